From an optimization exercise on the open Yosys and OpenROAD flow, aimed at small area; shortcuts taken in it are not production practice. At most, simulation tests tie the RTL to the original design; equivalence was not proved. Order is by start time. A run may have started before the one above it ended, and the first run may already hold edits. The series may have gaps, and a smaller design here may also do less where the tests do not look. No functional check of the RTL was part of run 10. No activity file was given, so power comes from the tool's default toggle rates.

<file path="flow/config.mk">
export PLATFORM = sky130hd
export DESIGN_NAME = Top_Module
export DESIGN_NICKNAME = Top_Module
export VERILOG_FILES = /design/flow/design.v
export SDC_FILE = /design/flow/constraint.sdc
export NUM_CORES = 4
export LEC_CHECK = 0
export CAP_MARGIN = 20
export CORE_MARGIN = 2
export CORE_UTILIZATION = 40
export SLEW_MARGIN = 20
</file>
<file path="flow/constraint.sdc">
create_clock -name core_clock -period 10.0 [get_ports {Gbl_CLK}]
set_input_delay 2.0000 -clock core_clock [delete_from_list [all_inputs] [get_ports {Gbl_CLK}]]
set_output_delay 2.0000 -clock core_clock [all_outputs]
set_load 0.01 [all_outputs]
</file>
<file path="flow/design.v">
`timescale 1ns / 1ps
module Top_Module(
    input Trigger_S1,
	 input Trigger_S2,
	 input Trigger_S3,
	 input Trigger_S4,
    input Gbl_CLK,
    input RST_EX,
	 input Dim_Load,
	 input [31:0] DIM_MAX,
    output SR_OUT1,
	 output SR_OUT2,
	 output SR_OUT3,
	 output SR_OUT4,
	 output Flag_ERR,
    output Flag_CNT,
    output Flag_DIAG,
    output Flag_MED,
	 output Result_Ready,
	 output [1:0] Quadrent,
    output [31:0] P,
	 output [31:0] Q,
	 output [31:0] R
	 );
	 wire LOADVALUE;
	 wire [3:0] LN_Out;
	 wire LN_EN;
	 wire	LN_ALL;
	 Latch_Network NW1(.LN_CLK(Gbl_CLK), .LN_DIN_S({Trigger_S1,Trigger_S2,Trigger_S3,Trigger_S4}), .LN_DIN_R(RST_EX), .LN_Q(LN_Out), .SROUT1(SR_OUT1), .SROUT2(SR_OUT2), .SROUT3(SR_OUT3), .SROUT4(SR_OUT4), .LN_CNT_EN(LN_EN), .LN_DIN_ALL(LN_ALL));
	 wire CLK_10MHz;
	 wire TICK_10MHz;
	 ClkDivider DIV_10MHz(.CLK_IN(Gbl_CLK), .CD_RST(RST_EX), .CLK_DIV(CLK_10MHz), .CLK_TICK(TICK_10MHz));
	 wire [31:0] CNTR_Out_A, CNTR_Out_B, CNTR_Out_C, CNTR_Out_D;
	 wire CNTR_COF_A, CNTR_COF_B, CNTR_COF_C, CNTR_COF_D;
	 Counter_Full CNT_A( .CR_CLK(Gbl_CLK), .CR_TICK(TICK_10MHz), .CR_EN(LN_EN), .CR_HALT(LN_Out[3]),   .CR_RST(RST_EX), .CR_LOADMAX(Dim_Load), .D_MAX(DIM_MAX), .CR_DOUT(CNTR_Out_A), .CR_COF(CNTR_COF_A));
	 Counter_Full CNT_B( .CR_CLK(Gbl_CLK), .CR_TICK(TICK_10MHz), .CR_EN(LN_EN), .CR_HALT(LN_Out[2]),   .CR_RST(RST_EX), .CR_LOADMAX(Dim_Load), .D_MAX(DIM_MAX), .CR_DOUT(CNTR_Out_B), .CR_COF(CNTR_COF_B));
	 Counter_Full CNT_C( .CR_CLK(Gbl_CLK), .CR_TICK(TICK_10MHz), .CR_EN(LN_EN), .CR_HALT(LN_Out[1]),   .CR_RST(RST_EX), .CR_LOADMAX(Dim_Load), .D_MAX(DIM_MAX), .CR_DOUT(CNTR_Out_C), .CR_COF(CNTR_COF_C));
	 Counter_Full CNT_D( .CR_CLK(Gbl_CLK), .CR_TICK(TICK_10MHz), .CR_EN(LN_EN), .CR_HALT(LN_Out[0]),   .CR_RST(RST_EX), .CR_LOADMAX(Dim_Load), .D_MAX(DIM_MAX), .CR_DOUT(CNTR_Out_D), .CR_COF(CNTR_COF_D));
	 wire Cofctrl;  
	 COFcontrol CTRL(.A32(CNTR_COF_A), .B32(CNTR_COF_B), .C32(CNTR_COF_C), .D32(CNTR_COF_D), .SRA(LN_Out[3]), .SRB(LN_Out[2]), .SRC(LN_Out[1]), .SRD(LN_Out[0]), .Cout(Cofctrl));
	 wire [1:0] route_data_x, route_data_y, route_data_z;     
	 FSM Logic_System(.FSM_CLK(Gbl_CLK), .COF(Cofctrl), .FSM_RST(RST_EX), .A(LN_Out[3]), .B(LN_Out[2]), .C(LN_Out[1]), .D(LN_Out[0]), .FSM_ERR(Flag_ERR), .FSM_CNT(Flag_CNT), .FSM_DIAG(Flag_DIAG), .FSM_MED(Flag_MED), .FSM_W(Quadrent), .FSM_X(route_data_x), .FSM_Y(route_data_y), .FSM_Z(route_data_z));
	 wire [31:0] Ass_x, Ass_y, Ass_z; 											 
	 Value_Assigner AssignA(.Assign_CLK(Gbl_CLK), .Ca(CNTR_Out_A), .Cb(CNTR_Out_B), .Cc(CNTR_Out_C), .Cd(CNTR_Out_D),
	 .SelX(route_data_x), .SelY(route_data_y), .SelZ(route_data_z), .VAssign_INI(LN_ALL), .RST(RST_EX), .Assign_Done(Result_Ready),
	 .Xassigner(P), .Yassigner(Q), .Zassigner(R));
endmodule
`timescale 1ns / 1ps
module Latch_Network(
    input LN_CLK,
	 input [3:0] LN_DIN_S,
	 input LN_DIN_R,
	 output reg SROUT1,
	 output reg SROUT2,
	 output reg SROUT3,
	 output reg SROUT4,
	 output reg [3:0] LN_Q,
    output reg LN_CNT_EN,
    output reg LN_DIN_ALL
    );
	always @(posedge LN_CLK)
	begin
		if(LN_DIN_S[0] == 1)
		begin
			LN_Q[0] <= 1;
		end
		else if(LN_DIN_R == 1)
		begin
			LN_Q[0] <= 1'b0;
		end
		else if(LN_DIN_S[0] == 0 & LN_DIN_R == 0)
		begin
			LN_Q[0] <= LN_Q[0];
		end
	end
	always @(posedge LN_CLK)
	begin
		if(LN_DIN_S[1] == 1)
		begin
			LN_Q[1] <= 1;
		end
		else if(LN_DIN_R == 1)
		begin
			LN_Q[1] <= 1'b0;
		end
		else if(LN_DIN_S[1] == 0 & LN_DIN_R == 0)
		begin
			LN_Q[1] <= LN_Q[1];
		end
	end
	always @(posedge LN_CLK)
	begin
		if(LN_DIN_S[2] == 1)
		begin
			LN_Q[2] <= 1;
		end
		else if(LN_DIN_R == 1)
		begin
			LN_Q[2] <= 1'b0;
		end
		else if(LN_DIN_S[2] == 0 & LN_DIN_R == 0)
		begin
			LN_Q[2] <= LN_Q[2];
		end
	end
	always @(posedge LN_CLK)
	begin
		if(LN_DIN_S[3] == 1)
		begin
			LN_Q[3] <= 1;
		end
		else if(LN_DIN_R == 1)
		begin
			LN_Q[3] <= 1'b0;
		end
		else if(LN_DIN_S[3] == 0 & LN_DIN_R == 0)
		begin
			LN_Q[3] <= LN_Q[3];
		end
	end
	always @(posedge LN_CLK)
	begin
		{SROUT1,SROUT2,SROUT3,SROUT4} <= LN_Q;
	end
	always @(posedge LN_CLK)
	begin
		LN_CNT_EN <= LN_Q[0] | LN_Q[1] | LN_Q[2] | LN_Q[3];
		LN_DIN_ALL <= LN_Q[0] & LN_Q[1] & LN_Q[2] & LN_Q[3];
	end
endmodule
`timescale 1ns / 1ps
module ClkDivider(
    input CLK_IN,							 
    input CD_RST,
    output reg CLK_DIV,
    output CLK_TICK						 
    );
	reg [7:0] count;
	localparam Limit = 8'd5;   
	assign CLK_TICK = ~CD_RST & (count == Limit - 1) & ~CLK_DIV;
	always @(posedge CLK_IN)
	begin
		 if (CD_RST == 1'b1)
		 begin
			  CLK_DIV <= 1'b0;
			  count <=  8'd0;
		 end
		 else if (count == Limit - 1)
		 begin
			  CLK_DIV <= ~CLK_DIV;
			  count <=  8'd0;
		 end
		 else
		 begin
			  CLK_DIV <= CLK_DIV;
			  count <= count + 1'b1;
		 end
	end
endmodule
`timescale 1ns / 1ps
module Counter_Full #(
    parameter CNT_W = 16						 
    )(
    input CR_CLK,
    input CR_TICK,							 
    input CR_EN,
	 input CR_HALT,
	 input CR_RST,
	 input CR_LOADMAX,
	 input [31:0] D_MAX,
    output [31:0] CR_DOUT,
    output reg CR_COF
    );
	 reg Latch_EN;								 
	 reg [31:0] D_MAX_TEMP;
	 reg [CNT_W-1:0] cnt;
	 assign CR_DOUT = {{(32-CNT_W){1'b0}}, cnt};
	 reg        en_n;
	 reg        cof_n;
	 reg [CNT_W-1:0] dout_n;
	 always@ (posedge CR_CLK)
	 begin
		en_n = Latch_EN;
		cof_n = CR_COF;
		dout_n = cnt;
		if(CR_RST)
		begin
			cof_n = 1'b0;
			en_n = 1'b0;
			dout_n = {CNT_W{1'b0}};
		end
		if(CR_TICK)
		begin
			if(CR_EN)
			begin
				en_n = 1'b1;
			end
			if(CR_HALT)
			begin
				en_n = 1'b0;
			end
			if(en_n)
			begin
				if ({{(32-CNT_W){1'b0}}, dout_n} >= D_MAX_TEMP)			 
				begin
					cof_n = 1'b1;
				end
				else
				begin
					dout_n = dout_n + 1'b1;
					cof_n = 1'b0;
				end
			end
		end
		if(CR_LOADMAX == 1'b1)
		begin
			D_MAX_TEMP <= D_MAX;
		end		
		Latch_EN <= en_n;
		CR_COF <= cof_n;
		cnt <= dout_n;
	end
endmodule
`timescale 1ns / 1ps
module COFcontrol(
    input A32,
    input B32,
    input C32,
    input D32,
    input SRA,
    input SRB,
    input SRC,
    input SRD,
    output reg Cout
    );
		wire P1,P2,P3;
		nand g1(P1,SRA,SRB,SRC,SRD);
		or g2(P2,A32,B32,C32,D32);
		and g3(P3,P1,P2);
		always @*
		begin
			Cout = P3;
		end
endmodule
`timescale 1ns / 1ps
module FSM(
    input FSM_CLK,
    input COF,
    input FSM_RST,
    input A,
    input B,
    input C,
    input D,
    output reg FSM_ERR,
    output reg FSM_CNT,
    output reg FSM_DIAG,
    output reg FSM_MED,
	 output reg [1:0] FSM_W,
	 output reg [1:0] FSM_X,
	 output reg [1:0] FSM_Y,
	 output reg [1:0] FSM_Z
    );
	 parameter S0 = 8'd0, S1 = 8'd1, S2 = 8'd2, S3 = 8'd3, S4 = 8'd4, S5 = 8'd5, S6 = 8'd6, S7 = 8'd7, S8 = 8'd8, S9 = 8'd9,
	 S10 = 8'd10, S11 = 8'd11, S12 = 8'd12, S13 = 8'd13, S14 = 8'd14, S15 = 8'd15, S16 = 8'd16, S17 = 8'd17, S18 = 8'd18, S19 = 8'd19,
	 S20 = 8'd20, S21 = 8'd21, S22 = 8'd22, S23 = 8'd23, S24 = 8'd24, S25 = 8'd25, S26 = 8'd26, S27 = 8'd27, S28 = 8'd28, S29 = 8'd29,
	 S30 = 8'd30, S31 = 8'd31, S32 = 8'd32, S33 = 8'd33, S34 = 8'd34, S35 = 8'd35, S36 = 8'd36, S37 = 8'd37, S38 = 8'd38, S39 = 8'd39,
	 S40 = 8'd40, S41 = 8'd41, S42 = 8'd42, S43 = 8'd43, S44 = 8'd44, S45 = 8'd45, S46 = 8'd46, S47 = 8'd47, S48 = 8'd48, S49 = 8'd49, 
	 S50 = 8'd50, S51 = 8'd51, S52 = 8'd52, S53 = 8'd53, S54 = 8'd54, S55 = 8'd55, S56 = 8'd56, S57 = 8'd57, S58 = 8'd58, S59 = 8'd59,
	 S60 = 8'd60, S61 = 8'd61, S62 = 8'd62, S63 = 8'd63, S64 = 8'd64, S65 = 8'd65, S66 = 8'd66, S67 = 8'd67, S68 = 8'd68, S69 = 8'd69,
	 S70 = 8'd70, S71 = 8'd71, S72 = 8'd72, S73 = 8'd73, S74 = 8'd74, S75 = 8'd75, S76 = 8'd76, S77 = 8'd77, S78 = 8'd78, S79 = 8'd79,
	 S80 = 8'd80, S81 = 8'd81;
	 reg [6:0] currentState;
	 reg [6:0] nextState;
	 always @(posedge FSM_CLK)
		begin
			if(FSM_RST)
			currentState <= S0;
			else
			currentState <= nextState;
		end
	 always @*  
		 begin
		 case(currentState)
			 S0:
				begin
					FSM_ERR = 1'b0;
					FSM_CNT = 1'b0;
					FSM_DIAG = 1'b0;
					FSM_MED = 1'b0;
					FSM_W = 2'b00;
					FSM_X = 2'b00;
					FSM_Y = 2'b00;
					FSM_Z = 2'b00;
				end
			S1:
				begin
					FSM_ERR = 1'b0;
					FSM_CNT = 1'b1;
					FSM_DIAG = 1'b0;
					FSM_MED = 1'b0;
					FSM_W = 2'b00;
					FSM_X = 2'b01;
					FSM_Y = 2'b10;
					FSM_Z = 2'b11;
				end
			S2:
				begin
					FSM_ERR = 1'b0;
					FSM_CNT = 1'b0;
					FSM_DIAG = 1'b0;
					FSM_MED = 1'b0;
					FSM_W = 2'b00;
					FSM_X = 2'b11;
					FSM_Y = 2'b01;
					FSM_Z = 2'b10;
				end
			S3:
				begin
					FSM_ERR = 1'b0;
					FSM_CNT = 1'b0;
					FSM_DIAG = 1'b0;
					FSM_MED = 1'b1;
					FSM_W = 2'b00;
					FSM_X = 2'b11;
					FSM_Y = 2'b01;
					FSM_Z = 2'b10;
				end
			S4:
				begin
					FSM_ERR = 1'b1;
					FSM_CNT = 1'b0;
					FSM_DIAG = 1'b0;
					FSM_MED = 1'b0;
					FSM_W = 2'b00;
					FSM_X = 2'b11;
					FSM_Y = 2'b01;
					FSM_Z = 2'b10;
				end
			S5:
				begin
					FSM_ERR = 1'b1;
					FSM_CNT = 1'b0;
					FSM_DIAG = 1'b0;
					FSM_MED = 1'b0;
					FSM_W = 2'b00;
					FSM_X = 2'b11;
					FSM_Y = 2'b01;
					FSM_Z = 2'b10;
				end
			S6:
				begin
					FSM_ERR = 1'b1;
					FSM_CNT = 1'b0;
					FSM_DIAG = 1'b0;
					FSM_MED = 1'b1;
					FSM_W = 2'b00;
					FSM_X = 2'b11;
					FSM_Y = 2'b01;
					FSM_Z = 2'b10;
				end
			S7:
				begin
					FSM_ERR = 1'b0;
					FSM_CNT = 1'b0;
					FSM_DIAG = 1'b0;
					FSM_MED = 1'b0;
					FSM_W = 2'b01;
					FSM_X = 2'b00;
					FSM_Y = 2'b10;
					FSM_Z = 2'b11;
				end
			S8:
				begin
					FSM_ERR = 1'b0;
					FSM_CNT = 1'b0;
					FSM_DIAG = 1'b0;
					FSM_MED = 1'b0;
					FSM_W = 2'b01;
					FSM_X = 2'b00;
					FSM_Y = 2'b10;
					FSM_Z = 2'b11;
				end
			S9:
				begin
					FSM_ERR = 1'b1;
					FSM_CNT = 1'b0;
					FSM_DIAG = 1'b0;
					FSM_MED = 1'b1;
					FSM_W = 2'b01;
					FSM_X = 2'b00;
					FSM_Y = 2'b10;
					FSM_Z = 2'b11;
				end
			S10:
				begin
					FSM_ERR = 1'b1;
					FSM_CNT = 1'b0;
					FSM_DIAG = 1'b0;
					FSM_MED = 1'b0;
					FSM_W = 2'b01;
					FSM_X = 2'b00;
					FSM_Y = 2'b10;
					FSM_Z = 2'b11;
				end
			S11:
				begin
					FSM_ERR = 1'b1;
					FSM_CNT = 1'b0;
					FSM_DIAG = 1'b0;
					FSM_MED = 1'b0;
					FSM_W = 2'b01;
					FSM_X = 2'b00;
					FSM_Y = 2'b10;
					FSM_Z = 2'b11;
				end
			S12:
				begin
					FSM_ERR = 1'b0;
					FSM_CNT = 1'b0;
					FSM_DIAG = 1'b0;
					FSM_MED = 1'b1;
					FSM_W = 2'b10;
					FSM_X = 2'b01;
					FSM_Y = 2'b11;
					FSM_Z = 2'b00;
				end
			S13:
				begin
					FSM_ERR = 1'b0;
					FSM_CNT = 1'b0;
					FSM_DIAG = 1'b0;
					FSM_MED = 1'b0;
					FSM_W = 2'b10;
					FSM_X = 2'b01;
					FSM_Y = 2'b11;
					FSM_Z = 2'b00;
				end
			S14:
				begin
					FSM_ERR = 1'b1;
					FSM_CNT = 1'b0;
					FSM_DIAG = 1'b0;
					FSM_MED = 1'b0;
					FSM_W = 2'b10;
					FSM_X = 2'b01;
					FSM_Y = 2'b11;
					FSM_Z = 2'b00;
				end
			S15:
				begin
					FSM_ERR = 1'b1;
					FSM_CNT = 1'b0;
					FSM_DIAG = 1'b0;
					FSM_MED = 1'b0;
					FSM_W = 2'b10;
					FSM_X = 2'b01;
					FSM_Y = 2'b11;
					FSM_Z = 2'b00;
				end
			S16:
				begin
					FSM_ERR = 1'b1;
					FSM_CNT = 1'b0;
					FSM_DIAG = 1'b0;
					FSM_MED = 1'b0;
					FSM_W = 2'b10;
					FSM_X = 2'b01;
					FSM_Y = 2'b11;
					FSM_Z = 2'b00;
				end
			S17:
				begin
					FSM_ERR = 1'b0;
					FSM_CNT = 1'b0;
					FSM_DIAG = 1'b0;
					FSM_MED = 1'b0;
					FSM_W = 2'b11;
					FSM_X = 2'b10;
					FSM_Y = 2'b00;
					FSM_Z = 2'b01;
				end
			S18:
				begin
					FSM_ERR = 1'b0;
					FSM_CNT = 1'b0;
					FSM_DIAG = 1'b0;
					FSM_MED = 1'b0;
					FSM_W = 2'b11;
					FSM_X = 2'b10;
					FSM_Y = 2'b00;
					FSM_Z = 2'b01;
				end
			S19:
				begin
					FSM_ERR = 1'b1;
					FSM_CNT = 1'b0;
					FSM_DIAG = 1'b0;
					FSM_MED = 1'b0;
					FSM_W = 2'b11;
					FSM_X = 2'b10;
					FSM_Y = 2'b00;
					FSM_Z = 2'b01;
				end
			S20:
				begin
					FSM_ERR = 1'b1;
					FSM_CNT = 1'b0;
					FSM_DIAG = 1'b0;
					FSM_MED = 1'b0;
					FSM_W = 2'b11;
					FSM_X = 2'b10;
					FSM_Y = 2'b00;
					FSM_Z = 2'b01;
				end
			S21:
				begin
					FSM_ERR = 1'b1;
					FSM_CNT = 1'b0;
					FSM_DIAG = 1'b0;
					FSM_MED = 1'b0;
					FSM_W = 2'b11;
					FSM_X = 2'b10;
					FSM_Y = 2'b00;
					FSM_Z = 2'b01;
				end
			S22:
				begin
					FSM_ERR = 1'b0;
					FSM_CNT = 1'b0;
					FSM_DIAG = 1'b0;
					FSM_MED = 1'b0;
					FSM_W = 2'b11;
					FSM_X = 2'b10;
					FSM_Y = 2'b00;
					FSM_Z = 2'b01;
				end
			S23:
				begin
					FSM_ERR = 1'b1;
					FSM_CNT = 1'b0;
					FSM_DIAG = 1'b0;
					FSM_MED = 1'b0;
					FSM_W = 2'b11;
					FSM_X = 2'b10;
					FSM_Y = 2'b00;
					FSM_Z = 2'b01;
				end
			S24:
				begin
					FSM_ERR = 1'b0;
					FSM_CNT = 1'b0;
					FSM_DIAG = 1'b0;
					FSM_MED = 1'b0;
					FSM_W = 2'b11;
					FSM_X = 2'b10;
					FSM_Y = 2'b00;
					FSM_Z = 2'b01;
				end
			S25:
				begin
					FSM_ERR = 1'b0;
					FSM_CNT = 1'b0;
					FSM_DIAG = 1'b1;
					FSM_MED = 1'b0;
					FSM_W = 2'b11;
					FSM_X = 2'b10;
					FSM_Y = 2'b00;
					FSM_Z = 2'b01;
				end
			S26:
				begin
					FSM_ERR = 1'b1;
					FSM_CNT = 1'b0;
					FSM_DIAG = 1'b0;
					FSM_MED = 1'b0;
					FSM_W = 2'b11;
					FSM_X = 2'b10;
					FSM_Y = 2'b00;
					FSM_Z = 2'b01;
				end
			S27:
				begin
					FSM_ERR = 1'b0;
					FSM_CNT = 1'b0;
					FSM_DIAG = 1'b0;
					FSM_MED = 1'b0;
					FSM_W = 2'b11;
					FSM_X = 2'b10;
					FSM_Y = 2'b00;
					FSM_Z = 2'b01;
				end
			S28:
				begin
					FSM_ERR = 1'b0;
					FSM_CNT = 1'b0;
					FSM_DIAG = 1'b0;
					FSM_MED = 1'b0;
					FSM_W = 2'b11;
					FSM_X = 2'b10;
					FSM_Y = 2'b00;
					FSM_Z = 2'b01;
				end
			S29:
				begin
					FSM_ERR = 1'b0;
					FSM_CNT = 1'b0;
					FSM_DIAG = 1'b0;
					FSM_MED = 1'b0;
					FSM_W = 2'b11;
					FSM_X = 2'b10;
					FSM_Y = 2'b00;
					FSM_Z = 2'b01;
				end
			S30:
				begin
					FSM_ERR = 1'b1;
					FSM_CNT = 1'b0;
					FSM_DIAG = 1'b0;
					FSM_MED = 1'b0;
					FSM_W = 2'b11;
					FSM_X = 2'b10;
					FSM_Y = 2'b00;
					FSM_Z = 2'b01;
				end
			S31:
				begin
					FSM_ERR = 1'b1;
					FSM_CNT = 1'b0;
					FSM_DIAG = 1'b0;
					FSM_MED = 1'b0;
					FSM_W = 2'b11;
					FSM_X = 2'b10;
					FSM_Y = 2'b00;
					FSM_Z = 2'b01;
				end
			S32:
				begin
					FSM_ERR = 1'b0;
					FSM_CNT = 1'b0;
					FSM_DIAG = 1'b0;
					FSM_MED = 1'b0;
					FSM_W = 2'b11;
					FSM_X = 2'b10;
					FSM_Y = 2'b00;
					FSM_Z = 2'b01;
				end
			S33:
				begin
					FSM_ERR = 1'b0;
					FSM_CNT = 1'b0;
					FSM_DIAG = 1'b0;
					FSM_MED = 1'b0;
					FSM_W = 2'b11;
					FSM_X = 2'b10;
					FSM_Y = 2'b00;
					FSM_Z = 2'b01;
				end
			S34:
				begin
					FSM_ERR = 1'b0;
					FSM_CNT = 1'b0;
					FSM_DIAG = 1'b0;
					FSM_MED = 1'b0;
					FSM_W = 2'b11;
					FSM_X = 2'b10;
					FSM_Y = 2'b00;
					FSM_Z = 2'b01;
				end
			S35:
				begin
					FSM_ERR = 1'b1;
					FSM_CNT = 1'b0;
					FSM_DIAG = 1'b0;
					FSM_MED = 1'b0;
					FSM_W = 2'b10;
					FSM_X = 2'b00;
					FSM_Y = 2'b00;
					FSM_Z = 2'b00;
				end
			S36:
				begin
					FSM_ERR = 1'b1;
					FSM_CNT = 1'b0;
					FSM_DIAG = 1'b0;
					FSM_MED = 1'b0;
					FSM_W = 2'b10;
					FSM_X = 2'b01;
					FSM_Y = 2'b11;
					FSM_Z = 2'b00;
				end
			S37:
				begin
					FSM_ERR = 1'b0;
					FSM_CNT = 1'b0;
					FSM_DIAG = 1'b0;
					FSM_MED = 1'b0;
					FSM_W = 2'b10;
					FSM_X = 2'b01;
					FSM_Y = 2'b11;
					FSM_Z = 2'b00;
				end
			S38:
				begin
					FSM_ERR = 1'b1;
					FSM_CNT = 1'b0;
					FSM_DIAG = 1'b0;
					FSM_MED = 1'b0;
					FSM_W = 2'b10;
					FSM_X = 2'b01;
					FSM_Y = 2'b11;
					FSM_Z = 2'b00;
				end
			S39:
				begin
					FSM_ERR = 1'b0;
					FSM_CNT = 1'b0;
					FSM_DIAG = 1'b0;
					FSM_MED = 1'b0;
					FSM_W = 2'b10;
					FSM_X = 2'b01;
					FSM_Y = 2'b11;
					FSM_Z = 2'b00;
				end
			S40:
				begin
					FSM_ERR = 1'b0;
					FSM_CNT = 1'b0;
					FSM_DIAG = 1'b1;
					FSM_MED = 1'b0;
					FSM_W = 2'b10;
					FSM_X = 2'b01;
					FSM_Y = 2'b11;
					FSM_Z = 2'b00;
				end
			S41:
				begin
					FSM_ERR = 1'b1;
					FSM_CNT = 1'b0;
					FSM_DIAG = 1'b0;
					FSM_MED = 1'b0;
					FSM_W = 2'b10;
					FSM_X = 2'b01;
					FSM_Y = 2'b11;
					FSM_Z = 2'b00;
				end
			S42:
				begin
					FSM_ERR = 1'b0;
					FSM_CNT = 1'b0;
					FSM_DIAG = 1'b0;
					FSM_MED = 1'b0;
					FSM_W = 2'b10;
					FSM_X = 2'b01;
					FSM_Y = 2'b11;
					FSM_Z = 2'b00;
				end
			S43:
				begin
					FSM_ERR = 1'b0;
					FSM_CNT = 1'b0;
					FSM_DIAG = 1'b0;
					FSM_MED = 1'b0;
					FSM_W = 2'b10;
					FSM_X = 2'b01;
					FSM_Y = 2'b11;
					FSM_Z = 2'b00;
				end
			S44:
				begin
					FSM_ERR = 1'b0;
					FSM_CNT = 1'b0;
					FSM_DIAG = 1'b0;
					FSM_MED = 1'b0;
					FSM_W = 2'b10;
					FSM_X = 2'b01;
					FSM_Y = 2'b11;
					FSM_Z = 2'b00;
				end
			S45:
				begin
					FSM_ERR = 1'b1;
					FSM_CNT = 1'b0;
					FSM_DIAG = 1'b0;
					FSM_MED = 1'b0;
					FSM_W = 2'b10;
					FSM_X = 2'b01;
					FSM_Y = 2'b11;
					FSM_Z = 2'b00;
				end
			S46:
				begin
					FSM_ERR = 1'b1;
					FSM_CNT = 1'b0;
					FSM_DIAG = 1'b0;
					FSM_MED = 1'b0;
					FSM_W = 2'b10;
					FSM_X = 2'b01;
					FSM_Y = 2'b11;
					FSM_Z = 2'b00;
				end
			S47:
				begin
					FSM_ERR = 1'b0;
					FSM_CNT = 1'b0;
					FSM_DIAG = 1'b0;
					FSM_MED = 1'b0;
					FSM_W = 2'b10;
					FSM_X = 2'b01;
					FSM_Y = 2'b11;
					FSM_Z = 2'b00;
				end
			S48:
				begin
					FSM_ERR = 1'b0;
					FSM_CNT = 1'b0;
					FSM_DIAG = 1'b0;
					FSM_MED = 1'b0;
					FSM_W = 2'b10;
					FSM_X = 2'b01;
					FSM_Y = 2'b11;
					FSM_Z = 2'b00;
				end
			S49:
				begin
					FSM_ERR = 1'b0;
					FSM_CNT = 1'b0;
					FSM_DIAG = 1'b0;
					FSM_MED = 1'b0;
					FSM_W = 2'b10;
					FSM_X = 2'b01;
					FSM_Y = 2'b11;
					FSM_Z = 2'b00;
				end
			S50:
				begin
					FSM_ERR = 1'b1;
					FSM_CNT = 1'b0;
					FSM_DIAG = 1'b0;
					FSM_MED = 1'b0;
					FSM_W = 2'b10;
					FSM_X = 2'b01;
					FSM_Y = 2'b11;
					FSM_Z = 2'b00;
				end
			S51:
				begin
					FSM_ERR = 1'b1;
					FSM_CNT = 1'b0;
					FSM_DIAG = 1'b0;
					FSM_MED = 1'b0;
					FSM_W = 2'b10;
					FSM_X = 2'b01;
					FSM_Y = 2'b11;
					FSM_Z = 2'b00;
				end
			S52:
				begin
					FSM_ERR = 1'b0;
					FSM_CNT = 1'b0;
					FSM_DIAG = 1'b0;
					FSM_MED = 1'b0;
					FSM_W = 2'b01;
					FSM_X = 2'b10;
					FSM_Y = 2'b00;
					FSM_Z = 2'b11;
				end
			S53:
				begin
					FSM_ERR = 1'b1;
					FSM_CNT = 1'b0;
					FSM_DIAG = 1'b0;
					FSM_MED = 1'b0;
					FSM_W = 2'b01;
					FSM_X = 2'b10;
					FSM_Y = 2'b00;
					FSM_Z = 2'b11;
				end
			S54:
				begin
					FSM_ERR = 1'b0;
					FSM_CNT = 1'b0;
					FSM_DIAG = 1'b0;
					FSM_MED = 1'b0;
					FSM_W = 2'b01;
					FSM_X = 2'b10;
					FSM_Y = 2'b00;
					FSM_Z = 2'b11;
				end
			S55:
				begin
					FSM_ERR = 1'b1;
					FSM_CNT = 1'b0;
					FSM_DIAG = 1'b1;
					FSM_MED = 1'b0;
					FSM_W = 2'b01;
					FSM_X = 2'b10;
					FSM_Y = 2'b00;
					FSM_Z = 2'b11;
				end
			S56:
			begin
					FSM_ERR = 1'b1;
					FSM_CNT = 1'b0;
					FSM_DIAG = 1'b0;
					FSM_MED = 1'b0;
					FSM_W = 2'b01;
					FSM_X = 2'b10;
					FSM_Y = 2'b00;
					FSM_Z = 2'b11;
				end
			S57:
				begin
					FSM_ERR = 1'b0;
					FSM_CNT = 1'b0;
					FSM_DIAG = 1'b0;
					FSM_MED = 1'b0;
					FSM_W = 2'b01;
					FSM_X = 2'b10;
					FSM_Y = 2'b00;
					FSM_Z = 2'b11;
				end
			S58:
				begin
					FSM_ERR = 1'b0;
					FSM_CNT = 1'b0;
					FSM_DIAG = 1'b0;
					FSM_MED = 1'b0;
					FSM_W = 2'b01;
					FSM_X = 2'b10;
					FSM_Y = 2'b00;
					FSM_Z = 2'b11;
				end
			S59:
				begin
					FSM_ERR = 1'b0;
					FSM_CNT = 1'b0;
					FSM_DIAG = 1'b0;
					FSM_MED = 1'b0;
					FSM_W = 2'b01;
					FSM_X = 2'b10;
					FSM_Y = 2'b00;
					FSM_Z = 2'b11;
				end
			S60:
				begin
					FSM_ERR = 1'b1;
					FSM_CNT = 1'b0;
					FSM_DIAG = 1'b0;
					FSM_MED = 1'b0;
					FSM_W = 2'b01;
					FSM_X = 2'b10;
					FSM_Y = 2'b00;
					FSM_Z = 2'b11;
				end
			S61:
				begin
					FSM_ERR = 1'b0;
					FSM_CNT = 1'b0;
					FSM_DIAG = 1'b0;
					FSM_MED = 1'b0;
					FSM_W = 2'b01;
					FSM_X = 2'b10;
					FSM_Y = 2'b00;
					FSM_Z = 2'b11;
				end
			S62:
				begin
					FSM_ERR = 1'b0;
					FSM_CNT = 1'b0;
					FSM_DIAG = 1'b0;
					FSM_MED = 1'b0;
					FSM_W = 2'b01;
					FSM_X = 2'b10;
					FSM_Y = 2'b00;
					FSM_Z = 2'b11;
				end
			S63:
				begin
					FSM_ERR = 1'b0;
					FSM_CNT = 1'b0;
					FSM_DIAG = 1'b0;
					FSM_MED = 1'b0;
					FSM_W = 2'b01;
					FSM_X = 2'b10;
					FSM_Y = 2'b00;
					FSM_Z = 2'b11;
				end
			S64:
				begin
					FSM_ERR = 1'b0;
					FSM_CNT = 1'b0;
					FSM_DIAG = 1'b0;
					FSM_MED = 1'b0;
					FSM_W = 2'b01;
					FSM_X = 2'b10;
					FSM_Y = 2'b00;
					FSM_Z = 2'b11;
				end
			S65:
				begin
					FSM_ERR = 1'b1;
					FSM_CNT = 1'b0;
					FSM_DIAG = 1'b0;
					FSM_MED = 1'b0;
					FSM_W = 2'b01;
					FSM_X = 2'b10;
					FSM_Y = 2'b00;
					FSM_Z = 2'b11;
				end
			S66:
				begin
					FSM_ERR = 1'b1;
					FSM_CNT = 1'b0;
					FSM_DIAG = 1'b0;
					FSM_MED = 1'b0;
					FSM_W = 2'b00;
					FSM_X = 2'b11;
					FSM_Y = 2'b01;
					FSM_Z = 2'b10;
				end
			S67:
				begin
					FSM_ERR = 1'b0;
					FSM_CNT = 1'b0;
					FSM_DIAG = 1'b0;
					FSM_MED = 1'b0;
					FSM_W = 2'b00;
					FSM_X = 2'b11;
					FSM_Y = 2'b01;
					FSM_Z = 2'b10;
				end
			S68:
				begin
					FSM_ERR = 1'b1;
					FSM_CNT = 1'b0;
					FSM_DIAG = 1'b0;
					FSM_MED = 1'b0;
					FSM_W = 2'b00;
					FSM_X = 2'b11;
					FSM_Y = 2'b01;
					FSM_Z = 2'b10;
				end
			S69:
				begin
					FSM_ERR = 1'b0;
					FSM_CNT = 1'b0;
					FSM_DIAG = 1'b0;
					FSM_MED = 1'b0;
					FSM_W = 2'b00;
					FSM_X = 2'b11;
					FSM_Y = 2'b01;
					FSM_Z = 2'b10;
				end
			S70:
				begin
					FSM_ERR = 1'b0;
					FSM_CNT = 1'b0;
					FSM_DIAG = 1'b1;
					FSM_MED = 1'b0;
					FSM_W = 2'b00;
					FSM_X = 2'b11;
					FSM_Y = 2'b01;
					FSM_Z = 2'b10;
				end
			S71:
				begin
					FSM_ERR = 1'b1;
					FSM_CNT = 1'b0;
					FSM_DIAG = 1'b0;
					FSM_MED = 1'b0;
					FSM_W = 2'b00;
					FSM_X = 2'b11;
					FSM_Y = 2'b01;
					FSM_Z = 2'b10;
				end
			S72:
				begin
					FSM_ERR = 1'b0;
					FSM_CNT = 1'b0;
					FSM_DIAG = 1'b0;
					FSM_MED = 1'b0;
					FSM_W = 2'b00;
					FSM_X = 2'b11;
					FSM_Y = 2'b01;
					FSM_Z = 2'b10;
				end
			S73:
				begin
					FSM_ERR = 1'b0;
					FSM_CNT = 1'b0;
					FSM_DIAG = 1'b0;
					FSM_MED = 1'b0;
					FSM_W = 2'b00;
					FSM_X = 2'b11;
					FSM_Y = 2'b01;
					FSM_Z = 2'b10;
				end
			S74:
				begin
					FSM_ERR = 1'b0;
					FSM_CNT = 1'b0;
					FSM_DIAG = 1'b0;
					FSM_MED = 1'b0;
					FSM_W = 2'b00;
					FSM_X = 2'b11;
					FSM_Y = 2'b01;
					FSM_Z = 2'b10;
				end
			S75:
				begin
					FSM_ERR = 1'b1;
					FSM_CNT = 1'b0;
					FSM_DIAG = 1'b0;
					FSM_MED = 1'b0;
					FSM_W = 2'b00;
					FSM_X = 2'b11;
					FSM_Y = 2'b01;
					FSM_Z = 2'b10;
				end
			S76:
				begin
					FSM_ERR = 1'b1;
					FSM_CNT = 1'b0;
					FSM_DIAG = 1'b0;
					FSM_MED = 1'b0;
					FSM_W = 2'b00;
					FSM_X = 2'b11;
					FSM_Y = 2'b01;
					FSM_Z = 2'b10;
				end
			S77:
				begin
					FSM_ERR = 1'b0;
					FSM_CNT = 1'b0;
					FSM_DIAG = 1'b0;
					FSM_MED = 1'b0;
					FSM_W = 2'b00;
					FSM_X = 2'b11;
					FSM_Y = 2'b01;
					FSM_Z = 2'b10;
				end
			S78:
				begin
					FSM_ERR = 1'b0;
					FSM_CNT = 1'b0;
					FSM_DIAG = 1'b0;
					FSM_MED = 1'b0;
					FSM_W = 2'b00;
					FSM_X = 2'b11;
					FSM_Y = 2'b01;
					FSM_Z = 2'b10;
				end
			S79:
				begin
					FSM_ERR = 1'b0;
					FSM_CNT = 1'b0;
					FSM_DIAG = 1'b0;
					FSM_MED = 1'b0;
					FSM_W = 2'b00;
					FSM_X = 2'b11;
					FSM_Y = 2'b01;
					FSM_Z = 2'b10;
				end
			S80:
				begin
					FSM_ERR = 1'b1;
					FSM_CNT = 1'b0;
					FSM_DIAG = 1'b0;
					FSM_MED = 1'b0;
					FSM_W = 2'b00;
					FSM_X = 2'b11;
					FSM_Y = 2'b01;
					FSM_Z = 2'b10;
				end
			S81:
				begin
					FSM_ERR = 1'b1;
					FSM_CNT = 1'b0;
					FSM_DIAG = 1'b0;
					FSM_MED = 1'b0;
					FSM_W = 2'b00;
					FSM_X = 2'b11;
					FSM_Y = 2'b01;
					FSM_Z = 2'b10;
				end
			default:
				begin
					FSM_ERR = 1'b0;
					FSM_CNT = 1'b0;
					FSM_DIAG = 1'b0;
					FSM_MED = 1'b0;
					FSM_W = 2'b00;
					FSM_X = 2'b00;
					FSM_Y = 2'b00;
					FSM_Z = 2'b00;
				end
			endcase
		end
		always @*  
		begin
			case(currentState)
			S0:
				begin
					if(A && B && C && D)
						nextState = S1;
					else if(D && A)
						nextState = S2;
					else if(A && B)
						nextState = S7;
					else if(B && C)
						nextState = S12;
					else if(C && D)
						nextState = S17;
					else if(D)
						nextState = S22;
					else if(C)
						nextState = S37;
					else if(B)
						nextState = S52;
					else if(A)
						nextState = S67;
					else
					nextState = S0;
				end
			S1: nextState = S1;
			S2:
				begin
				if(C && B)
					nextState = S3;
				else if(C)
					nextState = S5;
				else if(B)
					nextState = S6;
				else if (COF)
					nextState = S4;
				else
					nextState = S2;
				end
			S3:  nextState = S3;
			S4:  nextState = S4;
			S5:  nextState = S5;
			S6:  nextState = S6;
			S7:
				begin
				if(C && D)
					nextState = S8;
				else if(C)
					nextState = S11;
				else if(D)
					nextState = S10;
				else if (COF)
					nextState = S9;
				else
					nextState = S7;
				end
			S8: nextState = S8;
			S9: nextState = S9;
			S10: nextState = S10;
			S11: nextState = S11;
			S12:
				begin
				if(A && D)
					nextState = S13;
				else if(A)
					nextState = S16;
				else if(D)
					nextState = S15;
				else if (COF)
					nextState = S14;
				else
					nextState = S12;
				end
			S13: nextState = S13;
			S14: nextState = S14;
			S15: nextState = S15;
			S16: nextState = S16;
			S17:
				begin
				if(A && B)
					nextState = S18;
				else if(A)
					nextState = S21;
				else if(D)
					nextState = S20;
				else if (COF)
					nextState = S19;
				else
					nextState = S17;
				end
			S18: nextState = S18;
			S19: nextState = S19;
			S20: nextState = S20;
			S21: nextState = S21;
			S22:
				begin
				if(A && C)
					nextState = S24;
				else if (A)
					nextState = S32;
				else if (C)
					nextState = S27;
				else if (COF)
					nextState = S23;
				else
					nextState = S22;
				end
			S23: nextState = 23;
			S24:
				begin
				if(B)
					nextState = S25;
				else if (COF)
					nextState = S26;
				else
				   nextState = S24;
				end
			S25: nextState = S25;
			S26: nextState = S26;
		   S27:
				begin
				if(A)
					nextState = S28;
				else if (COF)
					nextState = S30;
				else
				   nextState = S27;
				end
			S28:
				begin
				if(B)
					nextState = S29;
				else if (COF)
					nextState = S31;
				else
				   nextState = S28;
				end
			S29: nextState = S29;
			S30: nextState = S30;
			S31: nextState = S31;
			S32:
				begin
				if(C)
					nextState = S33;
				else if (COF)
					nextState = S35;
				else
				   nextState = S32;
				end
			S33:
				begin
				if(B)
					nextState = S34;
				else if (COF)
					nextState = S36;
				else
				   nextState = S33;
				end
			S34: nextState = S34;
			S35: nextState = S35;
			S36: nextState = S36;
			S37:
				begin
				if(B && D)
					nextState = S39;
				else if (B)
					nextState = S42;
				else if (D)
					nextState = S47;
				else
					nextState = S28;
				end
			S38: nextState = S38;
			S39:
				begin
				if(A)
					nextState = S40;
				else if (COF)
					nextState = S41;
				else
				   nextState = S39;
				end
			S40: nextState = S40;
			S41: nextState = S41;
		   S42:
				begin
				if(D)
					nextState = S43;
				else if (COF)
					nextState = S45;
				else
				   nextState = S42;
				end
			S43:
				begin
				if(A)
					nextState = S44;
				else if (COF)
					nextState = S46;
				else
				   nextState = S43;
				end
			S44: nextState = S44;
			S45: nextState = S45;
			S46: nextState = S46;
			S47:
				begin
				if(B)
					nextState = S48;
				else if (COF)
					nextState = S50;
				else
				   nextState = S47;
				end
			S48:
				begin
				if(A)
					nextState = S49;
				else if (COF)
					nextState = S51;
				else
				   nextState = S48;
				end
			S49: nextState = S49;
			S50: nextState = S50;
			S51: nextState = S51;
			S52:
				begin
				if(A && C)
					nextState = S54;
				else if (A)
					nextState = S57;
				else if (C)
					nextState = S51;
				else
					nextState = S52;
				end
			S53: nextState = S53;
			S54:
				begin
				if(D)
					nextState = S55;
				else if (COF)
					nextState = S56;
				else
				   nextState = S54;
				end
			S55: nextState = S55;
			S56: nextState = S56;
		   S57:
				begin
				if(C)
					nextState = S58;
				else if (COF)
					nextState = S60;
				else
				   nextState = S57;
				end
			S58:
				begin
				if(D)
					nextState = S59;
				else if (COF)
					nextState = S61;
				else
				   nextState = S58;
				end
			S59: nextState = S59;
			S60: nextState = S60;
			S61: nextState = S61;
			S62:
				begin
				if(A)
					nextState = S63;
				else if (COF)
					nextState = S65;
				else
				   nextState = S62;
				end
			S63:
				begin
				if(D)
					nextState = S64;
				else if (COF)
					nextState = S66;
				else
				   nextState = S63;
				end
			S64: nextState = S64;
			S65: nextState = S65;
			S66: nextState = S66;
			S67:
				begin
				if(B && D)
					nextState = S69;
				else if (B)
					nextState = S72;
				else if (D)
					nextState = S77;
				else
					nextState = S67;
				end
			S68: nextState = S68;
			S69:
				begin
				if(C)
					nextState = S70;
				else if (COF)
					nextState = S71;
				else
				   nextState = S69;
				end
			S70: nextState = S70;
			S71: nextState = S71;
		   S72:
				begin
				if(D)
					nextState = S73;
				else if (COF)
					nextState = S75;
				else
				   nextState = S72;
				end
			S73:
				begin
				if(C)
					nextState = S74;
				else if (COF)
					nextState = S76;
				else
				   nextState = S73;
				end
			S74: nextState = S74;
			S75: nextState = S75;
			S76: nextState = S76;
			S77:
				begin
				if(B)
					nextState = S78;
				else if (COF)
					nextState = S80;
				else
				   nextState = S77;
				end
			S78:
				begin
				if(C)
					nextState = S79;
				else if (COF)
					nextState = S81;
				else
				   nextState = S78;
				end
			S79: nextState = S79;
			S80: nextState = S80;
			S81: nextState = S81;
			default: nextState = S0;
			endcase
		end
endmodule
`timescale 1ns / 1ps
module Value_Assigner(
    input Assign_CLK,
	 input [31:0] Ca,
    input [31:0] Cb,
    input [31:0] Cc,
    input [31:0] Cd,
    input [1:0] SelX,
    input [1:0] SelY,
    input [1:0] SelZ,
	 input VAssign_INI,
	 input RST,
	 output reg Assign_Done,
    output reg [31:0] Xassigner,
    output reg [31:0] Yassigner,
    output reg [31:0] Zassigner
    );
	 always @( posedge Assign_CLK)
		begin
			if(RST)
			begin
				Assign_Done <= 1'b0;
				Xassigner <= 31'h00000000;
				Yassigner <= 31'h00000000;
				Zassigner <= 31'h00000000;
			end
			if(VAssign_INI)
			begin
				case (SelX)
					2'b00: Xassigner <= Ca;
					2'b01: Xassigner <= Cb;
					2'b10: Xassigner <= Cc;
					2'b11: Xassigner <= Cd;
					default: Xassigner <= 31'bxxxxxxxxxxxxxxxxxxxxxxxxxxxxxxx;
				endcase
				case (SelY)
					2'b00: Yassigner <= Ca;
					2'b01: Yassigner <= Cb;
					2'b10: Yassigner <= Cc;
					2'b11: Yassigner <= Cd;
					default: Yassigner <= 31'bxxxxxxxxxxxxxxxxxxxxxxxxxxxxxxx;
				endcase
				case (SelZ)
					2'b00: Zassigner <= Ca;
					2'b01: Zassigner <= Cb;
					2'b10: Zassigner <= Cc;
					2'b11: Zassigner <= Cd;
					default: Zassigner <= 31'bxxxxxxxxxxxxxxxxxxxxxxxxxxxxxxx;
				endcase
				Assign_Done <= 1'b1;
		  end
	 end
endmodule
</file>
<file path="flow/run.sh">
#!/bin/bash
# synth_recipe.tcl (not shown) runs the flow's synth.tcl, then flattens the netlist and writes it again
# the make line also repeats each setting of config.mk as NAME=value (left out here)
make -C /OpenROAD-flow-scripts/flow DESIGN_CONFIG=/design/flow/config.mk WORK_HOME=/design/flow/orfs CLKGATE_MAP_FILE= SYNTH_SCRIPT=/design/flow/synth_recipe.tcl finish
</file>
==> results of run 1 <==
[area by class of cell]
class                      count  share of cell area (%)
antenna                        1                  0.0169
clock buffer                  18                    3.04
clock inverter                14                   0.786
inverter                      51                    1.29
multi-input combinational   1032                    52.5
sequential                   191                    31.3
tap                          442                    3.74
timing repair buffer         113                    7.34
[Yosys cell counts (all sizes together) (10+ instances only)]
| cell type | number | area share [%] |
|---|---|---|
| buf | 89 | 4.4 |
| xor2 | 18 | 1.2 |
| nor3 | 33 | 1.3 |
| clkbuf | 46 | 1.3 |
| nand2b | 21 | 1.0 |
| nor2 | 93 | 2.7 |
| ha | 87 | 8.3 |
| a21oi | 52 | 2.0 |
| xnor2 | 35 | 2.3 |
| and3 | 25 | 1.2 |
| a21o | 36 | 2.1 |
| nand4 | 33 | 1.6 |
| edfxtp | 80 | 18 |
| mux4 | 48 | 8.2 |
| mux2i | 10 | 0.76 |
| and2 | 54 | 2.6 |
| nand3 | 48 | 1.8 |
| nor2b | 66 | 3.1 |
| nor4 | 14 | 0.78 |
| inv | 49 | 1.4 |
| o22ai | 11 | 0.52 |
| o21ai | 43 | 1.7 |
| dfxtp | 111 | 17 |
| mux2 | 17 | 1.5 |
| nand2 | 72 | 2.1 |
[final timing paths]
check	startpoint	endpoint	slack, ps	depth (start not counted)
worst min register to register	DIV_10MHz.CLK_DIV	DIV_10MHz.CLK_DIV	480	2
worst max-delay path	RST_EX	CNT_A.cnt[13]	4480	15
worst min-delay path	DIV_10MHz.CLK_DIV	DIV_10MHz.CLK_DIV	480	2
worst max register to register	NW1.LN_Q[0]	AssignA.SelX[1]	4880	16
[metal layers]
metal,global-route usage (%),up-vias
met2,29.1,509
met5,0,-
li1,-,5039
met4,5.59,0
met3,4.27,50
met1,32.3,5083
[cells in the final DEF, fill, tap and decap left out, types with 18 or more instances in the layout]
master | Yosys | final
a21o_1 | 36 | 36
a21oi_1 | 50 | 50
and2_1 | 53 | 53
and3_1 | 25 | 25
clkbuf_16 | 0 | 18
clkdlybuf4s50_1 | 0 | 96
conb_1 | 1 | 48
dfxtp_1 | 111 | 107
edfxtp_1 | 80 | 80
ha_1 | 87 | 87
inv_1 | 47 | 47
mux4_2 | 48 | 48
nand2_1 | 71 | 71
nand2b_1 | 21 | 21
nand3_1 | 48 | 48
nand4_1 | 33 | 33
nor2_1 | 92 | 92
nor2b_1 | 66 | 66
nor3_1 | 31 | 31
o21ai_0 | 37 | 37
xnor2_1 | 35 | 35
xor2_1 | 18 | 18
[sequential cells by signal, summed over array words and instances (netlist names), 16 cells and up]
| signal | cells |
|---|---|
| AssignA.Xassigner | 16 |
| AssignA.Yassigner | 16 |
| AssignA.Zassigner | 16 |
| CNT_A.cnt | 16 |
| CNT_B.cnt | 16 |
| CNT_C.cnt | 16 |
| CNT_D.D_MAX_TEMP | 32 |
| CNT_D.cnt | 16 |
[per-stage QoR]
step	hold slack [ps]	setup WS (ps)	util, %
global placement	454	4170	43.8
CTS	476	4560	45.6
floorplan	370	4210	-
detailed placement	466	4100	43.9
finish	478	4480	45.6
global route	511	4260	45.6
[power breakdown]
group	internal [uW]	total, uW	switching (uW)
Combinational	326	790	464
Sequential	867	984	117
Clock	342	672	330
Total	1540	2450	911
[logic make-up (layout without fill, tap and decap cells)]
kind of cell | count (synthesis) | in the layout | synth area share, %
multiplexers | 75 | 75 | 10.4
AO/OA/AOI/OAI | 245 | 245 | 13.1
AND/OR/NAND/NOR | 524 | 524 | 22.3
other | 1 | 49 | 0.0285
buffers and inverters | 186 | 196 | 7.20
XOR/XNOR | 53 | 53 | 3.53
flip-flops | 191 | 191 | 35.1
adder cells (fa/ha/maj) | 87 | 87 | 8.27
[worst max-delay path, stage by stage]
cell and delay [ps]:
buf_2 80, buf_4 420, inv_1 440, nand2_1 230, ha_1 250, nand2b_1 140
a21o_1 170, a21o_1 170, a21o_1 180, a21oi_1 170, o21ai_0 110, a41oi_1 600
nand3_1 270, nor3_1 270, mux2_2 350
==> impl_metrics.env, run 1 <==
export IMPL_nFillCells=3073
export IMPL_peakVddDrop_mv=0.131
export IMPL_core_region_area_um2=32500
export IMPL_cts_resized=0
export IMPL_h_tree_depth=4
export IMPL_grt_max_degree=51
export IMPL_wl_met2_um=14700
export IMPL_maxCapViolCount=0
export IMPL_std_cell_rows=66
export IMPL_p_leak_uw=0.00588
export IMPL_routed_top_layer="met4"
export IMPL_synth_yosys_seq_area_share_pct=35.1
export IMPL_drt_iter0_drc=1176
export IMPL_final_cells=1862
export IMPL_placed_cell_area_um2=14200
export IMPL_final_max_slew_viol_count=0
export IMPL_syn_inst=1362
export IMPL_skew_ps=21.1
export IMPL_drt_pass1_iter_count=5
export IMPL_wl_met3_um=2900
export IMPL_yosys_register_bits=191
export IMPL_fmax_mhz=181
export IMPL_die_area_um2=34400
export IMPL_worst_hold_path_type="flop to flop"
export IMPL_nets=1532
export IMPL_hold_buffers=0
export IMPL_wl_um=35700
export IMPL_setup_violations=0
export IMPL_hpwl_um=26100
export IMPL_yosys_warnings=6
export IMPL_dp_cells=1829
export IMPL_avgSynthCellArea_um2=9.66
export IMPL_post_cts_buffers=0
export IMPL_wl_met1_um=17500
export IMPL_synth_cell_types=93
export IMPL_ys_flop_type="dfxtp_1"
export IMPL_slew_headroom_pct=37.7
export IMPL_syn2layout_area_growth_pct=12.5
export IMPL_totalPowerFinal_uw=2450
export IMPL_critPathLaunchType="primary input"
export IMPL_period_share_pct=55.2
export IMPL_io_buffers=97
export IMPL_grt_pass1_vias=9540
export IMPL_critPathArrivalTime_ps=5860
export IMPL_synth_edf_count=80
export IMPL_antenna_left=0
export IMPL_antenna_found_initial=0
export IMPL_rsz0062_at_grt="false"
export IMPL_gp_congestion=0.945
export IMPL_hold_viol=0
export IMPL_via_per_inst=5.74
export IMPL_cts_sink_count=191
export IMPL_cts_clk_slew_worst_paths_ps=70
export IMPL_timing_worst_setup_path_type="primary input to flop"
export IMPL_period_needed_ps=5520
export IMPL_start_util_pct=40.6
export IMPL_die_y_um=185
export IMPL_cts_buffers=17
export IMPL_p_per_area_nw_per_um2=165
export IMPL_stdcell_area_um2=14800
export IMPL_end_kind="flop"
export IMPL_clockBufferDepth=2
export IMPL_register_area_um2=4630
export IMPL_cp_data_required_time_ps=10340
export IMPL_multi_input_area_um2=7770
export IMPL_grt_total_usage_pct=20.9
export IMPL_worstMarginPinSlew_ps=931
export IMPL_die_w_um=185
export IMPL_layout_drive_gt1_share_pct=10.5
export IMPL_overflow=0
export IMPL_status="no timing/DRC/antenna violations"
export IMPL_wl_per_cell_um=19.2
export IMPL_worstSkewPairLatency_ps=460
export IMPL_route_detailed_drc=0
export IMPL_grt_pass1_wl_um=54900
export IMPL_fin_setup_tns_ps=0
export IMPL_async_reset_ff_share_pct=0
export IMPL_syn_area_um2=13200
export IMPL_critPathMaxFanout=46
export IMPL_vias=10700
export IMPL_clock_root_buffer="clkbuf_16"
export IMPL_ios=146
export IMPL_cts_tree="built"
==> run 2: changes to the inputs <==
--- a/flow/design.v
+++ b/flow/design.v
@@ -1,245 +1,115 @@
 `timescale 1ns / 1ps
-module Top_Module(
+module Top_Module #(parameter CW = 16) (
     input Trigger_S1,
-	 input Trigger_S2,
-	 input Trigger_S3,
-	 input Trigger_S4,
+    input Trigger_S2,
+    input Trigger_S3,
+    input Trigger_S4,
     input Gbl_CLK,
     input RST_EX,
-	 input Dim_Load,
-	 input [31:0] DIM_MAX,
+    input Dim_Load,
+    input [31:0] DIM_MAX,
     output SR_OUT1,
-	 output SR_OUT2,
-	 output SR_OUT3,
-	 output SR_OUT4,
-	 output Flag_ERR,
+    output SR_OUT2,
+    output SR_OUT3,
+    output SR_OUT4,
+    output Flag_ERR,
     output Flag_CNT,
     output Flag_DIAG,
     output Flag_MED,
-	 output Result_Ready,
-	 output [1:0] Quadrent,
+    output Result_Ready,
+    output [1:0] Quadrent,
     output [31:0] P,
-	 output [31:0] Q,
-	 output [31:0] R
-	 );
-	 wire LOADVALUE;
-	 wire [3:0] LN_Out;
-	 wire LN_EN;
-	 wire	LN_ALL;
-	 Latch_Network NW1(.LN_CLK(Gbl_CLK), .LN_DIN_S({Trigger_S1,Trigger_S2,Trigger_S3,Trigger_S4}), .LN_DIN_R(RST_EX), .LN_Q(LN_Out), .SROUT1(SR_OUT1), .SROUT2(SR_OUT2), .SROUT3(SR_OUT3), .SROUT4(SR_OUT4), .LN_CNT_EN(LN_EN), .LN_DIN_ALL(LN_ALL));
-	 wire CLK_10MHz;
-	 wire TICK_10MHz;
-	 ClkDivider DIV_10MHz(.CLK_IN(Gbl_CLK), .CD_RST(RST_EX), .CLK_DIV(CLK_10MHz), .CLK_TICK(TICK_10MHz));
-	 wire [31:0] CNTR_Out_A, CNTR_Out_B, CNTR_Out_C, CNTR_Out_D;
-	 wire CNTR_COF_A, CNTR_COF_B, CNTR_COF_C, CNTR_COF_D;
-	 Counter_Full CNT_A( .CR_CLK(Gbl_CLK), .CR_TICK(TICK_10MHz), .CR_EN(LN_EN), .CR_HALT(LN_Out[3]),   .CR_RST(RST_EX), .CR_LOADMAX(Dim_Load), .D_MAX(DIM_MAX), .CR_DOUT(CNTR_Out_A), .CR_COF(CNTR_COF_A));
-	 Counter_Full CNT_B( .CR_CLK(Gbl_CLK), .CR_TICK(TICK_10MHz), .CR_EN(LN_EN), .CR_HALT(LN_Out[2]),   .CR_RST(RST_EX), .CR_LOADMAX(Dim_Load), .D_MAX(DIM_MAX), .CR_DOUT(CNTR_Out_B), .CR_COF(CNTR_COF_B));
-	 Counter_Full CNT_C( .CR_CLK(Gbl_CLK), .CR_TICK(TICK_10MHz), .CR_EN(LN_EN), .CR_HALT(LN_Out[1]),   .CR_RST(RST_EX), .CR_LOADMAX(Dim_Load), .D_MAX(DIM_MAX), .CR_DOUT(CNTR_Out_C), .CR_COF(CNTR_COF_C));
-	 Counter_Full CNT_D( .CR_CLK(Gbl_CLK), .CR_TICK(TICK_10MHz), .CR_EN(LN_EN), .CR_HALT(LN_Out[0]),   .CR_RST(RST_EX), .CR_LOADMAX(Dim_Load), .D_MAX(DIM_MAX), .CR_DOUT(CNTR_Out_D), .CR_COF(CNTR_COF_D));
-	 wire Cofctrl;  
-	 COFcontrol CTRL(.A32(CNTR_COF_A), .B32(CNTR_COF_B), .C32(CNTR_COF_C), .D32(CNTR_COF_D), .SRA(LN_Out[3]), .SRB(LN_Out[2]), .SRC(LN_Out[1]), .SRD(LN_Out[0]), .Cout(Cofctrl));
-	 wire [1:0] route_data_x, route_data_y, route_data_z;     
-	 FSM Logic_System(.FSM_CLK(Gbl_CLK), .COF(Cofctrl), .FSM_RST(RST_EX), .A(LN_Out[3]), .B(LN_Out[2]), .C(LN_Out[1]), .D(LN_Out[0]), .FSM_ERR(Flag_ERR), .FSM_CNT(Flag_CNT), .FSM_DIAG(Flag_DIAG), .FSM_MED(Flag_MED), .FSM_W(Quadrent), .FSM_X(route_data_x), .FSM_Y(route_data_y), .FSM_Z(route_data_z));
-	 wire [31:0] Ass_x, Ass_y, Ass_z; 											 
-	 Value_Assigner AssignA(.Assign_CLK(Gbl_CLK), .Ca(CNTR_Out_A), .Cb(CNTR_Out_B), .Cc(CNTR_Out_C), .Cd(CNTR_Out_D),
-	 .SelX(route_data_x), .SelY(route_data_y), .SelZ(route_data_z), .VAssign_INI(LN_ALL), .RST(RST_EX), .Assign_Done(Result_Ready),
-	 .Xassigner(P), .Yassigner(Q), .Zassigner(R));
-endmodule
-`timescale 1ns / 1ps
-module Latch_Network(
-    input LN_CLK,
-	 input [3:0] LN_DIN_S,
-	 input LN_DIN_R,
-	 output reg SROUT1,
-	 output reg SROUT2,
-	 output reg SROUT3,
-	 output reg SROUT4,
-	 output reg [3:0] LN_Q,
-    output reg LN_CNT_EN,
-    output reg LN_DIN_ALL
+    output [31:0] Q,
+    output [31:0] R
     );
-	always @(posedge LN_CLK)
-	begin
-		if(LN_DIN_S[0] == 1)
-		begin
-			LN_Q[0] <= 1;
-		end
-		else if(LN_DIN_R == 1)
-		begin
-			LN_Q[0] <= 1'b0;
-		end
-		else if(LN_DIN_S[0] == 0 & LN_DIN_R == 0)
-		begin
-			LN_Q[0] <= LN_Q[0];
-		end
-	end
-	always @(posedge LN_CLK)
-	begin
-		if(LN_DIN_S[1] == 1)
-		begin
-			LN_Q[1] <= 1;
-		end
-		else if(LN_DIN_R == 1)
-		begin
-			LN_Q[1] <= 1'b0;
-		end
-		else if(LN_DIN_S[1] == 0 & LN_DIN_R == 0)
-		begin
-			LN_Q[1] <= LN_Q[1];
-		end
-	end
-	always @(posedge LN_CLK)
-	begin
-		if(LN_DIN_S[2] == 1)
-		begin
-			LN_Q[2] <= 1;
-		end
-		else if(LN_DIN_R == 1)
-		begin
-			LN_Q[2] <= 1'b0;
-		end
-		else if(LN_DIN_S[2] == 0 & LN_DIN_R == 0)
-		begin
-			LN_Q[2] <= LN_Q[2];
-		end
-	end
-	always @(posedge LN_CLK)
-	begin
-		if(LN_DIN_S[3] == 1)
-		begin
-			LN_Q[3] <= 1;
-		end
-		else if(LN_DIN_R == 1)
-		begin
-			LN_Q[3] <= 1'b0;
-		end
-		else if(LN_DIN_S[3] == 0 & LN_DIN_R == 0)
-		begin
-			LN_Q[3] <= LN_Q[3];
-		end
-	end
-	always @(posedge LN_CLK)
-	begin
-		{SROUT1,SROUT2,SROUT3,SROUT4} <= LN_Q;
-	end
-	always @(posedge LN_CLK)
-	begin
-		LN_CNT_EN <= LN_Q[0] | LN_Q[1] | LN_Q[2] | LN_Q[3];
-		LN_DIN_ALL <= LN_Q[0] & LN_Q[1] & LN_Q[2] & LN_Q[3];
-	end
-endmodule
-`timescale 1ns / 1ps
-module ClkDivider(
-    input CLK_IN,							 
-    input CD_RST,
-    output reg CLK_DIV,
-    output CLK_TICK						 
-    );
-	reg [7:0] count;
-	localparam Limit = 8'd5;   
-	assign CLK_TICK = ~CD_RST & (count == Limit - 1) & ~CLK_DIV;
-	always @(posedge CLK_IN)
-	begin
-		 if (CD_RST == 1'b1)
-		 begin
-			  CLK_DIV <= 1'b0;
-			  count <=  8'd0;
-		 end
-		 else if (count == Limit - 1)
-		 begin
-			  CLK_DIV <= ~CLK_DIV;
-			  count <=  8'd0;
-		 end
-		 else
-		 begin
-			  CLK_DIV <= CLK_DIV;
-			  count <= count + 1'b1;
-		 end
-	end
-endmodule
-`timescale 1ns / 1ps
-module Counter_Full #(
-    parameter CNT_W = 16						 
-    )(
-    input CR_CLK,
-    input CR_TICK,							 
-    input CR_EN,
-	 input CR_HALT,
-	 input CR_RST,
-	 input CR_LOADMAX,
-	 input [31:0] D_MAX,
-    output [31:0] CR_DOUT,
-    output reg CR_COF
-    );
-	 reg Latch_EN;								 
-	 reg [31:0] D_MAX_TEMP;
-	 reg [CNT_W-1:0] cnt;
-	 assign CR_DOUT = {{(32-CNT_W){1'b0}}, cnt};
-	 reg        en_n;
-	 reg        cof_n;
-	 reg [CNT_W-1:0] dout_n;
-	 always@ (posedge CR_CLK)
-	 begin
-		en_n = Latch_EN;
-		cof_n = CR_COF;
-		dout_n = cnt;
-		if(CR_RST)
-		begin
-			cof_n = 1'b0;
-			en_n = 1'b0;
-			dout_n = {CNT_W{1'b0}};
-		end
-		if(CR_TICK)
-		begin
-			if(CR_EN)
-			begin
-				en_n = 1'b1;
-			end
-			if(CR_HALT)
-			begin
-				en_n = 1'b0;
-			end
-			if(en_n)
-			begin
-				if ({{(32-CNT_W){1'b0}}, dout_n} >= D_MAX_TEMP)			 
-				begin
-					cof_n = 1'b1;
-				end
-				else
-				begin
-					dout_n = dout_n + 1'b1;
-					cof_n = 1'b0;
-				end
-			end
-		end
-		if(CR_LOADMAX == 1'b1)
-		begin
-			D_MAX_TEMP <= D_MAX;
-		end		
-		Latch_EN <= en_n;
-		CR_COF <= cof_n;
-		cnt <= dout_n;
-	end
-endmodule
-`timescale 1ns / 1ps
-module COFcontrol(
-    input A32,
-    input B32,
-    input C32,
-    input D32,
-    input SRA,
-    input SRB,
-    input SRC,
-    input SRD,
-    output reg Cout
-    );
-		wire P1,P2,P3;
-		nand g1(P1,SRA,SRB,SRC,SRD);
-		or g2(P2,A32,B32,C32,D32);
-		and g3(P3,P1,P2);
-		always @*
-		begin
-			Cout = P3;
-		end
+    reg [3:0] L, SR;
+    wire [3:0] T = {Trigger_S1, Trigger_S2, Trigger_S3, Trigger_S4};
+    always @(posedge Gbl_CLK) begin
+        L  <= T | (L & {4{~RST_EX}});
+        SR <= L;
+    end
+    assign {SR_OUT1, SR_OUT2, SR_OUT3, SR_OUT4} = SR;
+    wire any_r = |SR;           
+    wire all_r = &SR;           
+    wire all_l = &L;
+    wire [3:0] rise = T & ~L;
+    reg rst_d;
+    always @(posedge Gbl_CLK) rst_d <= RST_EX;
+    reg [3:0] ph;
+    always @(posedge Gbl_CLK)
+        if (RST_EX || ph == 4'd9) ph <= 4'd0;
+        else                      ph <= ph + 4'd1;
+    wire tick = ~RST_EX & (ph == 4'd4);
+    reg [CW-1:0] lim;
+    reg        lim_hi;
+    always @(posedge Gbl_CLK)
+        if (Dim_Load) begin
+            lim    <= DIM_MAX[CW-1:0];
+            lim_hi <= |DIM_MAX[31:CW];
+        end
+    reg [CW-1:0] G;
+    reg        cof_g;           
+    reg        cof_s;           
+    wire       ge    = ~lim_hi & (G >= lim);
+    wire       etick = tick & any_r & ~all_l;
+    wire [CW-1:0] G_n = (etick & ~ge) ? G + 1'b1 : G;
+    wire       cof_n = etick ? ge : cof_g;
+    always @(posedge Gbl_CLK) begin
+        G     <= rst_d ? {CW{1'b0}} : G_n;       
+        cof_g <= ~RST_EX & cof_n;
+        cof_s <= ~RST_EX & (cof_s | (|rise & cof_n));
+    end
+    wire COF = ~all_l & (cof_g | cof_s);
+    reg [CW-1:0] V1, V2;
+    reg [1:0]  s;
+    reg [1:0]  tA, tB, tC, tD;
+    wire       alloc = (|rise) & any_r & ~RST_EX & ~rst_d;
+    wire [1:0] s_n   = s + 2'd1;
+    always @(posedge Gbl_CLK) begin
+        if (alloc && s == 2'd0) V1 <= G_n;
+        if (alloc && s == 2'd1) V2 <= G_n;
+        if (RST_EX) begin
+            s <= 2'd0; tA <= 2'd0; tB <= 2'd0; tC <= 2'd0; tD <= 2'd0;
+        end else if (alloc) begin
+            s <= s_n;
+            if (rise[3]) tA <= s_n;
+            if (rise[2]) tB <= s_n;
+            if (rise[1]) tC <= s_n;
+            if (rise[0]) tD <= s_n;
+        end
+    end
+    wire [1:0] selX, selY, selZ;
+    FSM Logic_System(.FSM_CLK(Gbl_CLK), .COF(COF), .FSM_RST(RST_EX),
+        .A(L[3]), .B(L[2]), .C(L[1]), .D(L[0]),
+        .FSM_ERR(Flag_ERR), .FSM_CNT(Flag_CNT), .FSM_DIAG(Flag_DIAG), .FSM_MED(Flag_MED),
+        .FSM_W(Quadrent), .FSM_X(selX), .FSM_Y(selY), .FSM_Z(selZ));
+    function [1:0] pick(input [1:0] sel, input [1:0] a, input [1:0] b, input [1:0] c, input [1:0] d);
+        case (sel)
+            2'd0: pick = a;
+            2'd1: pick = b;
+            2'd2: pick = c;
+            default: pick = d;
+        endcase
+    endfunction
+    reg [1:0] tP, tQ, tR;
+    reg       rdy;
+    always @(posedge Gbl_CLK) begin
+        tP  <= all_r ? pick(selX, tA, tB, tC, tD) : 2'd0;
+        tQ  <= all_r ? pick(selY, tA, tB, tC, tD) : 2'd0;
+        tR  <= all_r ? pick(selZ, tA, tB, tC, tD) : 2'd0;
+        rdy <= all_r | (rdy & ~RST_EX);
+    end
+    assign Result_Ready = rdy;
+    function [CW-1:0] slot(input [1:0] t, input [CW-1:0] v1, input [CW-1:0] v2, input [CW-1:0] g);
+        case (t)
+            2'd0: slot = {CW{1'b0}};
+            2'd1: slot = v1;
+            2'd2: slot = v2;
+            default: slot = g;
+        endcase
+    endfunction
+    assign P = {{(32-CW){1'b0}}, slot(tP, V1, V2, G)};
+    assign Q = {{(32-CW){1'b0}}, slot(tQ, V1, V2, G)};
+    assign R = {{(32-CW){1'b0}}, slot(tR, V1, V2, G)};
 endmodule
 `timescale 1ns / 1ps
@@ -1558,55 +1428,2 @@
 		end
 endmodule
-`timescale 1ns / 1ps
-module Value_Assigner(
-    input Assign_CLK,
-	 input [31:0] Ca,
-    input [31:0] Cb,
-    input [31:0] Cc,
-    input [31:0] Cd,
-    input [1:0] SelX,
-    input [1:0] SelY,
-    input [1:0] SelZ,
-	 input VAssign_INI,
-	 input RST,
-	 output reg Assign_Done,
-    output reg [31:0] Xassigner,
-    output reg [31:0] Yassigner,
-    output reg [31:0] Zassigner
-    );
-	 always @( posedge Assign_CLK)
-		begin
-			if(RST)
-			begin
-				Assign_Done <= 1'b0;
-				Xassigner <= 31'h00000000;
-				Yassigner <= 31'h00000000;
-				Zassigner <= 31'h00000000;
-			end
-			if(VAssign_INI)
-			begin
-				case (SelX)
-					2'b00: Xassigner <= Ca;
-					2'b01: Xassigner <= Cb;
-					2'b10: Xassigner <= Cc;
-					2'b11: Xassigner <= Cd;
-					default: Xassigner <= 31'bxxxxxxxxxxxxxxxxxxxxxxxxxxxxxxx;
-				endcase
-				case (SelY)
-					2'b00: Yassigner <= Ca;
-					2'b01: Yassigner <= Cb;
-					2'b10: Yassigner <= Cc;
-					2'b11: Yassigner <= Cd;
-					default: Yassigner <= 31'bxxxxxxxxxxxxxxxxxxxxxxxxxxxxxxx;
-				endcase
-				case (SelZ)
-					2'b00: Zassigner <= Ca;
-					2'b01: Zassigner <= Cb;
-					2'b10: Zassigner <= Cc;
-					2'b11: Zassigner <= Cd;
-					default: Zassigner <= 31'bxxxxxxxxxxxxxxxxxxxxxxxxxxxxxxx;
-				endcase
-				Assign_Done <= 1'b1;
-		  end
-	 end
-endmodule
==> run 2 against run 1 <==
Global-route usage rose by 2.5 points. Cell count fell by 29%. Maximum frequency rose by 15%. Still clean on timing, DRC and antenna. Combinational power barely moved. Largest cell class unchanged. Core utilization rose by 2.0 points. Critical path depth fell by 7. Die area fell by 32%. Via count fell by 25%. Flip-flop and latch count fell by 75.
==> impl_metrics.env, run 2 <==
export IMPL_wl_per_cell_um=20.9
export IMPL_timing_worst_setup_path_type="primary input to flop"
export IMPL_rr_worst_depth=13
export IMPL_post_cts_buffers=0
export IMPL_rsz0062_at_grt="false"
export IMPL_gp_congestion=0.948
export IMPL_period_share_pct=47.8
export IMPL_cts_clk_slew_worst_paths_ps=50
export IMPL_layout_drive_gt1_share_pct=13.3
export IMPL_nFillCells=2081
export IMPL_clockBufferDepth=2
export IMPL_hold_ws_ps=471
export IMPL_grt_max_degree=49
export IMPL_slew_headroom_pct=25.7
export IMPL_fmax_mhz=209
export IMPL_multi_input_area_um2=5360
export IMPL_totalPowerFinal_uw=1950
export IMPL_worst_hold_path_type="flop to flop"
export IMPL_p_leak_uw=0.00403
export IMPL_grt_pass1_wl_um=43900
export IMPL_hold_viol=0
export IMPL_netlist_top_cells_count="dfxtp_1, buf_4, mux2_2"
export IMPL_p_per_area_nw_per_um2=187
export IMPL_antenna_found_initial=0
export IMPL_final_cell_mix="clkdlybuf4s50_1, dfxtp_1, mux2_2"
export IMPL_h_tree_depth=4
export IMPL_antenna_cells=0
export IMPL_critPathMaxFanout=22
export IMPL_clock_root_buffer="clkbuf_16"
export IMPL_synth_cell_types=90
export IMPL_std_cell_rows=54
export IMPL_cp_data_required_time_ps=10280
export IMPL_synth_most_common_cell="dfxtp_1"
export IMPL_hold_path_end="SR[2]"
export IMPL_vias=8042
export IMPL_worstSkewPairLatency_ps=420
export IMPL_setup_violations=0
export IMPL_r2r_slack_ps=5410
export IMPL_antenna_left=0
export IMPL_grt_total_usage_pct=23.4
export IMPL_synth_edf_count=49
export IMPL_core_region_area_um2=21800
export IMPL_wl_um=27800
export IMPL_synth_area_leader_cell="edfxtp_1"
export IMPL_hpwl_um=19000
export IMPL_critPathLaunchType="primary input"
export IMPL_die_y_um=153
export IMPL_ios=146
export IMPL_reg2reg_from="Logic_System.currentState[5]"
export IMPL_die_w_um=153
export IMPL_drt_pass1_iter_count=5
export IMPL_grt_pass1_vias=7984
export IMPL_worstMarginPinSlew_ps=1090
export IMPL_hold_depth=0
export IMPL_hold_buffers=0
export IMPL_avgSynthCellArea_um2=9.13
export IMPL_min_from="L[2]"
export IMPL_io_buffers=97
export IMPL_syn_inst=977
export IMPL_cts_tree="built"
export IMPL_die_area_um2=23500
export IMPL_crit_path_top_delay_cell="clkdlybuf4s50_1"
export IMPL_crit_family="compound AO/OA/AOI/OAI gates"
export IMPL_async_reset_ff_share_pct=0
export IMPL_peakVddDrop_mv=0.186
export IMPL_route_detailed_drc=0
export IMPL_nets=1113
export IMPL_placed_cell_area_um2=9810
export IMPL_register_area_um2=2810
export IMPL_yosys_warnings=2
export IMPL_status="no timing/DRC/antenna violations"
export IMPL_overflow=0
export IMPL_final_max_slew_viol_count=0
export IMPL_cts_sink_count=116
export IMPL_crit_buf_inv=1
export IMPL_maxCapViolCount=0
export IMPL_syn2layout_area_growth_pct=16.4
export IMPL_end_kind="flop"
export IMPL_final_common_cell="clkdlybuf4s50_1"
export IMPL_yosys_register_bits=116
export IMPL_crit_chain="clkdlybuf4s50_1, a21oi_2, o21ai_2, ha_1, a21boi_0, a2111oi_4, nor4b_2, a32oi_1"
export IMPL_cts_resized=0
export IMPL_syn_area_um2=8920
export IMPL_start_util_pct=40.9
export IMPL_synth_yosys_seq_area_share_pct=31.5
export IMPL_stdcell_area_um2=10400
export IMPL_critPathArrivalTime_ps=5060
export IMPL_period_needed_ps=4780
export IMPL_synth_area_top_cells="edfxtp_1, dfxtp_1, mux2_2, ha_1, buf_4"
export IMPL_synth_top_area_share_pct=16.5
export IMPL_ys_flop_type="dfxtp_1"
export IMPL_skew_ps=11.7
export IMPL_via_per_inst=6.06
export IMPL_r2r_end="Flag_ERR"
export IMPL_max_stage_delay_ps=850
export IMPL_drt_iter0_drc=716
export IMPL_fin_setup_tns_ps=0
export IMPL_cp_startpoint="RST_EX"
export IMPL_cts_buffers=17
[run 2: worst register-to-register path, delay by kind of cell, from the launching register on]
family | cells | cell delay, ps
buf+inv | 2 | 570
simple gates | 5 | 2240
fa+ha+maj | 1 | 290
flops | 1 | 300
compound gates | 5 | 1110
[run 2: power by group]
group / internal [uW] / switching (uW) / total (uW)
sequential: 533 / 26.0 / 559
combinational: 281 / 511 / 792
clock: 388 / 207 / 595
total: 1200 / 744 / 1950
[run 2: logic make-up (layout without fill, tap and decap cells)]
family	Yosys count	in the layout	synth area share [%]
XOR/XNOR	13	13	1.28
other	1	48	0.0421
AO/OA/AOI/OAI	242	242	20.3
adder cells (fa/ha/maj)	39	39	5.47
flip-flops	116	116	31.5
multiplexers	73	73	9.82
buffers and inverters	171	195	10.4
AND/OR/NAND/NOR	322	322	21.1
[run 2: how the worst max path moves through the flow]
stage	to	slack (ps)	depth (start not counted)
floorplan	V1[0]	6130	3
global placement	Flag_ERR	4870	8
detailed placement	Flag_ERR	4820	8
CTS	Flag_ERR	5260	8
global route	Flag_ERR	4960	8
finish	Flag_ERR	5220	8
[run 2: area by class of cell]
cell class | instances | area share (%)
Clock inverter | 11 | 1.30
Sequential cell | 116 | 27.1
Multi-Input combinational cell | 737 | 51.6
Tap cell | 280 | 3.37
Clock buffer | 21 | 4.24
Timing Repair Buffer | 115 | 10.7
Inverter | 48 | 1.74
[run 2: metal layers]
| metal | track usage, % | vias to the layer above | routed length (um) |
|---|---|---|---|
| li1 | - | 3712 | - |
| met1 | 29.7 | 3869 | 11700 |
| met2 | 39.1 | 393 | 13300 |
| met3 | 5.42 | 68 | 2110 |
| met4 | 8.02 | 0 | 746 |
| met5 | 0 | - | 0 |
[run 2: metrics by stage]
step | setup WS, ps | util, % | cells
after floorplan | 6130 | - | 1024
after global placement | 4870 | 44.9 | 1296
after detailed placement | 4820 | 44.9 | 1296
after CTS | 5260 | 47.6 | 1328
after global routing | 4960 | 47.6 | 1328
final | 5220 | 47.6 | 1328
==> run 3: changes to the inputs <==
==> flow/design.v (replaced) <==
`timescale 1ns / 1ps
module Top_Module #(parameter CW = 16) (
    input Trigger_S1,
    input Trigger_S2,
    input Trigger_S3,
    input Trigger_S4,
    input Gbl_CLK,
    input RST_EX,
    input Dim_Load,
    input [31:0] DIM_MAX,
    output SR_OUT1,
    output SR_OUT2,
    output SR_OUT3,
    output SR_OUT4,
    output Flag_ERR,
    output Flag_CNT,
    output Flag_DIAG,
    output Flag_MED,
    output Result_Ready,
    output [1:0] Quadrent,
    output [31:0] P,
    output [31:0] Q,
    output [31:0] R
    );
    reg [3:0] L, SR;
    wire [3:0] T = {Trigger_S1, Trigger_S2, Trigger_S3, Trigger_S4};
    always @(posedge Gbl_CLK) begin
        L  <= T | (L & {4{~RST_EX}});
        SR <= L;
    end
    assign {SR_OUT1, SR_OUT2, SR_OUT3, SR_OUT4} = SR;
    wire any_r = |SR;           
    wire all_r = &SR;           
    wire all_l = &L;
    wire [3:0] rise = T & ~L;
    reg rst_d;
    always @(posedge Gbl_CLK) rst_d <= RST_EX;
    reg [3:0] ph;
    always @(posedge Gbl_CLK)
        if (RST_EX || ph == 4'd9) ph <= 4'd0;
        else                      ph <= ph + 4'd1;
    wire tick = (ph == 4'd4);      
    reg [CW-1:0] lim;
    reg        lim_hi;
    always @(posedge Gbl_CLK)
        if (Dim_Load) begin
            lim    <= DIM_MAX[CW-1:0];
            lim_hi <= |DIM_MAX[31:CW];
        end
    reg [CW-1:0] G;
    reg        cof_g;           
    reg        cof_s;           
    wire [CW:0] c;
    assign c[0] = 1'b1;
    genvar i;
    generate for (i = 0; i < CW; i = i + 1) begin : cmp
        assign c[i+1] = (G[i] & ~lim[i]) | (c[i] & (G[i] | ~lim[i]));
    end endgenerate
    wire       ge    = ~lim_hi & c[CW];
    wire       etick = tick & any_r & ~all_l;
    wire [CW-1:0] G_n = (etick & ~ge) ? G + 1'b1 : G;
    wire       cof_n = etick ? ge : cof_g;
    always @(posedge Gbl_CLK) begin
        G     <= rst_d ? {CW{1'b0}} : G_n;       
        cof_g <= ~RST_EX & cof_n;
        cof_s <= ~RST_EX & (cof_s | (|rise & cof_n));
    end
    wire COF = ~all_l & (cof_g | cof_s);
    reg [CW-1:0] V1, V2;
    reg [1:0]  s;
    reg [1:0]  tA, tB, tC, tD;
    wire       alloc = (|rise) & any_r & ~RST_EX & ~rst_d;
    wire [1:0] s_n   = s + 2'd1;
    always @(posedge Gbl_CLK) begin
        if (alloc && s == 2'd0) V1 <= G_n;
        if (alloc && s == 2'd1) V2 <= G_n;
        if (RST_EX) begin
            s <= 2'd0; tA <= 2'd0; tB <= 2'd0; tC <= 2'd0; tD <= 2'd0;
        end else if (alloc) begin
            s <= s_n;
            if (rise[3]) tA <= s_n;
            if (rise[2]) tB <= s_n;
            if (rise[1]) tC <= s_n;
            if (rise[0]) tD <= s_n;
        end
    end
    wire [1:0] selX, selY, selZ;
    FSM Logic_System(.FSM_CLK(Gbl_CLK), .COF(COF), .FSM_RST(RST_EX),
        .A(L[3]), .B(L[2]), .C(L[1]), .D(L[0]),
        .FSM_ERR(Flag_ERR), .FSM_CNT(Flag_CNT), .FSM_DIAG(Flag_DIAG), .FSM_MED(Flag_MED),
        .FSM_W(Quadrent), .FSM_X(selX), .FSM_Y(selY), .FSM_Z(selZ));
    function [1:0] pick(input [1:0] sel, input [1:0] a, input [1:0] b, input [1:0] c, input [1:0] d);
        case (sel)
            2'd0: pick = a;
            2'd1: pick = b;
            2'd2: pick = c;
            default: pick = d;
        endcase
    endfunction
    reg [1:0] tP, tQ, tR;
    reg       rdy;
    always @(posedge Gbl_CLK) begin
        tP  <= all_r ? pick(selX, tA, tB, tC, tD) : 2'd0;
        tQ  <= all_r ? pick(selY, tA, tB, tC, tD) : 2'd0;
        tR  <= all_r ? pick(selZ, tA, tB, tC, tD) : 2'd0;
        rdy <= all_r | (rdy & ~RST_EX);
    end
    assign Result_Ready = rdy;
    function [CW-1:0] slot(input [1:0] t, input [CW-1:0] v1, input [CW-1:0] v2, input [CW-1:0] g);
        case (t)
            2'd0: slot = {CW{1'b0}};
            2'd1: slot = v1;
            2'd2: slot = v2;
            default: slot = g;
        endcase
    endfunction
    assign P = {{(32-CW){1'b0}}, slot(tP, V1, V2, G)};
    assign Q = {{(32-CW){1'b0}}, slot(tQ, V1, V2, G)};
    assign R = {{(32-CW){1'b0}}, slot(tR, V1, V2, G)};
endmodule
`timescale 1ns / 1ps
module FSM(input FSM_CLK, input COF, input FSM_RST, input A, input B, input C, input D,
  output FSM_ERR, output FSM_CNT, output FSM_DIAG, output FSM_MED,
  output [1:0] FSM_W, output [1:0] FSM_X, output [1:0] FSM_Y, output [1:0] FSM_Z);
  reg [8:0] q;
  wire [8:0] qn;
  assign qn[0] = (q[1]&~q[2]&D&~C) | (q[0]&q[3]&~A) | (~q[4]&~D&C&~B) | (q[2]&q[3]&C&~A) | (q[0]&q[8]) | (~q[3]&q[4]&D&B) | (q[1]&~q[2]&~q[3]&A) | (~D&~C&~B&A) | (~q[2]&~q[4]&~B&A) | (q[4]&~C) | (q[2]&q[3]&~B) | (~q[1]&q[3]&~q[4]&~COF) | (~q[1]&q[2]&~q[4]) | (~q[0]&q[2]&~q[4]&~q[8]&D&B&A) | (q[3]&~q[4]&~q[8]&~D&A&~COF) | (q[5]&~D&A) | (q[0]&~q[2]&~q[3]&D&C&B) | (~q[0]&~q[1]&~q[2]&q[4]&B) | (q[0]&q[2]&q[4]) | (q[4]&q[6]) | (~q[0]&q[4]&~B&COF) | (q[2]&q[4]&COF) | (~q[0]&~q[4]&~q[8]&A&COF) | (~q[1]&~q[4]&C&COF);
  assign qn[1] = (~D&~C&~A) | (~q[3]&q[4]&~D&~B) | (q[1]&q[3]&C&~COF) | (~q[1]&~q[2]&q[3]&~q[8]&C&~A) | (q[1]&q[8]) | (q[3]&~q[4]&~A) | (~q[3]&q[4]&~q[8]&D&B) | (~D&~C&~B) | (q[2]&~q[4]&~B) | (~q[1]&~q[4]&C&~B) | (q[0]&q[2]&q[4]&~q[8]&C) | (q[2]&~q[3]&~q[4]&~D) | (q[0]&~q[2]&~q[3]&~C&B) | (~q[1]&q[2]&q[3]&~q[4]&D&~C) | (q[2]&~q[4]&~D&C) | (q[5]&~D&A) | (~q[0]&~q[2]&q[4]&B) | (q[2]&~q[3]&~q[8]&C&COF) | (~q[1]&~q[4]&~C&COF) | (q[0]&q[1]&C&A&COF);
  assign qn[2] = (~q[4]&D&C&~A) | (q[0]&~q[1]&~q[3]&~q[7]&D&C) | (q[2]&~q[3]&~B) | (~q[3]&~D&B) | (q[1]&q[2]&~A) | (q[5]&~A) | (~D&~C&~B&A) | (q[4]&~q[8]&~C&A) | (q[0]&q[2]&q[3]) | (q[2]&q[8]) | (q[0]&~q[1]&~q[3]&~C&B) | (~q[0]&q[2]&~q[3]&~q[4]) | (q[2]&q[3]&q[4]&B&A) | (~q[2]&~q[3]&C&B&COF) | (~q[1]&~q[8]&~C&A&COF) | (q[1]&~q[2]&~q[4]&C&B&COF);
  assign qn[3] = (~q[4]&D&~B&~A) | (~q[2]&q[3]) | (q[4]&~D&~B) | (~q[1]&q[3]&C) | (~C&B&~A) | (q[3]&A&~COF) | (~q[2]&~q[4]&~D&B&A) | (q[3]&~q[4]&A);
  assign qn[4] = (~q[2]&D&~A) | (C&~A) | (q[4]) | (~q[2]&~D&C&~B);
  assign qn[5] = (~q[3]&~q[4]&C&B&~A) | (q[5]&~D&~A&~COF) | (~q[4]&q[5]) | (q[0]&~q[2]&~q[3]&~q[4]&~q[7]&B) | (~q[1]&q[2]&~D&~C&COF);
  assign qn[6] = (q[1]&~q[2]&q[3]&~q[4]&D) | (q[1]&q[2]&~q[3]&q[4]&~q[8]&A) | (~q[0]&~q[1]&~q[2]&C&B) | (q[6]);
  assign qn[7] = (q[1]&~q[2]&~q[3]&~q[4]&D&C&B&A) | (q[7]);
  assign qn[8] = (q[8]) | (q[2]&q[3]&C&~A) | (q[5]&D&~A) | (~q[1]&~q[4]&C&~B) | (~q[0]&q[2]&q[3]&~B) | (q[0]&~q[2]&~q[3]&~C&B) | (~q[1]&q[2]&q[3]&~q[4]&D&~C) | (~q[1]&q[2]&~q[4]&~D&C) | (q[5]&~D&A) | (q[1]&~q[2]&q[3]&~q[4]&D) | (q[4]&~C&~A&COF) | (~q[0]&q[4]&~B&COF) | (q[0]&q[1]&~A&COF) | (~q[1]&~q[4]&~C&COF) | (~q[0]&q[2]&~B&COF) | (q[2]&q[4]&~C&COF) | (q[1]&q[2]&q[4]&COF) | (~q[0]&q[2]&~q[3]&~D&COF) | (q[1]&~q[2]&q[3]&~q[4]&COF);
  always @(posedge FSM_CLK) q <= FSM_RST ? 9'd2 : qn;
  assign FSM_ERR = (q[8]);
  assign FSM_CNT = (q[7]);
  assign FSM_DIAG = (q[6]);
  assign FSM_MED = (q[5]);
  assign FSM_W[1] = (q[4]);
  assign FSM_W[0] = (q[3]);
  assign FSM_X[1] = (~q[3]&~q[4]&~q[7]) | (~q[2]&q[3]) | (q[3]&q[4]) | (~q[0]);
  assign FSM_X[0] = (~q[3]&~q[8]) | (q[1]&~q[3]);
  assign FSM_Y[1] = (q[2]&q[3]&~q[4]&~q[8]) | (q[1]&~q[3]&q[4]) | (q[7]) | (q[0]&q[3]&~q[4]&q[8]);
  assign FSM_Y[0] = (~q[3]&~q[7]&~q[8]) | (q[1]&~q[3]);
  assign FSM_Z[1] = (~q[4]);
  assign FSM_Z[0] = (q[3]) | (q[7]);
endmodule
==> flow/flow/run.sh (new file) <==
#!/bin/bash
set -euo pipefail
export BUFFER_PORTS_ARGS="-buffer_cell sky130_fd_sc_hd__buf_1"
bash standard.sh finish > make_finish.log 2>&1
==> flow/standard.sh (new file) <==
#!/bin/bash
# synth_recipe.tcl (not shown) runs the flow's synth.tcl, then flattens the netlist and writes it again
# the make line also repeats each setting of config.mk as NAME=value (left out here)
make -C /OpenROAD-flow-scripts/flow DESIGN_CONFIG=/design/flow/config.mk WORK_HOME=/design/flow/orfs CLKGATE_MAP_FILE= SYNTH_SCRIPT=/design/flow/synth_recipe.tcl "${@:-finish}"
--- a/flow/config.mk
+++ b/flow/config.mk
@@ -6,6 +6,8 @@
 export NUM_CORES = 4
 export LEC_CHECK = 0
+export ABC_AREA = 1
 export CAP_MARGIN = 20
 export CORE_MARGIN = 2
 export CORE_UTILIZATION = 40
+export CTS_BUF_LIST = sky130_fd_sc_hd__clkbuf_8
 export SLEW_MARGIN = 20
removed: flow/run.sh
==> run 3 against run 2 <==
Still clean on timing, DRC and antenna. Cell area fell by 33%. Sequential power fell by 7.2%. Register-to-register slack improved by 1600 ps. Worst setup slack improved by 950 ps. Largest power group is now registers. Highest routed layer unchanged.
==> impl_metrics.env, run 3 <==
export IMPL_status="no timing/DRC/antenna violations"
export IMPL_ys_flop_type="dfxtp_1"
export IMPL_antenna_cells=0
export IMPL_syn2layout_area_growth_pct=8.98
export IMPL_clockBufferDepth=2
export IMPL_hold_viol=0
export IMPL_cts_tree="built"
export IMPL_critPathArrivalTime_ps=1830
export IMPL_cts_sink_count=106
export IMPL_skew_ps=14.8
export IMPL_io_buffers=97
export IMPL_grt_total_usage_pct=21.1
export IMPL_critPathMaxFanout=16
export IMPL_setup_violations=0
export IMPL_reg2reg_from="L[2]"
export IMPL_critPathLaunchType="flop"
export IMPL_async_reset_ff_share_pct=0
export IMPL_synth_area_leader_cell="edfxtp_1"
export IMPL_die_w_um=130
export IMPL_period_share_pct=38.3
export IMPL_antenna_left=0
export IMPL_cts_buffers=9
export IMPL_cts_resized=0
export IMPL_wl_um=17800
export IMPL_ios=146
export IMPL_slew_headroom_pct=28.5
export IMPL_crit_chain="nand2_1, o221ai_1, buf_1"
export IMPL_hold_ws_ps=480
export IMPL_grt_pass1_wl_um=28000
export IMPL_min_from="rdy"
export IMPL_max_stage_delay_ps=450
export IMPL_final_max_slew_viol_count=0
export IMPL_worstMarginPinSlew_ps=1070
export IMPL_cp_startpoint="tP[0]"
export IMPL_antenna_found_initial=0
export IMPL_yosys_warnings=2
export IMPL_synth_area_top_cells="edfxtp_1, dfxtp_1, nand2_1, buf_4, o211ai_1"
export IMPL_end_kind="output pin"
export IMPL_drt_iter0_drc=482
export IMPL_start_util_pct=40.6
export IMPL_core_region_area_um2=15700
export IMPL_rr_worst_depth=9
export IMPL_maxCapViolCount=0
export IMPL_p_per_area_nw_per_um2=152
export IMPL_rsz0062_at_grt="false"
export IMPL_vias=5961
export IMPL_synth_top_area_share_pct=23.1
export IMPL_fmax_mhz=261
export IMPL_die_y_um=130
export IMPL_period_needed_ps=3830
export IMPL_timing_worst_setup_path_type="flop to output pin"
export IMPL_syn_area_um2=6380
export IMPL_std_cell_rows=46
export IMPL_worstSkewPairLatency_ps=390
export IMPL_synth_most_common_cell="nand2_1"
export IMPL_drt_pass1_iter_count=6
export IMPL_peakVddDrop_mv=0.0899
export IMPL_synth_cell_types=40
export IMPL_avgSynthCellArea_um2=7.61
export IMPL_layout_drive_gt1_share_pct=5.21
export IMPL_final_common_cell="nand2_1"
export IMPL_fin_setup_tns_ps=0
export IMPL_worst_hold_path_type="flop to flop"
export IMPL_hold_buffers=0
export IMPL_p_leak_uw=0.00262
export IMPL_netlist_top_cells_count="nand2_1, inv_1, nor2_1"
export IMPL_route_detailed_drc=0
export IMPL_syn_inst=838
export IMPL_synth_yosys_seq_area_share_pct=41.0
export IMPL_h_tree_depth=3
export IMPL_nets=962
export IMPL_overflow=0
export IMPL_crit_path_top_delay_cell="o221ai_1"
export IMPL_grt_max_degree=22
export IMPL_gp_congestion=0.938
export IMPL_hold_depth=2
export IMPL_die_area_um2=17000
export IMPL_clock_root_buffer="clkbuf_8"
export IMPL_via_per_inst=5.24
export IMPL_wl_per_cell_um=15.6
export IMPL_cts_clk_slew_worst_paths_ps=100
export IMPL_post_cts_buffers=0
export IMPL_yosys_register_bits=106
export IMPL_synth_edf_count=49
export IMPL_final_cell_mix="nand2_1, buf_1, inv_1"
export IMPL_hpwl_um=12900
export IMPL_cp_data_required_time_ps=8000
export IMPL_grt_pass1_vias=5452
-- run 3: cell types whose count changed after synthesis, moves of 33 or more --
cell | before | now
mux2_2 | 56 | 0
o211ai_1 | 4 | 47
inv_1 | 44 | 93
ha_1 | 39 | 6
a22o_1 | 50 | 5
nand2_1 | 39 | 195
-- run 3: worst max-delay path: cells and delay by family (launching register included) --
family                 cells  cell delay, ps
and+or+nand+nor            1             420
buffers and inverters      1             200
DFF                        1             390
AOI/OAI and AO/OA          1             450
-- run 3: logic make-up (layout without fill, tap and decap cells) --
kind of cell / after synthesis / after routing / synth area share (%)
simple gates: 370 / 370 / 25.2
other cells: 1 / 48 / 0.0588
flops: 106 / 106 / 41.0
compound gates: 159 / 159 / 16.5
xor+xnor: 16 / 16 / 2.20
buf+inv: 180 / 217 / 13.8
fa+ha+maj: 6 / 6 / 1.18
-- run 3: path summary, 6_finish.rpt --
path                            endpoint  slack, ps
worst min-delay path                 rdy        480
worst max register to register     V1[0]       7030
worst min register to register       rdy        480
worst max-delay path                P[1]       6170
-- run 3: per-layer routing --
layer  vias to the layer above  track usage (%)  wire [um]
li1                       2927                -          -
met1                      2704             27.4       7860
met2                       294             35.4       8200
met3                        36             4.06       1340
met4                         0             7.02        363
met5                         -                0          0
-- run 3: where the power goes --
part | leakage [uW] | internal, uW | total, uW | switching (uW)
sequential | 0.000929 | 477 | 519 | 41.9
combinational | 0.00157 | 71.2 | 230 | 158
clock | 0.000117 | 146 | 308 | 163
total | 0.00262 | 694 | 1060 | 363
-- run 3: area by class of cell --
| type | count | area [um^2] |
|---|---|---|
| fillers | 1632 | 8760 |
| multi-input cells | 599 | 3060 |
| flip-flops and latches | 106 | 2610 |
| repair buffers | 101 | 394 |
| inverters | 100 | 375 |
| well taps | 216 | 270 |
| clock buffers | 9 | 124 |
| clock inverters | 7 | 111 |
-- run 3: per-stage QoR --
stage	setup WS [ps]	area [um^2]	total power [uW]	util (%)	std cells
6_report	6170	6950	1060	44.2	1138
5_1_grt	5980	6950	1110	44.2	1138
4_1_cts	5860	6950	1060	44.2	1138
3_5_place_dp	6280	6710	751	42.7	1122
3_3_place_gp	6290	6710	755	42.7	1122
2_1_floorplan	6480	6560	693	-	885
==> run 4: changes to the inputs <==
==> flow/flow/run.sh (replaced) <==
#!/bin/bash
# The standard layout with two changes to how the layout is made:
#  - synthesis maps the logic with an area-oriented ABC script (flow/abc_area.script,
#    used in place of ORFS's own abc_area.script; only the ABC step differs)
#  - the port buffers use the smallest buffer cell
# Each step's full output goes to a log file in this folder.
set -euo pipefail
HERE=$(pwd)
rm -rf "$HERE/scripts_local"
cp -r "$FLOW_HOME/scripts" "$HERE/scripts_local"
cp "$HERE/flow/abc_area.script" "$HERE/scripts_local/abc_area.script"
bash standard.sh SCRIPTS_DIR="$HERE/scripts_local" synth > "$HERE/make_synth.log" 2>&1
export BUFFER_PORTS_ARGS="-buffer_cell sky130_fd_sc_hd__buf_1"
bash standard.sh finish > "$HERE/make_finish.log" 2>&1
==> flow/flow/abc_area.script (new file) <==
strash
&get -n
&deepsyn -T 60
&put
dch -f
amap
topo
stime -c
buffer -c
upsize -c
dnsize -c
==> run 4 against run 3 <==
Global-route usage fell by 0.20 points. Sequential share of layout area grew 3.4 points. Cell count decreased by 17%. Critical path type is now flop to flop. Worst hold slack lost 7.8 ps. Non-clock buffer count is 5 higher. Clock-buffer cell count unchanged. Still clean. Critical endpoint is now V1[15]. Maximum frequency decreased by 13%. Synthesized area fell by 8.8%. Flip-flop and latch count unchanged. Via count down 10%. Power shrank 9.4%. Synthesized cell count down 20%.
==> impl_metrics.env, run 4 <==
export IMPL_status="no timing/DRC/antenna violations"
export IMPL_synth_cell_types=48
export IMPL_grt_pass1_wl_um=26400
export IMPL_peakVddDrop_mv=0.0569
export IMPL_cts_tree="built"
export IMPL_fmax_mhz=226
export IMPL_final_common_cell="inv_1"
export IMPL_start_util_pct=40.5
export IMPL_timing_worst_setup_path_type="flop to flop"
export IMPL_critPathMaxFanout=6
export IMPL_antenna_cells=0
export IMPL_clock_root_buffer="clkbuf_8"
export IMPL_cts_sink_count=106
export IMPL_async_reset_ff_share_pct=0
export IMPL_rsz0062_at_grt="false"
export IMPL_r2r_slack_ps=5580
export IMPL_yosys_register_bits=106
export IMPL_die_area_um2=15500
export IMPL_io_buffers=97
export IMPL_route_detailed_drc=0
export IMPL_final_max_slew_viol_count=0
export IMPL_die_w_um=125
export IMPL_hold_buffers=0
export IMPL_p_leak_uw=0.00275
export IMPL_synth_area_top_cells="edfxtp_1, dfxtp_1, a222oi_1, inv_1, buf_4"
export IMPL_die_y_um=125
export IMPL_gp_congestion=0.940
export IMPL_syn_area_um2=5810
export IMPL_worstMarginPinSlew_ps=878
export IMPL_synth_edf_count=49
export IMPL_fin_setup_tns_ps=0
export IMPL_drt_iter0_drc=742
export IMPL_period_needed_ps=4420
export IMPL_clockBufferDepth=2
export IMPL_crit_path_top_delay_cell="dfxtp_1"
export IMPL_h_tree_depth=3
export IMPL_via_per_inst=5.62
export IMPL_core_region_area_um2=14400
export IMPL_avgSynthCellArea_um2=8.68
export IMPL_totalPowerFinal_uw=958
export IMPL_grt_total_usage_pct=20.9
export IMPL_critPathArrivalTime_ps=4570
export IMPL_setup_violations=0
export IMPL_dp_cells=933
export IMPL_worst_hold_path_type="flop to flop"
export IMPL_std_cell_rows=44
export IMPL_final_cell_mix="inv_1, buf_1, nor2_1"
export IMPL_synth_yosys_seq_area_share_pct=44.9
export IMPL_grt_pass1_vias=5061
export IMPL_nets=805
export IMPL_antenna_left=0
export IMPL_worstSkewPairLatency_ps=380
export IMPL_final_util_pct=44.4
export IMPL_layout_drive_gt1_share_pct=7.97
export IMPL_period_share_pct=44.2
export IMPL_drt_pass1_iter_count=10
export IMPL_maxCapViolCount=0
export IMPL_yosys_warnings=2
export IMPL_post_cts_buffers=0
export IMPL_hold_viol=0
export IMPL_cts_buffers=9
export IMPL_cts_resized=0
export IMPL_vias=5337
export IMPL_skew_ps=10.4
export IMPL_wl_um=16500
export IMPL_synth_area_leader_cell="edfxtp_1"
export IMPL_slew_headroom_pct=41.5
export IMPL_wl_per_cell_um=17.4
export IMPL_end_kind="flop"
export IMPL_ys_flop_type="dfxtp_1"
export IMPL_syn2layout_area_growth_pct=9.77
export IMPL_synth_top_area_share_pct=25.3
export IMPL_max_stage_delay_ps=390
export IMPL_cts_clk_slew_worst_paths_ps=110
export IMPL_p_per_area_nw_per_um2=150
export IMPL_crit_top_cell="nand2_1"
export IMPL_cp_data_required_time_ps=10150
export IMPL_final_cells=949
export IMPL_critPathLaunchType="flop"
export IMPL_hpwl_um=11800
export IMPL_syn_inst=670
export IMPL_hold_ws_ps=472
export IMPL_antenna_found_initial=0
export IMPL_netlist_top_cells_count="inv_1, nor2_1, dfxtp_1"
export IMPL_overflow=0
export IMPL_ios=146
export IMPL_synth_most_common_cell="inv_1"
export IMPL_grt_max_degree=21
-- run 4: changes by cell type in the layout (fill, tap and decap cells not counted), sizes merged, moves of 6 or more --
cell / previous run / this run
xor2: 14 / 0
a22oi: 0 / 8
nor2: 59 / 95
o21ai: 36 / 21
nand2: 207 / 36
o221ai: 5 / 12
o211ai: 47 / 3
nor3: 25 / 19
inv: 97 / 135
nand4: 16 / 3
a21oi: 37 / 10
o22ai: 6 / 28
nand3: 44 / 5
a222oi: 0 / 48
-- run 4: cells by family after synthesis --
| group | after synthesis | share of synthesized area (%) |
|---|---|---|
| simple gates | 183 | 14.8 |
| flops | 106 | 44.9 |
| buf+inv | 217 | 18.0 |
| other cells | 1 | 0.0645 |
| fa+ha+maj | 6 | 1.29 |
| compound gates | 157 | 20.9 |
-- run 4: worst paths after layout --
path | cells after the start | startpoint | to
hold reg to reg | 2 | rdy | rdy
setup / recovery | 33 | G[1] | V1[15]
hold / removal | 2 | rdy | rdy
setup reg to reg | 33 | G[1] | V1[15]
-- run 4: through the flow --
stage / worst slack [ps] / cell area (um^2)
2_1_floorplan: 6090 / 5990
3_3_place_gp: 5790 / 6190
3_5_place_dp: 5640 / 6190
4_1_cts: 5590 / 6380
5_1_grt: 5050 / 6380
6_report: 5580 / 6380
-- run 4: cell type report --
type,count,area (um^2)
Clock inverter,7,70.1
Clock buffer,9,124
Sequential cell,106,2610
Timing Repair Buffer,106,432
Multi-Input combinational cell,394,2330
Inverter,143,579
Fill cell,1422,7990
Tap cell,184,230
-- run 4: power by group --
| group | switching (uW) | leakage [uW] | internal (uW) | total (uW) |
|---|---|---|---|---|
| sequential | 32.7 | 0.000925 | 477 | 509 |
| clock | 162 | 0.0000951 | 97.0 | 259 |
| combinational | 128 | 0.00173 | 62.0 | 190 |
-- run 4: critical path, delay by kind of cell (launching register included) --
kind / cells / cell delay (ps)
and+or+nand+nor: 16 / 2080
buffers and inverters: 7 / 560
AOI/OAI and AO/OA: 10 / 1150
DFF: 1 / 390
-- run 4: per-layer routing --
layer	GRT usage (%)	share of wire (%)
met5	0	0
met4	6.74	2.0
met3	4.30	9.4
met2	31.9	44
met1	29.7	45
==> run 5: changes to the inputs <==
--- a/flow/design.v
+++ b/flow/design.v
@@ -125,13 +125,13 @@
   reg [8:0] q;
   wire [8:0] qn;
-  assign qn[0] = (q[1]&~q[2]&D&~C) | (q[0]&q[3]&~A) | (~q[4]&~D&C&~B) | (q[2]&q[3]&C&~A) | (q[0]&q[8]) | (~q[3]&q[4]&D&B) | (q[1]&~q[2]&~q[3]&A) | (~D&~C&~B&A) | (~q[2]&~q[4]&~B&A) | (q[4]&~C) | (q[2]&q[3]&~B) | (~q[1]&q[3]&~q[4]&~COF) | (~q[1]&q[2]&~q[4]) | (~q[0]&q[2]&~q[4]&~q[8]&D&B&A) | (q[3]&~q[4]&~q[8]&~D&A&~COF) | (q[5]&~D&A) | (q[0]&~q[2]&~q[3]&D&C&B) | (~q[0]&~q[1]&~q[2]&q[4]&B) | (q[0]&q[2]&q[4]) | (q[4]&q[6]) | (~q[0]&q[4]&~B&COF) | (q[2]&q[4]&COF) | (~q[0]&~q[4]&~q[8]&A&COF) | (~q[1]&~q[4]&C&COF);
-  assign qn[1] = (~D&~C&~A) | (~q[3]&q[4]&~D&~B) | (q[1]&q[3]&C&~COF) | (~q[1]&~q[2]&q[3]&~q[8]&C&~A) | (q[1]&q[8]) | (q[3]&~q[4]&~A) | (~q[3]&q[4]&~q[8]&D&B) | (~D&~C&~B) | (q[2]&~q[4]&~B) | (~q[1]&~q[4]&C&~B) | (q[0]&q[2]&q[4]&~q[8]&C) | (q[2]&~q[3]&~q[4]&~D) | (q[0]&~q[2]&~q[3]&~C&B) | (~q[1]&q[2]&q[3]&~q[4]&D&~C) | (q[2]&~q[4]&~D&C) | (q[5]&~D&A) | (~q[0]&~q[2]&q[4]&B) | (q[2]&~q[3]&~q[8]&C&COF) | (~q[1]&~q[4]&~C&COF) | (q[0]&q[1]&C&A&COF);
-  assign qn[2] = (~q[4]&D&C&~A) | (q[0]&~q[1]&~q[3]&~q[7]&D&C) | (q[2]&~q[3]&~B) | (~q[3]&~D&B) | (q[1]&q[2]&~A) | (q[5]&~A) | (~D&~C&~B&A) | (q[4]&~q[8]&~C&A) | (q[0]&q[2]&q[3]) | (q[2]&q[8]) | (q[0]&~q[1]&~q[3]&~C&B) | (~q[0]&q[2]&~q[3]&~q[4]) | (q[2]&q[3]&q[4]&B&A) | (~q[2]&~q[3]&C&B&COF) | (~q[1]&~q[8]&~C&A&COF) | (q[1]&~q[2]&~q[4]&C&B&COF);
+  assign qn[0] = (q[1]&~q[2]&D&~C) | (q[0]&~A&~COF) | (q[2]&q[3]&~q[4]&C) | (~q[3]&q[4]&D&B) | (~q[2]&~D&~C&A) | (q[2]&~D&~B) | (q[0]&~q[1]&~q[4]) | (q[3]&~q[8]&~C&A) | (q[0]&q[8]) | (q[1]&~q[2]&~q[3]&~q[4]&D&A) | (q[0]&q[2]&q[4]) | (~q[0]&q[2]&~q[4]&D&B&A) | (~q[2]&~q[4]&~D&B&A) | (q[5]&A) | (q[2]&~q[3]&q[4]&COF) | (~q[1]&~q[2]&~q[8]&C&~A) | (~q[0]&~q[4]&D&A&COF) | (~q[0]&~q[4]&B&A&COF);
+  assign qn[1] = (~q[3]&~D&~B) | (q[1]&q[3]&C&~COF) | (~q[1]&~q[2]&~q[8]&C&~A) | (q[1]&q[8]) | (~D&~C&~A) | (q[3]&~q[4]&~A) | (~q[3]&q[4]&~q[8]&D&B) | (q[1]&q[2]&~B) | (q[2]&~q[4]&C&~B) | (q[0]&q[2]&q[4]&~q[8]&C) | (q[2]&~q[3]&~q[4]&~D) | (~q[1]&q[2]&~q[4]&D&~C&B) | (q[2]&~q[4]&~D&C) | (q[5]&~D&A) | (~q[0]&~q[2]&q[4]&~q[8]&D&B) | (q[2]&~q[3]&~q[8]&~B&COF) | (q[2]&~D&C&COF) | (q[1]&q[3]&~D&C&B) | (q[0]&q[1]&~B&A) | (~q[1]&~q[4]&~C&COF);
+  assign qn[2] = (~q[0]&~q[2]&~q[3]&D&C&~A) | (q[2]&~q[3]&~B) | (~q[3]&~D&B) | (q[1]&q[2]&~A) | (q[5]&~A) | (q[1]&~q[2]&~q[8]&~C&A) | (q[4]&~q[8]&~C&A) | (~q[3]&D&~B&A) | (q[0]&q[2]&q[3]) | (~q[3]&~q[5]&q[8]) | (~q[0]&~q[2]&~q[3]&q[4]&B) | (q[2]&q[3]&q[4]&B&A) | (~q[2]&~q[3]&C&B&COF) | (~q[2]&~q[3]&~q[8]&B&A&COF);
   assign qn[3] = (~q[4]&D&~B&~A) | (~q[2]&q[3]) | (q[4]&~D&~B) | (~q[1]&q[3]&C) | (~C&B&~A) | (q[3]&A&~COF) | (~q[2]&~q[4]&~D&B&A) | (q[3]&~q[4]&A);
   assign qn[4] = (~q[2]&D&~A) | (C&~A) | (q[4]) | (~q[2]&~D&C&~B);
-  assign qn[5] = (~q[3]&~q[4]&C&B&~A) | (q[5]&~D&~A&~COF) | (~q[4]&q[5]) | (q[0]&~q[2]&~q[3]&~q[4]&~q[7]&B) | (~q[1]&q[2]&~D&~C&COF);
-  assign qn[6] = (q[1]&~q[2]&q[3]&~q[4]&D) | (q[1]&q[2]&~q[3]&q[4]&~q[8]&A) | (~q[0]&~q[1]&~q[2]&C&B) | (q[6]);
-  assign qn[7] = (q[1]&~q[2]&~q[3]&~q[4]&D&C&B&A) | (q[7]);
-  assign qn[8] = (q[8]) | (q[2]&q[3]&C&~A) | (q[5]&D&~A) | (~q[1]&~q[4]&C&~B) | (~q[0]&q[2]&q[3]&~B) | (q[0]&~q[2]&~q[3]&~C&B) | (~q[1]&q[2]&q[3]&~q[4]&D&~C) | (~q[1]&q[2]&~q[4]&~D&C) | (q[5]&~D&A) | (q[1]&~q[2]&q[3]&~q[4]&D) | (q[4]&~C&~A&COF) | (~q[0]&q[4]&~B&COF) | (q[0]&q[1]&~A&COF) | (~q[1]&~q[4]&~C&COF) | (~q[0]&q[2]&~B&COF) | (q[2]&q[4]&~C&COF) | (q[1]&q[2]&q[4]&COF) | (~q[0]&q[2]&~q[3]&~D&COF) | (q[1]&~q[2]&q[3]&~q[4]&COF);
+  assign qn[5] = (~q[3]&~q[4]&C&B&~A) | (q[5]&~D&~A&~COF) | (~q[4]&q[5]) | (~q[1]&q[2]&~q[3]&~q[4]&B) | (~q[1]&q[2]&~D&~C&COF);
+  assign qn[6] = (q[1]&~q[2]&q[3]&~q[4]&~q[8]&D) | (q[1]&q[2]&~q[3]&q[4]&~q[8]&A) | (~q[0]&~q[1]&~q[2]&~q[8]&C&B) | (q[6]);
+  assign qn[7] = (q[1]&~q[2]&~q[3]&~q[4]&~q[8]&D&C&B&A) | (q[7]);
+  assign qn[8] = (q[8]) | (q[2]&q[3]&C&~A) | (q[5]&D&~A) | (~q[1]&~q[4]&C&~B) | (~q[0]&q[2]&q[3]&~B) | (~q[1]&q[2]&~q[4]&D&~C&B) | (~q[1]&q[2]&~q[4]&~D&C) | (q[5]&~D&A) | (q[1]&~q[2]&q[3]&~q[4]&D) | (q[4]&~C&~A&COF) | (~q[0]&q[3]&~B&COF) | (q[0]&q[1]&~A&COF) | (~q[1]&~q[4]&~C&COF) | (~q[0]&q[2]&~B&COF) | (q[2]&q[4]&~C&COF) | (q[1]&q[2]&q[4]&COF) | (~q[0]&q[2]&~q[3]&~D&COF) | (q[1]&~q[2]&q[3]&~q[4]&COF);
   always @(posedge FSM_CLK) q <= FSM_RST ? 9'd2 : qn;
   assign FSM_ERR = (q[8]);
@@ -141,7 +141,7 @@
   assign FSM_W[1] = (q[4]);
   assign FSM_W[0] = (q[3]);
-  assign FSM_X[1] = (~q[3]&~q[4]&~q[7]) | (~q[2]&q[3]) | (q[3]&q[4]) | (~q[0]);
+  assign FSM_X[1] = (~q[2]&~q[4]&~q[7]) | (q[3]&q[4]) | (~q[3]&~q[4]&q[8]);
   assign FSM_X[0] = (~q[3]&~q[8]) | (q[1]&~q[3]);
-  assign FSM_Y[1] = (q[2]&q[3]&~q[4]&~q[8]) | (q[1]&~q[3]&q[4]) | (q[7]) | (q[0]&q[3]&~q[4]&q[8]);
+  assign FSM_Y[1] = (q[2]&q[3]&~q[4]) | (q[1]&~q[3]&q[4]) | (q[7]);
   assign FSM_Y[0] = (~q[3]&~q[7]&~q[8]) | (q[1]&~q[3]);
   assign FSM_Z[1] = (~q[4]);
--- a/flow/config.mk
+++ b/flow/config.mk
@@ -9,5 +9,5 @@
 export CAP_MARGIN = 20
 export CORE_MARGIN = 2
-export CORE_UTILIZATION = 40
+export CORE_UTILIZATION = 65
 export CTS_BUF_LIST = sky130_fd_sc_hd__clkbuf_8
 export SLEW_MARGIN = 20
==> run 5 against run 4 <==
Still clean on timing, DRC and antenna. Synthesized cell count fell by 2.8%. Combinational power barely moved. Clock skew rose by 7.0 ps. Clock power fell by 12%. Synthesized area fell by 1.8%.
==> impl_metrics.env, run 5 <==
export IMPL_io_buffers=97
export IMPL_crit_path_top_delay_cell="dfxtp_1"
export IMPL_wl_um=15600
export IMPL_netlist_top_cells_count="inv_1, nor2_1, dfxtp_1"
export IMPL_synth_cell_types=49
export IMPL_synth_most_common_cell="inv_1"
export IMPL_wl_per_cell_um=18.4
export IMPL_yosys_register_bits=106
export IMPL_p_sw_share_pct=32.4
export IMPL_slew_headroom_pct=30.7
export IMPL_die_area_um2=9550
export IMPL_synth_yosys_seq_area_share_pct=45.8
export IMPL_syn_area_um2=5710
export IMPL_async_reset_ff_share_pct=0
export IMPL_syn2layout_area_growth_pct=7.14
export IMPL_cts_clk_slew_worst_paths_ps=100
export IMPL_worstMarginPinSlew_ps=1030
export IMPL_h_tree_depth=3
export IMPL_layout_drive_gt1_share_pct=6.90
export IMPL_nets=779
export IMPL_final_cell_mix="inv_1, buf_1, nor2_1"
export IMPL_clockBufferDepth=2
export IMPL_avgSynthCellArea_um2=8.77
export IMPL_seq_power_share_pct=54.8
export IMPL_critPathArrivalTime_ps=4920
export IMPL_die_w_um=97.7
export IMPL_hold_viol=0
export IMPL_fmax_mhz=208
export IMPL_peakVddDrop_mv=0.0812
export IMPL_p_switching_uw=301
export IMPL_r2r_slack_ps=5200
export IMPL_multi_input_area_um2=2300
export IMPL_synth_area_leader_cell="edfxtp_1"
export IMPL_antenna_found_initial=0
export IMPL_ys_flop_type="dfxtp_1"
export IMPL_period_share_pct=48.0
export IMPL_drt_iter0_drc=881
export IMPL_register_area_um2=2610
export IMPL_endpoint="V1[15]"
export IMPL_synth_area_top_cells="edfxtp_1, dfxtp_1, a222oi_1, inv_1, buf_4"
export IMPL_vias=5303
export IMPL_std_cell_rows=34
export IMPL_reg2reg_from="G[0]"
export IMPL_grt_pass1_vias=4950
export IMPL_antenna_cells=0
export IMPL_antenna_left=0
export IMPL_hpwl_um=11300
export IMPL_worstSkewPairLatency_ps=360
export IMPL_setup_violations=0
export IMPL_gp_congestion=0.936
export IMPL_rsz0062_at_grt="false"
export IMPL_overflow=0
export IMPL_p_comb_share_pct=20.5
export IMPL_syn_inst=651
export IMPL_cts_tree="built"
export IMPL_fin_setup_tns_ps=0
export IMPL_cp_data_required_time_ps=10120
export IMPL_post_cts_buffers=0
export IMPL_p_leak_uw=0.00264
export IMPL_die_y_um=97.7
export IMPL_cp_startpoint="G[0]"
export IMPL_core_region_area_um2=8640
export IMPL_skew_ps=17.5
export IMPL_grt_pass1_wl_um=24500
export IMPL_grt_total_usage_pct=32.0
export IMPL_via_per_inst=6.26
export IMPL_grt_max_degree=18
export IMPL_cts_resized=0
export IMPL_hold_buffers=0
export IMPL_cts_sink_count=106
export IMPL_route_detailed_drc=0
export IMPL_drt_pass1_iter_count=9
export IMPL_crit_buf_inv=8
export IMPL_clock_root_buffer="clkbuf_8"
export IMPL_path_depth=34
export IMPL_timing_worst_setup_path_type="flop to flop"
export IMPL_ios=146
export IMPL_crit_family="simple AND/OR/NAND/NOR gates"
export IMPL_critPathMaxFanout=6
export IMPL_yosys_warnings=2
export IMPL_critPathLaunchType="flop"
export IMPL_final_common_cell="inv_1"
export IMPL_final_util_pct=70.8
export IMPL_final_max_slew_viol_count=0
export IMPL_synth_edf_count=49
export IMPL_cts_buffers=9
export IMPL_rr_worst_depth=34
export IMPL_synth_top_area_share_pct=25.8
export IMPL_maxCapViolCount=0
export IMPL_max_stage_delay_ps=390
export IMPL_status="no timing/DRC/antenna violations"
export IMPL_start_util_pct=66.1
export IMPL_worst_hold_path_type="flop to flop"
export IMPL_period_needed_ps=4800
export IMPL_end_kind="flop"
export IMPL_clkPwrFrac_pct=24.7
export IMPL_p_int_uw=626
export IMPL_p_per_area_nw_per_um2=152
export IMPL_r2r_end="V1[15]"
export IMPL_nFillCells=706
## run 5: cell types whose count changed in the layout (fill, tap and decap cells not counted), moves of 7 or more
cell and delta:
buf_4 -7, o221ai_1 -8, o22ai_1 +11, nor2_1 -24
inv_1 +7
## run 5: per-layer routing
metal  vias to the layer above  wire length [um]  track usage (%)
met5                         -                 0                0
met4                         0               253             11.2
met3                        35              2000             7.27
met2                       395              6940             47.6
met1                      2466              6430             46.3
li1                       2407                 -                -
## run 5: worst min path at each step
stage / from / end / depth (start not counted)
3_3_place_gp: cof_s / cof_s / 2
5_1_grt: rdy / rdy / 1
3_5_place_dp: rdy / rdy / 1
2_1_floorplan: L[1] / SR[1] / 0
6_report: rdy / rdy / 1
4_1_cts: rdy / rdy / 1
## run 5: metrics by stage
step | area [um^2] | hold WS, ps | power (uW) | instances | setup WS (ps)
after floorplan | 5890 | 329 | 651 | 698 | 5810
after detailed placement | 5960 | 448 | 700 | 831 | 5250
after CTS | 6120 | 472 | 920 | 847 | 5230
after global routing | 6120 | 488 | 967 | 847 | 4500
after global placement | 5930 | 440 | 697 | 830 | 5480
final | 6120 | 474 | 927 | 847 | 5200
## run 5: power groups by stage
stage	sequential [uW]	clock [uW]	combinational, uW
5_1_grt	512	248	208
6_report	508	229	190
3_5_place_dp	517	0	183
4_1_cts	507	229	184
3_3_place_gp	516	0	180
2_1_floorplan	502	0	149
## run 5: cell families (layout without fill, tap and decap cells)
family                     after synthesis  after routing  share of synthesized area (%)
other                                    1             48                         0.0657
DFF                                    106            106                           45.8
and+or+nand+nor                        163            163                           13.7
buffers and inverters                  213            254                           17.3
AOI/OAI and AO/OA                      162            162                           21.8
adders and majority gates                6              6                           1.31
## run 5: layout make-up
type | instances | area share (%)
clock inverters | 7 | 0.593
inverters | 138 | 8.47
multi-input cells | 379 | 37.6
repair buffers | 100 | 6.38
clock buffers | 9 | 2.02
well taps | 108 | 2.21
flip-flops and latches | 106 | 42.7
==> run 6: changes to the inputs <==
==> flow/flow/abc_area.script (replaced) <==
strash
&get -n
&deepsyn -T 60
&put
dch -f
amap
topo
--- a/flow/config.mk
+++ b/flow/config.mk
@@ -9,5 +9,5 @@
 export CAP_MARGIN = 20
 export CORE_MARGIN = 2
-export CORE_UTILIZATION = 65
+export CORE_UTILIZATION = 40
 export CTS_BUF_LIST = sky130_fd_sc_hd__clkbuf_8
 export SLEW_MARGIN = 20
==> run 6 against run 5 <==
Die area is 55% higher. Synthesized area is 3.1% lower. Combinational power is essentially flat. Largest cell class unchanged. Highest routed layer unchanged. Sequential power barely moved. Critical endpoint unchanged.
==> impl_metrics.env, run 6 <==
export IMPL_async_reset_ff_share_pct=0
export IMPL_crit_family="simple AND/OR/NAND/NOR gates"
export IMPL_cts_resized=0
export IMPL_ys_flop_type="dfxtp_1"
export IMPL_gp_congestion=0.882
export IMPL_p_leak_uw=0.00211
export IMPL_via_per_inst=5.57
export IMPL_final_util_pct=46.1
export IMPL_grt_total_usage_pct=21.8
export IMPL_final_cells=920
export IMPL_yosys_register_bits=106
export IMPL_nets=784
export IMPL_netlist_top_cells_count="clkinv_1, nor2_1, dfxtp_1"
export IMPL_setup_ws_ps=4060
export IMPL_slew_headroom_pct=36.2
export IMPL_synth_cell_types=38
export IMPL_antenna_left=0
export IMPL_synth_most_common_cell="clkinv_1"
export IMPL_final_max_slew_viol_count=0
export IMPL_wl_um=15700
export IMPL_timing_worst_setup_path_type="flop to flop"
export IMPL_skew_ps=8.37
export IMPL_critPathLaunchType="flop"
export IMPL_core_region_area_um2=13300
export IMPL_vias=5125
export IMPL_post_place_ws_ps=4120
export IMPL_layout_drive_gt1_share_pct=3.23
export IMPL_std_cell_rows=42
export IMPL_cp_data_required_time_ps=10140
export IMPL_dp_cells=904
export IMPL_placed_cell_area_um2=5980
export IMPL_critPathMaxFanout=6
export IMPL_final_common_cell="clkinv_1"
export IMPL_critPathArrivalTime_ps=6080
export IMPL_grt_max_degree=19
export IMPL_final_cell_mix="clkinv_1, buf_1, nor2_1"
export IMPL_p_per_area_nw_per_um2=153
export IMPL_status="no timing/DRC/antenna violations"
export IMPL_die_area_um2=14800
export IMPL_synth_area_top_cells="edfxtp_1, dfxtp_1, clkinv_1, a222oi_1, buf_4"
export IMPL_hold_buffers=0
export IMPL_crit_buf_inv=8
export IMPL_hold_viol=0
export IMPL_setup_violations=0
export IMPL_cts_sink_count=106
export IMPL_worstMarginPinSlew_ps=957
export IMPL_crit_top_cell="clkinv_1"
export IMPL_synth_top_area_share_pct=26.6
export IMPL_clock_root_buffer="clkbuf_8"
export IMPL_worstSkewPairLatency_ps=380
export IMPL_period_share_pct=59.4
export IMPL_syn2layout_area_growth_pct=11.3
export IMPL_syn_inst=626
export IMPL_synth_area_leader_cell="edfxtp_1"
export IMPL_route_detailed_drc=0
export IMPL_grt_pass1_wl_um=24900
export IMPL_avgSynthCellArea_um2=8.84
export IMPL_clockBufferDepth=2
export IMPL_overflow=0
export IMPL_antenna_cells=0
export IMPL_wl_per_cell_um=17.1
export IMPL_die_w_um=122
export IMPL_post_cts_buffers=0
export IMPL_fin_setup_tns_ps=0
export IMPL_cts_buffers=9
export IMPL_syn_area_um2=5530
export IMPL_fmax_mhz=168
export IMPL_synth_edf_count=49
export IMPL_h_tree_depth=3
export IMPL_ios=146
export IMPL_synth_yosys_seq_area_share_pct=47.2
export IMPL_drt_iter0_drc=567
export IMPL_worst_hold_path_type="flop to flop"
export IMPL_end_kind="flop"
export IMPL_grt_pass1_vias=4790
export IMPL_peakVddDrop_mv=0.0869
export IMPL_cts_tree="built"
export IMPL_rsz0062_at_grt="false"
export IMPL_cts_clk_slew_worst_paths_ps=100
export IMPL_period_needed_ps=5940
export IMPL_yosys_warnings=2
export IMPL_hpwl_um=11400
export IMPL_crit_path_top_delay_cell="nor4_1"
export IMPL_die_y_um=122
export IMPL_maxCapViolCount=0
export IMPL_stdcell_area_um2=6160
export IMPL_antenna_found_initial=0
export IMPL_io_buffers=97
export IMPL_drt_pass1_iter_count=8
export IMPL_start_util_pct=41.4
export IMPL_max_stage_delay_ps=460
==> run 6: changes by cell type in the layout (fill, tap and decap cells not counted), moves of 10 or more <==
cell,change
inv_1,-124
inv_2,-12
nor3_2,-10
clkinv_1,+133
nor3_1,+10
==> run 6: path summary, 6_finish.rpt <==
check	start	to	slack, ps	depth (start not counted)
hold / removal	rdy	rdy	480	1
hold reg to reg	rdy	rdy	480	1
setup reg to reg	G[0]	V1[15]	4060	34
setup / recovery	G[0]	V1[15]	4060	34
==> run 6: power by group <==
| group | total, uW | switching [uW] | internal [uW] |
|---|---|---|---|
| registers | 509 | 32.2 | 477 |
| logic | 187 | 124 | 62.7 |
| clock network | 248 | 149 | 98.6 |
==> run 6: final cells by class <==
type | instances | area [um^2]
inverter | 138 | 518
timing repair buffer | 105 | 424
multi-input combinational | 379 | 2200
clock inverter | 6 | 41.3
fill | 1341 | 7190
tap | 176 | 220
sequential | 106 | 2610
clock buffer | 10 | 138
==> run 6: per-layer routing <==
layer / vias to the layer above / wire, um / track usage (%)
li1: 2433 / - / -
met1: 2402 / 6470 / 26.8
met2: 261 / 7720 / 38.7
met3: 29 / 1170 / 3.42
met4: 0 / 371 / 7.90
met5: - / 0 / 0
==> run 6: logic make-up after synthesis <==
family / share of synthesized area, %
compound gates: 22.2
fa+ha+maj: 1.36
buf+inv: 16.2
flops: 47.2
other cells: 0.0678
simple gates: 13.0
==> run 6: stage by stage <==
stage                     hold WS [ps]  power, uW
after floorplan                    423        648
after global placement             445        703
after detailed placement           454        704
after CTS                          480        949
after global routing               496        994
final                              482        944
==> run 7: changes to the inputs <==
--- a/flow/design.v
+++ b/flow/design.v
@@ -72,7 +72,9 @@
     wire       alloc = (|rise) & any_r & ~RST_EX & ~rst_d;
     wire [1:0] s_n   = s + 2'd1;
+    reg        alloc_d;
+    always @(posedge Gbl_CLK) alloc_d <= alloc;
     always @(posedge Gbl_CLK) begin
-        if (alloc && s == 2'd0) V1 <= G_n;
-        if (alloc && s == 2'd1) V2 <= G_n;
+        if (alloc_d && s == 2'd1) V1 <= G;
+        if (alloc_d && s == 2'd2) V2 <= G;
         if (RST_EX) begin
             s <= 2'd0; tA <= 2'd0; tB <= 2'd0; tC <= 2'd0; tD <= 2'd0;
--- a/flow/flow/run.sh
+++ b/flow/flow/run.sh
@@ -12,3 +12,3 @@
 bash standard.sh SCRIPTS_DIR="$HERE/scripts_local" synth > "$HERE/make_synth.log" 2>&1
 export BUFFER_PORTS_ARGS="-buffer_cell sky130_fd_sc_hd__buf_1"
-bash standard.sh finish > "$HERE/make_finish.log" 2>&1
+bash standard.sh SKIP_REPAIR_TIE_FANOUT=1 finish > "$HERE/make_finish.log" 2>&1
--- a/flow/config.mk
+++ b/flow/config.mk
@@ -10,4 +10,4 @@
 export CORE_MARGIN = 2
 export CORE_UTILIZATION = 40
-export CTS_BUF_LIST = sky130_fd_sc_hd__clkbuf_8
+export CTS_BUF_LIST = sky130_fd_sc_hd__clkbuf_4 sky130_fd_sc_hd__clkbuf_8
 export SLEW_MARGIN = 20
==> run 7 against run 6 <==
Still clean. Register-to-register slack better by 1400 ps. Die area is 1.1% lower. Power is 0.26% higher. Maximum frequency is 31% higher. Flip-flop and latch count is 1 higher. Core utilization is 1.4 points lower. Cell area is 3.5% lower. Critical path type unchanged. Largest cell class unchanged. Largest power group unchanged.
==> impl_metrics.env, run 7 <==
export IMPL_status="no timing/DRC/antenna violations"
export IMPL_reg2reg_from="G[0]"
export IMPL_antenna_found_initial=0
export IMPL_clock_root_buffer="clkbuf_8"
export IMPL_p_int_uw=641
export IMPL_yosys_warnings=2
export IMPL_ys_flop_type="dfxtp_1"
export IMPL_final_max_slew_viol_count=0
export IMPL_core_region_area_um2=13300
export IMPL_hpwl_um=10100
export IMPL_r2r_end="G[15]"
export IMPL_synth_cell_types=41
export IMPL_critPathMaxFanout=7
export IMPL_antenna_cells=0
export IMPL_worstSkewPairLatency_ps=390
export IMPL_start_util_pct=41.1
export IMPL_skew_ps=15.2
export IMPL_hold_ws_ps=479
export IMPL_synth_most_common_cell="clkinv_1"
export IMPL_synth_yosys_seq_area_share_pct=48.2
export IMPL_use_met1_pct=26.2
export IMPL_cts_resized=0
export IMPL_route_detailed_drc=0
export IMPL_wl_per_cell_um=17.0
export IMPL_die_y_um=121
export IMPL_wl_um=14300
export IMPL_async_reset_ff_share_pct=0
export IMPL_p_leak_uw=0.00187
export IMPL_io_buffers=97
export IMPL_hold_depth=2
export IMPL_syn2layout_area_growth_pct=8.72
export IMPL_setup_violations=0
export IMPL_critPathArrivalTime_ps=4780
export IMPL_period_share_pct=45.4
export IMPL_grt_use_met2_pct=31.5
export IMPL_hold_buffers=0
export IMPL_syn_area_um2=5470
export IMPL_cts_sink_count=107
export IMPL_crit_top_cell="nor2_1"
export IMPL_std_cell_rows=42
export IMPL_max_stage_delay_ps=480
export IMPL_grtUsageMet3_pct=4.09
export IMPL_h_tree_depth=3
export IMPL_netlist_top_cells_count="clkinv_1, nor2_1, dfxtp_1"
export IMPL_worst_hold_path_type="flop to flop"
export IMPL_grt_pass1_wl_um=22600
export IMPL_endpoint="G[15]"
export IMPL_critPathLaunchType="flop"
export IMPL_synth_area_leader_cell="edfxtp_1"
export IMPL_post_cts_buffers=0
export IMPL_overflow=0
export IMPL_nets=703
export IMPL_cts_buffers=9
export IMPL_worstMarginPinSlew_ps=953
export IMPL_via_per_inst=5.79
export IMPL_grt_pass1_vias=4524
export IMPL_grt_max_degree=49
export IMPL_synth_edf_count=49
export IMPL_grt_total_usage_pct=19.5
export IMPL_syn_inst=590
export IMPL_seq_power_share_pct=53.7
export IMPL_drt_pass1_iter_count=11
export IMPL_rsz0062_at_grt="false"
export IMPL_cp_data_required_time_ps=10240
export IMPL_p_sw_share_pct=32.3
export IMPL_gp_congestion=0.908
export IMPL_maxCapViolCount=0
export IMPL_synth_top_area_share_pct=26.9
export IMPL_period_needed_ps=4540
export IMPL_crit_path_top_delay_cell="dfxtp_1"
export IMPL_ios=146
export IMPL_vias=4857
export IMPL_p_per_area_nw_per_um2=159
export IMPL_peakVddDrop_mv=0.0550
export IMPL_hold_viol=0
export IMPL_timing_worst_setup_path_type="flop to flop"
export IMPL_fin_setup_tns_ps=0
export IMPL_end_kind="flop"
export IMPL_p_comb_share_pct=19.5
export IMPL_rr_worst_depth=31
export IMPL_clkPwrFrac_pct=26.8
export IMPL_r2r_slack_ps=5460
export IMPL_final_cell_mix="clkinv_1, buf_1, nor2_1"
export IMPL_totalPowerFinal_uw=946
export IMPL_drt_iter0_drc=711
export IMPL_synth_area_top_cells="edfxtp_1, dfxtp_1, a222oi_1, clkinv_1, buf_4"
export IMPL_p_switching_uw=305
export IMPL_final_common_cell="clkinv_1"
export IMPL_post_place_ws_ps=5460
export IMPL_antenna_left=0
export IMPL_cp_startpoint="G[0]"
export IMPL_top_usage_layer="met2"
export IMPL_cts_tree="built"
export IMPL_yosys_register_bits=107
export IMPL_setup_ws_ps=5460
export IMPL_fmax_mhz=220
export IMPL_die_w_um=121
export IMPL_slew_headroom_pct=35.9
export IMPL_die_area_um2=14600
export IMPL_clockBufferDepth=2
export IMPL_avgSynthCellArea_um2=9.27
export IMPL_layout_drive_gt1_share_pct=4.22
export IMPL_cts_clk_slew_worst_paths_ps=100
export IMPL_min_from="cof_s"
## run 7: cell count changes in the layout (fill, tap and decap cells not counted), moves of 9 or more
cell	previous run	this run
conb_1	48	1
clkinv_1	138	111
o22ai_1	39	22
a211oi_1	5	17
nor2_1	75	66
## run 7: layer usage
| layer | vias to the layer above | wire length (um) |
|---|---|---|
| li1 | 2331 | - |
| met1 | 2240 | 6500 |
| met2 | 271 | 6400 |
| met3 | 15 | 1230 |
| met4 | 0 | 174 |
| met5 | - | 0 |
## run 7: area by class of cell
type | instances | area (um^2)
clock buffers | 10 | 138
repair buffers | 107 | 439
multi-input cells | 322 | 2050
well taps | 176 | 220
flip-flops and latches | 107 | 2630
fillers | 1295 | 7350
clock inverters | 6 | 50.0
inverters | 111 | 417
## run 7: worst min-delay path by stage
stage | end | slack [ps]
after floorplan | SR[2] | 410
after global placement | cof_s | 440
after detailed placement | SR[2] | 450
after CTS | cof_s | 480
after global routing | SR[2] | 500
final | cof_s | 480
## run 7: cells by family after synthesis
family,count (synthesis),share of synthesized area [%]
other cells,1,0.0686
fa+ha+maj,6,1.37
flops,107,48.2
compound gates,166,23.9
buf+inv,161,14.5
simple gates,149,12.0
## run 7: power groups by stage
stage | Clock (uW) | Combinational (uW) | Sequential, uW
finish | 253 | 185 | 508
global route | 278 | 204 | 511
floorplan | 0 | 137 | 509
global placement | 0 | 183 | 518
detailed placement | 0 | 181 | 517
CTS | 262 | 182 | 507
## run 7: stage by stage
step	cells	instance area [um^2]	utilization (%)
finish	839	5940	44.7
global route	839	5940	44.7
CTS	839	5940	44.7
detailed placement	823	5760	43.3
global placement	823	5760	43.3
floorplan	590	5470	-
## run 7: worst max-delay path: cells and delay by family (launching register included)
family / cells / cell delay (ps)
compound gates: 12 / 2320
buf+inv: 2 / 310
flops: 1 / 480
simple gates: 17 / 1260
==> run 8: changes to the inputs <==
--- a/flow/flow/run.sh
+++ b/flow/flow/run.sh
@@ -12,3 +12,3 @@
 bash standard.sh SCRIPTS_DIR="$HERE/scripts_local" synth > "$HERE/make_synth.log" 2>&1
 export BUFFER_PORTS_ARGS="-buffer_cell sky130_fd_sc_hd__buf_1"
-bash standard.sh SKIP_REPAIR_TIE_FANOUT=1 finish > "$HERE/make_finish.log" 2>&1
+bash standard.sh finish > "$HERE/make_finish.log" 2>&1
--- a/flow/config.mk
+++ b/flow/config.mk
@@ -10,4 +10,4 @@
 export CORE_MARGIN = 2
 export CORE_UTILIZATION = 40
-export CTS_BUF_LIST = sky130_fd_sc_hd__clkbuf_4 sky130_fd_sc_hd__clkbuf_8
+export CTS_BUF_LIST = sky130_fd_sc_hd__clkbuf_8
 export SLEW_MARGIN = 20
==> run 8 against run 7 <==
Wire length increased by 4.9%. Non-clock buffer count is 5 lower. Cell area up 2.6%. Synthesized cell count unchanged. Maximum frequency decreased by 1.8%. Critical path type unchanged.
==> impl_metrics.env, run 8 <==
export IMPL_synth_area_top_cells="edfxtp_1, dfxtp_1, a222oi_1, clkinv_1, buf_4"
export IMPL_peakVddDrop_mv=0.0678
export IMPL_layout_drive_gt1_share_pct=3.83
export IMPL_cts_sink_count=107
export IMPL_hpwl_um=10600
export IMPL_worst_hold_path_type="flop to flop"
export IMPL_nets=745
export IMPL_cp_data_required_time_ps=10260
export IMPL_skew_ps=11.4
export IMPL_maxCapViolCount=0
export IMPL_synth_cell_types=41
export IMPL_synth_yosys_seq_area_share_pct=48.2
export IMPL_antenna_found_initial=0
export IMPL_post_cts_buffers=0
export IMPL_gp_congestion=0.899
export IMPL_critPathArrivalTime_ps=4880
export IMPL_die_y_um=121
export IMPL_grt_pass1_vias=4687
export IMPL_h_tree_depth=3
export IMPL_reg2reg_from="G[0]"
export IMPL_route_detailed_drc=0
export IMPL_synth_top_area_share_pct=26.9
export IMPL_min_from="rdy"
export IMPL_seq_power_share_pct=52.9
export IMPL_syn2layout_area_growth_pct=11.6
export IMPL_cp_startpoint="G[0]"
export IMPL_final_max_slew_viol_count=0
export IMPL_p_int_uw=656
export IMPL_period_share_pct=46.2
export IMPL_status="no timing/DRC/antenna violations"
export IMPL_p_switching_uw=306
export IMPL_p_per_area_nw_per_um2=158
export IMPL_fmax_mhz=216
export IMPL_cts_tree="built"
export IMPL_drt_pass1_iter_count=10
export IMPL_period_needed_ps=4620
export IMPL_start_util_pct=41.1
export IMPL_hold_viol=0
export IMPL_setup_violations=0
export IMPL_end_kind="flop"
export IMPL_syn_inst=590
export IMPL_io_buffers=97
export IMPL_antenna_cells=0
export IMPL_synth_most_common_cell="clkinv_1"
export IMPL_grt_max_degree=20
export IMPL_p_comb_share_pct=19.5
export IMPL_yosys_warnings=2
export IMPL_max_stage_delay_ps=410
export IMPL_cts_resized=0
export IMPL_hold_buffers=0
export IMPL_p_sw_share_pct=31.8
export IMPL_antenna_left=0
export IMPL_wl_um=15000
export IMPL_clkPwrFrac_pct=27.6
export IMPL_core_region_area_um2=13300
export IMPL_timing_worst_setup_path_type="flop to flop"
export IMPL_post_place_ws_ps=5450
export IMPL_crit_top_cell="nor2_1"
export IMPL_drt_iter0_drc=790
export IMPL_p_leak_uw=0.00200
export IMPL_crit_path_top_delay_cell="dfxtp_1"
export IMPL_die_w_um=121
export IMPL_overflow=0
export IMPL_yosys_register_bits=107
export IMPL_slew_headroom_pct=35.5
export IMPL_std_cell_rows=42
export IMPL_worstSkewPairLatency_ps=370
export IMPL_fin_setup_tns_ps=0
export IMPL_final_common_cell="clkinv_1"
export IMPL_cts_buffers=9
export IMPL_ios=146
export IMPL_syn_area_um2=5470
export IMPL_clock_root_buffer="clkbuf_8"
export IMPL_cts_clk_slew_worst_paths_ps=100
export IMPL_ys_flop_type="dfxtp_1"
export IMPL_grt_total_usage_pct=20.3
export IMPL_wl_per_cell_um=17.0
export IMPL_synth_area_leader_cell="edfxtp_1"
export IMPL_stdcell_area_um2=6100
export IMPL_grt_pass1_wl_um=23400
export IMPL_via_per_inst=5.77
export IMPL_netlist_top_cells_count="clkinv_1, nor2_1, dfxtp_1"
export IMPL_vias=5080
export IMPL_placed_cell_area_um2=5910
export IMPL_final_cell_mix="clkinv_1, buf_1, nor2_1"
export IMPL_async_reset_ff_share_pct=0
export IMPL_critPathMaxFanout=7
export IMPL_clockBufferDepth=2
export IMPL_die_area_um2=14600
export IMPL_worstMarginPinSlew_ps=958
export IMPL_totalPowerFinal_uw=962
export IMPL_synth_edf_count=49
export IMPL_critPathLaunchType="flop"
export IMPL_setup_ws_ps=5380
export IMPL_avgSynthCellArea_um2=9.27
export IMPL_rsz0062_at_grt="false"
## run 8: cell counts after synthesis
No cell type changed its count.
## run 8: cell families after synthesis
group,after synthesis,share of synthesized area (%)
AOI/OAI and AO/OA,166,23.9
adders and majority gates,6,1.37
DFF,107,48.2
buffers and inverters,161,14.5
other,1,0.0686
and+or+nand+nor,149,12.0
## run 8: metal layers
metal | up-vias | global-route usage (%) | wire length (um)
li1 | 2362 | - | -
met1 | 2365 | 28.1 | 6450
met2 | 333 | 31.6 | 6840
met3 | 20 | 4.18 | 1530
met4 | 0 | 6.61 | 186
met5 | - | 0 | 0
## run 8: power by group through the flow
stage                     registers (uW)  logic (uW)  clock network [uW]
after floorplan                      509         137                   0
after global placement               518         183                   0
after detailed placement             518         184                   0
after CTS                            508         184                 269
after global routing                 512         207                 287
final                                509         187                 265
## run 8: final timing paths
path            to  slack, ps  cells after the start
max          G[15]       5380                     31
min            rdy        460                      2
max reg2reg  G[15]       5380                     31
min reg2reg    rdy        460                      2
## run 8: metrics by stage
stage               util [%]  hold WS (ps)  cells
floorplan                  -           408    637
detailed placement      44.4           445    865
CTS                     45.9           460    881
global route            45.9           465    881
finish                  45.9           461    881
global placement        44.3           444    865
## run 8: layout make-up
class | count | area, um^2
flip-flops and latches | 107 | 2630
clock inverters | 7 | 68.8
clock buffers | 9 | 124
repair buffers | 102 | 402
inverters | 111 | 417
fillers | 1298 | 7200
well taps | 176 | 220
multi-input cells | 369 | 2240
## run 8: worst max-delay path: cells and delay by family (launching register included)
family	cells	cell delay (ps)
DFF	1	410
and+or+nand+nor	17	2380
AOI/OAI and AO/OA	12	1430
buffers and inverters	2	340
==> run 9: changes to the inputs <==
--- a/flow/flow/run.sh
+++ b/flow/flow/run.sh
@@ -12,3 +12,4 @@
 bash standard.sh SCRIPTS_DIR="$HERE/scripts_local" synth > "$HERE/make_synth.log" 2>&1
 export BUFFER_PORTS_ARGS="-buffer_cell sky130_fd_sc_hd__buf_1"
+export CTS_ARGS="-sink_clustering_enable -repair_clock_nets -buf_list sky130_fd_sc_hd__clkbuf_8 -dont_use_dummy_load"
 bash standard.sh finish > "$HERE/make_finish.log" 2>&1
==> run 9 against run 8 <==
Still clean. Global-route usage about the same. Cell area decreased by 1.1%. Register-to-register slack about the same. Maximum frequency about the same. Clock power decreased by about 20%. Flip-flop and latch count unchanged. Cell count decreased by 0.79%. Via count decreased by 0.81%. Critical path type unchanged. Critical endpoint unchanged. Highest routed layer unchanged.
==> impl_metrics.env, run 9 <==
export IMPL_hold_buffers=0
export IMPL_fin_setup_tns_ps=0
export IMPL_wl_um=15000
export IMPL_timing_worst_setup_path_type="flop to flop"
export IMPL_cp_data_required_time_ps=10250
export IMPL_synth_simple_area_share_pct=12.0
export IMPL_antenna_left=0
export IMPL_synthAdderAreaFrac_pct=1.37
export IMPL_crit_top_cell="nor2_1"
export IMPL_p_leak_uw=0.00196
export IMPL_nFillCells=1307
export IMPL_cts_tree="built"
export IMPL_cts_resized=0
export IMPL_overflow=0
export IMPL_yosys_warnings=2
export IMPL_synth_edf_count=49
export IMPL_synth_top_family_by_area="compound AO/OA/AOI/OAI gates"
export IMPL_end_kind="flop"
export IMPL_antenna_found_initial=0
export IMPL_worst_hold_path_type="flop to flop"
export IMPL_die_y_um=121
export IMPL_drt_iter0_drc=728
export IMPL_synthMuxAreaShare_pct=0
export IMPL_synth_compound_area_share_pct=23.9
export IMPL_netlist_top_cells_count="clkinv_1, nor2_1, dfxtp_1"
export IMPL_p_per_area_nw_per_um2=151
export IMPL_totalPowerFinal_uw=910
export IMPL_max_stage_delay_ps=490
export IMPL_final_common_cell="clkinv_1"
export IMPL_period_share_pct=46.3
export IMPL_synth_area_leader_cell="edfxtp_1"
export IMPL_clock_root_buffer="clkbuf_8"
export IMPL_die_w_um=121
export IMPL_syn_inst=590
export IMPL_fmax_mhz=216
export IMPL_die_area_um2=14600
export IMPL_synth_cell_types=41
export IMPL_vias=5039
export IMPL_post_cts_buffers=0
export IMPL_grt_max_degree=20
export IMPL_reg2reg_from="G[2]"
export IMPL_grt_total_usage_pct=20.3
export IMPL_skew_ps=22.5
export IMPL_final_max_slew_viol_count=0
export IMPL_grt_pass1_vias=4698
export IMPL_syn_area_um2=5470
export IMPL_start_util_pct=41.1
export IMPL_yosys_register_bits=107
export IMPL_nets=745
export IMPL_period_needed_ps=4630
export IMPL_hold_ws_ps=461
export IMPL_critPathLaunchType="flop"
export IMPL_synth_area_top_cells="edfxtp_1, dfxtp_1, a222oi_1, clkinv_1, buf_4"
export IMPL_h_tree_depth=3
export IMPL_hold_depth=2
export IMPL_clockBufferDepth=2
export IMPL_drt_pass1_iter_count=10
export IMPL_rr_worst_depth=30
export IMPL_cts_buffers=9
export IMPL_cp_startpoint="G[2]"
export IMPL_syn2layout_area_growth_pct=10.3
export IMPL_via_per_inst=5.77
export IMPL_gp_congestion=0.899
export IMPL_ys_flop_type="dfxtp_1"
export IMPL_maxCapViolCount=0
export IMPL_critPathMaxFanout=7
export IMPL_worstSkewPairLatency_ps=370
export IMPL_core_region_area_um2=13300
export IMPL_std_cell_rows=42
export IMPL_io_buffers=97
export IMPL_synth_top_area_share_pct=26.9
export IMPL_avgSynthCellArea_um2=9.27
export IMPL_async_reset_ff_share_pct=0
export IMPL_wl_per_cell_um=17.2
export IMPL_cts_sink_count=107
export IMPL_final_cell_mix="clkinv_1, buf_1, nor2_1"
export IMPL_crit_path_top_delay_cell="dfxtp_1"
export IMPL_synth_xor_area_share_pct=0
export IMPL_setup_violations=0
export IMPL_rsz0062_at_grt="false"
export IMPL_hpwl_um=10600
export IMPL_critPathArrivalTime_ps=4880
export IMPL_grt_pass1_wl_um=23300
export IMPL_synth_most_common_cell="clkinv_1"
export IMPL_route_detailed_drc=0
export IMPL_cts_clk_slew_worst_paths_ps=100
export IMPL_slew_headroom_pct=35.1
export IMPL_layout_drive_gt1_share_pct=3.01
export IMPL_status="no timing/DRC/antenna violations"
export IMPL_min_from="rdy"
export IMPL_synth_yosys_seq_area_share_pct=48.2
export IMPL_hold_viol=0
export IMPL_ios=146
export IMPL_worstMarginPinSlew_ps=965
export IMPL_peakVddDrop_mv=0.0515
export IMPL_antenna_cells=0
run 9: cell counts after synthesis:
Identical to the previous run, type by type.
run 9: critical path: cells and delay by family (launching register included):
| kind | cells | cell delay (ps) |
|---|---|---|
| flops | 1 | 490 |
| simple gates | 17 | 1270 |
| compound gates | 11 | 2410 |
| buf+inv | 2 | 320 |
run 9: worst paths after layout:
check | end | slack [ps]
max reg2reg | G[15] | 5370
min reg2reg | rdy | 460
max | G[15] | 5370
min | rdy | 460
run 9: stage by stage:
step,instances,util [%],cell area [um^2],setup slack (ps)
after floorplan,637,-,5640,6090
after global routing,874,45.4,6030,4840
final,874,45.4,6030,5370
after CTS,874,45.4,6030,5390
after global placement,865,44.3,5890,5630
after detailed placement,865,44.4,5910,5450
run 9: area by class of cell:
| cell class | instances | area, um^2 | share of cell area (%) |
|---|---|---|---|
| Clock buffer | 9 | 124 | 2.05 |
| Inverter | 111 | 417 | 6.91 |
| Multi-Input combinational cell | 369 | 2240 | 37.1 |
| Sequential cell | 107 | 2630 | 43.7 |
| Tap cell | 176 | 220 | 3.65 |
| Timing Repair Buffer | 102 | 402 | 6.66 |
run 9: routing by layer:
| layer | wire length (um) | track usage (%) | share of wire, % |
|---|---|---|---|
| met5 | 0 | 0 | 0 |
| met4 | 261 | 6.69 | 1.7 |
| met3 | 1440 | 4.56 | 9.6 |
| met2 | 6760 | 31.3 | 45 |
| met1 | 6560 | 28.1 | 44 |
run 9: cells by family (layout without fill, tap and decap cells):
family                     after synthesis  after routing
AOI/OAI and AO/OA                      166            166
buffers and inverters                  161            222
and+or+nand+nor                        149            149
DFF                                    107            107
adders and majority gates                6              6
other                                    1             48
run 9: power by group:
part	total (uW)	switching [uW]	internal, uW
clock	213	132	81.3
combinational	188	126	61.9
sequential	509	31.0	478
==> run 10: changes to the inputs <==
--- a/flow/design.v
+++ b/flow/design.v
@@ -127,13 +127,13 @@
   reg [8:0] q;
   wire [8:0] qn;
-  assign qn[0] = (q[1]&~q[2]&D&~C) | (q[0]&~A&~COF) | (q[2]&q[3]&~q[4]&C) | (~q[3]&q[4]&D&B) | (~q[2]&~D&~C&A) | (q[2]&~D&~B) | (q[0]&~q[1]&~q[4]) | (q[3]&~q[8]&~C&A) | (q[0]&q[8]) | (q[1]&~q[2]&~q[3]&~q[4]&D&A) | (q[0]&q[2]&q[4]) | (~q[0]&q[2]&~q[4]&D&B&A) | (~q[2]&~q[4]&~D&B&A) | (q[5]&A) | (q[2]&~q[3]&q[4]&COF) | (~q[1]&~q[2]&~q[8]&C&~A) | (~q[0]&~q[4]&D&A&COF) | (~q[0]&~q[4]&B&A&COF);
-  assign qn[1] = (~q[3]&~D&~B) | (q[1]&q[3]&C&~COF) | (~q[1]&~q[2]&~q[8]&C&~A) | (q[1]&q[8]) | (~D&~C&~A) | (q[3]&~q[4]&~A) | (~q[3]&q[4]&~q[8]&D&B) | (q[1]&q[2]&~B) | (q[2]&~q[4]&C&~B) | (q[0]&q[2]&q[4]&~q[8]&C) | (q[2]&~q[3]&~q[4]&~D) | (~q[1]&q[2]&~q[4]&D&~C&B) | (q[2]&~q[4]&~D&C) | (q[5]&~D&A) | (~q[0]&~q[2]&q[4]&~q[8]&D&B) | (q[2]&~q[3]&~q[8]&~B&COF) | (q[2]&~D&C&COF) | (q[1]&q[3]&~D&C&B) | (q[0]&q[1]&~B&A) | (~q[1]&~q[4]&~C&COF);
-  assign qn[2] = (~q[0]&~q[2]&~q[3]&D&C&~A) | (q[2]&~q[3]&~B) | (~q[3]&~D&B) | (q[1]&q[2]&~A) | (q[5]&~A) | (q[1]&~q[2]&~q[8]&~C&A) | (q[4]&~q[8]&~C&A) | (~q[3]&D&~B&A) | (q[0]&q[2]&q[3]) | (~q[3]&~q[5]&q[8]) | (~q[0]&~q[2]&~q[3]&q[4]&B) | (q[2]&q[3]&q[4]&B&A) | (~q[2]&~q[3]&C&B&COF) | (~q[2]&~q[3]&~q[8]&B&A&COF);
-  assign qn[3] = (~q[4]&D&~B&~A) | (~q[2]&q[3]) | (q[4]&~D&~B) | (~q[1]&q[3]&C) | (~C&B&~A) | (q[3]&A&~COF) | (~q[2]&~q[4]&~D&B&A) | (q[3]&~q[4]&A);
-  assign qn[4] = (~q[2]&D&~A) | (C&~A) | (q[4]) | (~q[2]&~D&C&~B);
-  assign qn[5] = (~q[3]&~q[4]&C&B&~A) | (q[5]&~D&~A&~COF) | (~q[4]&q[5]) | (~q[1]&q[2]&~q[3]&~q[4]&B) | (~q[1]&q[2]&~D&~C&COF);
-  assign qn[6] = (q[1]&~q[2]&q[3]&~q[4]&~q[8]&D) | (q[1]&q[2]&~q[3]&q[4]&~q[8]&A) | (~q[0]&~q[1]&~q[2]&~q[8]&C&B) | (q[6]);
-  assign qn[7] = (q[1]&~q[2]&~q[3]&~q[4]&~q[8]&D&C&B&A) | (q[7]);
-  assign qn[8] = (q[8]) | (q[2]&q[3]&C&~A) | (q[5]&D&~A) | (~q[1]&~q[4]&C&~B) | (~q[0]&q[2]&q[3]&~B) | (~q[1]&q[2]&~q[4]&D&~C&B) | (~q[1]&q[2]&~q[4]&~D&C) | (q[5]&~D&A) | (q[1]&~q[2]&q[3]&~q[4]&D) | (q[4]&~C&~A&COF) | (~q[0]&q[3]&~B&COF) | (q[0]&q[1]&~A&COF) | (~q[1]&~q[4]&~C&COF) | (~q[0]&q[2]&~B&COF) | (q[2]&q[4]&~C&COF) | (q[1]&q[2]&q[4]&COF) | (~q[0]&q[2]&~q[3]&~D&COF) | (q[1]&~q[2]&q[3]&~q[4]&COF);
+  assign qn[0] = (~q[2]&~q[4]&D&~C) | (q[0]&~A&~COF) | (~q[4]&C&B&~A) | (~q[3]&q[4]&~q[8]&D&B) | (~q[2]&~C&A) | (q[2]&~q[8]&~D&~B) | (q[0]&q[2]&q[3]&~COF) | (q[0]&q[8]) | (q[0]&~q[2]&~q[3]) | (~q[2]&~q[4]&D&~B&A) | (q[2]&q[3]&~q[4]&A) | (q[2]&~q[4]&D&B&A) | (~q[2]&~q[4]&~D&B&A) | (~q[1]&~q[4]) | (~q[0]&~q[1]&~q[2]&B) | (q[6]&~q[8]) | (q[2]&~q[3]&q[4]&~q[8]&COF) | (~q[1]&~q[2]&C&~A) | (~q[0]&~q[4]&D&A&COF) | (q[0]&q[2]&q[4]&C) | (~q[0]&~q[4]&B&A&COF);
+  assign qn[1] = (~q[4]&~D&~A) | (q[1]&q[8]) | (~D&~B) | (q[3]&C&~A) | (q[3]&~q[4]&~A) | (q[0]&q[1]) | (q[1]&~q[2]&D&C&B) | (~q[3]&q[4]&~q[8]&D&B) | (q[2]&~q[4]&~B) | (~q[1]&~q[4]&C&~B) | (q[1]&q[3]&C) | (q[2]&q[3]&C&~B) | (q[2]&~q[3]&~q[4]&~D) | (~q[1]&~q[2]&~q[3]&~C&B) | (~q[1]&q[2]&q[3]&~q[4]&D&~C) | (q[2]&~q[4]&~D&C) | (q[0]&q[2]&q[4]&C) | (q[4]&~C&~A&COF) | (q[2]&~q[8]&C&COF) | (~q[1]&~q[4]&~C&COF) | (~q[0]&q[3]&~B&COF);
+  assign qn[2] = (q[2]&q[8]) | (~q[0]&~q[2]&~q[3]&D&C&~A) | (q[2]&~B) | (~q[3]&~D&B) | (q[1]&q[2]&~A) | (~D&~C&~B&A) | (q[4]&~C&A) | (~q[1]&~q[4]&C&~B) | (~q[0]&~q[2]&~q[3]&q[4]&D) | (q[0]&~q[1]&q[2]) | (~q[0]&q[2]&~q[3]&~q[4]) | (q[2]&q[3]&q[4]) | (q[4]&~C&COF) | (~q[0]&q[3]&~B&COF) | (q[0]&q[1]&~A&COF) | (~q[1]&~C&~B&COF) | (q[0]&q[1]&~q[2]&~q[8]&~C&COF);
+  assign qn[3] = (~q[4]&D&~B&~A) | (~q[2]&q[3]) | (q[3]&q[8]) | (q[4]&~D&~B) | (~q[1]&q[3]&C) | (~C&B&~A) | (q[3]&A&~COF) | (~q[2]&~q[4]&~D&B&A) | (q[3]&~q[4]&A);
+  assign qn[4] = (~q[2]&D&~A) | (q[4]) | (C&~A) | (~q[2]&~D&C&~B);
+  assign qn[5] = (~q[3]&~q[4]&C&B&~A) | (q[5]&~D&~A&~COF) | (~q[4]&q[5]) | (~q[1]&~q[2]&~q[3]&B) | (~q[1]&q[2]&~D&~C&COF);
+  assign qn[6] = (q[0]&q[1]&~q[2]&~q[4]&~q[8]&D&C) | (q[1]&q[2]&~q[3]&q[4]&~q[5]&~q[8]&A) | (~q[0]&~q[1]&~q[2]&B) | (q[6]);
+  assign qn[7] = (~q[0]&~q[2]&~q[4]&~q[8]&D&C&B&A);
+  assign qn[8] = (q[8]) | (q[2]&q[3]&C&~A) | (q[5]&D&~A) | (~q[1]&~q[4]&C&~B) | (~q[0]&q[2]&q[3]&~B) | (~q[1]&~q[2]&~q[3]&~C&B) | (~q[1]&q[2]&q[3]&~q[4]&D&~C) | (~q[1]&q[2]&~q[4]&~D&C) | (q[5]&~D&A) | (q[1]&~q[2]&q[3]&~q[4]&D) | (q[4]&~C&~A&COF) | (~q[0]&q[3]&~B&COF) | (q[0]&q[1]&~A&COF) | (~q[1]&~q[4]&~C&COF) | (~q[0]&q[2]&~B&COF) | (q[2]&q[4]&~C&COF) | (q[1]&q[2]&q[4]&COF) | (~q[0]&q[2]&~q[3]&~D&COF) | (q[0]&~q[2]&~q[4]&~C&COF) | (q[1]&~q[2]&q[3]&~q[4]&COF);
   always @(posedge FSM_CLK) q <= FSM_RST ? 9'd2 : qn;
   assign FSM_ERR = (q[8]);
@@ -143,8 +143,8 @@
   assign FSM_W[1] = (q[4]);
   assign FSM_W[0] = (q[3]);
-  assign FSM_X[1] = (~q[2]&~q[4]&~q[7]) | (q[3]&q[4]) | (~q[3]&~q[4]&q[8]);
-  assign FSM_X[0] = (~q[3]&~q[8]) | (q[1]&~q[3]);
+  assign FSM_X[1] = (~q[2]&~q[4]&~q[7]) | (~q[3]&~q[4]&~q[7]) | (q[3]&q[4]);
+  assign FSM_X[0] = (q[0]&~q[3]) | (q[7]);
   assign FSM_Y[1] = (q[2]&q[3]&~q[4]) | (q[1]&~q[3]&q[4]) | (q[7]);
-  assign FSM_Y[0] = (~q[3]&~q[7]&~q[8]) | (q[1]&~q[3]);
+  assign FSM_Y[0] = (q[0]&~q[3]);
   assign FSM_Z[1] = (~q[4]);
   assign FSM_Z[0] = (q[3]) | (q[7]);
==> run 10 against run 9 <==
Clock-buffer cell count stayed put. Cell area up 0.54%. Sequential share of layout area fell by 0.23 points.
==> impl_metrics.env, run 10 <==
export IMPL_yosys_register_bits=107
export IMPL_final_cells=882
export IMPL_gp_congestion=0.903
export IMPL_syn2layout_area_growth_pct=10.7
export IMPL_final_cell_mix="clkinv_1, buf_1, nor2_1"
export IMPL_grt_pass1_wl_um=23100
export IMPL_layout_drive_gt1_share_pct=2.97
export IMPL_peakVddDrop_mv=0.0654
export IMPL_avgSynthCellArea_um2=9.20
export IMPL_worst_hold_path_type="flop to flop"
export IMPL_wl_per_cell_um=16.3
export IMPL_worstSkewPairLatency_ps=380
export IMPL_critPathLaunchType="flop"
export IMPL_grtUsageMet3_pct=3.29
export IMPL_post_cts_buffers=0
export IMPL_grt_max_degree=19
export IMPL_p_switching_uw=282
export IMPL_h_tree_depth=3
export IMPL_seq_power_share_pct=56.1
export IMPL_placed_cell_area_um2=5940
export IMPL_worstMarginPinSlew_ps=931
export IMPL_stdcell_area_um2=6060
export IMPL_p_leak_uw=0.00203
export IMPL_synth_edf_count=49
export IMPL_use_met1_pct=27.9
export IMPL_setup_violations=0
export IMPL_clockBufferDepth=2
export IMPL_grt_total_usage_pct=19.7
export IMPL_dp_cells=873
export IMPL_hold_buffers=0
export IMPL_grt_pass1_vias=4660
export IMPL_skew_ps=26.3
export IMPL_drt_pass1_iter_count=8
export IMPL_start_util_pct=41.2
export IMPL_p_comb_share_pct=20.5
export IMPL_synth_area_leader_cell="edfxtp_1"
export IMPL_cts_sink_count=107
export IMPL_yosys_warnings=2
export IMPL_core_region_area_um2=13300
export IMPL_maxCapViolCount=0
export IMPL_max_stage_delay_ps=380
export IMPL_cts_resized=0
export IMPL_p_per_area_nw_per_um2=149
export IMPL_io_buffers=97
export IMPL_antenna_cells=0
export IMPL_std_cell_rows=42
export IMPL_fin_setup_tns_ps=0
export IMPL_via_per_inst=5.65
export IMPL_netlist_top_cells_count="clkinv_1, nor2_1, dfxtp_1"
export IMPL_crit_top_cell="nor2_1"
export IMPL_hold_viol=0
export IMPL_top_usage_layer="met2"
export IMPL_cp_data_required_time_ps=10290
export IMPL_antenna_left=0
export IMPL_vias=4980
export IMPL_nets=753
export IMPL_setup_ws_ps=4740
export IMPL_fmax_mhz=190
export IMPL_p_sw_share_pct=31.2
export IMPL_grt_use_met2_pct=30.7
export IMPL_overflow=0
export IMPL_final_common_cell="clkinv_1"
export IMPL_die_w_um=121
export IMPL_crit_path_top_delay_cell="dfxtp_1"
export IMPL_final_max_slew_viol_count=0
export IMPL_rsz0062_at_grt="false"
export IMPL_synth_most_common_cell="clkinv_1"
export IMPL_synth_area_top_cells="edfxtp_1, dfxtp_1, a222oi_1, clkinv_1, buf_4"
export IMPL_cts_tree="built"
export IMPL_hpwl_um=10300
export IMPL_cts_clk_slew_worst_paths_ps=100
export IMPL_nFillCells=1305
export IMPL_timing_worst_setup_path_type="flop to flop"
export IMPL_ys_flop_type="dfxtp_1"
export IMPL_synth_yosys_seq_area_share_pct=48.1
export IMPL_slew_headroom_pct=37.4
export IMPL_syn_inst=595
export IMPL_route_detailed_drc=0
export IMPL_p_int_uw=622
export IMPL_period_share_pct=52.6
export IMPL_drt_iter0_drc=638
export IMPL_critPathArrivalTime_ps=5550
export IMPL_synth_top_area_share_pct=26.9
export IMPL_syn_area_um2=5480
export IMPL_wl_um=14400
export IMPL_async_reset_ff_share_pct=0
export IMPL_die_y_um=121
export IMPL_clock_root_buffer="clkbuf_8"
export IMPL_status="no timing/DRC/antenna violations"
export IMPL_cts_buffers=9
export IMPL_critPathMaxFanout=7
export IMPL_period_needed_ps=5260
export IMPL_clkPwrFrac_pct=23.4
export IMPL_ios=146
export IMPL_synth_cell_types=41
export IMPL_post_place_ws_ps=4830
export IMPL_end_kind="flop"
export IMPL_antenna_found_initial=0
export IMPL_die_area_um2=14600
-- run 10: changes by cell type after synthesis, moves of 3 or more --
| cell | change |
|---|---|
| o21ai_0 | +5 |
| or2_0 | +5 |
| a211oi_1 | -4 |
| a21o_1 | +4 |
| nor2_1 | -4 |
| a21oi_1 | +3 |
| nand3_1 | +3 |
| nand4_1 | -3 |
| nor3_1 | -3 |
| o211ai_1 | +3 |
| o22a_1 | -3 |
-- run 10: kinds of logic after synthesis --
kind of cell / after synthesis / synth area share [%]
compound gates: 171 / 23.7
buf+inv: 162 / 14.5
simple gates: 148 / 12.2
flops: 107 / 48.1
fa+ha+maj: 6 / 1.37
other cells: 1 / 0.0685
-- run 10: per-layer routing --
metal	share of wire (%)	routed length [um]
met4	1.6	226
met1	44	6290
met5	0	0
met3	10	1460
met2	45	6410
-- run 10: final timing paths --
kind         start     to  slack [ps]  cells past startpoint
max           G[0]  G[15]        4740                     35
min            rdy    rdy         450                      2
max reg2reg   G[0]  G[15]        4740                     35
min reg2reg    rdy    rdy         450                      2
-- run 10: stage by stage --
| step | hold WS [ps] | power (uW) | utilization, % |
|---|---|---|---|
| 6_report | 453 | 904 | 45.6 |
| 5_1_grt | 467 | 950 | 45.6 |
| 4_1_cts | 454 | 907 | 45.6 |
| 3_5_place_dp | 437 | 698 | 44.7 |
| 3_3_place_gp | 431 | 698 | 44.4 |
| 2_1_floorplan | 391 | 644 | - |
-- run 10: power by group through the flow --
stage	registers, uW	clock network [uW]	logic, uW
after floorplan	509	0	136
after global placement	517	0	181
after detailed placement	516	0	181
after CTS	506	218	182
after global routing	510	234	206
final	507	211	185
-- run 10: critical path: cells and delay by family, from the launching register on --
| kind | cells | cell delay [ps] |
|---|---|---|
| AND/OR/NAND/NOR | 15 | 2330 |
| AO/OA/AOI/OAI | 18 | 2120 |
| flip-flops | 1 | 380 |
| buffers and inverters | 2 | 330 |
-- run 10: layout make-up --
type                            count  area [um^2]  share of cell area (%)
Sequential cell                   107         2630                    43.4
Multi-Input combinational cell    373         2230                    36.9
Timing Repair Buffer              105          432                    7.12
Inverter                          112          420                    6.93
Tap cell                          176          220                    3.63
Clock buffer                        9          124                    2.04
==> run 11: changes to the inputs <==
==> flow/design.v: back to that of run 7 <==
--- a/flow/flow/run.sh
+++ b/flow/flow/run.sh
@@ -12,4 +12,4 @@
 bash standard.sh SCRIPTS_DIR="$HERE/scripts_local" synth > "$HERE/make_synth.log" 2>&1
 export BUFFER_PORTS_ARGS="-buffer_cell sky130_fd_sc_hd__buf_1"
-export CTS_ARGS="-sink_clustering_enable -repair_clock_nets -buf_list sky130_fd_sc_hd__clkbuf_8 -dont_use_dummy_load"
+export CTS_ARGS="-sink_clustering_enable -repair_clock_nets -buf_list sky130_fd_sc_hd__clkbuf_8 -sink_clustering_buffer sky130_fd_sc_hd__clkbuf_4 -sink_clustering_size 8 -dont_use_dummy_load"
 bash standard.sh finish > "$HERE/make_finish.log" 2>&1
==> run 11 against run 10 <==
Non-clock buffer count fell by 3. Cell area down 0.54%. Synthesized cell count is 0.84% lower. Sequential power barely moved. Global-route usage increased by 0.54 points. Largest cell class unchanged. Die area fell by 0.18%. Still clean on timing, DRC and antenna. Register-to-register slack improved by 630 ps. Combinational power about the same.
==> impl_metrics.env, run 11 <==
export IMPL_status="no timing/DRC/antenna violations"
export IMPL_placed_cell_area_um2=5910
export IMPL_route_detailed_drc=0
export IMPL_cts_clk_slew_worst_paths_ps=100
export IMPL_die_area_um2=14600
export IMPL_crit_path_top_delay_cell="dfxtp_1"
export IMPL_fin_setup_tns_ps=0
export IMPL_fmax_mhz=216
export IMPL_post_cts_buffers=0
export IMPL_critPathMaxFanout=7
export IMPL_final_common_cell="clkinv_1"
export IMPL_drt_pass1_iter_count=10
export IMPL_crit_family="compound AO/OA/AOI/OAI gates"
export IMPL_core_region_area_um2=13300
export IMPL_cp_data_required_time_ps=10250
export IMPL_min_from="rdy"
export IMPL_std_cell_rows=42
export IMPL_die_w_um=121
export IMPL_netlist_top_cells_count="clkinv_1, nor2_1, dfxtp_1"
export IMPL_endpoint="G[15]"
export IMPL_r2r_end="G[15]"
export IMPL_syn_area_um2=5470
export IMPL_stdcell_area_um2=6030
export IMPL_synth_area_leader_cell="edfxtp_1"
export IMPL_wl_um=15000
export IMPL_register_area_um2=2630
export IMPL_nFillCells=1307
export IMPL_totalPowerFinal_uw=910
export IMPL_layout_drive_gt1_share_pct=3.01
export IMPL_nets=745
export IMPL_max_stage_delay_ps=490
export IMPL_hold_ws_ps=461
export IMPL_hold_buffers=0
export IMPL_yosys_register_bits=107
export IMPL_worstMarginPinSlew_ps=965
export IMPL_synth_simple_area_share_pct=12.0
export IMPL_synth_cell_types=41
export IMPL_hpwl_um=10600
export IMPL_rsz0062_at_grt="false"
export IMPL_hold_viol=0
export IMPL_path_depth=30
export IMPL_crit_buf_inv=2
export IMPL_p_per_area_nw_per_um2=151
export IMPL_crit_top_cell="nor2_1"
export IMPL_synthMuxAreaShare_pct=0
export IMPL_overflow=0
export IMPL_grt_max_degree=20
export IMPL_grt_total_usage_pct=20.3
export IMPL_critPathArrivalTime_ps=4880
export IMPL_period_share_pct=46.3
export IMPL_wl_per_cell_um=17.2
export IMPL_synth_edf_count=49
export IMPL_io_buffers=97
export IMPL_cts_sink_count=107
export IMPL_ys_flop_type="dfxtp_1"
export IMPL_maxCapViolCount=0
export IMPL_cp_startpoint="G[2]"
export IMPL_reg2reg_from="G[2]"
export IMPL_multi_input_area_um2=2240
export IMPL_avgSynthCellArea_um2=9.27
export IMPL_peakVddDrop_mv=0.0515
export IMPL_ios=146
export IMPL_start_util_pct=41.1
export IMPL_synth_yosys_seq_area_share_pct=48.2
export IMPL_cts_buffers=9
export IMPL_worst_hold_path_type="flop to flop"
export IMPL_vias=5039
export IMPL_final_util_pct=45.4
export IMPL_syn_inst=590
export IMPL_worstSkewPairLatency_ps=370
export IMPL_synth_most_common_cell="clkinv_1"
export IMPL_h_tree_depth=3
export IMPL_synth_top_family_by_area="compound AO/OA/AOI/OAI gates"
export IMPL_die_y_um=121
export IMPL_period_needed_ps=4630
export IMPL_slew_headroom_pct=35.1
export IMPL_setup_violations=0
export IMPL_via_per_inst=5.77
export IMPL_syn2layout_area_growth_pct=10.3
export IMPL_clockBufferDepth=2
export IMPL_r2r_slack_ps=5370
export IMPL_antenna_left=0
export IMPL_end_kind="flop"
export IMPL_synth_xor_area_share_pct=0
export IMPL_antenna_found_initial=0
export IMPL_final_max_slew_viol_count=0
export IMPL_final_cell_mix="clkinv_1, buf_1, nor2_1"
export IMPL_grt_pass1_vias=4698
export IMPL_drt_iter0_drc=728
export IMPL_clock_root_buffer="clkbuf_8"
export IMPL_synth_top_area_share_pct=26.9
export IMPL_critPathLaunchType="flop"
export IMPL_grt_pass1_wl_um=23300
export IMPL_cts_resized=0
export IMPL_async_reset_ff_share_pct=0
export IMPL_antenna_cells=0
export IMPL_synth_area_top_cells="edfxtp_1, dfxtp_1, a222oi_1, clkinv_1, buf_4"
export IMPL_synth_compound_area_share_pct=23.9
export IMPL_rr_worst_depth=30
export IMPL_yosys_warnings=2
export IMPL_p_leak_uw=0.00196
export IMPL_cts_tree="built"
export IMPL_skew_ps=22.5
export IMPL_timing_worst_setup_path_type="flop to flop"
export IMPL_synthAdderAreaFrac_pct=1.37
export IMPL_gp_congestion=0.899
==> run 11: cell types whose count changed after synthesis, sizes merged, moves of 3 or more <==
cell,before,now
o21ai,21,16
or2,8,3
a211oi,13,17
a21o,4,0
nor2,62,66
a21oi,16,13
nand3,8,5
nand4,2,5
nor3,10,13
o211ai,6,3
o22a,1,4
==> run 11: layout make-up <==
cell class | count | area share (%)
flip-flops and latches | 107 | 43.7
multi-input cells | 369 | 37.1
inverters | 111 | 6.91
repair buffers | 102 | 6.66
well taps | 176 | 3.65
clock buffers | 9 | 2.05
==> run 11: how the worst min path moves through the flow <==
stage	endpoint	slack [ps]	cells past startpoint
6_report	rdy	460	2
5_1_grt	rdy	460	2
4_1_cts	rdy	460	2
3_5_place_dp	rdy	450	2
3_3_place_gp	cof_s	440	2
2_1_floorplan	SR[2]	410	0
==> run 11: where the power goes <==
group          internal (uW)  switching (uW)
clock network           81.3             132
logic                   61.9             126
registers                478            31.0
==> run 11: kinds of logic after synthesis <==
logic type,Yosys count
buffers and inverters,161
adder cells (fa/ha/maj),6
other,1
AND/OR/NAND/NOR,149
AO/OA/AOI/OAI,166
flip-flops,107
==> run 11: metrics by stage <==
stage	cells	setup WS [ps]
2_1_floorplan	637	6090
3_3_place_gp	865	5630
3_5_place_dp	865	5450
4_1_cts	874	5390
5_1_grt	874	4840
6_report	874	5370
==> run 11: tightest hold or removal path, cell delays in order, from the launching register on <==
cell and delay, ps:
dfxtp_1 320, nand2_1 60, nand2_1 40
==> run 11: metal layers <==
metal,up-vias,share of wire (%),GRT usage (%)
met5,-,0,0
met4,0,1.7,6.69
met3,29,9.6,4.56
met2,287,45,31.3
met1,2371,44,28.1
li1,2352,-,-
==> run 12: changes to the inputs <==
==> flow/flow/run.sh (replaced) <==
#!/bin/bash
# The standard layout with three changes to how the layout is made:
#  - synthesis maps the logic with an area-oriented ABC script (flow/abc_area.script,
#    used in place of ORFS's own abc_area.script; only the ABC step differs)
#  - the port buffers use the smallest buffer cell
#  - clock tree synthesis uses clkbuf_8 buffers and inserts no dummy loads
# Each step's full output goes to a log file in this folder.
set -euo pipefail
HERE=$(pwd)
rm -rf "$HERE/scripts_local"
cp -r "$FLOW_HOME/scripts" "$HERE/scripts_local"
cp "$HERE/flow/abc_area.script" "$HERE/scripts_local/abc_area.script"
bash standard.sh SCRIPTS_DIR="$HERE/scripts_local" synth > "$HERE/make_synth.log" 2>&1
export BUFFER_PORTS_ARGS="-buffer_cell sky130_fd_sc_hd__buf_1"
export CTS_ARGS="-sink_clustering_enable -repair_clock_nets -buf_list sky130_fd_sc_hd__clkbuf_8 -dont_use_dummy_load"
bash standard.sh finish > "$HERE/make_finish.log" 2>&1
==> run 12 against run 11 <==
Synthesized cell count unchanged. Worst hold slack unchanged. Sequential share of layout area unchanged. Cell count unchanged. Cell area unchanged. Non-clock buffer count unchanged. Flip-flop and latch count unchanged. Sequential power about the same. Register-to-register slack about the same. Power unchanged. Combinational power about the same.
==> impl_metrics.env, run 12 <==
export IMPL_status="no timing/DRC/antenna violations"
export IMPL_grt_pass1_wl_um=23300
export IMPL_period_needed_ps=4630
export IMPL_cp_data_required_time_ps=10250
export IMPL_h_tree_depth=3
export IMPL_multi_input_area_um2=2240
export IMPL_via_per_inst=5.77
export IMPL_timing_worst_setup_path_type="flop to flop"
export IMPL_synth_area_top_cells="edfxtp_1, dfxtp_1, a222oi_1, clkinv_1, buf_4"
export IMPL_hpwl_um=10600
export IMPL_peakVddDrop_mv=0.0515
export IMPL_synth_yosys_seq_area_share_pct=48.2
export IMPL_synth_top_area_share_pct=26.9
export IMPL_critPathLaunchType="flop"
export IMPL_io_buffers=97
export IMPL_std_cell_rows=42
export IMPL_register_area_um2=2630
export IMPL_antenna_found_initial=0
export IMPL_wl_um=15000
export IMPL_cts_sink_count=107
export IMPL_hold_buffers=0
export IMPL_fmax_mhz=216
export IMPL_critPathMaxFanout=7
export IMPL_overflow=0
export IMPL_worstSkewPairLatency_ps=370
export IMPL_rr_worst_depth=30
export IMPL_fin_setup_tns_ps=0
export IMPL_period_share_pct=46.3
export IMPL_synth_area_leader_cell="edfxtp_1"
export IMPL_crit_family="compound AO/OA/AOI/OAI gates"
export IMPL_nets=745
export IMPL_slew_headroom_pct=35.1
export IMPL_grt_max_degree=20
export IMPL_cts_buffers=9
export IMPL_route_detailed_drc=0
export IMPL_vias=5039
export IMPL_antenna_cells=0
export IMPL_wl_per_cell_um=17.2
export IMPL_syn2layout_area_growth_pct=10.3
export IMPL_post_cts_buffers=0
export IMPL_hold_viol=0
export IMPL_drt_iter0_drc=728
export IMPL_async_reset_ff_share_pct=0
export IMPL_yosys_register_bits=107
export IMPL_crit_path_top_delay_cell="dfxtp_1"
export IMPL_gp_congestion=0.899
export IMPL_cts_clk_slew_worst_paths_ps=100
export IMPL_final_cell_mix="clkinv_1, buf_1, nor2_1"
export IMPL_critPathArrivalTime_ps=4880
export IMPL_syn_inst=590
export IMPL_crit_buf_inv=2
export IMPL_layout_drive_gt1_share_pct=3.01
export IMPL_yosys_warnings=2
export IMPL_nFillCells=1307
export IMPL_cts_resized=0
export IMPL_synth_most_common_cell="clkinv_1"
export IMPL_die_y_um=121
export IMPL_p_leak_uw=0.00196
export IMPL_synth_edf_count=49
export IMPL_syn_area_um2=5470
export IMPL_drt_pass1_iter_count=10
export IMPL_setup_violations=0
export IMPL_end_kind="flop"
export IMPL_netlist_top_cells_count="clkinv_1, nor2_1, dfxtp_1"
export IMPL_ys_flop_type="dfxtp_1"
export IMPL_worst_hold_path_type="flop to flop"
export IMPL_start_util_pct=41.1
export IMPL_crit_top_cell="nor2_1"
export IMPL_hold_depth=2
export IMPL_path_depth=30
export IMPL_cts_tree="built"
export IMPL_clock_root_buffer="clkbuf_8"
export IMPL_die_w_um=121
export IMPL_p_per_area_nw_per_um2=151
export IMPL_ios=146
export IMPL_rsz0062_at_grt="false"
export IMPL_clockBufferDepth=2
export IMPL_final_common_cell="clkinv_1"
export IMPL_antenna_left=0
export IMPL_grt_pass1_vias=4698
export IMPL_avgSynthCellArea_um2=9.27
export IMPL_maxCapViolCount=0
export IMPL_grt_total_usage_pct=20.3
export IMPL_core_region_area_um2=13300
export IMPL_die_area_um2=14600
export IMPL_final_max_slew_viol_count=0
export IMPL_max_stage_delay_ps=490
export IMPL_skew_ps=22.5
export IMPL_synth_cell_types=41
export IMPL_totalPowerFinal_uw=910
export IMPL_worstMarginPinSlew_ps=965
-- run 12: worst min-delay path, stage by stage (launching register included) --
cell and delay, ps:
dfxtp_1 320, nand2_1 60, nand2_1 40
-- run 12: final timing paths --
path,slack [ps],start,endpoint
min reg2reg,460,rdy,rdy
max reg2reg,5370,G[2],G[15]
min,460,rdy,rdy
max,5370,G[2],G[15]
-- run 12: per-stage QoR --
stage               setup slack, ps  area [um^2]  cells  hold WS [ps]  utilization [%]
CTS                            5390         6030    874           458             45.4
global route                   4840         6030    874           464             45.4
floorplan                      6090         5640    637           408                -
global placement               5630         5890    865           444             44.3
finish                         5370         6030    874           461             45.4
detailed placement             5450         5910    865           445             44.4
-- run 12: layout make-up --
class,instances,area share (%)
Clock buffer,9,2.05
Inverter,111,6.91
Multi-Input combinational cell,369,37.1
Sequential cell,107,43.7
Tap cell,176,3.65
Timing Repair Buffer,102,6.66
-- run 12: cells by family after synthesis --
group	share of synthesized area [%]
AO/OA/AOI/OAI	23.9
adder cells (fa/ha/maj)	1.37
buffers and inverters	14.5
flip-flops	48.2
other	0.0686
AND/OR/NAND/NOR	12.0
-- run 12: routing by layer --
layer	share of wire [%]	wire length, um	GRT usage [%]
met4	1.7	261	6.69
met2	45	6760	31.3
met3	9.6	1440	4.56
met1	44	6560	28.1
met5	0	0	0
-- run 12: where the power goes --
group          internal [uW]  switching (uW)  leakage (uW)
sequential               478            31.0      0.000935
clock                   81.3             132     0.0000647
combinational           61.9             126      0.000962
total                    621             289       0.00196
==> run 13: changes to the inputs <==
--- a/flow/config.mk
+++ b/flow/config.mk
@@ -7,7 +7,9 @@
 export LEC_CHECK = 0
 export ABC_AREA = 1
-export CAP_MARGIN = 20
+export CAP_MARGIN = 5
 export CORE_MARGIN = 2
 export CORE_UTILIZATION = 40
 export CTS_BUF_LIST = sky130_fd_sc_hd__clkbuf_8
-export SLEW_MARGIN = 20
+export GPL_ROUTABILITY_DRIVEN = 0
+export GPL_TIMING_DRIVEN = 0
+export SLEW_MARGIN = 5
==> run 13 against run 12 <==
First-iteration DRC count down 14%. Clock-buffer cell count unchanged. Cell count up 5.3%. Global-route usage down 1.4 points. Sequential share of layout area down 2.3 points. Via count up 0.93%. Cell area up 5.6%. Synthesized area unchanged. Core utilization up 2.5 points. Critical path type unchanged. Largest cell class unchanged. Largest power group unchanged.
==> impl_metrics.env, run 13 <==
export IMPL_status="no timing/DRC/antenna violations"
export IMPL_crit_path_top_delay_cell="dfxtp_1"
export IMPL_wl_um=14000
export IMPL_async_reset_ff_share_pct=0
export IMPL_hold_viol=0
export IMPL_timing_worst_setup_path_type="flop to flop"
export IMPL_worstSkewPairLatency_ps=370
export IMPL_synth_edf_count=49
export IMPL_cts_resized=0
export IMPL_post_cts_buffers=0
export IMPL_syn_area_um2=5470
export IMPL_synth_yosys_seq_area_share_pct=48.2
export IMPL_antenna_found_initial=0
export IMPL_vias=5086
export IMPL_grt_pass1_vias=4506
export IMPL_drt_iter0_drc=629
export IMPL_p_per_area_nw_per_um2=143
export IMPL_die_area_um2=14600
export IMPL_critPathLaunchType="flop"
export IMPL_nets=791
export IMPL_yosys_warnings=2
export IMPL_cp_data_required_time_ps=10220
export IMPL_std_cell_rows=42
export IMPL_hold_buffers=0
export IMPL_syn2layout_area_growth_pct=16.5
export IMPL_via_per_inst=5.53
export IMPL_worstMarginPinSlew_ps=1310
export IMPL_antenna_left=0
export IMPL_final_cell_mix="clkinv_1, buf_1, nor2_1"
export IMPL_critPathMaxFanout=7
export IMPL_cts_clk_slew_worst_paths_ps=100
export IMPL_synth_area_leader_cell="edfxtp_1"
export IMPL_crit_family="compound AO/OA/AOI/OAI gates"
export IMPL_route_detailed_drc=0
export IMPL_setup_violations=0
export IMPL_grt_pass1_wl_um=21900
export IMPL_fmax_mhz=216
export IMPL_cts_buffers=9
export IMPL_grt_total_usage_pct=18.8
export IMPL_fin_setup_tns_ps=0
export IMPL_clockBufferDepth=2
export IMPL_hpwl_um=9900
export IMPL_peakVddDrop_mv=0.0486
export IMPL_drt_pass1_iter_count=7
export IMPL_ys_flop_type="dfxtp_1"
export IMPL_overflow=0
export IMPL_final_max_slew_viol_count=0
export IMPL_maxCapViolCount=0
export IMPL_clock_root_buffer="clkbuf_8"
export IMPL_grt_max_degree=20
export IMPL_ios=146
export IMPL_netlist_top_cells_count="clkinv_1, nor2_1, dfxtp_1"
export IMPL_period_needed_ps=4630
export IMPL_syn_inst=590
export IMPL_max_stage_delay_ps=520
export IMPL_layout_drive_gt1_share_pct=8.33
export IMPL_post_place_ws_ps=5340
export IMPL_synth_top_area_share_pct=26.9
export IMPL_period_share_pct=46.3
export IMPL_p_leak_uw=0.00222
export IMPL_cts_tree="built"
export IMPL_start_util_pct=41.1
export IMPL_worst_hold_path_type="flop to flop"
export IMPL_critPathArrivalTime_ps=4850
export IMPL_skew_ps=25.2
export IMPL_setup_ws_ps=5370
export IMPL_synth_cell_types=41
export IMPL_nFillCells=1252
export IMPL_synth_area_top_cells="edfxtp_1, dfxtp_1, a222oi_1, clkinv_1, buf_4"
export IMPL_crit_top_cell="nor2_1"
export IMPL_slew_headroom_pct=12.6
export IMPL_avgSynthCellArea_um2=9.27
export IMPL_io_buffers=97
export IMPL_core_region_area_um2=13300
export IMPL_wl_per_cell_um=15.2
export IMPL_synth_most_common_cell="clkinv_1"
export IMPL_h_tree_depth=3
export IMPL_final_common_cell="clkinv_1"
export IMPL_rsz0062_at_grt="false"
export IMPL_yosys_register_bits=107
export IMPL_crit_buf_inv=2
export IMPL_cts_sink_count=107
export IMPL_die_w_um=121
export IMPL_die_y_um=121
export IMPL_end_kind="flop"
export IMPL_antenna_cells=0
run 13: cell types whose count changed in the layout (fill, tap and decap cells not counted), sizes merged:
| cell | before | now |
|---|---|---|
| buf | 102 | 148 |
run 13: final timing paths:
path              start     to  slack [ps]  cells after the start
setup / recovery   G[0]  G[15]        5370                     31
hold / removal    ph[0]  ph[0]         470                      1
setup reg to reg   G[0]  G[15]        5370                     31
hold reg to reg   ph[0]  ph[0]         470                      1
run 13: final cells by class:
class	count	area [um^2]	share of cell area [%]
repair buffers	98	375	5.90
multi-input cells	369	2220	34.9
well taps	176	220	3.46
inverters	111	417	6.54
clock buffers	9	124	1.95
flip-flops and latches	107	2630	41.3
plain buffers	50	375	5.90
run 13: cells by family (layout without fill, tap and decap cells):
group	after synthesis	after routing	synth area share (%)
compound gates	166	166	23.9
flops	107	107	48.2
fa+ha+maj	6	6	1.37
buf+inv	161	268	14.5
other cells	1	48	0.0686
simple gates	149	149	12.0
run 13: power by group:
group	internal [uW]	total, uW	leakage (uW)	switching, uW
registers	478	507	0.000935	29.5
clock network	81.1	207	0.0000647	126
logic	74.3	196	0.00122	122
total	633	910	0.00222	277
run 13: metal layers:
| layer | wire length (um) | vias to the layer above | global-route usage (%) |
|---|---|---|---|
| met5 | 0 | - | 0 |
| met4 | 283 | 0 | 7.63 |
| met3 | 1340 | 23 | 3.48 |
| met2 | 6310 | 304 | 29.3 |
| met1 | 6020 | 2329 | 25.9 |
| li1 | - | 2430 | - |
run 13: metrics by stage:
| stage | utilization (%) | hold WS [ps] | total power, uW | instance area, um^2 | cells |
|---|---|---|---|---|---|
| 2_1_floorplan | - | 408 | 647 | 5640 | 637 |
| 3_3_place_gp | 46.8 | 445 | 706 | 6230 | 910 |
| 3_5_place_dp | 46.9 | 463 | 709 | 6230 | 910 |
| 4_1_cts | 47.8 | 480 | 915 | 6360 | 919 |
| 5_1_grt | 47.9 | 497 | 961 | 6370 | 920 |
| 6_report | 47.9 | 475 | 910 | 6370 | 920 |
==> run 14: changes to the inputs <==
==> flow/config.mk (replaced) <==
export PLATFORM = sky130hd
export DESIGN_NAME = Top_Module
export DESIGN_NICKNAME = Top_Module
export VERILOG_FILES = /design/flow/design.v
export SDC_FILE = /design/flow/constraint.sdc
export NUM_CORES = 4
export LEC_CHECK = 0
export ABC_AREA = 1
export CAP_MARGIN = 20
export CORE_MARGIN = 2
export CORE_UTILIZATION = 65
export CTS_BUF_LIST = sky130_fd_sc_hd__clkbuf_8
export SLEW_MARGIN = 20
==> run 14 against run 13 <==
Worst setup slack better by 4.3 ps. Worst hold slack got worse by 19 ps. Clock skew rose by 10 ps. Clock-buffer cell count unchanged. Cell count shrank 13%. Sequential share of layout area increased by 3.0 points. Power decreased by 0.41%. Die area decreased by 37%. Cell area shrank 6.8%. First-iteration DRC count decreased by 1.4%. Critical path depth unchanged. Global-route usage up 13 points. Largest power group unchanged.
==> impl_metrics.env, run 14 <==
export IMPL_p_int_uw=621
export IMPL_skew_ps=35.5
export IMPL_rr_worst_depth=31
export IMPL_hold_path_end="rdy"
export IMPL_grt_total_usage_pct=31.5
export IMPL_final_common_cell="clkinv_1"
export IMPL_p_switching_uw=286
export IMPL_hpwl_um=10000
export IMPL_die_area_um2=9160
export IMPL_layout_drive_gt1_share_pct=3.01
export IMPL_cts_buffers=9
export IMPL_vias=5208
export IMPL_wl_um=14500
export IMPL_p_per_area_nw_per_um2=153
export IMPL_cts_sink_count=107
export IMPL_antenna_cells=0
export IMPL_p_comb_share_pct=20.7
export IMPL_stdcell_area_um2=5940
export IMPL_clock_root_buffer="clkbuf_8"
export IMPL_synth_top_area_share_pct=26.9
export IMPL_period_needed_ps=4630
export IMPL_drt_pass1_iter_count=11
export IMPL_totalPowerFinal_uw=907
export IMPL_p_leak_uw=0.00195
export IMPL_r2r_end="G[15]"
export IMPL_status="no timing/DRC/antenna violations"
export IMPL_seq_power_share_pct=56.2
export IMPL_critPathLaunchType="flop"
export IMPL_synth_edf_count=49
export IMPL_netlist_top_cells_count="clkinv_1, nor2_1, dfxtp_1"
export IMPL_wl_per_cell_um=18.0
export IMPL_ios=146
export IMPL_peakVddDrop_mv=0.0739
export IMPL_hold_depth=2
export IMPL_placed_cell_area_um2=5790
export IMPL_fin_setup_tns_ps=0
export IMPL_via_per_inst=6.49
export IMPL_cp_startpoint="G[2]"
export IMPL_async_reset_ff_share_pct=0
export IMPL_route_detailed_drc=0
export IMPL_grt_pass1_wl_um=22600
export IMPL_worst_hold_path_type="flop to flop"
export IMPL_fmax_mhz=216
export IMPL_synth_area_top_cells="edfxtp_1, dfxtp_1, a222oi_1, clkinv_1, buf_4"
export IMPL_timing_worst_setup_path_type="flop to flop"
export IMPL_synth_cell_types=41
export IMPL_end_kind="flop"
export IMPL_yosys_warnings=2
export IMPL_hold_viol=0
export IMPL_setup_violations=0
export IMPL_slew_headroom_pct=34.5
export IMPL_gp_congestion=0.967
export IMPL_yosys_register_bits=107
export IMPL_synth_yosys_seq_area_share_pct=48.2
export IMPL_critPathMaxFanout=7
export IMPL_hold_buffers=0
export IMPL_crit_path_top_delay_cell="dfxtp_1"
export IMPL_core_region_area_um2=8180
export IMPL_syn_inst=590
export IMPL_worstMarginPinSlew_ps=973
export IMPL_maxCapViolCount=0
export IMPL_drt_iter0_drc=620
export IMPL_clockBufferDepth=2
export IMPL_die_w_um=95.7
export IMPL_cp_data_required_time_ps=10240
export IMPL_period_share_pct=46.3
export IMPL_grt_max_degree=20
export IMPL_synth_area_leader_cell="edfxtp_1"
export IMPL_worstSkewPairLatency_ps=380
export IMPL_max_stage_delay_ps=480
export IMPL_min_from="rdy"
export IMPL_reg2reg_from="G[2]"
export IMPL_crit_top_cell="nor2_1"
export IMPL_nFillCells=611
export IMPL_syn_area_um2=5470
export IMPL_clkPwrFrac_pct=23.1
export IMPL_cts_tree="built"
export IMPL_antenna_left=0
export IMPL_nets=744
export IMPL_std_cell_rows=33
export IMPL_cts_clk_slew_worst_paths_ps=110
export IMPL_start_util_pct=66.9
export IMPL_rsz0062_at_grt="false"
export IMPL_avgSynthCellArea_um2=9.27
export IMPL_post_cts_buffers=0
export IMPL_final_max_slew_viol_count=0
export IMPL_overflow=0
export IMPL_r2r_slack_ps=5370
export IMPL_syn2layout_area_growth_pct=8.61
export IMPL_die_y_um=95.7
export IMPL_p_sw_share_pct=31.5
export IMPL_critPathArrivalTime_ps=4870
export IMPL_synth_most_common_cell="clkinv_1"
export IMPL_io_buffers=97
export IMPL_cts_resized=0
export IMPL_ys_flop_type="dfxtp_1"
export IMPL_antenna_found_initial=0
export IMPL_grt_pass1_vias=4623
export IMPL_h_tree_depth=3
export IMPL_final_cell_mix="clkinv_1, buf_1, dfxtp_1, nor2_1, a222oi_1"
[run 14: cell types whose count changed in the layout (fill, tap and decap cells not counted), sizes merged]
cell	before	now
buf	148	101
[run 14: power groups by stage]
| stage | Clock, uW | Combinational (uW) | Sequential, uW |
|---|---|---|---|
| after CTS | 209 | 180 | 507 |
| after detailed placement | 0 | 179 | 517 |
| after global placement | 0 | 177 | 517 |
| after floorplan | 0 | 137 | 509 |
| final | 210 | 188 | 509 |
| after global routing | 224 | 206 | 512 |
[run 14: critical path, delay by kind of cell, from the launching register on]
family | cells | cell delay, ps
compound gates | 12 | 2420
simple gates | 17 | 1290
flops | 1 | 480
buf+inv | 2 | 320
[run 14: layout make-up]
cell class	count	area, um^2	area share, %
inverter	111	417	7.02
tap	105	131	2.21
multi-input combinational	369	2240	37.7
timing repair buffer	101	394	6.64
clock buffer	9	124	2.09
sequential	107	2630	44.3
[run 14: cells by family after synthesis]
kind of cell               synth area share [%]
AOI/OAI and AO/OA                          23.9
and+or+nand+nor                            12.0
adders and majority gates                  1.37
other                                    0.0686
DFF                                        48.2
buffers and inverters                      14.5
[run 14: how the worst max path moves through the flow]
| stage | endpoint | cells past startpoint | slack (ps) |
|---|---|---|---|
| 2_1_floorplan | G[15] | 31 | 6090 |
| 3_3_place_gp | G[15] | 31 | 5660 |
| 3_5_place_dp | G[15] | 31 | 5400 |
| 4_1_cts | G[15] | 30 | 5410 |
| 5_1_grt | G[15] | 31 | 4690 |
| 6_report | G[15] | 31 | 5370 |
[run 14: layer usage]
| metal | vias to the layer above | GRT usage [%] | part of all wire, % |
|---|---|---|---|
| li1 | 2350 | - | - |
| met1 | 2396 | 45.6 | 39 |
| met2 | 429 | 45.9 | 45 |
| met3 | 33 | 9.40 | 14 |
| met4 | 0 | 9.29 | 1.9 |
| met5 | - | 0 | 0 |
[run 14: stage by stage]
step / util [%] / instances / hold WS, ps / worst slack (ps)
2_1_floorplan: - / 637 / 408 / 6090
3_3_place_gp: 70.9 / 793 / 442 / 5660
3_5_place_dp: 70.9 / 793 / 447 / 5400
4_1_cts: 72.4 / 802 / 461 / 5410
5_1_grt: 72.6 / 802 / 479 / 4690
6_report: 72.6 / 802 / 456 / 5370
==> run 15: changes to the inputs <==
--- a/flow/config.mk
+++ b/flow/config.mk
@@ -9,5 +9,5 @@
 export CAP_MARGIN = 20
 export CORE_MARGIN = 2
-export CORE_UTILIZATION = 65
+export CORE_UTILIZATION = 55
 export CTS_BUF_LIST = sky130_fd_sc_hd__clkbuf_8
 export SLEW_MARGIN = 20
==> run 15 against run 14 <==
Still clean. Core utilization decreased by 11 points. Via count shrank 3.6%. Sequential share of layout area down 0.39 points. Highest routed layer unchanged.
==> impl_metrics.env, run 15 <==
export IMPL_multi_input_area_um2=2230
export IMPL_period_share_pct=45.4
export IMPL_synth_most_common_cell="clkinv_1"
export IMPL_cts_clk_slew_worst_paths_ps=110
export IMPL_grt_pass1_vias=4514
export IMPL_io_buffers=97
export IMPL_placed_cell_area_um2=5860
export IMPL_final_common_cell="clkinv_1"
export IMPL_p_per_area_nw_per_um2=151
export IMPL_overflow=0
export IMPL_drt_iter0_drc=652
export IMPL_die_w_um=104
export IMPL_syn_area_um2=5470
export IMPL_final_cell_mix="clkinv_1, buf_1, nor2_1"
export IMPL_antenna_found_initial=0
export IMPL_cts_tree="built"
export IMPL_die_y_um=104
export IMPL_stdcell_area_um2=5990
export IMPL_final_util_pct=61.6
export IMPL_crit_top_cell="nor2_1"
export IMPL_hold_path_end="rdy"
export IMPL_critPathArrivalTime_ps=4780
export IMPL_critPathLaunchType="flop"
export IMPL_route_detailed_drc=0
export IMPL_grt_pass1_wl_um=22000
export IMPL_hold_depth=2
export IMPL_min_from="rdy"
export IMPL_yosys_warnings=2
export IMPL_reg2reg_from="G[2]"
export IMPL_h_tree_depth=3
export IMPL_hold_buffers=0
export IMPL_nets=746
export IMPL_via_per_inst=6.03
export IMPL_synth_area_leader_cell="edfxtp_1"
export IMPL_rr_worst_depth=31
export IMPL_cp_data_required_time_ps=10240
export IMPL_end_kind="flop"
export IMPL_post_cts_buffers=0
export IMPL_wl_um=14100
export IMPL_vias=5018
export IMPL_synth_edf_count=49
export IMPL_crit_path_top_delay_cell="dfxtp_1"
export IMPL_worstSkewPairLatency_ps=370
export IMPL_hpwl_um=10100
export IMPL_async_reset_ff_share_pct=0
export IMPL_period_needed_ps=4540
export IMPL_register_area_um2=2630
export IMPL_slew_headroom_pct=37.6
export IMPL_r2r_slack_ps=5460
export IMPL_drt_pass1_iter_count=8
export IMPL_final_max_slew_viol_count=0
export IMPL_yosys_register_bits=107
export IMPL_clockBufferDepth=2
export IMPL_synth_yosys_seq_area_share_pct=48.2
export IMPL_gp_congestion=0.938
export IMPL_layout_drive_gt1_share_pct=3.00
export IMPL_core_region_area_um2=9730
export IMPL_grt_total_usage_pct=25.3
export IMPL_syn_inst=590
export IMPL_rsz0062_at_grt="false"
export IMPL_antenna_left=0
export IMPL_maxCapViolCount=0
export IMPL_peakVddDrop_mv=0.0860
export IMPL_cts_buffers=9
export IMPL_avgSynthCellArea_um2=9.27
export IMPL_skew_ps=40.7
export IMPL_die_area_um2=10800
export IMPL_cts_sink_count=107
export IMPL_wl_per_cell_um=16.9
export IMPL_syn2layout_area_growth_pct=9.57
export IMPL_post_place_ws_ps=5500
export IMPL_critPathMaxFanout=7
export IMPL_synth_cell_types=41
export IMPL_worst_hold_path_type="flop to flop"
export IMPL_p_leak_uw=0.00197
export IMPL_ios=146
export IMPL_r2r_end="G[15]"
export IMPL_std_cell_rows=36
export IMPL_cts_resized=0
export IMPL_ys_flop_type="dfxtp_1"
export IMPL_max_stage_delay_ps=470
export IMPL_setup_violations=0
export IMPL_fmax_mhz=220
export IMPL_fin_setup_tns_ps=0
export IMPL_synth_area_top_cells="edfxtp_1, dfxtp_1, a222oi_1, clkinv_1, buf_4"
export IMPL_setup_ws_ps=5460
export IMPL_clock_root_buffer="clkbuf_8"
export IMPL_timing_worst_setup_path_type="flop to flop"
export IMPL_status="no timing/DRC/antenna violations"
export IMPL_netlist_top_cells_count="clkinv_1, nor2_1, dfxtp_1"
export IMPL_antenna_cells=0
export IMPL_synth_top_area_share_pct=26.9
export IMPL_start_util_pct=56.2
export IMPL_hold_viol=0
export IMPL_worstMarginPinSlew_ps=928
export IMPL_nFillCells=868
export IMPL_grt_max_degree=21
-- run 15: metal layers --
metal	part of all wire, %	global-route usage (%)	wire, um
met4	1.2	7.72	172
met5	0	0	0
met1	43	36.3	6070
met3	12	4.85	1710
met2	44	38.9	6140
-- run 15: cells by family (layout without fill, tap and decap cells) --
group           count (synthesis)  after routing  share of synthesized area, %
flops                         107            107                          48.2
fa+ha+maj                       6              6                          1.37
simple gates                  149            149                          12.0
compound gates                166            166                          23.9
buf+inv                       161            223                          14.5
other cells                     1             48                        0.0686
-- run 15: critical path: cells and delay by family (launching register included) --
family	cells	cell delay, ps
compound gates	12	2370
simple gates	17	1280
flops	1	470
buf+inv	2	320
-- run 15: worst max-delay path by stage --
stage	from	to	slack (ps)	cells past startpoint
5_1_grt	G[2]	G[15]	4830	31
2_1_floorplan	G[2]	G[15]	6090	31
3_3_place_gp	G[2]	G[15]	5620	31
6_report	G[2]	G[15]	5460	31
3_5_place_dp	G[2]	G[15]	5500	31
4_1_cts	G[2]	G[15]	5480	31
-- run 15: layout make-up --
cell class / instances / share of cell area [%]
Clock buffer: 9 / 2.07
Inverter: 111 / 6.96
Multi-Input combinational cell: 369 / 37.3
Sequential cell: 107 / 44.0
Tap cell: 133 / 2.78
Timing Repair Buffer: 103 / 6.96
-- run 15: where the power goes --
| part | internal (uW) | switching, uW | leakage (uW) |
|---|---|---|---|
| clock | 81.3 | 129 | 0.0000647 |
| combinational | 62.8 | 123 | 0.000969 |
| sequential | 478 | 30.0 | 0.000935 |
-- run 15: per-stage QoR --
stage,std cells,hold WS (ps),total power (uW)
final,832,462,904
after floorplan,637,408,647
after CTS,832,467,901
after global routing,832,505,944
after global placement,819,444,695
after detailed placement,823,451,697

[port drivers added, routing unchanged]
The results above use ideal ports. As a check the final layouts listed here were re-extracted and re-timed, cells and wires unchanged. Step 1 sets driving cells, clkbuf_16 on the clock port and buf_2 on the other inputs (assumed; they add their load-dependent delay and slew). Step 2 also shifts input and output timing later by t, the mid clock arrival at the registers, as if the neighbouring blocks saw the same clock. Three values: ideal, step 1, step 2; two values: the first two.
run | t, ns | slack for setup (ns) | pins driven straight from the clock port
run 1 | 0.494 | 4.481 / 4.507 / 4.013 | 1
run 2 | 0.456 | 5.221 / 5.240 / 4.785 | 1
run 3 | 0.421 | 6.167 / 6.132 / 6.225 | 1
run 4 | 0.414 | 5.579 / 5.579 / 5.579 | 1
run 5 | 0.391 | 5.201 / 5.201 / 5.201 | 1
run 6 | 0.411 | 4.059 / 4.059 / 4.059 | 1
run 7 | 0.414 | 5.461 / 5.461 / 5.461 | 1
run 8 | 0.393 | 5.379 / 5.379 / 5.379 | 1
run 9 | 0.391 | 5.375 / 5.375 / 5.375 | 1
run 10 | 0.394 | 4.744 / 4.744 / 4.744 | 1
run 11 | 0.391 | 5.375 / 5.375 / 5.375 | 1
run 12 | 0.391 | 5.375 / 5.375 / 5.375 | 1
run 13 | 0.390 | 5.371 / 5.371 / 5.371 | 1
run 14 | 0.383 | 5.375 / 5.375 / 5.375 | 1
run 15 | 0.388 | 5.461 / 5.461 / 5.461 | 1
After both steps every run listed still meets setup and hold. For run 1, which loses most, drivers alone change the setup slack by +0.026 ns; drivers and shift together by -0.468 ns.
